Source: an optimization exercise on an open RTL-to-GDS flow (aim: small area, a short achievable clock period and few clock cycles). Production flows keep margins and buffers that such runs may drop.
In this exercise RTL edits were held to simulation tests only and were not proved equivalent to the original.
Order is by start time. A run may have started before the one above it ended, and the first run may already hold edits.
Not every run is shown, and edits may drop behaviour that the tests do not exercise.
Power is estimated from default activity; no workload was simulated.

==> flow/design.v <==
module cache(
    clk,
    proc_reset,
    proc_read,
    proc_write,
    proc_addr,
    proc_rdata,
    proc_wdata,
    proc_stall,
    mem_read,
    mem_write,
    mem_addr,
    mem_rdata,
    mem_wdata,
    mem_ready
);
    input          clk;
    input          proc_reset;                   
    input          proc_read, proc_write;        
    input   [29:0] proc_addr;                    
    input   [31:0] proc_wdata;                   
    output         proc_stall;                   
    output  [31:0] proc_rdata;                   
    input  [127:0] mem_rdata;                    
    input          mem_ready;                    
    output         mem_read, mem_write;          
    output  [27:0] mem_addr;                     
    output [127:0] mem_wdata;                    
    parameter WORDLEN = 32;
    parameter BLOCKNUM = 8;
    parameter TAGLEN = 25;
    parameter IDLE = 2'd0;
    parameter COMPARE = 2'd1;
    parameter ALLOCATE = 2'd2;
    parameter WRITEBACK = 2'd3;
    reg     [WORDLEN*4-1:0] cch     [0:BLOCKNUM-1];
    reg     [WORDLEN*4-1:0] cch_nxt [0:BLOCKNUM-1];
    reg     [1:0]           state, state_nxt;
    reg     [TAGLEN-1:0]    tag     [0:BLOCKNUM-1];
    reg     [TAGLEN-1:0]    tag_nxt [0:BLOCKNUM-1];
    reg     valid       [0:BLOCKNUM-1];
    reg     valid_nxt   [0:BLOCKNUM-1];
    reg     dirty       [0:BLOCKNUM-1];
    reg     dirty_nxt   [0:BLOCKNUM-1];
    reg     proc_stall, proc_stall_nxt;
    reg     [31:0]  proc_rdata, proc_rdata_nxt;
    reg     mem_read, mem_read_nxt;
    reg     mem_write, mem_write_nxt;
    reg     [27:0]  mem_addr, mem_addr_nxt;
    reg     [127:0] mem_wdata, mem_wdata_nxt;
    wire    [2:0]   block_now;
    wire    [24:0]  tag_now;
    wire    [1:0]   word_idx;
    integer i;
assign block_now = proc_addr[4:2];
assign tag_now = proc_addr[29:5];
assign word_idx = proc_addr[1:0];
always @(*) begin  
    state_nxt = state;
    case (state)
        IDLE: begin
            if (proc_read || proc_write) begin
                state_nxt = COMPARE;
                proc_stall_nxt = 1;
            end
            else begin
                state_nxt = IDLE;
                proc_stall_nxt = 0;
            end
        end 
        COMPARE: begin
            if (valid[block_now]==1) begin
                if (tag[block_now] == tag_now) begin
                    proc_stall_nxt = 0;
                    state_nxt = IDLE;
                end
                else if (dirty[block_now] == 0) begin
                    proc_stall_nxt = 1;
                    state_nxt = ALLOCATE;
                end
                else begin
                    proc_stall_nxt = 1;
                    state_nxt = WRITEBACK;
                end
            end
            else begin
                proc_stall_nxt = 1;
                state_nxt = ALLOCATE;
            end
        end
        ALLOCATE: begin
            proc_stall_nxt = 1;
            if (mem_ready) begin
                state_nxt = COMPARE;
            end
            else begin
                state_nxt = ALLOCATE;
            end
        end
        WRITEBACK: begin
            proc_stall_nxt = 1;
            if (mem_ready) begin
                state_nxt = ALLOCATE;
            end
            else begin
                state_nxt = WRITEBACK;
            end
        end
        default: begin
            proc_stall_nxt = 0;
            state_nxt = IDLE;
        end
    endcase
end
always @(*) begin
    for(i=0;i<BLOCKNUM;i=i+1) begin
        cch_nxt[i] = cch[i];
        valid_nxt[i] = valid[i];
        tag_nxt[i] = tag[i];
        dirty_nxt[i] = dirty[i];
    end
    proc_rdata_nxt = 0;
    mem_read_nxt = 0;
    mem_write_nxt = 0;
    mem_addr_nxt = 0;
    mem_wdata_nxt = 0;
    case (state)
        IDLE: begin
            tag_nxt[block_now] = tag[block_now];
            dirty_nxt[block_now] = dirty[block_now];
            valid_nxt[block_now] = valid[block_now];
        end
        COMPARE: begin
            if (valid[block_now]==1 && tag[block_now] == tag_now) begin
                if (proc_read && ~proc_write) begin
                    case (word_idx)
                        0: proc_rdata_nxt = cch[block_now][31:0];
                        1: proc_rdata_nxt = cch[block_now][63:32];
                        2: proc_rdata_nxt = cch[block_now][95:64];
                        3: proc_rdata_nxt = cch[block_now][127:96];
                        default: proc_rdata_nxt = 0;
                    endcase
                end
                else if (proc_write && ~proc_read) begin
                    case (word_idx)
                        0: cch_nxt[block_now][31:0] = proc_wdata;
                        1: cch_nxt[block_now][63:32] = proc_wdata;
                        2: cch_nxt[block_now][95:64] = proc_wdata;
                        3: cch_nxt[block_now][127:96] = proc_wdata;
                        default: cch_nxt[block_now] = cch[block_now];
                    endcase
                    valid_nxt[block_now] = valid[block_now];
                    tag_nxt[block_now] = tag_now;
                    dirty_nxt[block_now] = 1;
                end
            end
        end
        ALLOCATE: begin
            if (~mem_ready) begin
                mem_read_nxt = 1;
                mem_write_nxt = 0;
                mem_wdata_nxt = 0;
                mem_addr_nxt = proc_addr[29:2];
            end
            else begin
                tag_nxt[block_now] = tag_now;
                valid_nxt[block_now] = 1;
                dirty_nxt[block_now] = 0;
                cch_nxt[block_now] = mem_rdata;
            end
        end
        WRITEBACK: begin
            if (~mem_ready) begin 
                mem_write_nxt = 1;
                mem_wdata_nxt = cch[block_now];
                mem_addr_nxt = {tag[block_now],block_now};
            end
        end
        default: begin
            tag_nxt[block_now] = tag[block_now];
            valid_nxt[block_now] = valid[block_now];
            dirty_nxt[block_now] = dirty[block_now];
        end
    endcase
end
always@( posedge clk ) begin
    if( proc_reset ) begin
        state   <= IDLE;
        for (i = 0; i<BLOCKNUM; i=i+1) begin
            cch[i]      <= 0;
            tag[i]      <= 0;
            valid[i]    <= 0;
            dirty[i]    <= 0;
        end
        proc_stall      <= 0;
        proc_rdata      <= 0;
        mem_read        <= 0;
        mem_write       <= 0;
        mem_addr        <= 0;
        mem_wdata       <= 0;
    end
    else begin
        state   <= state_nxt;
        for (i = 0; i<BLOCKNUM; i=i+1) begin
            cch[i]      <= cch_nxt[i];
            tag[i]      <= tag_nxt[i];
            valid[i]    <= valid_nxt[i];
            dirty[i]    <= dirty_nxt[i];
        end
        proc_rdata      <= proc_rdata_nxt;
        mem_read        <= mem_read_nxt;
        mem_write       <= mem_write_nxt;
        mem_addr        <= mem_addr_nxt;
        mem_wdata       <= mem_wdata_nxt;
        proc_stall      <= proc_stall_nxt;
    end
end
endmodule
==> flow/run.sh <==
#!/bin/bash
# synth_recipe.tcl (not shown) runs the flow's synth.tcl, then flattens the netlist and writes it again
# the make line also repeats each setting of config.mk as NAME=value (left out here)
make -C /OpenROAD-flow-scripts/flow DESIGN_CONFIG=/design/flow/config.mk WORK_HOME=/design/flow/orfs CLKGATE_MAP_FILE= SYNTH_SCRIPT=/design/flow/synth_recipe.tcl finish
==> flow/config.mk <==
export PLATFORM = sky130hd
export DESIGN_NAME = cache
export DESIGN_NICKNAME = cache
export VERILOG_FILES = /design/flow/design.v
export SDC_FILE = /design/flow/constraint.sdc
export NUM_CORES = 4
export LEC_CHECK = 0
export CAP_MARGIN = 20
export CORE_MARGIN = 2
export CORE_UTILIZATION = 40
export SLEW_MARGIN = 20
==> flow/constraint.sdc <==
create_clock -name core_clock -period 5.0 [get_ports {clk}]
set_input_delay 1.0000 -clock core_clock [delete_from_list [all_inputs] [get_ports {clk}]]
set_output_delay 1.0000 -clock core_clock [all_outputs]
set_load 0.01 [all_outputs]
==> results.txt, run 1 <==
status no timing/DRC/antenna violations; Die X-Extent 392 µm; aggregate global routing overflow 0; setup bufs post-CTS 0; R2R cell count 12; Pwr per Cell Area slightly above 400 mW/mm²; Clock power frac 39.0%; first-pass GRT wire length 373000 µm; Area after DPL 0.0697 mm²; Core Area between 0.1 and 0.15 mm²; IO Port Bufs ~390; Synth warnings 9; Critical Path Sink Type register; die area around 0.15 mm²; critical path fanouts, max 32; DR iter-0 viols 6241; critical path class in -> reg; hold path depth 1; switching power 0.00935 W; Peak Freq 217 MHz; cts-stage hold buffer count 0; worst hold path class reg -> reg; Area Overhead vs Synth 24.6%; CP startpoint kind primary input; ys flop type dfxtp_1; minimum clock period after layout around 4.6 ns; DRC 0; vias in the first global route 50900; Slew Limit Fails 0; WP data arrival around 5.4 ns; #FFs+latches synth between 1000 and 1500; Post-Place Cells ~8400; worst skew pair latency about 0.83 ns; CTS Buf Count 155; Starting Density about two fifths; post-synthesis cell type count 79; Leak 30.5 nW; Mean Syn Cell Area 9.98 µm²; largest net degree at the start of global routing ~220; fill cell count 13600; final core utilization 50.2%; FF+latch area 0.0287 mm²; DP Wirelength 176000 µm; initial antenna violation count 37; CTS Root Buffer Type clkbuf_16; final period utilization 92.2%; drt pass-1 iters 6; post-synthesis sequential area ratio ~48%; routability cong. 0.959; Final Cell Area 0.0751 mm²; Yosys top cell by area dfxtp_1; sequential power share 41.6%; unrepaired setup endpoints after global routing false; CTS Sinks 1433; Max VDD drop 0.350 mV; vias 53000; Boundary Pins 386; Int Power roughly 0.022 W; Layout Cells excl Fill 8684; GRT Overall Usage about 33%; final count of hold timing violations 0; ys async rst share 0%; Max Buffers Root-to-Sink 3; worst slew pin tran 1.19 ns; Synth area leaders dfxtp_1 (48%), mux2i_1 (11%), a22o_1 (11%), nand2b_1 (5.4%), clkbuf_1 (2.3%); nets@finish 6720; net count after synthesis around 6200; synthesized instance count slightly above 6000; combinational power share 19.4%; die height between 300 and 400 µm; multi-input logic area 0.0298 mm²; Setup-failing EPs final 0; Detail Route Antenna Nets 0; Synth top area share 47.6%; H-tree depth 4; slew margin rel. 20.5%; clk slew on worst S/H paths roughly 0.06 ns; num rows 142; CP required 5.74 ns; setup TNS 0 ns; Sw Share ~30%; Mapped Area 0.0603 mm²; max-cap viol count 0; routed wire length per instance 30.3 µm; CTS resizes 0; drt total wl between 200000 and 300000 µm; Post-synth EDFFs 0; clock skew 0.0666 ns; CTS tree yes; Vias per Instance between 6 and 7; layout cell share with drive strength beyond 1 14.1%
==> path summary, 6_finish.rpt <==
| check | slack (ns) | startpoint | to |
|---|---|---|---|
| max reg2reg | 0.86 | tag[7][5] | cch[1][115] |
| max | 0.39 | proc_addr[2] | cch[1][115] |
| min | 0.46 | tag[1][22] | tag[1][22] |
| min reg2reg | 0.46 | tag[1][22] | tag[1][22] |
==> critical path, stage by stage <==
cell	delay (ns)
clkbuf_8	0.13
buf_4	0.21
buf_12	0.24
nand2b_1	0.38
nor2_1	0.10
a311oi_1	0.69
nor3_1	0.13
a221o_1	0.33
or4_1	0.64
o41ai_4	0.45
buf_12	0.21
and3_2	0.27
buf_12	0.24
mux2i_1	0.22
==> final cells by class <==
class                           count  area share, %
Timing Repair Buffer              860           11.5
Clock buffer                      217           5.87
Inverter                           36          0.186
Sequential cell                  1433           38.2
Multi-Input combinational cell   4035           39.6
Tap cell                         2016           3.36
Clock inverter                     68           1.27
Antenna cell                       19         0.0633
==> cells in the mapped netlist, types with 27 or more instances <==
cell type,count
mux2_2,78
inv_1,33
o2bb2ai_1,34
a21oi_1,245
a22oi_1,69
a22o_1,737
buf_1,46
clkbuf_1,367
mux4_2,27
nor2b_1,73
nand2_1,317
a21o_1,96
mux2i_1,648
nor3_1,103
nand2b_1,522
o21ai_0,182
and2_1,27
a221oi_1,90
nor2_1,351
buf_2,89
dfxtp_1,1433
o221ai_1,34
a211oi_1,27
o22ai_1,131
==> cells in the final DEF, fill, tap and decap left out, types with 10 or more instances in the layout <==
cell and count:
diode_2 19, nand2b_1 520, mux4_2 27, nand3_1 14
dfxtp_1 1433, mux2_2 78, nor4_1 12, a221oi_1 90
clkbuf_8 29, nand2_1 317, a21oi_1 237, mux2_1 10
o221ai_1 34, a21o_1 96, a211oi_1 27, buf_12 95
nor3_1 103, a22o_1 737, clkbuf_16 156, inv_1 30
nor2b_1 71, clkdlybuf4s50_1 379, a22oi_1 68, clkbuf_1 33
o22a_1 22, buf_4 379, bufinv_16 15, a221o_1 11
o22ai_1 131, o2bb2ai_1 34, o21ai_0 181, and2_1 27
mux2i_1 648, clkinv_2 30, nor2_1 342
==> power by group through the flow <==
stage | logic, W | registers (W) | clock network (W)
after detailed placement | 0.00587 | 0.0132 | 0
after CTS | 0.00589 | 0.0129 | 0.0122
final | 0.00604 | 0.0130 | 0.0122
after floorplan | 0.00322 | 0.0130 | 0
after global routing | 0.00621 | 0.0131 | 0.0127
after global placement | 0.00581 | 0.0131 | 0
==> cells by family (layout without fill, tap and decap cells) <==
group,Yosys count,in the layout,synth area share (%)
adders and majority gates,4,4,0.0830
muxes,763,763,13.4
and+or+nand+nor,1475,1475,12.4
other,0,19,0
xor gates and xnor gates,4,4,0.0581
DFF,1433,1433,47.6
buffers and inverters,577,1181,4.16
AOI/OAI and AO/OA,1789,1789,22.3
==> per-layer routing <==
layer,track usage (%),routed length (µm),up-vias
li1,-,-,23100
met1,44.0,108000,26300
met2,48.2,110000,2895
met3,7.67,26400,639
met4,21.6,19100,26
met5,0,182,-
==> sequential cells by signal, summed over array words and instances (netlist names), 2 cells and up <==
register	cells
cch	1024
dirty	8
mem_addr	28
mem_wdata	128
proc_rdata	32
state	2
tag	200
valid	8
==> stage by stage <==
stage | total power [W] | hold WS (ns) | setup slack [ns]
floorplan | 0.0162 | 0.424 | 0.466
global placement | 0.0190 | 0.439 | -0.290
detailed placement | 0.0190 | 0.443 | -0.280
CTS | 0.0310 | 0.460 | 0.557
global route | 0.0320 | 0.474 | 0.347
finish | 0.0312 | 0.464 | 0.391
Testbench counts, summed over its fixed seeds: cycles 209,281.
==> run 2: changes to the inputs <==
==> flow/design.v (replaced) <==
module cache(
    clk,
    proc_reset,
    proc_read,
    proc_write,
    proc_addr,
    proc_rdata,
    proc_wdata,
    proc_stall,
    mem_read,
    mem_write,
    mem_addr,
    mem_rdata,
    mem_wdata,
    mem_ready
);
    input          clk;
    input          proc_reset;
    input          proc_read, proc_write;
    input   [29:0] proc_addr;
    input   [31:0] proc_wdata;
    output         proc_stall;
    output  [31:0] proc_rdata;
    input  [127:0] mem_rdata;
    input          mem_ready;
    output         mem_read, mem_write;
    output  [27:0] mem_addr;
    output [127:0] mem_wdata;
    reg [127:0] data  [0:7];
    reg  [24:0] tag   [0:7];
    reg   [7:0] valid;
    reg   [7:0] dirty;
    reg         st_acc;      
    reg         st_hit;      
    reg         st_wb;       
    reg         st_rd;       
    reg         mem_read_q, mem_write_q;
    reg  [27:0] mem_addr_q;
    reg   [7:0] blk_q;       
    reg   [3:0] word_q;      
    reg   [3:0] wsel_q;      
    reg         wr_q;
    wire  [2:0] idx  = proc_addr[4:2];
    wire [24:0] ptag = proc_addr[29:5];
    wire        req  = proc_read | proc_write;
    wire [24:0] tag_idx = tag[idx];
    wire        hit     = valid[idx] & (tag_idx == ptag);
    wire        vd      = valid[idx] & dirty[idx];
    wire        fill    = st_rd & mem_ready;
    integer b, w;
    reg [127:0] sel_blk;
    always @(*) begin
        sel_blk = 128'd0;
        for (b = 0; b < 8; b = b + 1)
            sel_blk = sel_blk | (data[b] & {128{blk_q[b]}});
    end
    reg [31:0] rword;
    always @(*) begin
        rword = 32'd0;
        for (w = 0; w < 4; w = w + 1)
            rword = rword | (sel_blk[32*w +: 32] & {32{st_hit & word_q[w]}})
                          | (mem_rdata[32*w +: 32] & {32{~st_hit & word_q[w]}});
    end
    reg [127:0] wdata;
    always @(*) begin
        for (w = 0; w < 4; w = w + 1)
            wdata[32*w +: 32] = wsel_q[w] ? proc_wdata : mem_rdata[32*w +: 32];
    end
    assign proc_stall = ~(st_hit | fill);
    assign proc_rdata = rword;
    assign mem_read   = mem_read_q;
    assign mem_write  = mem_write_q;
    assign mem_addr   = mem_addr_q;
    assign mem_wdata  = sel_blk;
    always @(posedge clk) begin
        blk_q  <= 8'd1 << idx;
        word_q <= 4'd1 << proc_addr[1:0];
        wsel_q <= {4{proc_write}} & (4'd1 << proc_addr[1:0]);
        wr_q   <= proc_write;
        mem_addr_q <= {(st_acc & vd) ? tag_idx : ptag, idx};
    end
    always @(posedge clk) begin
        if (proc_reset) begin
            st_acc      <= 1'b1;
            st_hit      <= 1'b0;
            st_wb       <= 1'b0;
            st_rd       <= 1'b0;
            mem_read_q  <= 1'b0;
            mem_write_q <= 1'b0;
        end else begin
            st_acc      <= (st_acc & ~req) | st_hit | fill;
            st_hit      <= st_acc & req & hit;
            st_wb       <= (st_acc & req & ~hit & vd) | (st_wb & ~mem_ready);
            st_rd       <= (st_acc & req & ~hit & ~vd) | (st_wb & mem_ready) | (st_rd & ~mem_ready);
            mem_read_q  <= (st_acc & req & ~hit & ~vd) | (st_wb & mem_ready);
            mem_write_q <= st_acc & req & ~hit & vd;
        end
    end
    always @(posedge clk) begin
        for (b = 0; b < 8; b = b + 1) begin
            for (w = 0; w < 4; w = w + 1)
                if (blk_q[b] & (fill | (st_hit & wsel_q[w])))
                    data[b][32*w +: 32] <= wdata[32*w +: 32];
            if (blk_q[b] & fill)
                tag[b] <= ptag;
            if (blk_q[b] & (fill | (st_hit & wr_q)))
                dirty[b] <= wr_q;
        end
    end
    always @(posedge clk) begin
        if (proc_reset)
            valid <= 8'd0;
        else
            for (b = 0; b < 8; b = b + 1)
                if (blk_q[b] & fill)
                    valid[b] <= 1'b1;
    end
endmodule
==> results.txt, run 2 <==
critical path class reg -> out (was in -> reg); slew margin rel. 26.5% (was 20.5%); Worst path depth 7 (was 14); biggest regs data: 1024 flops, tag: 200 flops, mem_addr_q: 28 flops (was cch: 1024 flops, tag: 200 flops, mem_wdata: 128 flops); die height 356 µm (was 392 µm); Peak Freq 205 MHz (was 217 MHz); WP data arrival 3.88 ns (was 5.35 ns); setup bufs post-CTS 0 (unchanged); Slew Limit Fails 0 (unchanged); Core Area 0.122 mm² (was 0.150 mm²); commonest non-fill, non-tap cell in the layout edfxtp_1 (was dfxtp_1); Min Hold Slack 0.494 ns (was 0.464 ns); Detail Route Antenna Nets 0 (unchanged); slowest CP cell a22oi_1 (was a311oi_1); worst hold path class reg -> reg (unchanged); Post-synth EDFFs 1232 (was 0); multi-input logic area 0.0106 mm² (was 0.0298 mm²); Max VDD drop 0.356 mV (was 0.350 mV); drt total wl 180000 µm (was 263000 µm); Area Overhead vs Synth 22.0% (was 24.6%); Int Power 0.0184 W (was 0.0218 W); ys async rst share 0% (unchanged); Clock power frac 41.4% (was 39.0%); layout cell share with drive strength beyond 1 15.7% (was 14.1%); largest net degree at the start of global routing 61 (was 221); Boundary Pins 386 (unchanged); CTS Root Buffer Type clkbuf_16 (unchanged); most frequent cell after synthesis edfxtp_1 (was dfxtp_1); CTS Sinks 1291 (was 1433); Yosys top cell by area edfxtp_1 (was dfxtp_1); DR iter-0 viols 5167 (was 6241); synth cell count leaders edfxtp_1 (1232), a22oi_1 (586), clkbuf_1 (181), mux2_2 (144), nand4_1 (131) (was dfxtp_1 (1433), a22o_1 (737), mux2i_1 (648), nand2b_1 (522), clkbuf_1 (367)); drt pass-1 iters 6 (unchanged); worst slew pin tran 1.10 ns (was 1.19 ns); initial antenna violation count 16 (was 37); Mean Syn Cell Area 17.1 µm² (was 9.98 µm²); setup TNS 0 ns (unchanged); post-synthesis sequential area ratio 77.2% (was 47.6%); Leak 19.1 nW (was 30.5 nW); cts-stage hold buffer count 0 (unchanged); CTS tree yes (unchanged); most frequent cells in the layout edfxtp_1 (1232), a22oi_1 (586), clkdlybuf4s50_1 (382), mux2_2 (144), clkbuf_16 (139) (was dfxtp_1 (1433), a22o_1 (737), mux2i_1 (648), nand2b_1 (520)); vias in the first global route 30200 (was 50900); num rows 128 (was 142); CTS resizes 0 (unchanged); CP cell instances buf_4, buf_4, a22oi_1, nand4_1, a22oi_1, nand3_1, clkdlybuf4s50_1 (was clkbuf_8, buf_4, buf_12, nand2b_1, nor2_1, a311oi_1, nor3_1, a221o_1, or4_1, o41ai_4, buf_12, and3_2, buf_12, mux2i_1); post-synthesis cell type count 63 (was 79); max FFs per register 1024 (unchanged); Setup-failing EPs final 0 (unchanged); ys flop type edfxtp_1 (was dfxtp_1); status no timing/DRC/antenna violations (unchanged); die area 0.126 mm² (was 0.154 mm²); DP Wirelength 121000 µm (was 176000 µm); first-pass GRT wire length 246000 µm (was 373000 µm); minimum clock period after layout 4.88 ns (was 4.61 ns); H-tree depth 4 (unchanged); sequential power share 50.3% (was 41.6%); delay-heaviest family, CP buffers and inverters (was simple AND/OR/NAND/NOR gates); worst skew pair latency 0.75 ns (was 0.83 ns); Synth top area share 74.9% (was 47.6%); clock skew 0.0368 ns (was 0.0666 ns); CP startpoint kind register (was primary input); Synth warnings 3 (was 9); FF+latch area 0.0382 mm² (was 0.0287 mm²); Max Buffers Root-to-Sink 3 (unchanged); Buf/Inv on CP 3 (was 5); DRC 0 (unchanged); max-cap viol count 0 (unchanged); Vias per Instance 6.33 (was 6.10); #FFs+latches synth 1291 (was 1433); unrepaired setup endpoints after global routing false (unchanged); switching power 0.00562 W (was 0.00935 W); clk slew on worst S/H paths 0.06 ns (about the same); Critical Path Sink Type output pin (was register); Pwr per Cell Area 399 mW/mm² (was 415 mW/mm²); final period utilization 97.6% (was 92.2%); CP required 4.00 ns (was 5.74 ns); Largest Register data (was cch); CTS Buf Count 136 (was 155); R2R cell count 4 (was 12); Synth area leaders edfxtp_1 (75%), a22oi_1 (8.9%), mux2_2 (3.3%), dfxtp_1 (2.4%), nand4_1 (1.7%) (was dfxtp_1 (48%), mux2i_1 (11%), a22o_1 (11%), nand2b_1 (5.4%), clkbuf_1 (2.3%)); Starting Density 40.4% (was 40.3%); GRT Overall Usage 27.9% (was 33.2%); fill cell count 10200 (was 13600); Die X-Extent 356 µm (was 392 µm); synthesized instance count 2893 (was 6045); hold path depth 1 (unchanged); vias 32200 (was 53000); critical path fanouts, max 48 (was 32); Mapped Area 0.0494 mm² (was 0.0603 mm²); Sw Share 23.3% (was 30.0%); net count after synthesis 3088 (was 6244); aggregate global routing overflow 0 (unchanged); final count of hold timing violations 0 (unchanged); routed wire length per instance 35.4 µm (was 30.3 µm); nets@finish 3543 (was 6720); IO Port Bufs 385 (unchanged); combinational power share 8.3% (was 19.4%); max incr delay on CP 0.61 ns (was 0.69 ns); routability cong. 1.05 (was 0.959)
## run 2: metrics by stage
stage | area [µm²] | setup WS, ns | power (W) | utilization [%] | cells
after global placement | 55900 | 0.738 | 0.0143 | 45.8 | 4835
after global routing | 60300 | 0.0985 | 0.0246 | 49.3 | 5079
final | 60300 | 0.121 | 0.0241 | 49.3 | 5083
after detailed placement | 55900 | 0.665 | 0.0143 | 45.8 | 4835
after floorplan | 49400 | 1.64 | 0.0131 | - | 2893
after CTS | 60300 | 0.192 | 0.0241 | 49.3 | 5079
## run 2: kinds of logic (layout without fill, tap and decap cells)
family	count (synthesis)	count (layout)	synth area share, %
DFF	1291	1291	77.2
AOI/OAI and AO/OA	790	790	12.1
other	0	4	0
xor gates and xnor gates	6	6	0.106
muxes	189	189	4.33
buffers and inverters	230	791	1.87
and+or+nand+nor	387	387	4.38
## run 2: power groups by stage
stage | logic [W] | registers [W] | clock network, W
2_1_floorplan | 0.000774 | 0.0123 | 0
3_3_place_gp | 0.00194 | 0.0123 | 0
3_5_place_dp | 0.00195 | 0.0123 | 0
4_1_cts | 0.00196 | 0.0121 | 0.0100
5_1_grt | 0.00204 | 0.0121 | 0.0104
6_report | 0.00200 | 0.0121 | 0.00995
## run 2: path summary, 6_finish.rpt
| check | startpoint | to | slack [ns] |
|---|---|---|---|
| setup / recovery | blk_q[4] | proc_rdata[8] | 0.12 |
| hold / removal | st_acc | st_acc | 0.49 |
| setup reg to reg | st_rd | data[3][49] | 2.20 |
| hold reg to reg | st_acc | st_acc | 0.49 |
## run 2: final cells by class
cell class | instances | share of cell area (%)
antenna | 4 | 0.0166
clock buffer | 165 | 5.93
clock inverter | 79 | 1.32
inverter | 23 | 0.143
multi-input combinational | 1372 | 17.6
sequential | 1291 | 63.4
tap | 1625 | 3.37
timing repair buffer | 524 | 8.25
## run 2: worst register-to-register path: cells and delay by family, from the launching register on
family	cells	cell delay, ns
AOI/OAI and AO/OA	1	0.29
buffers and inverters	1	0.46
DFF	1	0.51
and+or+nand+nor	2	1.21
## run 2: per-layer routing
metal / GRT usage [%] / share of wire, % / vias to the layer above
li1: - / - / 13000
met1: 38.7 / 39 / 16600
met2: 42.1 / 45 / 2268
met3: 7.09 / 11 / 304
met4: 11.1 / 4.4 / 10
met5: 0 / 0.033 / -
Testbench counts for the RTL of run 2, summed over its fixed seeds: cycles 154,099.
==> run 3: changes to the inputs <==
--- a/flow/design.v
+++ b/flow/design.v
@@ -38,8 +38,9 @@
     reg  [27:0] mem_addr_q;
-    reg   [7:0] blk_q;       
-    reg   [3:0] word_q;      
-    reg   [3:0] wsel_q;      
-    reg         wr_q;
+    reg [127:0] blk_q;       
+    reg   [3:0] hsel_q;      
+    reg   [3:0] fsel_q;      
     wire  [2:0] idx  = proc_addr[4:2];
     wire [24:0] ptag = proc_addr[29:5];
+    wire  [3:0] word = 4'd1 << proc_addr[1:0];
+    wire  [7:0] blk  = 8'd1 << idx;
     wire        req  = proc_read | proc_write;
@@ -48,2 +49,3 @@
     wire        vd      = valid[idx] & dirty[idx];
+    wire        look    = st_acc & req;
     wire        fill    = st_rd & mem_ready;
@@ -54,3 +56,3 @@
         for (b = 0; b < 8; b = b + 1)
-            sel_blk = sel_blk | (data[b] & {128{blk_q[b]}});
+            sel_blk = sel_blk | (data[b] & {128{blk[b]}});
     end
@@ -60,9 +62,11 @@
         for (w = 0; w < 4; w = w + 1)
-            rword = rword | (sel_blk[32*w +: 32] & {32{st_hit & word_q[w]}})
-                          | (mem_rdata[32*w +: 32] & {32{~st_hit & word_q[w]}});
+            rword = rword | (blk_q[32*w +: 32] & {32{hsel_q[w]}})
+                          | (mem_rdata[32*w +: 32] & {32{fsel_q[w]}});
     end
     reg [127:0] wdata;
+    reg   [3:0] wsel;
     always @(*) begin
+        wsel = {4{proc_write}} & word;
         for (w = 0; w < 4; w = w + 1)
-            wdata[32*w +: 32] = wsel_q[w] ? proc_wdata : mem_rdata[32*w +: 32];
+            wdata[32*w +: 32] = wsel[w] ? proc_wdata : mem_rdata[32*w +: 32];
     end
@@ -73,8 +77,7 @@
     assign mem_addr   = mem_addr_q;
-    assign mem_wdata  = sel_blk;
+    assign mem_wdata  = blk_q;
     always @(posedge clk) begin
-        blk_q  <= 8'd1 << idx;
-        word_q <= 4'd1 << proc_addr[1:0];
-        wsel_q <= {4{proc_write}} & (4'd1 << proc_addr[1:0]);
-        wr_q   <= proc_write;
+        blk_q      <= sel_blk;
+        hsel_q     <= {4{look & hit}} & word;
+        fsel_q     <= {4{~(look & hit)}} & word;
         mem_addr_q <= {(st_acc & vd) ? tag_idx : ptag, idx};
@@ -91,7 +94,7 @@
             st_acc      <= (st_acc & ~req) | st_hit | fill;
-            st_hit      <= st_acc & req & hit;
-            st_wb       <= (st_acc & req & ~hit & vd) | (st_wb & ~mem_ready);
-            st_rd       <= (st_acc & req & ~hit & ~vd) | (st_wb & mem_ready) | (st_rd & ~mem_ready);
-            mem_read_q  <= (st_acc & req & ~hit & ~vd) | (st_wb & mem_ready);
-            mem_write_q <= st_acc & req & ~hit & vd;
+            st_hit      <= look & hit;
+            st_wb       <= (look & ~hit & vd) | (st_wb & ~mem_ready);
+            st_rd       <= (look & ~hit & ~vd) | (st_wb & mem_ready) | (st_rd & ~mem_ready);
+            mem_read_q  <= (look & ~hit & ~vd) | (st_wb & mem_ready);
+            mem_write_q <= look & ~hit & vd;
         end
@@ -101,8 +104,8 @@
             for (w = 0; w < 4; w = w + 1)
-                if (blk_q[b] & (fill | (st_hit & wsel_q[w])))
+                if (blk[b] & (fill | (st_hit & wsel[w])))
                     data[b][32*w +: 32] <= wdata[32*w +: 32];
-            if (blk_q[b] & fill)
+            if (blk[b] & fill)
                 tag[b] <= ptag;
-            if (blk_q[b] & (fill | (st_hit & wr_q)))
-                dirty[b] <= wr_q;
+            if (blk[b] & (fill | (st_hit & proc_write)))
+                dirty[b] <= proc_write;
         end
@@ -114,3 +117,3 @@
             for (b = 0; b < 8; b = b + 1)
-                if (blk_q[b] & fill)
+                if (blk[b] & fill)
                     valid[b] <= 1'b1;
--- a/flow/config.mk
+++ b/flow/config.mk
@@ -9,3 +9,4 @@
 export CORE_MARGIN = 2
-export CORE_UTILIZATION = 40
+export CORE_UTILIZATION = 60
+export SETUP_SLACK_MARGIN = 2.5
 export SLEW_MARGIN = 20
==> results.txt, run 3 <==
status no timing/DRC/antenna violations (unchanged); vias 34100 (was 32200); vias in the first global route 32800 (was 30200); ys async rst share 0% (unchanged); Area after DPL 0.0592 mm² (was 0.0559 mm²); most frequent cells in the layout edfxtp_1 (1232), a22oi_1 (343), mux2_2 (213), dlygate4sd2_1 (192), clkbuf_16 (146) (was edfxtp_1 (1232), a22oi_1 (586), clkdlybuf4s50_1 (382), mux2_2 (144), clkbuf_16 (139)); Max VDD drop 0.386 mV (was 0.356 mV); synth cell count leaders edfxtp_1 (1232), a22oi_1 (401), mux2_2 (275), dfxtp_1 (178), clkbuf_1 (157) (was edfxtp_1 (1232), a22oi_1 (586), clkbuf_1 (181), mux2_2 (144), nand4_1 (131)); Final Cell Area 0.0660 mm² (was 0.0603 mm²); setup TNS 0 ns (unchanged); Synth warnings 3 (unchanged); critical path fanouts, max 5 (was 48); routability cong. 1.02 (was 1.05); worst hold path class reg -> reg (unchanged); CP required 4.00 ns (about the same); Area Overhead vs Synth 25.3% (was 22.0%); clock skew 0.0246 ns (was 0.0368 ns); r2r setup slk 2.16 ns (was 2.20 ns); CTS Sinks 1410 (was 1291); clk slew on worst S/H paths 0.06 ns (about the same); Setup-failing EPs final 0 (unchanged); Synth area leaders edfxtp_1 (70%), dfxtp_1 (6.8%), mux2_2 (5.9%), a22oi_1 (5.7%), a221oi_1 (2.6%) (was edfxtp_1 (75%), a22oi_1 (8.9%), mux2_2 (3.3%), dfxtp_1 (2.4%), nand4_1 (1.7%)); Mapped Area 0.0527 mm² (was 0.0494 mm²); final count of hold timing violations 0 (unchanged); hold path depth 2 (was 1); post-synthesis sequential area ratio 77.0% (was 77.2%); H-tree depth 4 (unchanged); net count after synthesis 3250 (was 3088); Largest Register data (unchanged); layout cell share with drive strength beyond 1 30.3% (was 15.7%); Yosys top cell by area edfxtp_1 (unchanged); max-cap viol count 0 (unchanged); #FFs+latches synth 1410 (was 1291); biggest regs data: 1024 flops, tag: 200 flops, blk_q: 128 flops (was data: 1024 flops, tag: 200 flops, mem_addr_q: 28 flops); Vias per Instance 6.95 (was 6.33); largest net degree at the start of global routing 96 (was 61); routed wire length per instance 37.2 µm (was 35.4 µm); worst slew pin tran 1.14 ns (was 1.10 ns); first-pass GRT wire length 249000 µm (was 246000 µm); Leak 22.4 nW (was 19.1 nW); commonest non-fill, non-tap cell in the layout edfxtp_1 (unchanged); num rows 108 (was 128); FF-to-FF Start tag[7][8] (was st_rd); Tot Pwr 0.0256 W (was 0.0241 W); Max Buffers Root-to-Sink 3 (unchanged); Peak Freq 310 MHz (was 205 MHz); critical path class reg -> out (unchanged); Slew Limit Fails 0 (unchanged); DR iter-0 viols 5197 (was 5167); Boundary Pins 386 (unchanged); ys flop type edfxtp_1 (unchanged); CTS tree yes (unchanged); Core Area 0.0869 mm² (was 0.122 mm²); WP data arrival 2.23 ns (was 3.88 ns); Detail Route Antenna Nets 0 (unchanged); slew margin rel. 23.8% (was 26.5%); Mean Syn Cell Area 17.2 µm² (was 17.1 µm²); CP startpoint kind register (unchanged); capture point of the worst reg-to-reg path hsel_q[1] (was data[3][49]); Synth top area share 70.2% (was 74.9%); CTS Buf Count 139 (was 136); initial antenna violation count 15 (was 16); post-synthesis cell type count 60 (was 63); DRC 0 (unchanged); drt pass-1 iters 9 (was 6); minimum clock period after layout 3.23 ns (was 4.88 ns); drt total wl 182000 µm (was 180000 µm); Worst Hold End blk_q[119] (was st_acc); synthesized instance count 3055 (was 2893); GRT Overall Usage 40.0% (was 27.9%); worst skew pair latency 0.77 ns (was 0.75 ns); DP Wirelength 113000 µm (was 121000 µm); nets@finish 3818 (was 3543); Worst Min Path Start data[1][119] (was st_acc); cts-stage hold buffer count 0 (unchanged); fill cell count 5009 (was 10200); die height 300 µm (was 356 µm); Pwr per Cell Area 388 mW/mm² (was 399 mW/mm²); Post-synth EDFFs 1232 (unchanged); Die X-Extent 300 µm (was 356 µm); most frequent cell after synthesis edfxtp_1 (unchanged); final period utilization 64.6% (was 97.6%); Starting Density 60.6% (was 40.4%); aggregate global routing overflow 0 (unchanged); CTS Root Buffer Type clkbuf_16 (unchanged); unrepaired setup endpoints after global routing true (was false); max FFs per register 1024 (unchanged); die area 0.0902 mm² (was 0.126 mm²); Critical Path Sink Type output pin (unchanged); R2R cell count 9 (was 4); IO Port Bufs 385 (unchanged)
-- run 3: cell count changes after synthesis, moves of 55 or more --
| cell | delta |
|---|---|
| mux2_2 | +131 |
| nand4_1 | -55 |
| dfxtp_1 | +119 |
| o21ai_0 | +72 |
| a221oi_1 | +120 |
| a22oi_1 | -185 |
-- run 3: kinds of logic (layout without fill, tap and decap cells) --
kind of cell	after synthesis	after routing	synth area share [%]
AO/OA/AOI/OAI	773	773	11.1
XOR/XNOR	13	13	0.216
buffers and inverters	223	902	1.68
flip-flops	1410	1410	77.0
multiplexers	319	319	6.91
other	0	12	0
AND/OR/NAND/NOR	317	318	3.08
-- run 3: critical path, cell delays in order, from the launching register on --
cell and delay (ns):
dfxtp_4 0.42, buf_6 0.14, a22oi_2 0.47, nand4_1 0.23, buf_2 0.20
-- run 3: final cells by class --
cell class                 count  area [µm²]  area share [%]
clock inverter                70         689            1.04
tap                         1155        1450            2.19
sequential                  1410       40800            61.9
inverter                      24         104           0.157
timing repair buffer         625        6180            9.37
clock buffer                 183        3810            5.77
antenna                       12        30.0          0.0455
multi-input combinational   1423       12900            19.6
-- run 3: timing repair --
| item | 4_1_cts | 5_1_grt |
|---|---|---|
| hold endpoints to repair | 0 | 0 |
| endpoints found under the setup margin | 2560 | 909 |
| pin swaps | 88 | 68 |
| gates cloned | 13 | 6 |
| resized for setup | 764 | 102 |
| buffers inserted | 82 | 39 |
-- run 3: worst max path at each step --
stage                 startpoint              to  slack [ns]  depth (start not counted)
global route           hsel_q[0]   proc_rdata[4]        1.76                          4
global placement    proc_addr[4]       blk_q[79]        0.91                          6
CTS                    hsel_q[0]  proc_rdata[29]        1.88                          5
finish                 hsel_q[0]   proc_rdata[4]        1.77                          4
floorplan           proc_addr[3]       hsel_q[0]        1.73                         11
detailed placement  proc_addr[2]       hsel_q[1]        0.85                         11
-- run 3: layer usage --
metal,vias up,global-route usage (%),wire length (µm)
met1,17300,55.5,66600
met5,-,0,21
met3,401,12.6,25700
met2,2575,57.8,79600
met4,4,19.7,10500
li1,13800,-,-
-- run 3: stage by stage --
step / std cells / setup slack [ns] / util [%] / hold slack, ns
global route: 4892 / 1.76 / 76.0 / 0.487
detailed placement: 4497 / 0.850 / 68.1 / 0.453
finish: 4902 / 1.77 / 76.0 / 0.457
CTS: 4845 / 1.88 / 75.1 / 0.465
global placement: 4496 / 0.909 / 68.1 / 0.445
floorplan: 3055 / 1.73 / - / 0.435
-- run 3: power by group --
part	switching, W	internal, W	total, W	leakage [nW]
registers	0.000275	0.0130	0.0133	12.6
clock network	0.00440	0.00591	0.0103	2.20
logic	0.00125	0.000749	0.00200	7.57
Testbench counts for the RTL of run 3, summed over its fixed seeds: cycles 154,099.
==> run 4: changes to the inputs <==
--- a/flow/design.v
+++ b/flow/design.v
@@ -41,2 +41,3 @@
     reg   [3:0] fsel_q;      
+    integer b, w;
     wire  [2:0] idx  = proc_addr[4:2];
@@ -47,7 +48,10 @@
     wire [24:0] tag_idx = tag[idx];
-    wire        hit     = valid[idx] & (tag_idx == ptag);
-    wire        vd      = valid[idx] & dirty[idx];
+    wire        vd      = |(blk & valid & dirty);
+    reg   [7:0] match;
+    always @(*)
+        for (b = 0; b < 8; b = b + 1)
+            match[b] = valid[b] & (tag[b] == ptag);
+    wire        hit     = |(blk & match);
     wire        look    = st_acc & req;
     wire        fill    = st_rd & mem_ready;
-    integer b, w;
     reg [127:0] sel_blk;
==> flow/flow/run.sh (new file) <==
#!/bin/bash
# The standard layout (standard.sh, unchanged synthesis and steps),
# with the input and output port buffers made of the smallest buffer cell
# (sky130_fd_sc_hd__buf_1) instead of clkdlybuf4s50_1; timing repair still
# resizes any of them that limit timing. make's full output goes to
# standard.log; each ORFS step keeps its own log under orfs/logs/.
set -uo pipefail
export BUFFER_PORTS_ARGS="-buffer_cell sky130_fd_sc_hd__buf_1"
bash standard.sh > standard.log 2>&1
==> flow/standard.sh (new file) <==
#!/bin/bash
# synth_recipe.tcl (not shown) runs the flow's synth.tcl, then flattens the netlist and writes it again
# the make line also repeats each setting of config.mk as NAME=value (left out here)
make -C /OpenROAD-flow-scripts/flow DESIGN_CONFIG=/design/flow/config.mk WORK_HOME=/design/flow/orfs CLKGATE_MAP_FILE= SYNTH_SCRIPT=/design/flow/synth_recipe.tcl "${@:-finish}"
--- a/flow/config.mk
+++ b/flow/config.mk
@@ -10,2 +10,4 @@
 export CORE_UTILIZATION = 60
+export CTS_CLUSTER_DIAMETER = 100
+export CTS_CLUSTER_SIZE = 20
 export SETUP_SLACK_MARGIN = 2.5
removed: flow/run.sh
==> results.txt, run 4 <==
status no timing/DRC/antenna violations (unchanged); FF-to-FF Start st_rd (was tag[7][8]); CTS Buf Count 80 (was 139); DR iter-0 viols 5486 (was 5197); WP data arrival 2.13 ns (was 2.23 ns); Peak Freq 319 MHz (was 310 MHz); Area Overhead vs Synth 15.3% (was 25.3%); #FFs+latches synth 1410 (unchanged); worst hold path class reg -> reg (unchanged); GRT Overall Usage 41.1% (was 40.0%); met3 routed wirelength 26700 µm (was 25700 µm); final core utilization 69.6% (was 76.0%); Setup-failing EPs final 0 (unchanged); DP Wirelength 114000 µm (was 113000 µm); die height 302 µm (was 300 µm); post-synthesis cell type count 47 (was 60); drt pass-1 iters 8 (was 9); cts-stage hold buffer count 0 (unchanged); DRC 0 (unchanged); drt total wl 191000 µm (was 182000 µm); unrepaired setup endpoints after global routing true (unchanged); vias in the first global route 32500 (was 32800); setup slack after layout 1.87 ns (was 1.77 ns); Worst Min Path Start data[0][63] (was data[1][119]); Starting Density 60.4% (was 60.6%); Core Area 0.0882 mm² (was 0.0869 mm²); CP startpoint kind register (unchanged); ys async rst share 0% (unchanged); worst skew pair latency 0.69 ns (was 0.77 ns); layout cell share with drive strength beyond 1 18.9% (was 30.3%); Worst Setup SP hsel_q[0] (unchanged); DR WL met2 84400 µm (was 79600 µm); Pwr per Cell Area 357 mW/mm² (was 388 mW/mm²); Yosys top cell by area edfxtp_1 (unchanged); Post-synth EDFFs 1232 (unchanged); Critical Path Sink Type output pin (unchanged); most frequent cell after synthesis edfxtp_1 (unchanged); Mapped Area 0.0533 mm² (was 0.0527 mm²); Max Buffers Root-to-Sink 3 (unchanged); minimum clock period after layout 3.13 ns (was 3.23 ns); Detail Route Antenna Nets 0 (unchanged); nets@finish 3895 (was 3818); CTS tree yes (unchanged); worst slack, placed 1.22 ns (was 0.850 ns); post-synthesis sequential area ratio 76.1% (was 77.0%); most frequent cells in the layout edfxtp_1 (1232), a22oi_1 (572), buf_1 (320), nand4_1 (195) (was edfxtp_1 (1232), a22oi_1 (343), mux2_2 (213), dlygate4sd2_1 (192), clkbuf_16 (146)); biggest regs data: 1024 flops, tag: 200 flops, blk_q: 128 flops (unchanged); synth cell count leaders edfxtp_1 (1232), a22oi_1 (650), nand4_1 (195), dfxtp_1 (178), clkbuf_1 (154) (was edfxtp_1 (1232), a22oi_1 (401), mux2_2 (275), dfxtp_1 (178), clkbuf_1 (157)); Slew Limit Fails 0 (unchanged); num rows 109 (was 108); commonest non-fill, non-tap cell in the layout edfxtp_1 (unchanged); max-cap viol count 0 (unchanged); Largest Register data (unchanged); clock skew 0.0248 ns (was 0.0246 ns); top sig layer met5 (unchanged); critical path class reg -> out (unchanged); max FFs per register 1024 (unchanged); Synth warnings 3 (unchanged); largest net degree at the start of global routing 98 (was 96); Max VDD drop 0.383 mV (was 0.386 mV); ys flop type edfxtp_1 (unchanged); IO Port Bufs 385 (unchanged); r2r setup slk 2.61 ns (was 2.16 ns); CTS Sinks 1410 (unchanged); DRT met1 WL 67300 µm (was 66600 µm); worst slew pin tran 1.06 ns (was 1.14 ns); H-tree depth 3 (was 4); routed wire length per instance 38.6 µm (was 37.2 µm); fill cell count 5897 (was 5009); Leak 19.4 nW (was 22.4 nW); setup TNS 0 ns (unchanged); Area after DPL 0.0565 mm² (was 0.0592 mm²); aggregate global routing overflow 0 (unchanged); first-pass GRT wire length 256000 µm (was 249000 µm); slew margin rel. 29.5% (was 23.8%); Boundary Pins 386 (unchanged); clk slew on worst S/H paths 0.08 ns (was 0.06 ns); vias 34800 (was 34100); net count after synthesis 3426 (was 3250); critical path fanouts, max 8 (was 5); final period utilization 62.7% (was 64.6%); Mean Syn Cell Area 16.5 µm² (was 17.2 µm²); Die X-Extent 302 µm (was 300 µm); routability cong. 1.01 (was 1.02); CTS Root Buffer Type clkbuf_16 (unchanged); Synth area leaders edfxtp_1 (69%), a22oi_1 (9.2%), dfxtp_1 (6.7%), mux2_2 (2.9%), nand4_1 (2.3%) (was edfxtp_1 (70%), dfxtp_1 (6.8%), mux2_2 (5.9%), a22oi_1 (5.7%), a221oi_1 (2.6%)); die area 0.0912 mm² (was 0.0902 mm²); Synth top area share 69.4% (was 70.2%); Final Cell Area 0.0614 mm² (was 0.0660 mm²); initial antenna violation count 22 (was 15); Vias per Instance 7.05 (was 6.95); synthesized instance count 3231 (was 3055); CP required 4.00 ns (about the same); final count of hold timing violations 0 (unchanged)
## run 4: worst paths after layout
check / end / cells after the start
min reg2reg: blk_q[63] / 2
max: proc_rdata[5] / 4
min: blk_q[63] / 2
max reg2reg: data[0][121] / 5
## run 4: repair_timing
item                                    in CTS  in global routing
gates resized for setup                    267                 65
pin swaps                                   69                 41
endpoints found under the setup margin    1034                911
cloned                                      13                  3
setup buffers                               77                 36
## run 4: cells by family (layout without fill, tap and decap cells)
group | Yosys count | in the layout | share of synthesized area (%)
compound gates | 796 | 796 | 10.9
xor+xnor | 200 | 200 | 3.29
buf+inv | 237 | 765 | 1.90
flops | 1410 | 1410 | 76.1
mux | 159 | 159 | 3.38
other cells | 0 | 10 | 0
simple gates | 429 | 433 | 4.39
## run 4: report_power, final
group,internal [W],switching [W]
Clock,0.00316,0.00373
Sequential,0.0130,0.000303
Combinational,0.000533,0.00120
Total,0.0167,0.00523
## run 4: layout make-up
type / count / area, µm² / area share, %
flip-flops and latches: 1410 / 40600 / 66.1
multi-input cells: 1588 / 12700 / 20.6
repair buffers: 597 / 4180 / 6.80
clock buffers: 140 / 2290 / 3.73
well taps: 1165 / 1460 / 2.37
inverters: 23 / 90.1 / 0.147
clock inverters: 5 / 80.1 / 0.130
diodes: 10 / 25.0 / 0.0407
## run 4: per-layer routing
| metal | track usage [%] | vias to the layer above |
|---|---|---|
| met5 | 0.621 | - |
| met4 | 20.7 | 24 |
| met3 | 13.5 | 535 |
| met2 | 61.0 | 2656 |
| met1 | 54.9 | 17600 |
| li1 | - | 14000 |
## run 4: stage by stage
stage	hold WS [ns]	instances	power, W
floorplan	0.427	3231	0.0142
global placement	0.436	4654	0.0150
detailed placement	0.455	4654	0.0150
CTS	0.473	4889	0.0218
global route	0.487	4934	0.0224
finish	0.475	4938	0.0219
## run 4: critical path: stages (launching register included)
cell and delay, ns:
dfxtp_4 0.38, buf_12 0.16, a22oi_2 0.55, nand4_1 0.17, buf_1 0.18
Testbench counts for the RTL of run 4, summed over its fixed seeds: cycles 154,099.
==> run 5: changes to the inputs <==
==> flow/run.sh (new file) <==
#!/bin/bash
# synth_recipe.tcl (not shown) runs the flow's synth.tcl, then flattens the netlist and writes it again
# the make line also repeats each setting of config.mk as NAME=value (left out here)
make -C /OpenROAD-flow-scripts/flow DESIGN_CONFIG=/design/flow/config.mk WORK_HOME=/design/flow/orfs CLKGATE_MAP_FILE= SYNTH_SCRIPT=/design/flow/synth_recipe.tcl finish
removed: flow/flow/run.sh
removed: flow/standard.sh
==> results.txt, run 5 <==
Peak Freq 324 MHz (was 319 MHz); Pwr per Cell Area 348 mW/mm² (was 357 mW/mm²); most frequent cells in the layout edfxtp_1 (1232), a22oi_1 (575), dlygate4sd2_1 (250), nand4_1 (195), mux2_2 (139) (was edfxtp_1 (1232), a22oi_1 (572), buf_1 (320), nand4_1 (195)); nets@finish 3851 (was 3895); Yosys top cell by area edfxtp_1 (unchanged); Area Overhead vs Synth 18.3% (was 15.3%); WP data arrival 2.08 ns (was 2.13 ns); setup TNS 0 ns (unchanged); Starting Density 60.4% (unchanged); biggest regs data: 1024 flops, tag: 200 flops, blk_q: 128 flops (unchanged); GRT Overall Usage 40.2% (was 41.1%); r2r setup slk 2.61 ns (about the same); unrepaired setup endpoints after global routing true (unchanged); worst slew pin tran 1.04 ns (was 1.06 ns); Core Area 0.0882 mm² (unchanged); first-pass GRT wire length 252000 µm (was 256000 µm); CTS Root Buffer Type clkbuf_16 (unchanged); Critical Path Sink Type output pin (unchanged); critical path fanouts, max 2 (was 8); minimum clock period after layout 3.08 ns (was 3.13 ns); num rows 109 (unchanged); ys flop type edfxtp_1 (unchanged); Synth warnings 3 (unchanged); Synth area leaders edfxtp_1 (69%), a22oi_1 (9.2%), dfxtp_1 (6.7%), mux2_2 (2.9%), nand4_1 (2.3%) (unchanged); clock skew 0.0536 ns (was 0.0248 ns); net count after synthesis 3426 (unchanged); status no timing/DRC/antenna violations (unchanged); synthesized instance count 3231 (unchanged); synth cell count leaders edfxtp_1 (1232), a22oi_1 (650), nand4_1 (195), dfxtp_1 (178), clkbuf_1 (154) (unchanged); drt total wl 187000 µm (was 191000 µm); die height 302 µm (unchanged); worst skew pair latency 0.69 ns (about the same); fill cell count 5678 (was 5897); max FFs per register 1024 (unchanged); largest net degree at the start of global routing 113 (was 98); worst hold path class reg -> reg (unchanged); IO Port Bufs 385 (unchanged); CP startpoint kind primary input (was register); Detail Route Antenna Nets 0 (unchanged); routed wire length per instance 38.2 µm (was 38.6 µm); Slew Limit Fails 0 (unchanged); commonest non-fill, non-tap cell in the layout edfxtp_1 (unchanged); Final Cell Area 0.0630 mm² (was 0.0614 mm²); Vias per Instance 7.01 (was 7.05); Die X-Extent 302 µm (unchanged); Synth top area share 69.4% (unchanged); post-synthesis cell type count 47 (unchanged); DR iter-0 viols 5501 (was 5486); CTS Buf Count 80 (unchanged); DP Wirelength 116000 µm (was 114000 µm); drt pass-1 iters 6 (was 8); CP required 4.00 ns (about the same); Post-synth EDFFs 1232 (unchanged); CTS Sinks 1410 (unchanged); most frequent cell after synthesis edfxtp_1 (unchanged); DRC 0 (unchanged); Largest Register data (unchanged); Mean Syn Cell Area 16.5 µm² (unchanged); Mapped Area 0.0533 mm² (unchanged); final count of hold timing violations 0 (unchanged); ys async rst share 0% (unchanged); H-tree depth 3 (unchanged); aggregate global routing overflow 0 (unchanged); vias 34300 (was 34800); final core utilization 71.4% (was 69.6%); Boundary Pins 386 (unchanged); #FFs+latches synth 1410 (unchanged); Max Buffers Root-to-Sink 3 (unchanged); clk slew on worst S/H paths 0.08 ns (about the same); Leak 20.5 nW (was 19.4 nW); Area after DPL 0.0588 mm² (was 0.0565 mm²); Setup-failing EPs final 0 (unchanged); initial antenna violation count 22 (unchanged); die area 0.0912 mm² (unchanged); slew margin rel. 30.5% (was 29.5%); layout cell share with drive strength beyond 1 20.5% (was 18.9%); post-synthesis sequential area ratio 76.1% (unchanged); max-cap viol count 0 (unchanged); vias in the first global route 32200 (was 32500); critical path class in -> out (was reg -> out); routability cong. 0.977 (was 1.01); final period utilization 61.7% (was 62.7%); CTS tree yes (unchanged); Max VDD drop 0.425 mV (was 0.383 mV)
## run 5: changes by cell type in the layout (fill, tap and decap cells not counted), sizes merged
cell,delta
clkdlybuf4s50,+41
clkinv,+4
clkbuf,+16
dlymetal6s2s,+5
buf,-373
clkinvlp,-1
dlygate4sd2,+250
clkdlybuf4s15,+19
bufbuf,-6
## run 5: what timing repair did
| action | 4_1_cts | 5_1_grt |
|---|---|---|
| gates cloned | 8 | 6 |
| setup endpoints to repair | 2370 | 372 |
| hold buffers | 0 | 0 |
| resized for setup | 927 | 84 |
| buffers inserted | 54 | 23 |
| pin swaps | 96 | 46 |
## run 5: stage by stage
step / hold WS, ns / total power (W) / instances / worst slack, ns
3_5_place_dp: 0.455 / 0.0153 / 4648 / 0.981
6_report: 0.460 / 0.0219 / 4893 / 1.92
4_1_cts: 0.460 / 0.0218 / 4854 / 2.02
5_1_grt: 0.480 / 0.0224 / 4887 / 1.96
3_3_place_gp: 0.435 / 0.0153 / 4648 / 1.03
2_1_floorplan: 0.427 / 0.0142 / 3231 / 2.09
## run 5: layout make-up
class | instances | area, µm² | area share [%]
well taps | 1165 | 1460 | 2.31
flip-flops and latches | 1410 | 40800 | 64.8
diodes | 10 | 25.0 | 0.0397
clock buffers | 136 | 2210 | 3.51
repair buffers | 553 | 5520 | 8.75
multi-input cells | 1588 | 12700 | 20.2
inverters | 23 | 86.3 | 0.137
clock inverters | 8 | 140 | 0.222
## run 5: worst max-delay path, cell delays in order
cell and delay, ns:
clkdlybuf4s15_1 0.19, a22oi_2 0.42, nand4_1 0.26, buf_2 0.21
## run 5: metal layers
metal  global-route usage, %  routed length [µm]
met5                       0                  88
met4                    19.7               11700
met3                    10.9               25300
met2                    60.3               83300
met1                    55.1               66300
## run 5: worst paths after layout
kind                                     from             end  cells past startpoint
worst max-delay path            mem_rdata[24]  proc_rdata[24]                      4
worst max register to register          st_rd    data[3][100]                      5
worst min register to register   data[6][111]      blk_q[111]                      2
worst min-delay path             data[6][111]      blk_q[111]                      2
## run 5: logic make-up (layout without fill, tap and decap cells)
group / count (synthesis) / count (layout) / share of synthesized area, %
AO/OA/AOI/OAI: 796 / 796 / 10.9
other: 0 / 10 / 0
XOR/XNOR: 200 / 200 / 3.29
flip-flops: 1410 / 1410 / 76.1
AND/OR/NAND/NOR: 429 / 433 / 4.39
buffers and inverters: 237 / 720 / 1.90
multiplexers: 159 / 159 / 3.38
## run 5: report_power, final
part	switching (W)	internal, W	total (W)
Clock	0.00375	0.00308	0.00683
Combinational	0.00119	0.000640	0.00183
Sequential	0.000281	0.0130	0.0133
==> run 6: changes to the inputs <==
==> flow/flow/run.sh (new file) <==
#!/bin/bash
# The standard layout (standard.sh: unchanged synthesis and steps)
# with two changes to how it is placed:
#  - the input and output port buffers are the smallest buffer cell
#    (sky130_fd_sc_hd__buf_1) instead of clkdlybuf4s50_1; timing repair
#    still resizes any of them that limit timing;
#  - before pin placement, flow/pins.tcl groups the ports of each data bit
#    side by side on the die edge (see gen/make_pins.py).
# make's full output goes to standard.log; each ORFS step keeps its own log
# under orfs/logs/.
set -uo pipefail
here=$(pwd)
export BUFFER_PORTS_ARGS="-buffer_cell sky130_fd_sc_hd__buf_1"
export PRE_IO_PLACEMENT_TCL="$here/flow/pins.tcl"
bash standard.sh > standard.log 2>&1
==> flow/flow/pins.tcl (new file) <==
set_io_pin_constraint -group -order -pin_names {proc_wdata[0] mem_rdata[0] mem_rdata[32] mem_rdata[64] mem_rdata[96] proc_rdata[0] mem_wdata[0] mem_wdata[32] mem_wdata[64] mem_wdata[96]}
set_io_pin_constraint -group -order -pin_names {proc_wdata[1] mem_rdata[1] mem_rdata[33] mem_rdata[65] mem_rdata[97] proc_rdata[1] mem_wdata[1] mem_wdata[33] mem_wdata[65] mem_wdata[97]}
set_io_pin_constraint -group -order -pin_names {proc_wdata[2] mem_rdata[2] mem_rdata[34] mem_rdata[66] mem_rdata[98] proc_rdata[2] mem_wdata[2] mem_wdata[34] mem_wdata[66] mem_wdata[98]}
set_io_pin_constraint -group -order -pin_names {proc_wdata[3] mem_rdata[3] mem_rdata[35] mem_rdata[67] mem_rdata[99] proc_rdata[3] mem_wdata[3] mem_wdata[35] mem_wdata[67] mem_wdata[99]}
set_io_pin_constraint -group -order -pin_names {proc_wdata[4] mem_rdata[4] mem_rdata[36] mem_rdata[68] mem_rdata[100] proc_rdata[4] mem_wdata[4] mem_wdata[36] mem_wdata[68] mem_wdata[100]}
set_io_pin_constraint -group -order -pin_names {proc_wdata[5] mem_rdata[5] mem_rdata[37] mem_rdata[69] mem_rdata[101] proc_rdata[5] mem_wdata[5] mem_wdata[37] mem_wdata[69] mem_wdata[101]}
set_io_pin_constraint -group -order -pin_names {proc_wdata[6] mem_rdata[6] mem_rdata[38] mem_rdata[70] mem_rdata[102] proc_rdata[6] mem_wdata[6] mem_wdata[38] mem_wdata[70] mem_wdata[102]}
set_io_pin_constraint -group -order -pin_names {proc_wdata[7] mem_rdata[7] mem_rdata[39] mem_rdata[71] mem_rdata[103] proc_rdata[7] mem_wdata[7] mem_wdata[39] mem_wdata[71] mem_wdata[103]}
set_io_pin_constraint -group -order -pin_names {proc_wdata[8] mem_rdata[8] mem_rdata[40] mem_rdata[72] mem_rdata[104] proc_rdata[8] mem_wdata[8] mem_wdata[40] mem_wdata[72] mem_wdata[104]}
set_io_pin_constraint -group -order -pin_names {proc_wdata[9] mem_rdata[9] mem_rdata[41] mem_rdata[73] mem_rdata[105] proc_rdata[9] mem_wdata[9] mem_wdata[41] mem_wdata[73] mem_wdata[105]}
set_io_pin_constraint -group -order -pin_names {proc_wdata[10] mem_rdata[10] mem_rdata[42] mem_rdata[74] mem_rdata[106] proc_rdata[10] mem_wdata[10] mem_wdata[42] mem_wdata[74] mem_wdata[106]}
set_io_pin_constraint -group -order -pin_names {proc_wdata[11] mem_rdata[11] mem_rdata[43] mem_rdata[75] mem_rdata[107] proc_rdata[11] mem_wdata[11] mem_wdata[43] mem_wdata[75] mem_wdata[107]}
set_io_pin_constraint -group -order -pin_names {proc_wdata[12] mem_rdata[12] mem_rdata[44] mem_rdata[76] mem_rdata[108] proc_rdata[12] mem_wdata[12] mem_wdata[44] mem_wdata[76] mem_wdata[108]}
set_io_pin_constraint -group -order -pin_names {proc_wdata[13] mem_rdata[13] mem_rdata[45] mem_rdata[77] mem_rdata[109] proc_rdata[13] mem_wdata[13] mem_wdata[45] mem_wdata[77] mem_wdata[109]}
set_io_pin_constraint -group -order -pin_names {proc_wdata[14] mem_rdata[14] mem_rdata[46] mem_rdata[78] mem_rdata[110] proc_rdata[14] mem_wdata[14] mem_wdata[46] mem_wdata[78] mem_wdata[110]}
set_io_pin_constraint -group -order -pin_names {proc_wdata[15] mem_rdata[15] mem_rdata[47] mem_rdata[79] mem_rdata[111] proc_rdata[15] mem_wdata[15] mem_wdata[47] mem_wdata[79] mem_wdata[111]}
set_io_pin_constraint -group -order -pin_names {proc_wdata[16] mem_rdata[16] mem_rdata[48] mem_rdata[80] mem_rdata[112] proc_rdata[16] mem_wdata[16] mem_wdata[48] mem_wdata[80] mem_wdata[112]}
set_io_pin_constraint -group -order -pin_names {proc_wdata[17] mem_rdata[17] mem_rdata[49] mem_rdata[81] mem_rdata[113] proc_rdata[17] mem_wdata[17] mem_wdata[49] mem_wdata[81] mem_wdata[113]}
set_io_pin_constraint -group -order -pin_names {proc_wdata[18] mem_rdata[18] mem_rdata[50] mem_rdata[82] mem_rdata[114] proc_rdata[18] mem_wdata[18] mem_wdata[50] mem_wdata[82] mem_wdata[114]}
set_io_pin_constraint -group -order -pin_names {proc_wdata[19] mem_rdata[19] mem_rdata[51] mem_rdata[83] mem_rdata[115] proc_rdata[19] mem_wdata[19] mem_wdata[51] mem_wdata[83] mem_wdata[115]}
set_io_pin_constraint -group -order -pin_names {proc_wdata[20] mem_rdata[20] mem_rdata[52] mem_rdata[84] mem_rdata[116] proc_rdata[20] mem_wdata[20] mem_wdata[52] mem_wdata[84] mem_wdata[116]}
set_io_pin_constraint -group -order -pin_names {proc_wdata[21] mem_rdata[21] mem_rdata[53] mem_rdata[85] mem_rdata[117] proc_rdata[21] mem_wdata[21] mem_wdata[53] mem_wdata[85] mem_wdata[117]}
set_io_pin_constraint -group -order -pin_names {proc_wdata[22] mem_rdata[22] mem_rdata[54] mem_rdata[86] mem_rdata[118] proc_rdata[22] mem_wdata[22] mem_wdata[54] mem_wdata[86] mem_wdata[118]}
set_io_pin_constraint -group -order -pin_names {proc_wdata[23] mem_rdata[23] mem_rdata[55] mem_rdata[87] mem_rdata[119] proc_rdata[23] mem_wdata[23] mem_wdata[55] mem_wdata[87] mem_wdata[119]}
set_io_pin_constraint -group -order -pin_names {proc_wdata[24] mem_rdata[24] mem_rdata[56] mem_rdata[88] mem_rdata[120] proc_rdata[24] mem_wdata[24] mem_wdata[56] mem_wdata[88] mem_wdata[120]}
set_io_pin_constraint -group -order -pin_names {proc_wdata[25] mem_rdata[25] mem_rdata[57] mem_rdata[89] mem_rdata[121] proc_rdata[25] mem_wdata[25] mem_wdata[57] mem_wdata[89] mem_wdata[121]}
set_io_pin_constraint -group -order -pin_names {proc_wdata[26] mem_rdata[26] mem_rdata[58] mem_rdata[90] mem_rdata[122] proc_rdata[26] mem_wdata[26] mem_wdata[58] mem_wdata[90] mem_wdata[122]}
set_io_pin_constraint -group -order -pin_names {proc_wdata[27] mem_rdata[27] mem_rdata[59] mem_rdata[91] mem_rdata[123] proc_rdata[27] mem_wdata[27] mem_wdata[59] mem_wdata[91] mem_wdata[123]}
set_io_pin_constraint -group -order -pin_names {proc_wdata[28] mem_rdata[28] mem_rdata[60] mem_rdata[92] mem_rdata[124] proc_rdata[28] mem_wdata[28] mem_wdata[60] mem_wdata[92] mem_wdata[124]}
set_io_pin_constraint -group -order -pin_names {proc_wdata[29] mem_rdata[29] mem_rdata[61] mem_rdata[93] mem_rdata[125] proc_rdata[29] mem_wdata[29] mem_wdata[61] mem_wdata[93] mem_wdata[125]}
set_io_pin_constraint -group -order -pin_names {proc_wdata[30] mem_rdata[30] mem_rdata[62] mem_rdata[94] mem_rdata[126] proc_rdata[30] mem_wdata[30] mem_wdata[62] mem_wdata[94] mem_wdata[126]}
set_io_pin_constraint -group -order -pin_names {proc_wdata[31] mem_rdata[31] mem_rdata[63] mem_rdata[95] mem_rdata[127] proc_rdata[31] mem_wdata[31] mem_wdata[63] mem_wdata[95] mem_wdata[127]}
==> flow/standard.sh (new file) <==
#!/bin/bash
# synth_recipe.tcl (not shown) runs the flow's synth.tcl, then flattens the netlist and writes it again
# the make line also repeats each setting of config.mk as NAME=value (left out here)
make -C /OpenROAD-flow-scripts/flow DESIGN_CONFIG=/design/flow/config.mk WORK_HOME=/design/flow/orfs CLKGATE_MAP_FILE= SYNTH_SCRIPT=/design/flow/synth_recipe.tcl "${@:-finish}"
removed: flow/run.sh
==> results.txt, run 6 <==
Max VDD drop 0.349 mV (was 0.425 mV); Synth area leaders edfxtp_1 (69%), a22oi_1 (9.2%), dfxtp_1 (6.7%), mux2_2 (2.9%), nand4_1 (2.3%) (unchanged); synthesized instance count 3231 (unchanged); Synth warnings 3 (unchanged); final period utilization 57.7% (was 61.7%); minimum clock period after layout 2.88 ns (was 3.08 ns); critical path class reg -> out (was in -> out); cts-stage hold buffer count 0 (unchanged); CP startpoint kind register (was primary input); CP required 4.00 ns (about the same); post-synthesis cell type count 47 (unchanged); synth cell count leaders edfxtp_1 (1232), a22oi_1 (650), nand4_1 (195), dfxtp_1 (178), clkbuf_1 (154) (unchanged); drt total wl 182000 µm (was 187000 µm); net count after synthesis 3426 (unchanged); ys async rst share 0% (unchanged); unrepaired setup endpoints after global routing true (unchanged); commonest non-fill, non-tap cell in the layout edfxtp_1 (unchanged); die height 302 µm (unchanged); first-pass GRT wire length 247000 µm (was 252000 µm); Leak 19.4 nW (was 20.5 nW); vias in the first global route 32200 (about the same); Starting Density 60.4% (unchanged); slew margin rel. 32.9% (was 30.5%); Mean Syn Cell Area 16.5 µm² (unchanged); #FFs+latches synth 1410 (unchanged); Critical Path Sink Type output pin (unchanged); H-tree depth 3 (unchanged); status no timing/DRC/antenna violations (unchanged); Largest Register data (unchanged); Area Overhead vs Synth 15.2% (was 18.3%); largest net degree at the start of global routing 129 (was 113); clock skew 0.0377 ns (was 0.0536 ns); critical path fanouts, max 8 (was 2); Slew Limit Fails 0 (unchanged); Max Buffers Root-to-Sink 3 (unchanged); vias 34400 (was 34300); FF-to-FF Start tag[7][4] (was st_rd); Setup-failing EPs final 0 (unchanged); Vias per Instance 6.99 (was 7.01); fill cell count 5896 (was 5678); num rows 109 (unchanged); max-cap viol count 0 (unchanged); Core Area 0.0882 mm² (unchanged); initial antenna violation count 15 (was 22); clk slew on worst S/H paths 0.08 ns (about the same); die area 0.0912 mm² (unchanged); worst skew pair latency 0.69 ns (about the same); Die X-Extent 302 µm (unchanged); post-synthesis sequential area ratio 76.1% (unchanged); IO Port Bufs 385 (unchanged); most frequent cells in the layout edfxtp_1 (1232), a22oi_1 (590), buf_1 (325), nand4_1 (195), dfxtp_1 (148) (was edfxtp_1 (1232), a22oi_1 (575), dlygate4sd2_1 (250), nand4_1 (195), mux2_2 (139)); layout cell share with drive strength beyond 1 18.0% (was 20.5%); DRC 0 (unchanged); Worst Setup SP hsel_q[2] (was mem_rdata[24]); Worst Min Path Start data[5][47] (was data[6][111]); Detail Route Antenna Nets 0 (unchanged); Boundary Pins 386 (unchanged); Synth top area share 69.4% (unchanged); routed wire length per instance 37.1 µm (was 38.2 µm); aggregate global routing overflow 0 (unchanged); routability cong. 0.918 (was 0.977); r2r setup slk 2.62 ns (was 2.61 ns); Pwr per Cell Area 355 mW/mm² (was 348 mW/mm²); CTS tree yes (unchanged); Mapped Area 0.0533 mm² (unchanged); CTS Buf Count 80 (unchanged); biggest regs data: 1024 flops, tag: 200 flops, blk_q: 128 flops (unchanged); DP Wirelength 105000 µm (was 116000 µm); max FFs per register 1024 (unchanged); CTS Root Buffer Type clkbuf_16 (unchanged); GRT Overall Usage 39.3% (was 40.2%); Min Hold Slack 0.447 ns (was 0.460 ns); final count of hold timing violations 0 (unchanged); DR iter-0 viols 5823 (was 5501); nets@finish 3878 (was 3851); ys flop type edfxtp_1 (unchanged); setup TNS 0 ns (unchanged); worst hold path class reg -> reg (unchanged); Peak Freq 347 MHz (was 324 MHz); CTS Sinks 1410 (unchanged); drt pass-1 iters 8 (was 6); worst slew pin tran 1.01 ns (was 1.04 ns); Post-synth EDFFs 1232 (unchanged); Yosys top cell by area edfxtp_1 (unchanged); most frequent cell after synthesis edfxtp_1 (unchanged); WP data arrival 1.88 ns (was 2.08 ns)
[run 6: power by group]
| part | total, W | internal, W | switching (W) |
|---|---|---|---|
| registers | 0.0133 | 0.0130 | 0.000296 |
| clock network | 0.00684 | 0.00312 | 0.00372 |
| logic | 0.00166 | 0.000538 | 0.00112 |
[run 6: layout make-up]
class | count | area [µm²] | area share (%)
multi-input cells | 1590 | 12700 | 20.7
inverters | 23 | 86.3 | 0.141
clock buffers | 137 | 2260 | 3.68
clock inverters | 6 | 91.3 | 0.149
repair buffers | 578 | 4160 | 6.78
diodes | 7 | 17.5 | 0.0285
well taps | 1165 | 1460 | 2.37
flip-flops and latches | 1410 | 40600 | 66.2
[run 6: logic make-up after synthesis]
kind of cell | count (synthesis) | share of synthesized area [%]
AO/OA/AOI/OAI | 796 | 10.9
buffers and inverters | 237 | 1.90
XOR/XNOR | 200 | 3.29
multiplexers | 159 | 3.38
flip-flops | 1410 | 76.1
AND/OR/NAND/NOR | 429 | 4.39
[run 6: per-stage QoR]
| step | cells | utilization (%) | setup WS, ns | total power (W) | area (µm²) |
|---|---|---|---|---|---|
| floorplan | 3231 | - | 2.09 | 0.0142 | 54000 |
| global placement | 4654 | 64.0 | 1.02 | 0.0149 | 56400 |
| detailed placement | 4654 | 64.0 | 1.03 | 0.0149 | 56400 |
| CTS | 4881 | 68.9 | 2.15 | 0.0217 | 60800 |
| global route | 4912 | 69.6 | 2.07 | 0.0223 | 61400 |
| finish | 4916 | 69.6 | 2.12 | 0.0218 | 61400 |
[run 6: worst paths after layout]
kind / depth (start not counted) / to
setup / recovery: 5 / proc_rdata[30]
hold / removal: 2 / blk_q[47]
setup reg to reg: 7 / st_rd
hold reg to reg: 2 / blk_q[47]
[run 6: critical path, cell delays in order (launching register included)]
cell	delay (ns)
dfxtp_4	0.43
buf_12	0.16
buf_16	0.16
a22oi_2	0.17
nand4_1	0.12
buf_2	0.16
[run 6: what timing repair did]
| item | 4_1_cts | 5_1_grt |
|---|---|---|
| setup buffers | 61 | 21 |
| endpoints found under the setup margin | 1446 | 522 |
| resized for setup | 263 | 90 |
| cloned | 23 | 7 |
| pin swaps | 60 | 32 |
[run 6: metal layers]
layer | vias up | GRT usage [%] | share of wire [%]
li1 | 14000 | - | -
met1 | 17400 | 56.4 | 38
met2 | 2586 | 57.7 | 44
met3 | 408 | 11.4 | 14
met4 | 4 | 14.3 | 4.6
met5 | - | 0 | 0.014
==> run 7: changes to the inputs <==
--- a/flow/config.mk
+++ b/flow/config.mk
@@ -12,3 +12,3 @@
 export CTS_CLUSTER_SIZE = 20
-export SETUP_SLACK_MARGIN = 2.5
+export SETUP_SLACK_MARGIN = 2.2
 export SLEW_MARGIN = 20
==> results.txt, run 7 <==
status no timing/DRC/antenna violations (unchanged); critical path class in -> reg (was reg -> out); Area Overhead vs Synth 11.5% (was 15.2%); Buf/Inv on CP 2 (was 3); worst skew pair latency 0.67 ns (was 0.69 ns); sequential power share 61.6% (was 61.0%); most frequent cells in the layout edfxtp_1 (1232), a22oi_1 (645), buf_1 (363), nand4_1 (195), dfxtp_1 (172) (was edfxtp_1 (1232), a22oi_1 (590), buf_1 (325), nand4_1 (195), dfxtp_1 (148)); CTS tree yes (unchanged); net count after synthesis 3426 (unchanged); post-synthesis simple-gate area fraction 4.39% (unchanged); adder-cell area share of the yosys netlist 0% (unchanged); #FFs+latches synth 1410 (unchanged); vias in the first global route 31700 (was 32200); capture point of the worst reg-to-reg path fsel_q[2] (was st_rd); Critical Path Sink Type register (was output pin); Int Power 0.0165 W (was 0.0167 W); Detail Route Antenna Nets 0 (unchanged); Synth warnings 3 (unchanged); cts-stage hold buffer count 0 (unchanged); Vias per Instance 6.93 (was 6.99); Synth area leaders edfxtp_1 (69%), a22oi_1 (9.2%), dfxtp_1 (6.7%), mux2_2 (2.9%), nand4_1 (2.3%) (unchanged); Pwr per Cell Area 362 mW/mm² (was 355 mW/mm²); delay-heaviest family, CP simple AND/OR/NAND/NOR gates (was buffers and inverters); combinational power share 7.2% (was 7.6%); vias 33500 (was 34400); Worst Setup SP proc_addr[2] (was hsel_q[2]); drt pass-1 iters 6 (was 8); Post-Place Cells 4666 (was 4654); routability cong. 0.934 (was 0.918); max-cap viol count 0 (unchanged); nets@finish 3804 (was 3878); mux share of post-synthesis cell area 3.38% (unchanged); DR iter-0 viols 5077 (was 5823); Synth top area share 69.4% (unchanged); die height 302 µm (unchanged); Compound-Gate Fraction of Synth Area 10.9% (unchanged); routed wire length per instance 35.6 µm (was 37.1 µm); largest family of logic cells by synthesized area compound AO/OA/AOI/OAI gates (unchanged); max incr delay on CP 0.58 ns (was 0.43 ns); final period utilization 56.0% (was 57.7%); setup TNS 0 ns (unchanged); CTS Buf Count 80 (unchanged); worst slew pin tran 1.20 ns (was 1.01 ns); die area 0.0912 mm² (unchanged); Mapped Area 0.0533 mm² (unchanged); Area after DPL 0.0565 mm² (was 0.0564 mm²); WP data arrival 3.08 ns (was 1.88 ns); Final Cell Area 0.0594 mm² (was 0.0614 mm²); Mean Syn Cell Area 16.5 µm² (unchanged); CTS Root Buffer Type clkbuf_16 (unchanged); most frequent cell after synthesis edfxtp_1 (unchanged); initial antenna violation count 12 (was 15); XOR/XNOR Fraction of Synth Area 3.29% (unchanged); Max Buffers Root-to-Sink 3 (unchanged); Die X-Extent 302 µm (unchanged); H-tree depth 3 (unchanged); worst hold path class reg -> reg (unchanged); Largest Register data (unchanged); slowest CP cell buf_4 (was dfxtp_4); Peak Freq 357 MHz (was 347 MHz); Yosys top cell by area edfxtp_1 (unchanged); fill cell count 6050 (was 5896); Worst path depth 6 (was 5); num rows 109 (unchanged); clk slew on worst S/H paths 0.08 ns (about the same); Post-synth EDFFs 1232 (unchanged); DP Wirelength 107000 µm (was 105000 µm); first-pass GRT wire length 237000 µm (was 247000 µm); CP cell instances buf_4, or2b_4, nor2_4, nand2_4, nor2_4, buf_4 (was buf_12, buf_16, a22oi_2, nand4_1, buf_2); synth cell count leaders edfxtp_1 (1232), a22oi_1 (650), nand4_1 (195), dfxtp_1 (178), clkbuf_1 (154) (unchanged); r2r setup slk 2.47 ns (was 2.62 ns); minimum clock period after layout 2.80 ns (was 2.88 ns); post-synthesis cell type count 47 (unchanged); switching power 0.00500 W (was 0.00514 W); post-synthesis sequential area ratio 76.1% (unchanged); CTS Sinks 1410 (unchanged); ys async rst share 0% (unchanged); Slew Limit Fails 0 (unchanged); R2R cell count 7 (unchanged); Sw Share 23.2% (was 23.6%); drt total wl 172000 µm (was 182000 µm); GRT Overall Usage 37.3% (was 39.3%); DRC 0 (unchanged); critical path fanouts, max 32 (was 8); Clock power frac 31.2% (was 31.4%); commonest non-fill, non-tap cell in the layout edfxtp_1 (unchanged); aggregate global routing overflow 0 (unchanged); slew margin rel. 20.1% (was 32.9%); IO Port Bufs 385 (unchanged); layout cell share with drive strength beyond 1 12.5% (was 18.0%); Leak 18.5 nW (was 19.4 nW); Max VDD drop 0.360 mV (was 0.349 mV); synthesized instance count 3231 (unchanged); FF-to-FF Start tag[5][16] (was tag[7][4]); clock skew 0.0295 ns (was 0.0377 ns); Starting Density 60.4% (unchanged); Core Area 0.0882 mm² (unchanged); ys flop type edfxtp_1 (unchanged); final count of hold timing violations 0 (unchanged); unrepaired setup endpoints after global routing true (unchanged); largest net degree at the start of global routing 132 (was 129); Boundary Pins 386 (unchanged); CP required 5.28 ns (was 4.00 ns); Worst setup endpoint data[1][58] (was proc_rdata[30]); Setup-failing EPs final 0 (unchanged); Layout Cells excl Fill 4835 (was 4916); CP startpoint kind primary input (was register); biggest regs data: 1024 flops, tag: 200 flops, blk_q: 128 flops (unchanged); max FFs per register 1024 (unchanged)
run 7: changes by cell type in the layout (fill, tap and decap cells not counted), moves of 9 or more:
cell / change
buf_12: -19
bufbuf_16: -9
buf_1: +38
buf_6: -22
buf_4: -17
a22oi_1: +55
buf_2: -33
dfxtp_2: -22
a22oi_2: -55
dfxtp_1: +24
nor4_1: +9
run 7: cells by family after synthesis:
logic type / Yosys count
buffers and inverters: 237
muxes: 159
DFF: 1410
AOI/OAI and AO/OA: 796
xor gates and xnor gates: 200
and+or+nand+nor: 429
run 7: metal layers:
layer  global-route usage, %  routed length, µm  vias to the layer above
met5                    1.04                147                        -
met4                    12.8               6880                        4
met3                    9.70              22500                      357
met2                    55.5              76600                     2350
met1                    54.1              66200                    17100
li1                        -                  -                    13800
run 7: area by class of cell:
type | instances | area [µm²] | share of cell area (%)
diodes | 3 | 7.51 | 0.0126
repair buffers | 508 | 2820 | 4.74
well taps | 1165 | 1460 | 2.45
flip-flops and latches | 1410 | 40600 | 68.3
clock buffers | 136 | 2230 | 3.76
inverters | 23 | 90.1 | 0.152
clock inverters | 4 | 52.6 | 0.0884
multi-input cells | 1586 | 12200 | 20.5
run 7: timing repair:
action	in CTS	in global routing
gates resized for setup	42	37
buffers inserted	20	1
endpoints found under the setup margin	466	355
cloned	3	2
pin swaps	4	1
run 7: worst min path at each step:
stage,cells after the start,startpoint,slack [ns],end
after floorplan,1,st_wb,0.43,st_wb
after global placement,1,st_wb,0.44,st_wb
after detailed placement,1,st_wb,0.45,st_wb
after CTS,1,st_wb,0.48,st_wb
after global routing,2,data[3][0],0.50,blk_q[0]
final,2,data[3][72],0.47,blk_q[72]
run 7: metrics by stage:
| stage | utilization, % | worst slack, ns | total power, W | hold slack (ns) |
|---|---|---|---|---|
| final | 67.3 | 2.20 | 0.0215 | 0.471 |
| after CTS | 67.1 | 2.13 | 0.0215 | 0.476 |
| after global placement | 64.0 | 1.30 | 0.0149 | 0.437 |
| after floorplan | - | 2.00 | 0.0141 | 0.427 |
| after global routing | 67.3 | 2.18 | 0.0220 | 0.498 |
| after detailed placement | 64.0 | 1.24 | 0.0150 | 0.450 |
run 7: worst reg2reg max path: stages (launching register included):
cell      delay (ns)
edfxtp_1        0.46
xor2_1          0.20
nor4_1          0.65
nand4_1         0.23
o32ai_1         0.18
or4_4           0.21
nand2b_1        0.23
and2_1          0.26
run 7: power groups by stage:
stage	registers [W]	logic, W	clock network (W)
floorplan	0.0134	0.000746	0
global placement	0.0135	0.00141	0
detailed placement	0.0135	0.00144	0
CTS	0.0132	0.00149	0.00675
global route	0.0133	0.00161	0.00715
finish	0.0133	0.00154	0.00672
==> run 8: changes to the inputs <==
--- a/flow/config.mk
+++ b/flow/config.mk
@@ -9,6 +9,7 @@
 export CORE_MARGIN = 2
-export CORE_UTILIZATION = 60
+export CORE_UTILIZATION = 66
 export CTS_CLUSTER_DIAMETER = 100
 export CTS_CLUSTER_SIZE = 20
-export SETUP_SLACK_MARGIN = 2.2
+export PLACE_DENSITY = 0.72
+export SETUP_SLACK_MARGIN = 2.5
 export SLEW_MARGIN = 20
==> results.txt, run 8 <==
post-synthesis sequential area ratio 76.1% (unchanged); R2R cell count 8 (was 7); Pwr per Cell Area 357 mW/mm² (was 362 mW/mm²); routed wire length per instance 36.3 µm (was 35.6 µm); Max Buffers Root-to-Sink 3 (unchanged); sequential power share 61.2% (was 61.6%); Peak Freq 353 MHz (was 357 MHz); CP required 4.00 ns (was 5.28 ns); post-synthesis cell type count 47 (unchanged); Detail Route Antenna Nets 0 (unchanged); Mean Syn Cell Area 16.5 µm² (unchanged); Synth warnings 3 (unchanged); Worst setup endpoint proc_rdata[31] (was data[1][58]); DP Wirelength 103000 µm (was 107000 µm); H-tree depth 3 (unchanged); drt total wl 173000 µm (was 172000 µm); Die X-Extent 288 µm (was 302 µm); Int Power 0.0166 W (was 0.0165 W); DR iter-0 viols 5769 (was 5077); DRC 0 (unchanged); critical path fanouts, max 8 (was 32); Tot Pwr 0.0217 W (was 0.0215 W); CTS Buf Count 80 (unchanged); net count after synthesis 3426 (unchanged); Min Hold Slack 0.470 ns (was 0.471 ns); IO Port Bufs 385 (unchanged); clk slew on worst S/H paths 0.09 ns (was 0.08 ns); CP startpoint kind register (was primary input); layout cell share with drive strength beyond 1 17.2% (was 12.5%); commonest non-fill, non-tap cell in the layout edfxtp_1 (unchanged); Clock power frac 31.3% (was 31.2%); Core Area 0.0803 mm² (was 0.0882 mm²); most frequent cells in the layout edfxtp_1 (1232), a22oi_1 (578), buf_1 (328), nand4_1 (195), dfxtp_1 (169) (was edfxtp_1 (1232), a22oi_1 (645), buf_1 (363), nand4_1 (195), dfxtp_1 (172)); worst skew pair latency 0.67 ns (about the same); setup slack after layout 2.17 ns (was 2.20 ns); FF-to-FF Start tag[5][11] (was tag[5][16]); r2r setup slk 2.62 ns (was 2.47 ns); final period utilization 56.6% (was 56.0%); worst hold path class reg -> reg (unchanged); aggregate global routing overflow 0 (unchanged); combinational power share 7.5% (was 7.2%); clock skew 0.0174 ns (was 0.0295 ns); Setup-failing EPs final 0 (unchanged); status no timing/DRC/antenna violations (unchanged); Synth area leaders edfxtp_1 (69%), a22oi_1 (9.2%), dfxtp_1 (6.7%), mux2_2 (2.9%), nand4_1 (2.3%) (unchanged); Worst Setup SP fsel_q[0] (was proc_addr[2]); ys async rst share 0% (unchanged); die height 288 µm (was 302 µm); cts-stage hold buffer count 0 (unchanged); fill cell count 4698 (was 6050); slew margin rel. 32.2% (was 20.1%); most frequent cell after synthesis edfxtp_1 (unchanged); Yosys top cell by area edfxtp_1 (unchanged); first-pass GRT wire length 240000 µm (was 237000 µm); max-cap viol count 0 (unchanged); unrepaired setup endpoints after global routing true (unchanged); Largest Register data (unchanged); ys flop type edfxtp_1 (unchanged); CTS Sinks 1410 (unchanged); nets@finish 3845 (was 3804); final count of hold timing violations 0 (unchanged); critical path class reg -> out (was in -> reg); CTS tree yes (unchanged); switching power 0.00508 W (was 0.00500 W); Post-synth EDFFs 1232 (unchanged); Worst Min Path Start data[3][32] (was data[3][72]); Starting Density 66.4% (was 60.4%); Sw Share 23.4% (was 23.2%); minimum clock period after layout 2.83 ns (was 2.80 ns); CTS Root Buffer Type clkbuf_16 (unchanged); GRT Overall Usage 41.4% (was 37.3%); biggest regs data: 1024 flops, tag: 200 flops, blk_q: 128 flops (unchanged); synth cell count leaders edfxtp_1 (1232), a22oi_1 (650), nand4_1 (195), dfxtp_1 (178), clkbuf_1 (154) (unchanged); Slew Limit Fails 0 (unchanged); initial antenna violation count 5 (was 12); Synth top area share 69.4% (unchanged); setup TNS 0 ns (unchanged); largest net degree at the start of global routing 129 (was 132); Vias per Instance 7.23 (was 6.93); WP data arrival 1.83 ns (was 3.08 ns); Area Overhead vs Synth 14.0% (was 11.5%); worst slack, placed 0.938 ns (was 1.24 ns); vias in the first global route 32500 (was 31700); num rows 104 (was 109); Max VDD drop 0.313 mV (was 0.360 mV); Leak 19.0 nW (was 18.5 nW); drt pass-1 iters 7 (was 6); multi-input logic area 0.0129 mm² (was 0.0122 mm²); die area 0.0830 mm² (was 0.0912 mm²); Boundary Pins 386 (unchanged); vias 34500 (was 33500); #FFs+latches synth 1410 (unchanged); routability cong. 0.935 (was 0.934); Critical Path Sink Type output pin (was register); capture point of the worst reg-to-reg path hsel_q[1] (was fsel_q[2]); worst slew pin tran 1.02 ns (was 1.20 ns); FF+latch area 0.0406 mm² (about the same); max FFs per register 1024 (unchanged); Mapped Area 0.0533 mm² (unchanged); synthesized instance count 3231 (unchanged)
run 8: power groups by stage:
stage | combinational [W] | clock, W | sequential, W
5_1_grt | 0.00169 | 0.00716 | 0.0133
2_1_floorplan | 0.000768 | 0 | 0.0134
3_3_place_gp | 0.00137 | 0 | 0.0135
3_5_place_dp | 0.00141 | 0 | 0.0135
4_1_cts | 0.00154 | 0.00679 | 0.0132
6_report | 0.00163 | 0.00677 | 0.0133
run 8: stage by stage:
step | cell area, µm² | cells | utilization (%)
after floorplan | 54000 | 3231 | -
after global placement | 56300 | 4549 | 70.1
after detailed placement | 56300 | 4549 | 70.1
after CTS | 60200 | 4760 | 75.0
after global routing | 60700 | 4771 | 75.6
final | 60700 | 4772 | 75.6
run 8: layer usage:
| metal | vias to the layer above | track usage [%] | routed length, µm |
|---|---|---|---|
| li1 | 13800 | - | - |
| met1 | 17400 | 57.7 | 61500 |
| met2 | 2810 | 62.3 | 78800 |
| met3 | 438 | 11.7 | 24600 |
| met4 | 2 | 17.2 | 8190 |
| met5 | - | 0 | 13 |
run 8: cell families (layout without fill, tap and decap cells):
group           count (synthesis)  after routing  share of synthesized area [%]
flops                        1410           1410                           76.1
xor+xnor                      200            200                           3.29
other cells                     0              1                              0
compound gates                796            796                           10.9
buf+inv                       237            711                           1.90
simple gates                  429            435                           4.39
mux                           159            159                           3.38
run 8: how the worst min path moves through the flow:
stage / endpoint / cells past startpoint / slack (ns)
after detailed placement: blk_q[36] / 2 / 0.46
after floorplan: st_wb / 1 / 0.43
after global placement: st_wb / 1 / 0.44
after global routing: blk_q[32] / 2 / 0.49
final: blk_q[32] / 2 / 0.47
after CTS: blk_q[32] / 2 / 0.46
run 8: worst max-delay path, cell delays in order (launching register included):
cell and delay, ns:
dfxtp_4 0.41, buf_12 0.15, buf_16 0.16, a22oi_2 0.16, nand4_1 0.11, buf_2 0.16
run 8: repair_timing:
item                                   in CTS  in global routing
pin swaps                                  71                 31
setup endpoints to repair                1935               1101
buffers inserted                           60                  8
gates cloned                                8                  3
resized for setup                         209                 87
endpoints found under the hold margin       0                  0
run 8: area by class of cell:
class	count	area share [%]
clock inverters	8	0.245
diodes	1	0.00412
inverters	23	0.148
well taps	1060	2.18
clock buffers	135	3.64
repair buffers	545	5.74
flip-flops and latches	1410	66.8
multi-input cells	1590	21.2
==> run 9: changes to the inputs <==
--- a/flow/config.mk
+++ b/flow/config.mk
@@ -9,7 +9,6 @@
 export CORE_MARGIN = 2
-export CORE_UTILIZATION = 66
+export CORE_UTILIZATION = 60
 export CTS_CLUSTER_DIAMETER = 100
 export CTS_CLUSTER_SIZE = 20
-export PLACE_DENSITY = 0.72
-export SETUP_SLACK_MARGIN = 2.5
+export SETUP_SLACK_MARGIN = 1.9
 export SLEW_MARGIN = 20
==> results.txt, run 9 <==
status no timing/DRC/antenna violations (unchanged); vias in the first global route 31200 (was 32500); slew margin rel. 22.4% (was 32.2%); Boundary Pins 386 (unchanged); final period utilization 60.6% (was 56.6%); Setup-failing EPs final 0 (unchanged); Peak Freq 330 MHz (was 353 MHz); Synth top area share 69.4% (unchanged); Area Overhead vs Synth 10.5% (was 14.0%); Post-Place Cells 4667 (was 4549); largest net degree at the start of global routing 130 (was 129); synth cell count leaders edfxtp_1 (1232), a22oi_1 (650), nand4_1 (195), dfxtp_1 (178), clkbuf_1 (154) (unchanged); DP Wirelength 107000 µm (was 103000 µm); biggest regs data: 1024 flops, tag: 200 flops, blk_q: 128 flops (unchanged); hold path depth 1 (was 2); unrepaired setup endpoints after global routing true (unchanged); DRC 0 (unchanged); die height 302 µm (was 288 µm); Die X-Extent 302 µm (was 288 µm); max-cap viol count 0 (unchanged); final core utilization 66.7% (was 75.6%); nets@finish 3783 (was 3845); first-pass GRT wire length 232000 µm (was 240000 µm); CP required 5.58 ns (was 4.00 ns); Largest Register data (unchanged); net count after synthesis 3426 (unchanged); die area 0.0912 mm² (was 0.0830 mm²); worst slew pin tran 1.16 ns (was 1.02 ns); num rows 109 (was 104); minimum clock period after layout 3.03 ns (was 2.83 ns); Area after DPL 0.0564 mm² (was 0.0563 mm²); most frequent cell after synthesis edfxtp_1 (unchanged); Synth warnings 3 (unchanged); Core Area 0.0882 mm² (was 0.0803 mm²); Slew Limit Fails 0 (unchanged); final count of hold timing violations 0 (unchanged); CTS tree yes (unchanged); CP startpoint kind primary input (was register); critical path class in -> reg (was reg -> out); post-synthesis sequential area ratio 76.1% (unchanged); worst hold path class reg -> reg (unchanged); clock skew 0.0265 ns (was 0.0174 ns); WP data arrival 3.61 ns (was 1.83 ns); drt total wl 167000 µm (was 173000 µm); Final Cell Area 0.0589 mm² (was 0.0607 mm²); setup TNS 0 ns (unchanged); Post-synth EDFFs 1232 (unchanged); H-tree depth 3 (unchanged); Detail Route Antenna Nets 0 (unchanged); DR iter-0 viols 5118 (was 5769); aggregate global routing overflow 0 (unchanged); critical path fanouts, max 50 (was 8); Leak 18.2 nW (was 19.0 nW); Starting Density 60.4% (was 66.4%); Mean Syn Cell Area 16.5 µm² (unchanged); post-synthesis cell type count 47 (unchanged); routability cong. 0.922 (was 0.935); CTS Sinks 1410 (unchanged); worst skew pair latency 0.66 ns (was 0.67 ns); commonest non-fill, non-tap cell in the layout edfxtp_1 (unchanged); Max Buffers Root-to-Sink 3 (unchanged); GRT Overall Usage 36.4% (was 41.4%); Mapped Area 0.0533 mm² (unchanged); Critical Path Sink Type register (was output pin); layout cell share with drive strength beyond 1 11.1% (was 17.2%); CTS Buf Count 80 (unchanged); Pwr per Cell Area 367 mW/mm² (was 357 mW/mm²); Synth area leaders edfxtp_1 (69%), a22oi_1 (9.2%), dfxtp_1 (6.7%), mux2_2 (2.9%), nand4_1 (2.3%) (unchanged); R2R cell count 5 (was 8); CTS Root Buffer Type clkbuf_16 (unchanged); Vias per Instance 6.89 (was 7.23); ys async rst share 0% (unchanged); Max VDD drop 0.331 mV (was 0.313 mV); routed wire length per instance 34.6 µm (was 36.3 µm); clk slew on worst S/H paths 0.08 ns (was 0.09 ns); Layout Cells excl Fill 4822 (was 4772); ys flop type edfxtp_1 (unchanged); initial antenna violation count 8 (was 5); IO Port Bufs 385 (unchanged); most frequent cells in the layout edfxtp_1 (1232), a22oi_1 (650), buf_1 (373), nand4_1 (195), dfxtp_1 (174) (was edfxtp_1 (1232), a22oi_1 (578), buf_1 (328), nand4_1 (195), dfxtp_1 (169)); drt pass-1 iters 6 (was 7); #FFs+latches synth 1410 (unchanged); Min Hold Slack 0.461 ns (was 0.470 ns); Yosys top cell by area edfxtp_1 (unchanged); max FFs per register 1024 (unchanged); vias 33200 (was 34500); synthesized instance count 3231 (unchanged)
==> run 9: cell count changes in the layout (fill, tap and decap cells not counted), moves of 8 or more <==
cell      delta
buf_1       +45
buf_2       -29
clkbuf_4    -10
a22oi_2     -72
buf_12      -30
nor2_4       -8
xor2_1      +11
buf_6       -23
a22oi_1     +72
xor2_2      -11
==> run 9: final cells by class <==
class,instances,area (µm²)
Clock buffer,145,2310
Tap cell,1165,1460
Antenna cell,2,5.00
Fill cell,6144,29400
Multi-Input combinational cell,1586,12100
Timing Repair Buffer,487,2310
Sequential cell,1410,40600
Inverter,23,86.3
Clock inverter,4,37.5
==> run 9: power by group <==
group | internal, W | leakage [nW] | switching [W]
registers | 0.0130 | 12.6 | 0.000291
clock network | 0.00316 | 1.12 | 0.00366
logic | 0.000439 | 4.54 | 0.00106
==> run 9: cell families after synthesis <==
kind of cell | Yosys count | synth area share (%)
buf+inv | 237 | 1.90
xor+xnor | 200 | 3.29
mux | 159 | 3.38
simple gates | 429 | 4.39
compound gates | 796 | 10.9
flops | 1410 | 76.1
==> run 9: worst paths after layout <==
check        slack (ns)          from           to
min reg2reg        0.46         st_wb        st_wb
min                0.46         st_wb        st_wb
max                1.97  proc_addr[3]        st_rd
max reg2reg        2.27         st_rd  data[6][61]
==> run 9: critical path, stage by stage <==
cell and delay, ns:
clkbuf_2 0.31, buf_4 0.68, nor2_4 0.17, nand4_1 0.15
o32ai_1 0.09, or4_4 0.59, or3_1 0.41, a31oi_1 0.18
==> run 9: timing repair <==
action / CTS / global route
resized for setup: 6 / 20
endpoints found under the setup margin: 78 / 150
buffers inserted: 0 / 2
hold buffers: 0 / 0
pin swaps: 1 / 2
gates cloned: 0 / 2
==> run 9: through the flow <==
stage                     power [W]  setup WS, ns
after floorplan              0.0141          1.25
after global placement       0.0149          1.10
after detailed placement     0.0150          1.04
after CTS                    0.0216          1.86
after global routing         0.0221          1.90
final                        0.0216          1.97
==> run 9: routing by layer <==
layer  part of all wire, %  vias to the layer above  GRT usage, %
met5                 0.078                        -             0
met4                   2.3                        2          8.50
met3                    14                      254          12.0
met2                    44                     2307          53.4
met1                    39                    16900          53.4
li1                      -                    13700             -
==> run 10: changes to the inputs <==
--- a/flow/config.mk
+++ b/flow/config.mk
@@ -12,3 +12,3 @@
 export CTS_CLUSTER_SIZE = 20
-export SETUP_SLACK_MARGIN = 1.9
+export SETUP_SLACK_MARGIN = 1.6
 export SLEW_MARGIN = 20
==> results.txt, run 10 <==
#FFs+latches synth 1410 (unchanged); routed wire length per instance 34.3 µm (was 34.6 µm); Pwr per Cell Area 365 mW/mm² (was 367 mW/mm²); R2R cell count 5 (unchanged); r2r setup slk 2.27 ns (about the same); Core Area 0.0882 mm² (unchanged); Max Buffers Root-to-Sink 3 (unchanged); Peak Freq 306 MHz (was 330 MHz); Setup-failing EPs final 0 (unchanged); most frequent cells in the layout edfxtp_1 (1232), a22oi_1 (650), buf_1 (382), nand4_1 (195), dfxtp_1 (171) (was edfxtp_1 (1232), a22oi_1 (650), buf_1 (373), nand4_1 (195), dfxtp_1 (174)); hold path depth 2 (was 1); Starting Density 60.4% (unchanged); CTS resizes 0 (was 6); Leak 18.2 nW (about the same); max FFs per register 1024 (unchanged); most frequent cell after synthesis edfxtp_1 (unchanged); setup bufs post-CTS 0 (unchanged); clk slew on worst S/H paths 0.09 ns (was 0.08 ns); GRT Overall Usage 36.0% (was 36.4%); Post-synth EDFFs 1232 (unchanged); Slew Limit Fails 0 (unchanged); vias 33200 (about the same); post-synthesis sequential area ratio 76.1% (unchanged); cts-stage hold buffer count 0 (unchanged); Boundary Pins 386 (unchanged); Clock power frac 31.5% (was 31.6%); die height 302 µm (unchanged); critical path class reg -> out (was in -> reg); layout cell share with drive strength beyond 1 10.7% (was 11.1%); minimum clock period after layout 3.27 ns (was 3.03 ns); Yosys top cell by area edfxtp_1 (unchanged); switching power 0.00498 W (was 0.00501 W); vias in the first global route 31600 (was 31200); ys flop type edfxtp_1 (unchanged); slew margin rel. 24.4% (was 22.4%); FF-to-FF Start st_rd (unchanged); CTS tree yes (unchanged); Worst Min Path Start data[0][3] (was st_wb); Synth area leaders edfxtp_1 (69%), a22oi_1 (9.2%), dfxtp_1 (6.7%), mux2_2 (2.9%), nand4_1 (2.3%) (unchanged); critical path fanouts, max 32 (was 50); Die X-Extent 302 µm (unchanged); Mapped Area 0.0533 mm² (unchanged); capture point of the worst reg-to-reg path data[0][114] (was data[6][61]); sequential power share 61.7% (was 61.5%); biggest regs data: 1024 flops, tag: 200 flops, blk_q: 128 flops (unchanged); Worst Hold End blk_q[3] (was st_wb); CP startpoint kind register (was primary input); num rows 109 (unchanged); setup slack after layout 1.73 ns (was 1.97 ns); die area 0.0912 mm² (unchanged); Synth top area share 69.4% (unchanged); synth cell count leaders edfxtp_1 (1232), a22oi_1 (650), nand4_1 (195), dfxtp_1 (178), clkbuf_1 (154) (unchanged); Critical Path Sink Type output pin (was register); aggregate global routing overflow 0 (unchanged); Int Power 0.0165 W (was 0.0166 W); routability cong. 0.931 (was 0.922); drt pass-1 iters 6 (unchanged); post-synthesis cell type count 47 (unchanged); unrepaired setup endpoints after global routing false (was true); WP data arrival 2.27 ns (was 3.61 ns); DR iter-0 viols 5146 (was 5118); first-pass GRT wire length 232000 µm (about the same); CTS Root Buffer Type clkbuf_16 (unchanged); H-tree depth 3 (unchanged); CTS Buf Count 80 (unchanged); clock skew 0.0200 ns (was 0.0265 ns); worst hold path class reg -> reg (unchanged); net count after synthesis 3426 (unchanged); final count of hold timing violations 0 (unchanged); IO Port Bufs 385 (unchanged); DRC 0 (unchanged); Area Overhead vs Synth 10.5% (about the same); combinational power share 6.8% (was 6.9%); worst slack, placed 1.24 ns (was 1.04 ns); Sw Share 23.2% (about the same); status no timing/DRC/antenna violations (unchanged); Vias per Instance 6.91 (was 6.89); CP required 4.00 ns (was 5.58 ns); max-cap viol count 0 (unchanged); largest net degree at the start of global routing 131 (was 130); Max VDD drop 0.351 mV (was 0.331 mV); setup TNS 0 ns (unchanged); final period utilization 65.4% (was 60.6%); synthesized instance count 3231 (unchanged); DP Wirelength 105000 µm (was 107000 µm); worst slew pin tran 1.13 ns (was 1.16 ns); Largest Register data (unchanged); drt total wl 165000 µm (was 167000 µm); initial antenna violation count 12 (was 8); nets@finish 3776 (was 3783); Mean Syn Cell Area 16.5 µm² (unchanged); ys async rst share 0% (unchanged); Synth warnings 3 (unchanged); worst skew pair latency 0.66 ns (about the same); commonest non-fill, non-tap cell in the layout edfxtp_1 (unchanged); Detail Route Antenna Nets 0 (unchanged); CTS Sinks 1410 (unchanged)
[run 10: cell counts after synthesis]
No cell type changed its count.
[run 10: worst max path at each step]
stage,cells after the start,startpoint,slack (ns),end
6_report,3,fsel_q[0],1.73,proc_rdata[14]
5_1_grt,3,hsel_q[2],1.72,proc_rdata[30]
4_1_cts,3,fsel_q[2],1.70,proc_rdata[8]
3_5_place_dp,8,proc_addr[17],1.24,fsel_q[2]
3_3_place_gp,8,proc_addr[17],1.20,fsel_q[2]
2_1_floorplan,7,proc_addr[4],0.96,data[2][0]
[run 10: cells by family (layout without fill, tap and decap cells)]
logic type / after synthesis / count (layout) / synth area share, %
other cells: 0 / 2 / 0
flops: 1410 / 1410 / 76.1
buf+inv: 237 / 647 / 1.90
xor+xnor: 200 / 200 / 3.29
simple gates: 429 / 429 / 4.39
compound gates: 796 / 796 / 10.9
mux: 159 / 159 / 3.38
[run 10: layout make-up]
| class | count | area, µm² |
|---|---|---|
| Timing Repair Buffer | 482 | 2380 |
| Clock buffer | 136 | 2230 |
| Antenna cell | 2 | 5.00 |
| Tap cell | 1165 | 1460 |
| Multi-Input combinational cell | 1584 | 12000 |
| Inverter | 23 | 86.3 |
| Clock inverter | 6 | 98.8 |
| Sequential cell | 1410 | 40600 |
| Fill cell | 6128 | 29400 |
[run 10: critical path: stages, from the launching register on]
cell     delay (ns)
dfxtp_2        0.97
a22oi_1        0.23
nand4_1        0.17
buf_1          0.17
[run 10: per-layer routing]
| metal | up-vias | GRT usage [%] | share of wire, % |
|---|---|---|---|
| met5 | - | 0 | 0.0073 |
| li1 | 13700 | - | - |
| met2 | 2281 | 52.7 | 44 |
| met4 | 2 | 11.2 | 3.1 |
| met1 | 16900 | 54.5 | 40 |
| met3 | 312 | 7.86 | 13 |
[run 10: metrics by stage]
step	utilization, %	cells	total power, W	hold slack [ns]	cell area (µm²)
after detailed placement	64.1	4664	0.0149	0.460	56500
after CTS	66.7	4806	0.0215	0.445	58900
final	66.7	4808	0.0215	0.460	58900
after global placement	64.1	4664	0.0149	0.435	56500
after floorplan	-	3231	0.0141	0.427	53400
after global routing	66.7	4807	0.0220	0.476	58900
[run 10: power groups by stage]
stage | clock [W] | combinational (W) | sequential (W)
2_1_floorplan | 0 | 0.000729 | 0.0134
3_3_place_gp | 0 | 0.00140 | 0.0135
3_5_place_dp | 0 | 0.00142 | 0.0135
4_1_cts | 0.00682 | 0.00143 | 0.0133
5_1_grt | 0.00718 | 0.00154 | 0.0133
6_report | 0.00677 | 0.00145 | 0.0133
==> run 11: changes to the inputs <==
--- a/flow/config.mk
+++ b/flow/config.mk
@@ -9,6 +9,7 @@
 export CORE_MARGIN = 2
-export CORE_UTILIZATION = 60
+export CORE_UTILIZATION = 66
 export CTS_CLUSTER_DIAMETER = 100
 export CTS_CLUSTER_SIZE = 20
-export SETUP_SLACK_MARGIN = 1.6
+export PLACE_DENSITY = 0.72
+export SETUP_SLACK_MARGIN = 2.2
 export SLEW_MARGIN = 20
==> results.txt, run 11 <==
status no timing/DRC/antenna violations (unchanged); post-synthesis cell type count 47 (unchanged); Area Overhead vs Synth 11.6% (was 10.5%); Tot Pwr 0.0215 W (about the same); drt total wl 166000 µm (was 165000 µm); GRT Overall Usage 39.9% (was 36.0%); aggregate global routing overflow 0 (unchanged); die height 288 µm (was 302 µm); first-pass GRT wire length 232000 µm (about the same); ys async rst share 0% (unchanged); Max VDD drop 0.318 mV (was 0.351 mV); max-cap viol count 0 (unchanged); CP startpoint kind primary input (was register); Detail Route Antenna Nets 0 (unchanged); Critical Path Sink Type register (was output pin); worst skew pair latency 0.68 ns (was 0.66 ns); CTS Buf Count 80 (unchanged); worst slew pin tran 1.11 ns (was 1.13 ns); commonest non-fill, non-tap cell in the layout edfxtp_1 (unchanged); Boundary Pins 386 (unchanged); IO Port Bufs 385 (unchanged); Synth warnings 3 (unchanged); cts-stage hold buffer count 0 (unchanged); H-tree depth 3 (unchanged); Final Cell Area 0.0594 mm² (was 0.0589 mm²); largest net degree at the start of global routing 129 (was 131); synth cell count leaders edfxtp_1 (1232), a22oi_1 (650), nand4_1 (195), dfxtp_1 (178), clkbuf_1 (154) (unchanged); clk slew on worst S/H paths 0.09 ns (about the same); critical path fanouts, max 17 (was 32); Max Buffers Root-to-Sink 3 (unchanged); slew margin rel. 26.1% (was 24.4%); routability cong. 0.950 (was 0.931); Mapped Area 0.0533 mm² (unchanged); biggest regs data: 1024 flops, tag: 200 flops, blk_q: 128 flops (unchanged); clock skew 0.0334 ns (was 0.0200 ns); Post-synth EDFFs 1232 (unchanged); Mean Syn Cell Area 16.5 µm² (unchanged); vias 33900 (was 33200); Starting Density 66.4% (was 60.4%); DP Wirelength 99600 µm (was 105000 µm); layout cell share with drive strength beyond 1 12.7% (was 10.7%); #FFs+latches synth 1410 (unchanged); post-synthesis sequential area ratio 76.1% (unchanged); CTS Root Buffer Type clkbuf_16 (unchanged); DR iter-0 viols 4997 (was 5146); most frequent cells in the layout edfxtp_1 (1232), a22oi_1 (649), buf_1 (362), nand4_1 (195), dfxtp_1 (170) (was edfxtp_1 (1232), a22oi_1 (650), buf_1 (382), nand4_1 (195), dfxtp_1 (171)); initial antenna violation count 5 (was 12); Largest Register data (unchanged); Leak 18.6 nW (was 18.2 nW); ys flop type edfxtp_1 (unchanged); Peak Freq 358 MHz (was 306 MHz); drt pass-1 iters 6 (unchanged); num rows 104 (was 109); die area 0.0830 mm² (was 0.0912 mm²); Synth area leaders edfxtp_1 (69%), a22oi_1 (9.2%), dfxtp_1 (6.7%), mux2_2 (2.9%), nand4_1 (2.3%) (unchanged); final count of hold timing violations 0 (unchanged); Slew Limit Fails 0 (unchanged); Pwr per Cell Area 362 mW/mm² (was 365 mW/mm²); Die X-Extent 288 µm (was 302 µm); worst hold path class reg -> reg (unchanged); critical path class in -> reg (was reg -> out); routed wire length per instance 35.1 µm (was 34.3 µm); unrepaired setup endpoints after global routing true (was false); synthesized instance count 3231 (unchanged); minimum clock period after layout 2.79 ns (was 3.27 ns); Yosys top cell by area edfxtp_1 (unchanged); nets@finish 3811 (was 3776); DRC 0 (unchanged); CTS Sinks 1410 (unchanged); Synth top area share 69.4% (unchanged); most frequent cell after synthesis edfxtp_1 (unchanged); setup TNS 0 ns (unchanged); CP required 5.54 ns (was 4.00 ns); Vias per Instance 7.15 (was 6.91); Setup-failing EPs final 0 (unchanged); WP data arrival 3.33 ns (was 2.27 ns); Area after DPL 0.0564 mm² (was 0.0565 mm²); Core Area 0.0803 mm² (was 0.0882 mm²); final period utilization 55.8% (was 65.4%); net count after synthesis 3426 (unchanged); vias in the first global route 32200 (was 31600); CTS tree yes (unchanged); max FFs per register 1024 (unchanged)
## run 11: cell counts after synthesis
Identical to the previous run, type by type.
## run 11: layout make-up
class | count | area, µm²
Inverter | 23 | 86.3
Clock buffer | 138 | 2240
Timing Repair Buffer | 515 | 2930
Sequential cell | 1410 | 40600
Antenna cell | 1 | 2.50
Tap cell | 1060 | 1330
Clock inverter | 6 | 98.8
Fill cell | 4822 | 20800
Multi-Input combinational cell | 1586 | 12200
## run 11: cells by family after synthesis
family | Yosys count | synth area share (%)
mux | 159 | 3.38
xor+xnor | 200 | 3.29
buf+inv | 237 | 1.90
simple gates | 429 | 4.39
compound gates | 796 | 10.9
flops | 1410 | 76.1
## run 11: worst paths after layout
path / from / endpoint / slack, ns / depth (start not counted)
worst max-delay path: proc_addr[4] / fsel_q[0] / 2.21 / 8
worst min-delay path: data[0][68] / blk_q[68] / 0.47 / 2
worst max register to register: st_rd / data[2][106] / 2.45 / 5
worst min register to register: data[0][68] / blk_q[68] / 0.47 / 2
## run 11: layer usage
layer	part of all wire, %	global-route usage, %
met5	0.11	0
met4	5.6	19.5
met3	15	11.1
met2	44	59.2
met1	35	55.5
## run 11: where the power goes
| part | internal, W | switching, W | total (W) | leakage [nW] |
|---|---|---|---|---|
| Clock | 0.00310 | 0.00367 | 0.00676 | 1.11 |
| Sequential | 0.0130 | 0.000251 | 0.0132 | 12.6 |
| Combinational | 0.000459 | 0.00105 | 0.00151 | 4.87 |
| Total | 0.0165 | 0.00497 | 0.0215 | 18.6 |
## run 11: critical path: stages
cell      delay, ns
clkbuf_2       0.32
nor3_2         0.53
nand4_1        0.19
nor3_1         0.44
a22o_1         0.22
or4_4          0.16
nand2b_1       0.22
and2_1         0.23
## run 11: stage by stage
step | util, % | hold slack (ns) | setup slack (ns) | instances
floorplan | - | 0.427 | 2.00 | 3231
global placement | 70.2 | 0.437 | 1.19 | 4550
detailed placement | 70.2 | 0.458 | 1.18 | 4550
CTS | 73.8 | 0.454 | 2.12 | 4726
global route | 74.0 | 0.496 | 2.11 | 4738
finish | 74.0 | 0.469 | 2.21 | 4739
## run 11: what timing repair did
action | CTS | global route
pin swaps | 3 | 3
hold endpoints to repair | 0 | 0
gates cloned | 3 | 0
buffers inserted | 29 | 12
gates resized for setup | 31 | 36
endpoints found under the setup margin | 282 | 392
==> run 12: changes to the inputs <==
--- a/flow/config.mk
+++ b/flow/config.mk
@@ -9,7 +9,6 @@
 export CORE_MARGIN = 2
-export CORE_UTILIZATION = 66
+export CORE_UTILIZATION = 60
 export CTS_CLUSTER_DIAMETER = 100
 export CTS_CLUSTER_SIZE = 20
-export PLACE_DENSITY = 0.72
-export SETUP_SLACK_MARGIN = 2.2
+export SETUP_SLACK_MARGIN = 2.35
 export SLEW_MARGIN = 20
==> results.txt, run 12 <==
largest family of logic cells by synthesized area compound AO/OA/AOI/OAI gates (unchanged); status no timing/DRC/antenna violations (unchanged); max incr delay on CP 0.55 ns (was 0.53 ns); Slew Limit Fails 0 (unchanged); worst skew pair latency 0.68 ns (about the same); routed wire length per instance 35.9 µm (was 35.1 µm); Tot Pwr 0.0217 W (was 0.0215 W); Synth area leaders edfxtp_1 (69%), a22oi_1 (9.2%), dfxtp_1 (6.7%), mux2_2 (2.9%), nand4_1 (2.3%) (unchanged); R2R cell count 5 (unchanged); Setup-failing EPs final 0 (unchanged); vias 33800 (was 33900); worst slack, placed 0.880 ns (was 1.18 ns); setup slack after layout 2.16 ns (was 2.21 ns); Max VDD drop 0.293 mV (was 0.318 mV); delay-heaviest family, CP flip-flops (was simple AND/OR/NAND/NOR gates); Post-synth EDFFs 1232 (unchanged); Synth warnings 3 (unchanged); Leak 18.8 nW (was 18.6 nW); DRC 0 (unchanged); critical path class reg -> out (was in -> reg); Area Overhead vs Synth 13.0% (was 11.6%); final count of hold timing violations 0 (unchanged); most frequent cell after synthesis edfxtp_1 (unchanged); max FFs per register 1024 (unchanged); DR iter-0 viols 5122 (was 4997); post-synthesis simple-gate area fraction 4.39% (unchanged); critical path fanouts, max 8 (was 17); Synth top area share 69.4% (unchanged); Largest Register data (unchanged); CP cell instances buf_12, a22oi_1, nand4_1, buf_2 (was clkbuf_2, nor3_2, nand4_1, nor3_1, a22o_1, or4_4, nand2b_1, and2_1); layout cell share with drive strength beyond 1 15.8% (was 12.7%); Mean Syn Cell Area 16.5 µm² (unchanged); max-cap viol count 0 (unchanged); Compound-Gate Fraction of Synth Area 10.9% (unchanged); minimum clock period after layout 2.84 ns (was 2.79 ns); Detail Route Antenna Nets 0 (unchanged); Yosys top cell by area edfxtp_1 (unchanged); WP data arrival 1.84 ns (was 3.33 ns); DP Wirelength 106000 µm (was 99600 µm); XOR/XNOR Fraction of Synth Area 3.29% (unchanged); Core Area 0.0882 mm² (was 0.0803 mm²); worst slew pin tran 1.13 ns (was 1.11 ns); net count after synthesis 3426 (unchanged); Worst Hold End st_wb (was blk_q[68]); Starting Density 60.4% (was 66.4%); Peak Freq 352 MHz (was 358 MHz); final period utilization 56.8% (was 55.8%); first-pass GRT wire length 239000 µm (was 232000 µm); CTS Root Buffer Type clkbuf_16 (unchanged); initial antenna violation count 6 (was 5); hold path depth 1 (was 2); IO Port Bufs 385 (unchanged); Critical Path Sink Type output pin (was register); clock skew 0.0337 ns (was 0.0334 ns); capture point of the worst reg-to-reg path data[5][60] (was data[2][106]); Vias per Instance 6.96 (was 7.15); r2r setup slk 2.54 ns (was 2.45 ns); Post-Place Cells 4652 (was 4550); synthesized instance count 3231 (unchanged); nets@finish 3825 (was 3811); Die X-Extent 302 µm (was 288 µm); #FFs+latches synth 1410 (unchanged); aggregate global routing overflow 0 (unchanged); largest net degree at the start of global routing 129 (unchanged); Worst Min Path Start st_wb (was data[0][68]); worst hold path class reg -> reg (unchanged); drt total wl 174000 µm (was 166000 µm); Pwr per Cell Area 360 mW/mm² (was 362 mW/mm²); GRT Overall Usage 37.7% (was 39.9%); final core utilization 68.2% (was 74.0%); synth cell count leaders edfxtp_1 (1232), a22oi_1 (650), nand4_1 (195), dfxtp_1 (178), clkbuf_1 (154) (unchanged); Max Buffers Root-to-Sink 3 (unchanged); Boundary Pins 386 (unchanged); drt pass-1 iters 5 (was 6); vias in the first global route 31800 (was 32200); cts-stage hold buffer count 0 (unchanged); slew margin rel. 24.3% (was 26.1%); Buf/Inv on CP 2 (was 1); ys async rst share 0% (unchanged); Layout Cells excl Fill 4858 (was 4739); clk slew on worst S/H paths 0.09 ns (about the same); H-tree depth 3 (unchanged); post-synthesis cell type count 47 (unchanged); most frequent cells in the layout edfxtp_1 (1232), a22oi_1 (590), buf_1 (327), nand4_1 (195), dfxtp_1 (172) (was edfxtp_1 (1232), a22oi_1 (649), buf_1 (362), nand4_1 (195), dfxtp_1 (170)); FF-to-FF Start st_rd (unchanged); num rows 109 (was 104); commonest non-fill, non-tap cell in the layout edfxtp_1 (unchanged); mux share of post-synthesis cell area 3.38% (unchanged); slowest CP cell dfxtp_4 (was nor3_2); die area 0.0912 mm² (was 0.0830 mm²); ys flop type edfxtp_1 (unchanged); CP required 4.00 ns (was 5.54 ns); adder-cell area share of the yosys netlist 0% (unchanged); CTS tree yes (unchanged); unrepaired setup endpoints after global routing true (unchanged); CP startpoint kind register (was primary input); setup TNS 0 ns (unchanged); post-synthesis sequential area ratio 76.1% (unchanged); die height 302 µm (was 288 µm); CTS Sinks 1410 (unchanged); CTS Buf Count 80 (unchanged); Mapped Area 0.0533 mm² (unchanged); routability cong. 0.974 (was 0.950); biggest regs data: 1024 flops, tag: 200 flops, blk_q: 128 flops (unchanged)
## run 12: cell counts after synthesis
No cell type changed its count.
## run 12: cell type report
| cell class | count | area [µm²] |
|---|---|---|
| diodes | 3 | 7.51 |
| clock buffers | 136 | 2250 |
| clock inverters | 6 | 85.1 |
| fillers | 5960 | 28000 |
| inverters | 23 | 90.1 |
| multi-input cells | 1590 | 12600 |
| flip-flops and latches | 1410 | 40600 |
| well taps | 1165 | 1460 |
| repair buffers | 525 | 3100 |
## run 12: power by group
| part | switching [W] | internal, W |
|---|---|---|
| clock network | 0.00368 | 0.00312 |
| logic | 0.00110 | 0.000489 |
| registers | 0.000286 | 0.0130 |
## run 12: how the worst max path moves through the flow
stage,startpoint,endpoint,slack [ns],depth (start not counted)
2_1_floorplan,proc_addr[4],data[1][100],2.09,7
3_3_place_gp,proc_addr[25],fsel_q[2],1.0,8
3_5_place_dp,proc_addr[15],hsel_q[2],0.88,8
4_1_cts,hsel_q[3],proc_rdata[17],2.17,4
5_1_grt,hsel_q[2],proc_rdata[27],2.13,4
6_report,fsel_q[3],proc_rdata[23],2.16,4
## run 12: timing repair
item,4_1_cts,5_1_grt
setup endpoints to repair,667,810
gates cloned,6,5
buffers inserted,34,16
gates resized for setup,122,106
pin swaps,31,44
## run 12: cells by family after synthesis
logic type      count (synthesis)
xor+xnor                      200
buf+inv                       237
compound gates                796
simple gates                  429
mux                           159
flops                        1410
## run 12: routing by layer
metal  routed length, µm  up-vias  global-route usage, %
li1                    -    13800                      -
met1               66900    17200                   54.0
met2               80100     2408                   58.9
met3               20700      335                   8.19
met4                6180        6                   11.1
met5                 278        -                   2.07
## run 12: metrics by stage
| stage | hold WS, ns | area, µm² |
|---|---|---|
| 2_1_floorplan | 0.427 | 53900 |
| 3_3_place_gp | 0.437 | 56400 |
| 3_5_place_dp | 0.440 | 56400 |
| 4_1_cts | 0.459 | 59700 |
| 5_1_grt | 0.498 | 60200 |
| 6_report | 0.456 | 60200 |
==> run 13: changes to the inputs <==
--- a/flow/design.v
+++ b/flow/design.v
@@ -41,2 +41,5 @@
     reg   [3:0] fsel_q;      
+    reg   [7:0] blk_r;       
+    reg   [3:0] wsel_r;      
+    reg         wr_r;        
     integer b, w;
@@ -53,3 +56,3 @@
             match[b] = valid[b] & (tag[b] == ptag);
-    wire        hit     = |(blk & match);
+    wire        hit     = match[idx];
     wire        look    = st_acc & req;
@@ -74,3 +77,3 @@
         for (w = 0; w < 4; w = w + 1)
-            wdata[32*w +: 32] = wsel[w] ? proc_wdata : mem_rdata[32*w +: 32];
+            wdata[32*w +: 32] = wsel_r[w] ? proc_wdata : mem_rdata[32*w +: 32];
     end
@@ -84,4 +87,7 @@
         blk_q      <= sel_blk;
-        hsel_q     <= {4{look & hit}} & word;
-        fsel_q     <= {4{~(look & hit)}} & word;
+        hsel_q     <= {4{st_acc}} & word;
+        fsel_q     <= {4{~st_acc}} & word;
+        blk_r      <= blk;
+        wsel_r     <= wsel;
+        wr_r       <= proc_write;
         mem_addr_q <= {(st_acc & vd) ? tag_idx : ptag, idx};
@@ -108,8 +114,8 @@
             for (w = 0; w < 4; w = w + 1)
-                if (blk[b] & (fill | (st_hit & wsel[w])))
+                if (blk_r[b] & (fill | (st_hit & wsel_r[w])))
                     data[b][32*w +: 32] <= wdata[32*w +: 32];
-            if (blk[b] & fill)
+            if (blk_r[b] & fill)
                 tag[b] <= ptag;
-            if (blk[b] & (fill | (st_hit & proc_write)))
-                dirty[b] <= proc_write;
+            if (blk_r[b] & (fill | (st_hit & wr_r)))
+                dirty[b] <= wr_r;
         end
@@ -121,3 +127,3 @@
             for (b = 0; b < 8; b = b + 1)
-                if (blk[b] & fill)
+                if (blk_r[b] & fill)
                     valid[b] <= 1'b1;
--- a/flow/config.mk
+++ b/flow/config.mk
@@ -12,3 +12,3 @@
 export CTS_CLUSTER_SIZE = 20
-export SETUP_SLACK_MARGIN = 2.35
+export SETUP_SLACK_MARGIN = 2.2
 export SLEW_MARGIN = 20
==> results.txt, run 13 <==
WP data arrival 3.42 ns (was 1.84 ns); critical path class in -> reg (was reg -> out); Synth warnings 3 (unchanged); critical path fanouts, max 37 (was 8); Tot Pwr 0.0221 W (was 0.0217 W); unrepaired setup endpoints after global routing false (was true); die area 0.0918 mm² (was 0.0912 mm²); Yosys top cell by area edfxtp_1 (unchanged); DP Wirelength 109000 µm (was 106000 µm); drt total wl 174000 µm (about the same); Starting Density 60.6% (was 60.4%); vias in the first global route 31700 (was 31800); vias 33600 (was 33800); Setup-failing EPs final 0 (unchanged); clock skew 0.0401 ns (was 0.0337 ns); Area Overhead vs Synth 11.7% (was 13.0%); Post-synth EDFFs 1232 (unchanged); CTS Buf Count 81 (was 80); CP startpoint kind primary input (was register); post-synthesis sequential area ratio 76.1% (about the same); Max Buffers Root-to-Sink 3 (unchanged); Synth area leaders edfxtp_1 (69%), a22oi_1 (9.3%), dfxtp_1 (7.1%), mux2_2 (2.9%), nand4_1 (2.4%) (was edfxtp_1 (69%), a22oi_1 (9.2%), dfxtp_1 (6.7%), mux2_2 (2.9%), nand4_1 (2.3%)); drt pass-1 iters 6 (was 5); routability cong. 0.937 (was 0.974); synth cell count leaders edfxtp_1 (1232), a22oi_1 (667), nand4_1 (202), dfxtp_1 (191), xnor2_1 (144) (was edfxtp_1 (1232), a22oi_1 (650), nand4_1 (195), dfxtp_1 (178), clkbuf_1 (154)); Max VDD drop 0.345 mV (was 0.293 mV); net count after synthesis 3406 (was 3426); minimum clock period after layout 2.82 ns (was 2.84 ns); met2 usage 56.3% (was 58.9%); #FFs+latches synth 1423 (was 1410); Slew Limit Fails 0 (unchanged); DR iter-0 viols 5289 (was 5122); worst skew pair latency 0.67 ns (was 0.68 ns); post-synthesis cell type count 56 (was 47); final period utilization 56.4% (was 56.8%); slew margin rel. 31.3% (was 24.3%); max-cap viol count 0 (unchanged); DRC 0 (unchanged); gr busiest metal met2 (unchanged); synthesized instance count 3211 (was 3231); Mapped Area 0.0537 mm² (was 0.0533 mm²); H-tree depth 3 (unchanged); routed wire length per instance 36.0 µm (was 35.9 µm); worst hold path class reg -> reg (unchanged); largest net degree at the start of global routing 89 (was 129); most frequent cell after synthesis edfxtp_1 (unchanged); clk slew on worst S/H paths 0.09 ns (about the same); num rows 109 (unchanged); Vias per Instance 6.96 (about the same); Synth top area share 68.9% (was 69.4%); CTS tree yes (unchanged); Mean Syn Cell Area 16.7 µm² (was 16.5 µm²); most frequent cells in the layout edfxtp_1 (1232), a22oi_1 (666), buf_1 (380), nand4_1 (202), dfxtp_1 (178) (was edfxtp_1 (1232), a22oi_1 (590), buf_1 (327), nand4_1 (195), dfxtp_1 (172)); final core utilization 67.7% (was 68.2%); aggregate global routing overflow 0 (unchanged); cts-stage hold buffer count 0 (unchanged); commonest non-fill, non-tap cell in the layout edfxtp_1 (unchanged); GRT Overall Usage 37.5% (was 37.7%); met1 layer usage reported by global route 54.8% (was 54.0%); IO Port Bufs 385 (unchanged); max FFs per register 1024 (unchanged); Boundary Pins 386 (unchanged); ys flop type edfxtp_1 (unchanged); die height 303 µm (was 302 µm); worst slew pin tran 1.03 ns (was 1.13 ns); biggest regs data: 1024 flops, tag: 200 flops, blk_q: 128 flops (unchanged); CTS Root Buffer Type clkbuf_16 (unchanged); setup TNS 0 ns (unchanged); status no timing/DRC/antenna violations (unchanged); CP required 5.61 ns (was 4.00 ns); Pwr per Cell Area 369 mW/mm² (was 360 mW/mm²); CTS Sinks 1423 (was 1410); GR Util met3 8.20% (was 8.19%); final count of hold timing violations 0 (unchanged); Detail Route Antenna Nets 0 (unchanged); Critical Path Sink Type register (was output pin); fill cell count 6030 (was 5960); Peak Freq 355 MHz (was 352 MHz); Die X-Extent 303 µm (was 302 µm); initial antenna violation count 9 (was 6); nets@finish 3785 (was 3825); Leak 18.4 nW (was 18.8 nW); first-pass GRT wire length 239000 µm (about the same); ys async rst share 0% (unchanged); Core Area 0.0885 mm² (was 0.0882 mm²); layout cell share with drive strength beyond 1 11.9% (was 15.8%); Largest Register data (unchanged)
==> run 13: changes by cell type after synthesis, moves of 14 or more <==
cell / change
inv_1: -14
buf_4: -22
xnor2_1: +20
a22oi_1: +17
o22ai_1: +17
nor2b_1: +28
nor2_1: -61
clkbuf_1: -34
xor2_1: -23
a21oi_1: -17
buf_2: +58
==> run 13: layout make-up <==
type | instances | area, µm² | share of cell area (%)
Sequential cell | 1423 | 40900 | 68.2
Antenna cell | 3 | 7.51 | 0.0125
Multi-Input combinational cell | 1564 | 12100 | 20.2
Timing Repair Buffer | 509 | 3050 | 5.09
Clock inverter | 6 | 90.1 | 0.150
Clock buffer | 145 | 2310 | 3.85
Inverter | 11 | 46.3 | 0.0772
Tap cell | 1165 | 1460 | 2.43
==> run 13: per-layer routing <==
| layer | share of wire (%) | vias up |
|---|---|---|
| met5 | 0.014 | - |
| met4 | 3.8 | 4 |
| met3 | 12 | 333 |
| met2 | 45 | 2448 |
| met1 | 38 | 17100 |
| li1 | - | 13700 |
==> run 13: worst max-delay path: stages <==
cell	delay, ns
clkbuf_2	0.32
nor2_2	0.59
nand2_1	0.21
inv_4	0.51
buf_4	0.46
a22oi_1	0.17
nand4_1	0.12
==> run 13: worst paths after layout <==
path	startpoint	endpoint	slack, ns	cells after the start
max reg2reg	wsel_r[1]	data[1][60]	2.38	5
min	data[1][121]	blk_q[121]	0.46	2
max	proc_addr[2]	blk_q[52]	2.18	7
min reg2reg	data[1][121]	blk_q[121]	0.46	2
==> run 13: repair_timing <==
item                       4_1_cts  5_1_grt
buffers inserted                16        3
pin swaps                        0        2
setup endpoints to repair       95       17
gates cloned                     0        0
resized for setup               15        7
==> run 13: kinds of logic after synthesis <==
family,after synthesis,synth area share [%]
AOI/OAI and AO/OA,805,10.9
xor gates and xnor gates,200,3.31
buffers and inverters,224,1.90
DFF,1423,76.1
muxes,160,3.44
and+or+nand+nor,399,4.34
==> run 13: stage by stage <==
stage / setup slack [ns] / area, µm² / instances / hold WS (ns)
after floorplan: 1.67 / 53700 / 3211 / 0.444
after global placement: 1.46 / 57100 / 4653 / 0.448
after detailed placement: 1.40 / 57100 / 4653 / 0.460
after CTS: 2.20 / 59900 / 4820 / 0.465
after global routing: 2.20 / 59900 / 4823 / 0.485
final: 2.18 / 59900 / 4826 / 0.461
==> run 13: power breakdown <==
part | leakage (nW) | internal [W] | switching (W) | total [W]
registers | 12.7 | 0.0132 | 0.000301 | 0.0135
clock network | 1.14 | 0.00318 | 0.00372 | 0.00690
logic | 4.56 | 0.000530 | 0.00120 | 0.00173
Testbench counts for the RTL of run 13, summed over its fixed seeds: cycles 154,099.
==> run 14: changes to the inputs <==
--- a/flow/config.mk
+++ b/flow/config.mk
@@ -9,5 +9,6 @@
 export CORE_MARGIN = 2
-export CORE_UTILIZATION = 60
+export CORE_UTILIZATION = 66
 export CTS_CLUSTER_DIAMETER = 100
 export CTS_CLUSTER_SIZE = 20
+export PLACE_DENSITY = 0.72
 export SETUP_SLACK_MARGIN = 2.2
==> results.txt, run 14 <==
status no timing/DRC/antenna violations (unchanged); WP data arrival 1.81 ns (was 3.42 ns); clock skew 0.0536 ns (was 0.0401 ns); CTS Root Buffer Type clkbuf_16 (unchanged); final period utilization 56.3% (was 56.4%); capture point of the worst reg-to-reg path data[7][66] (was data[1][60]); worst slew pin tran 1.00 ns (was 1.03 ns); Core Area 0.0805 mm² (was 0.0885 mm²); critical path fanouts, max 2 (was 37); Layout Cells excl Fill 4711 (was 4826); ys flop type edfxtp_1 (unchanged); initial antenna violation count 12 (was 9); setup TNS 0 ns (unchanged); commonest non-fill, non-tap cell in the layout edfxtp_1 (unchanged); die area 0.0836 mm² (was 0.0918 mm²); FF-to-FF Start wsel_r[2] (was wsel_r[1]); final count of hold timing violations 0 (unchanged); Peak Freq 355 MHz (about the same); first-pass GRT wire length 231000 µm (was 239000 µm); routed wire length per instance 35.0 µm (was 36.0 µm); critical path class reg -> out (was in -> reg); sequential power share 61.0% (about the same); Vias per Instance 7.10 (was 6.96); synthesized instance count 3211 (unchanged); Max Buffers Root-to-Sink 3 (unchanged); CTS tree yes (unchanged); num rows 104 (was 109); R2R cell count 4 (was 5); Boundary Pins 386 (unchanged); Slew Limit Fails 0 (unchanged); Clock power frac 31.4% (was 31.2%); Synth warnings 3 (unchanged); Largest Register data (unchanged); worst skew pair latency 0.68 ns (was 0.67 ns); CTS Buf Count 81 (unchanged); Min Hold Slack 0.452 ns (was 0.461 ns); largest net degree at the start of global routing 130 (was 89); Pwr per Cell Area 373 mW/mm² (was 369 mW/mm²); DRC 0 (unchanged); Int Power 0.0169 W (about the same); most frequent cells in the layout edfxtp_1 (1232), a22oi_1 (664), buf_1 (376), nand4_1 (202), dfxtp_1 (175) (was edfxtp_1 (1232), a22oi_1 (666), buf_1 (380), nand4_1 (202), dfxtp_1 (178)); cts-stage hold buffer count 0 (unchanged); Setup-failing EPs final 0 (unchanged); r2r setup slk 2.37 ns (was 2.38 ns); DP Wirelength 108000 µm (was 109000 µm); CP required 4.00 ns (was 5.61 ns); CTS Sinks 1423 (unchanged); vias in the first global route 31800 (was 31700); DR iter-0 viols 4935 (was 5289); Worst setup endpoint proc_rdata[23] (was blk_q[52]); combinational power share 7.6% (was 7.8%); Area Overhead vs Synth 10.8% (was 11.7%); vias 33500 (was 33600); GRT Overall Usage 39.4% (was 37.5%); routability cong. 0.976 (was 0.937); IO Port Bufs 385 (unchanged); CP startpoint kind register (was primary input); Die X-Extent 289 µm (was 303 µm); post-synthesis cell type count 56 (unchanged); synth cell count leaders edfxtp_1 (1232), a22oi_1 (667), nand4_1 (202), dfxtp_1 (191), xnor2_1 (144) (unchanged); drt pass-1 iters 6 (unchanged); biggest regs data: 1024 flops, tag: 200 flops, blk_q: 128 flops (unchanged); Sw Share 23.7% (was 23.6%); aggregate global routing overflow 0 (unchanged); Starting Density 66.6% (was 60.6%); minimum clock period after layout 2.81 ns (was 2.82 ns); #FFs+latches synth 1423 (unchanged); most frequent cell after synthesis edfxtp_1 (unchanged); die height 289 µm (was 303 µm); max FFs per register 1024 (unchanged); post-synthesis sequential area ratio 76.1% (unchanged); nets@finish 3773 (was 3785); Detail Route Antenna Nets 0 (unchanged); net count after synthesis 3406 (unchanged); layout cell share with drive strength beyond 1 11.9% (about the same); max-cap viol count 0 (unchanged); switching power 0.00526 W (was 0.00522 W); Leak 18.3 nW (was 18.4 nW); Yosys top cell by area edfxtp_1 (unchanged); ys async rst share 0% (unchanged); Max VDD drop 0.381 mV (was 0.345 mV); Synth area leaders edfxtp_1 (69%), a22oi_1 (9.3%), dfxtp_1 (7.1%), mux2_2 (2.9%), nand4_1 (2.4%) (unchanged); Post-synth EDFFs 1232 (unchanged); Mean Syn Cell Area 16.7 µm² (unchanged); clk slew on worst S/H paths 0.08 ns (was 0.09 ns); Mapped Area 0.0537 mm² (unchanged); slew margin rel. 33.1% (was 31.3%); drt total wl 165000 µm (was 174000 µm); Worst Setup SP blk_q[55] (was proc_addr[2]); worst hold path class reg -> reg (unchanged); Critical Path Sink Type output pin (was register); Synth top area share 68.9% (unchanged); H-tree depth 3 (unchanged); unrepaired setup endpoints after global routing true (was false); Post-Place Cells 4546 (was 4653); Tot Pwr 0.0222 W (was 0.0221 W)
run 14: what timing repair did:
item	CTS	global route
endpoints found under the hold margin	0	0
setup endpoints to repair	199	48
gates resized for setup	23	32
setup buffers	7	0
pin swaps	1	0
run 14: area by class of cell:
type	instances	area (µm²)
Fill cell	4946	21100
Clock inverter	6	125
Multi-Input combinational cell	1564	12100
Tap cell	1060	1330
Inverter	11	46.3
Sequential cell	1423	40800
Antenna cell	4	10.0
Timing Repair Buffer	497	2630
Clock buffer	146	2310
run 14: layer usage:
metal  share of wire (%)  vias up  global-route usage [%]
li1                    -    13700                       -
met1                  36    16900                    54.5
met2                  46     2487                    60.0
met3                  13      356                    10.5
met4                 5.1        6                    17.2
met5               0.022        -                       0
run 14: power groups by stage:
stage	Sequential [W]	Combinational, W	Clock [W]
final	0.0135	0.00169	0.00695
after global routing	0.0135	0.00177	0.00734
after CTS	0.0135	0.00165	0.00696
after detailed placement	0.0138	0.00161	0
after global placement	0.0138	0.00157	0
after floorplan	0.0136	0.000812	0
run 14: worst max-delay path, stage by stage, from the launching register on:
cell     delay, ns
dfxtp_1       0.69
a22oi_1       0.17
nand4_1       0.11
buf_1         0.16
run 14: metrics by stage:
stage / utilization [%] / setup WS [ns] / area [µm²]
2_1_floorplan: - / 1.67 / 53700
3_3_place_gp: 70.3 / 1.46 / 56700
3_5_place_dp: 70.4 / 1.42 / 56700
4_1_cts: 73.6 / 2.20 / 59300
5_1_grt: 73.8 / 2.18 / 59400
6_report: 73.8 / 2.19 / 59400
run 14: logic make-up (layout without fill, tap and decap cells):
kind of cell / after synthesis / in the layout / synth area share, %
other: 0 / 4 / 0
xor gates and xnor gates: 200 / 200 / 3.31
DFF: 1423 / 1423 / 76.1
buffers and inverters: 224 / 660 / 1.90
muxes: 160 / 160 / 3.44
and+or+nand+nor: 399 / 399 / 4.34
AOI/OAI and AO/OA: 805 / 805 / 10.9
run 14: worst min-delay path by stage:
stage	cells past startpoint	from	to	slack, ns
finish	2	data[0][66]	blk_q[66]	0.45
global route	2	data[2][42]	blk_q[42]	0.49
CTS	2	data[0][66]	blk_q[66]	0.45
detailed placement	2	data[2][76]	blk_q[76]	0.46
global placement	2	data[7][125]	blk_q[125]	0.45
floorplan	2	data[2][0]	blk_q[0]	0.44
==> run 15: changes to the inputs <==
--- a/flow/design.v
+++ b/flow/design.v
@@ -41,5 +41,2 @@
     reg   [3:0] fsel_q;      
-    reg   [7:0] blk_r;       
-    reg   [3:0] wsel_r;      
-    reg         wr_r;        
     integer b, w;
@@ -56,3 +53,3 @@
             match[b] = valid[b] & (tag[b] == ptag);
-    wire        hit     = match[idx];
+    wire        hit     = |(blk & match);
     wire        look    = st_acc & req;
@@ -77,3 +74,3 @@
         for (w = 0; w < 4; w = w + 1)
-            wdata[32*w +: 32] = wsel_r[w] ? proc_wdata : mem_rdata[32*w +: 32];
+            wdata[32*w +: 32] = wsel[w] ? proc_wdata : mem_rdata[32*w +: 32];
     end
@@ -87,7 +84,4 @@
         blk_q      <= sel_blk;
-        hsel_q     <= {4{st_acc}} & word;
-        fsel_q     <= {4{~st_acc}} & word;
-        blk_r      <= blk;
-        wsel_r     <= wsel;
-        wr_r       <= proc_write;
+        hsel_q     <= {4{look & hit}} & word;
+        fsel_q     <= {4{~(look & hit)}} & word;
         mem_addr_q <= {(st_acc & vd) ? tag_idx : ptag, idx};
@@ -114,8 +108,8 @@
             for (w = 0; w < 4; w = w + 1)
-                if (blk_r[b] & (fill | (st_hit & wsel_r[w])))
+                if (blk[b] & (fill | (st_hit & wsel[w])))
                     data[b][32*w +: 32] <= wdata[32*w +: 32];
-            if (blk_r[b] & fill)
+            if (blk[b] & fill)
                 tag[b] <= ptag;
-            if (blk_r[b] & (fill | (st_hit & wr_r)))
-                dirty[b] <= wr_r;
+            if (blk[b] & (fill | (st_hit & proc_write)))
+                dirty[b] <= proc_write;
         end
@@ -127,3 +121,3 @@
             for (b = 0; b < 8; b = b + 1)
-                if (blk_r[b] & fill)
+                if (blk[b] & fill)
                     valid[b] <= 1'b1;
--- a/flow/config.mk
+++ b/flow/config.mk
@@ -9,6 +9,5 @@
 export CORE_MARGIN = 2
-export CORE_UTILIZATION = 66
-export CTS_CLUSTER_DIAMETER = 100
-export CTS_CLUSTER_SIZE = 20
-export PLACE_DENSITY = 0.72
+export CORE_UTILIZATION = 60
+export CTS_CLUSTER_DIAMETER = 80
+export CTS_CLUSTER_SIZE = 25
 export SETUP_SLACK_MARGIN = 2.2
==> results.txt, run 15 <==
status no timing/DRC/antenna violations (unchanged); critical path class in -> reg (was reg -> out); worst slew pin tran 1.19 ns (was 1.00 ns); Mapped Area 0.0533 mm² (was 0.0537 mm²); DRC 0 (unchanged); Yosys top cell by area edfxtp_1 (unchanged); clock skew 0.0258 ns (was 0.0536 ns); Min Hold Slack 0.454 ns (was 0.452 ns); Max VDD drop 0.312 mV (was 0.381 mV); vias 33500 (about the same); synthesized instance count 3231 (was 3211); most frequent cell after synthesis edfxtp_1 (unchanged); DP Wirelength 107000 µm (was 108000 µm); worst hold path class reg -> reg (unchanged); ys flop type edfxtp_1 (unchanged); switching power 0.00493 W (was 0.00526 W); Vias per Instance 6.93 (was 7.10); Largest Register data (unchanged); CP startpoint kind primary input (was register); Area Overhead vs Synth 11.3% (was 10.8%); max-cap viol count 0 (unchanged); synth cell count leaders edfxtp_1 (1232), a22oi_1 (650), nand4_1 (195), dfxtp_1 (178), clkbuf_1 (154) (was edfxtp_1 (1232), a22oi_1 (667), nand4_1 (202), dfxtp_1 (191), xnor2_1 (144)); Int Power 0.0162 W (was 0.0169 W); most frequent cells in the layout edfxtp_1 (1232), a22oi_1 (649), buf_1 (365), nand4_1 (195), dfxtp_1 (173) (was edfxtp_1 (1232), a22oi_1 (664), buf_1 (376), nand4_1 (202), dfxtp_1 (175)); drt pass-1 iters 8 (was 6); worst skew pair latency 0.65 ns (was 0.68 ns); Synth warnings 3 (unchanged); Slew Limit Fails 0 (unchanged); CP required 5.57 ns (was 4.00 ns); minimum clock period after layout 2.85 ns (was 2.81 ns); max FFs per register 1024 (unchanged); Peak Freq 351 MHz (was 355 MHz); Synth top area share 69.4% (was 68.9%); multi-input logic area 0.0122 mm² (was 0.0121 mm²); Setup-failing EPs final 0 (unchanged); CTS Buf Count 67 (was 81); Post-synth EDFFs 1232 (unchanged); Core Area 0.0882 mm² (was 0.0805 mm²); final period utilization 57.1% (was 56.3%); largest net degree at the start of global routing 132 (was 130); Synth area leaders edfxtp_1 (69%), a22oi_1 (9.2%), dfxtp_1 (6.7%), mux2_2 (2.9%), nand4_1 (2.3%) (was edfxtp_1 (69%), a22oi_1 (9.3%), dfxtp_1 (7.1%), mux2_2 (2.9%), nand4_1 (2.4%)); IO Port Bufs 385 (unchanged); net count after synthesis 3426 (was 3406); commonest non-fill, non-tap cell in the layout edfxtp_1 (unchanged); Critical Path Sink Type register (was output pin); nets@finish 3804 (was 3773); final core utilization 67.2% (was 73.8%); initial antenna violation count 10 (was 12); Sw Share 23.3% (was 23.7%); die height 302 µm (was 289 µm); Pwr per Cell Area 356 mW/mm² (was 373 mW/mm²); Die X-Extent 302 µm (was 289 µm); FF+latch area 0.0406 mm² (was 0.0408 mm²); setup TNS 0 ns (unchanged); CTS tree yes (unchanged); clk slew on worst S/H paths 0.10 ns (was 0.08 ns); die area 0.0912 mm² (was 0.0836 mm²); Boundary Pins 386 (unchanged); critical path fanouts, max 40 (was 2); sequential power share 62.9% (was 61.0%); #FFs+latches synth 1410 (was 1423); cts-stage hold buffer count 0 (unchanged); fill cell count 6081 (was 4946); CTS Root Buffer Type clkbuf_16 (unchanged); CTS Sinks 1410 (was 1423); layout cell share with drive strength beyond 1 12.5% (was 11.9%); num rows 109 (was 104); combinational power share 7.3% (was 7.6%); final count of hold timing violations 0 (unchanged); first-pass GRT wire length 237000 µm (was 231000 µm); ys async rst share 0% (unchanged); post-synthesis sequential area ratio 76.1% (about the same); unrepaired setup endpoints after global routing true (unchanged); Detail Route Antenna Nets 0 (unchanged); routed wire length per instance 35.6 µm (was 35.0 µm); Starting Density 60.4% (was 66.6%); WP data arrival 3.42 ns (was 1.81 ns); Mean Syn Cell Area 16.5 µm² (was 16.7 µm²); Area after DPL 0.0565 mm² (was 0.0567 mm²); aggregate global routing overflow 0 (unchanged); DR iter-0 viols 4829 (was 4935); vias in the first global route 31600 (was 31800); Leak 18.4 nW (was 18.3 nW); drt total wl 172000 µm (was 165000 µm); slew margin rel. 20.7% (was 33.1%); routability cong. 0.934 (was 0.976); post-synthesis cell type count 47 (was 56); Final Cell Area 0.0593 mm² (was 0.0594 mm²); biggest regs data: 1024 flops, tag: 200 flops, blk_q: 128 flops (unchanged); H-tree depth 3 (unchanged); Max Buffers Root-to-Sink 3 (unchanged); Clock power frac 29.8% (was 31.4%); GRT Overall Usage 37.3% (was 39.4%)
==> run 15: cell types whose count changed after synthesis, sizes merged, moves of 18 or more <==
cell	previous run	this run
nor2	27	86
clkbuf	120	155
buf	93	59
nor2b	43	15
xnor2	144	124
xor2	56	76
a22oi	668	650
==> run 15: layout make-up <==
cell class	instances	area share (%)
multi-input combinational	1587	20.6
tap	1165	2.46
antenna	3	0.0127
sequential	1410	68.5
clock buffer	109	3.13
inverter	23	0.152
clock inverter	13	0.285
timing repair buffer	520	4.95
==> run 15: worst max-delay path, stage by stage <==
cell and delay (ns):
buf_2 0.42, buf_4 0.52, nor2_1 0.16, nand2_1 0.35
buf_4 0.42, o21ai_0 0.28, o21ai_0 0.20
==> run 15: cells by family (layout without fill, tap and decap cells) <==
group	count (synthesis)	after routing	share of synthesized area [%]
xor gates and xnor gates	200	200	3.29
other	0	3	0
AOI/OAI and AO/OA	796	796	10.9
buffers and inverters	237	665	1.90
and+or+nand+nor	429	432	4.39
muxes	159	159	3.38
DFF	1410	1410	76.1
==> run 15: power by group through the flow <==
stage / Sequential [W] / Clock (W) / Combinational (W)
floorplan: 0.0134 / 0 / 0.000746
global placement: 0.0135 / 0 / 0.00141
detailed placement: 0.0135 / 0 / 0.00144
CTS: 0.0132 / 0.00631 / 0.00150
global route: 0.0133 / 0.00670 / 0.00162
finish: 0.0133 / 0.00630 / 0.00155
==> run 15: layer usage <==
layer	track usage (%)	part of all wire [%]	up-vias
li1	-	-	13800
met1	54.3	39	17100
met2	55.8	45	2275
met3	9.16	13	353
met4	12.3	3.7	6
met5	1.04	0.094	-
==> run 15: per-stage QoR <==
stage / instances / power (W) / worst slack [ns]
6_report: 4830 / 0.0211 / 2.15
5_1_grt: 4828 / 0.0216 / 2.18
4_1_cts: 4815 / 0.0211 / 2.12
3_5_place_dp: 4666 / 0.0150 / 1.24
3_3_place_gp: 4665 / 0.0149 / 1.30
2_1_floorplan: 3231 / 0.0141 / 2.00
==> run 15: final timing paths <==
kind / from / end / slack, ns / cells after the start
setup / recovery: proc_addr[4] / mem_addr_q[6] / 2.15 / 7
hold / removal: data[3][72] / blk_q[72] / 0.45 / 2
setup reg to reg: st_rd / data[5][14] / 2.44 / 5
hold reg to reg: data[3][72] / blk_q[72] / 0.45 / 2
==> run 15: repair_timing <==
action | 4_1_cts | 5_1_grt
setup endpoints to repair | 488 | 382
pin swaps | 7 | 4
setup buffers | 23 | 11
resized for setup | 43 | 32
gates cloned | 4 | 1
Testbench counts for the RTL of run 15, summed over its fixed seeds: cycles 154,099.
==> run 16: changes to the inputs <==
--- a/flow/config.mk
+++ b/flow/config.mk
@@ -9,5 +9,5 @@
 export CORE_MARGIN = 2
-export CORE_UTILIZATION = 60
-export CTS_CLUSTER_DIAMETER = 80
-export CTS_CLUSTER_SIZE = 25
+export CORE_UTILIZATION = 55
+export CTS_CLUSTER_DIAMETER = 100
+export CTS_CLUSTER_SIZE = 20
 export SETUP_SLACK_MARGIN = 2.2
==> results.txt, run 16 <==
largest net degree at the start of global routing 129 (was 132); Leak 18.5 nW (was 18.4 nW); CTS Buf Count 80 (was 67); setup slack after layout 2.16 ns (was 2.15 ns); largest family of logic cells by synthesized area compound AO/OA/AOI/OAI gates (unchanged); mux share of post-synthesis cell area 3.38% (unchanged); critical path class reg -> out (was in -> reg); DP Wirelength 106000 µm (was 107000 µm); slew margin rel. 18.3% (was 20.7%); Critical Path Sink Type output pin (was register); Post-synth EDFFs 1232 (unchanged); Mean Syn Cell Area 16.5 µm² (unchanged); Compound-Gate Fraction of Synth Area 10.9% (unchanged); routed wire length per instance 35.2 µm (was 35.6 µm); setup TNS 0 ns (unchanged); cts-stage hold buffer count 0 (unchanged); commonest non-fill, non-tap cell in the layout edfxtp_1 (unchanged); biggest regs data: 1024 flops, tag: 200 flops, blk_q: 128 flops (unchanged); Max VDD drop 0.306 mV (was 0.312 mV); worst skew pair latency 0.69 ns (was 0.65 ns); Slew Limit Fails 0 (unchanged); status no timing/DRC/antenna violations (unchanged); GRT Overall Usage 34.2% (was 37.3%); aggregate global routing overflow 0 (unchanged); Synth warnings 3 (unchanged); FF-to-FF Start tag[6][3] (was st_rd); CTS Sinks 1410 (unchanged); layout cell share with drive strength beyond 1 12.8% (was 12.5%); unrepaired setup endpoints after global routing true (unchanged); CTS Root Buffer Type clkbuf_16 (unchanged); ys flop type edfxtp_1 (unchanged); Synth area leaders edfxtp_1 (69%), a22oi_1 (9.2%), dfxtp_1 (6.7%), mux2_2 (2.9%), nand4_1 (2.3%) (unchanged); most frequent cell after synthesis edfxtp_1 (unchanged); Synth top area share 69.4% (unchanged); routability cong. 0.961 (was 0.934); DR iter-0 viols 5304 (was 4829); XOR/XNOR Fraction of Synth Area 3.29% (unchanged); CP startpoint kind register (was primary input); clock skew 0.0304 ns (was 0.0258 ns); CP required 4.00 ns (was 5.57 ns); worst slack, placed 1.33 ns (was 1.24 ns); max-cap viol count 0 (unchanged); worst slew pin tran 1.23 ns (was 1.19 ns); minimum clock period after layout 2.84 ns (was 2.85 ns); vias 33300 (was 33500); adder-cell area share of the yosys netlist 0% (unchanged); drt pass-1 iters 8 (unchanged); post-synthesis cell type count 47 (unchanged); max FFs per register 1024 (unchanged); Area Overhead vs Synth 11.9% (was 11.3%); H-tree depth 3 (unchanged); WP data arrival 1.84 ns (was 3.42 ns); #FFs+latches synth 1410 (unchanged); nets@finish 3797 (was 3804); Detail Route Antenna Nets 0 (unchanged); Tot Pwr 0.0216 W (was 0.0211 W); Worst Min Path Start st_wb (was data[3][72]); vias in the first global route 31200 (was 31600); Vias per Instance 6.74 (was 6.93); critical path fanouts, max 16 (was 40); Largest Register data (unchanged); final count of hold timing violations 0 (unchanged); clk slew on worst S/H paths 0.09 ns (was 0.10 ns); synthesized instance count 3231 (unchanged); DRC 0 (unchanged); Starting Density 55.3% (was 60.4%); Boundary Pins 386 (unchanged); initial antenna violation count 7 (was 10); synth cell count leaders edfxtp_1 (1232), a22oi_1 (650), nand4_1 (195), dfxtp_1 (178), clkbuf_1 (154) (unchanged); die area 0.0994 mm² (was 0.0912 mm²); Max Buffers Root-to-Sink 3 (unchanged); Mapped Area 0.0533 mm² (unchanged); num rows 114 (was 109); post-synthesis sequential area ratio 76.1% (unchanged); Yosys top cell by area edfxtp_1 (unchanged); Worst Setup SP fsel_q[1] (was proc_addr[4]); final period utilization 56.7% (was 57.1%); net count after synthesis 3426 (unchanged); Peak Freq 352 MHz (was 351 MHz); most frequent cells in the layout edfxtp_1 (1232), a22oi_1 (637), buf_1 (352), nand4_1 (195), dfxtp_1 (174) (was edfxtp_1 (1232), a22oi_1 (649), buf_1 (365), nand4_1 (195), dfxtp_1 (173)); first-pass GRT wire length 238000 µm (was 237000 µm); IO Port Bufs 385 (unchanged); Pwr per Cell Area 363 mW/mm² (was 356 mW/mm²); Core Area 0.0963 mm² (was 0.0882 mm²); worst hold path class reg -> reg (unchanged); die height 315 µm (was 302 µm); Setup-failing EPs final 0 (unchanged); post-synthesis simple-gate area fraction 4.39% (unchanged); CTS tree yes (unchanged); ys async rst share 0% (unchanged); drt total wl 174000 µm (was 172000 µm); Die X-Extent 315 µm (was 302 µm)
-- run 16: through the flow --
| step | util (%) | hold slack (ns) | cells | area [µm²] |
|---|---|---|---|---|
| final | 61.9 | 0.458 | 4946 | 59600 |
| after global routing | 61.9 | 0.486 | 4940 | 59600 |
| after CTS | 61.5 | 0.462 | 4921 | 59300 |
| after detailed placement | 58.9 | 0.442 | 4766 | 56700 |
| after global placement | 58.9 | 0.437 | 4766 | 56700 |
| after floorplan | - | 0.427 | 3231 | 53700 |
-- run 16: repair_timing --
item                                    CTS  global route
gates cloned                              0             5
setup buffers                            11            14
gates resized for setup                  35            57
pin swaps                                 3             4
endpoints found under the setup margin   81           303
-- run 16: kinds of logic after synthesis --
group,count (synthesis)
AOI/OAI and AO/OA,796
xor gates and xnor gates,200
buffers and inverters,237
DFF,1410
muxes,159
and+or+nand+nor,429
-- run 16: critical path, cell delays in order (launching register included) --
cell and delay [ns]:
dfxtp_4 0.42, buf_12 0.18, a22oi_1 0.21, nand4_1 0.15, clkbuf_2 0.16
-- run 16: cell type report --
cell class,count,area (µm²)
Sequential cell,1410,40600
Fill cell,7136,36600
Multi-Input combinational cell,1584,12200
Timing Repair Buffer,503,2840
Clock buffer,138,2240
Tap cell,1276,1600
Clock inverter,6,92.6
Inverter,23,90.1
Antenna cell,6,15.0
-- run 16: worst paths after layout --
path              slack [ns]  cells past startpoint        endpoint
setup reg to reg        2.56                      7       fsel_q[2]
setup / recovery        2.16                      4  proc_rdata[15]
hold / removal          0.46                      1           st_wb
hold reg to reg         0.46                      1           st_wb
-- run 16: layer usage --
metal,up-vias,share of wire (%),GRT usage [%]
met1,17100,40,51.4
met3,261,12,6.43
li1,13800,-,-
met2,2228,46,51.9
met5,-,0.0080,0
met4,2,2.7,8.44
-- run 16: power by group --
part / switching, W / leakage (nW) / internal (W) / total (W)
Combinational: 0.00108 / 4.81 / 0.000460 / 0.00154
Sequential: 0.000261 / 12.6 / 0.0130 / 0.0133
Clock: 0.00375 / 1.11 / 0.00310 / 0.00685
==> run 17: changes to the inputs <==
--- a/flow/config.mk
+++ b/flow/config.mk
@@ -9,6 +9,6 @@
 export CORE_MARGIN = 2
-export CORE_UTILIZATION = 55
+export CORE_UTILIZATION = 60
 export CTS_CLUSTER_DIAMETER = 100
 export CTS_CLUSTER_SIZE = 20
-export SETUP_SLACK_MARGIN = 2.2
+export SETUP_SLACK_MARGIN = 2.1
 export SLEW_MARGIN = 20
==> results.txt, run 17 <==
first-pass GRT wire length 236000 µm (was 238000 µm); commonest non-fill, non-tap cell in the layout edfxtp_1 (unchanged); Layout Cells excl Fill 4840 (was 4946); DR iter-0 viols 5455 (was 5304); CTS tree yes (unchanged); setup TNS 0 ns (unchanged); IO Port Bufs 385 (unchanged); post-synthesis sequential area ratio 76.1% (unchanged); capture point of the worst reg-to-reg path data[5][90] (was fsel_q[2]); hold path depth 2 (was 1); Slew Limit Fails 0 (unchanged); worst slack, placed 1.03 ns (was 1.33 ns); Setup-failing EPs final 0 (unchanged); met1 layer usage reported by global route 54.8% (was 51.4%); Starting Density 60.4% (was 55.3%); most frequent cells in the layout edfxtp_1 (1232), a22oi_1 (650), buf_1 (365), nand4_1 (195), dfxtp_1 (172) (was edfxtp_1 (1232), a22oi_1 (637), buf_1 (352), nand4_1 (195), dfxtp_1 (174)); worst hold path class reg -> reg (unchanged); num rows 109 (was 114); clk slew on worst S/H paths 0.09 ns (about the same); post-synthesis cell type count 47 (unchanged); die area 0.0912 mm² (was 0.0994 mm²); Yosys top cell by area edfxtp_1 (unchanged); synthesized instance count 3231 (unchanged); CTS Root Buffer Type clkbuf_16 (unchanged); Worst path depth 3 (was 4); final count of hold timing violations 0 (unchanged); GR Util met3 9.43% (was 6.43%); Boundary Pins 386 (unchanged); Post-synth EDFFs 1232 (unchanged); routability cong. 0.957 (was 0.961); Max Buffers Root-to-Sink 3 (unchanged); most frequent cell after synthesis edfxtp_1 (unchanged); met2 usage 55.4% (was 51.9%); drt pass-1 iters 6 (was 8); unrepaired setup endpoints after global routing true (unchanged); drt total wl 169000 µm (was 174000 µm); Mapped Area 0.0533 mm² (unchanged); largest net degree at the start of global routing 100 (was 129); max FFs per register 1024 (unchanged); Sw Share 23.3% (was 23.5%); aggregate global routing overflow 0 (unchanged); Area Overhead vs Synth 11.0% (was 11.9%); Synth top area share 69.4% (unchanged); synth cell count leaders edfxtp_1 (1232), a22oi_1 (650), nand4_1 (195), dfxtp_1 (178), clkbuf_1 (154) (unchanged); vias 33600 (was 33300); slowest CP cell dfxtp_4 (unchanged); Worst Hold End blk_q[109] (was st_wb); DP Wirelength 107000 µm (was 106000 µm); vias in the first global route 31600 (was 31200); combinational power share 7.0% (was 7.1%); net count after synthesis 3426 (unchanged); R2R cell count 5 (was 7); max-cap viol count 0 (unchanged); Int Power 0.0165 W (was 0.0166 W); WP data arrival 1.94 ns (was 1.84 ns); Mean Syn Cell Area 16.5 µm² (unchanged); CP required 4.00 ns (about the same); setup slack after layout 2.06 ns (was 2.16 ns); GRT Overall Usage 36.9% (was 34.2%); gr busiest metal met2 (unchanged); Synth area leaders edfxtp_1 (69%), a22oi_1 (9.2%), dfxtp_1 (6.7%), mux2_2 (2.9%), nand4_1 (2.3%) (unchanged); H-tree depth 3 (unchanged); status no timing/DRC/antenna violations (unchanged); max incr delay on CP 0.70 ns (was 0.42 ns); CP cell instances a22oi_1, nand4_1, buf_1 (was buf_12, a22oi_1, nand4_1, clkbuf_2); FF-to-FF Start st_rd (was tag[6][3]); Max VDD drop 0.372 mV (was 0.306 mV); Core Area 0.0882 mm² (was 0.0963 mm²); Peak Freq 340 MHz (was 352 MHz); critical path class reg -> out (unchanged); Clock power frac 31.4% (was 31.6%); r2r setup slk 2.38 ns (was 2.56 ns); die height 302 µm (was 315 µm); cts-stage hold buffer count 0 (unchanged); sequential power share 61.6% (was 61.2%); worst skew pair latency 0.67 ns (was 0.69 ns); Post-Place Cells 4667 (was 4766); nets@finish 3804 (was 3797); Die X-Extent 302 µm (was 315 µm); final period utilization 58.8% (was 56.7%); CP startpoint kind register (unchanged); layout cell share with drive strength beyond 1 12.0% (was 12.8%); biggest regs data: 1024 flops, tag: 200 flops, blk_q: 128 flops (unchanged); #FFs+latches synth 1410 (unchanged); worst slew pin tran 1.16 ns (was 1.23 ns); switching power 0.00501 W (was 0.00509 W); CTS Buf Count 80 (unchanged); fill cell count 6052 (was 7136); DRC 0 (unchanged); FF+latch area 0.0406 mm² (about the same); Detail Route Antenna Nets 0 (unchanged); ys async rst share 0% (unchanged); CTS Sinks 1410 (unchanged); minimum clock period after layout 2.94 ns (was 2.84 ns); Largest Register data (unchanged); clock skew 0.0300 ns (was 0.0304 ns); Vias per Instance 6.94 (was 6.74); final core utilization 67.0% (was 61.9%); Buf/Inv on CP 1 (was 2); delay-heaviest family, CP flip-flops (unchanged); routed wire length per instance 34.9 µm (was 35.2 µm); critical path fanouts, max 32 (was 16); Synth warnings 3 (unchanged); Critical Path Sink Type output pin (unchanged); ys flop type edfxtp_1 (unchanged); Pwr per Cell Area 364 mW/mm² (was 363 mW/mm²); Worst Min Path Start data[4][109] (was st_wb); slew margin rel. 22.6% (was 18.3%); initial antenna violation count 5 (was 7); Leak 18.4 nW (was 18.5 nW); multi-input logic area 0.0121 mm² (was 0.0122 mm²)
==> run 17: repair_timing <==
item                       4_1_cts  5_1_grt
pin swaps                        2        5
buffers inserted                 6       18
cloned                           1        0
resized for setup               13       33
setup endpoints to repair       94      198
==> run 17: kinds of logic after synthesis <==
group,after synthesis,share of synthesized area (%)
compound gates,796,10.9
xor+xnor,200,3.29
buf+inv,237,1.90
flops,1410,76.1
mux,159,3.38
simple gates,429,4.39
==> run 17: routing by layer <==
metal / vias to the layer above / part of all wire, %
met2: 2473 / 45
met4: 4 / 2.6
met5: - / 0.098
li1: 13800 / -
met3: 319 / 14
met1: 17000 / 39
==> run 17: worst max-delay path by stage <==
stage	end	start
after global routing	proc_rdata[11]	fsel_q[0]
after global placement	mem_addr_q[10]	proc_addr[3]
final	proc_rdata[5]	hsel_q[2]
after floorplan	data[6][100]	proc_addr[2]
after CTS	proc_rdata[11]	hsel_q[3]
after detailed placement	mem_addr_q[10]	proc_addr[3]
==> run 17: metrics by stage <==
| step | total power, W | hold WS (ns) | cell area (µm²) |
|---|---|---|---|
| final | 0.0215 | 0.476 | 59200 |
| after global routing | 0.0221 | 0.487 | 59200 |
| after CTS | 0.0215 | 0.474 | 58900 |
| after detailed placement | 0.0149 | 0.457 | 56500 |
| after global placement | 0.0149 | 0.435 | 56500 |
| after floorplan | 0.0141 | 0.427 | 53600 |
==> run 17: layout make-up <==
class                      instances  area share, %
tap                             1165           2.46
clock inverter                     4         0.0888
multi-input combinational       1584           20.4
clock buffer                     142           3.81
sequential                      1410           68.6
antenna                            2        0.00846
timing repair buffer             510           4.47
inverter                          23          0.146
==> run 17: tightest hold or removal path, cell delays in order, from the launching register on <==
cell	delay, ns
edfxtp_1	0.33
a22oi_1	0.06
nand4_1	0.06
==> run 17: power by group through the flow <==
| stage | Combinational [W] | Clock [W] | Sequential [W] |
|---|---|---|---|
| floorplan | 0.000741 | 0 | 0.0134 |
| global placement | 0.00141 | 0 | 0.0135 |
| detailed placement | 0.00143 | 0 | 0.0135 |
| CTS | 0.00146 | 0.00680 | 0.0132 |
| global route | 0.00158 | 0.00722 | 0.0133 |
| finish | 0.00150 | 0.00677 | 0.0133 |

## afterwards: timing with drivers on the ports
How much do the figures lean on ideal ports? The routed layouts below were timed once more, with nothing changed but the port constraints. Step 1 sets driving cells, clkbuf_16 on the clock port and buf_2 on the other inputs (assumed; they add their load-dependent delay and slew). Step 2, shift: input delay + t, output delay - t, t = (earliest + latest rising clock arrival at the registers) / 2. This alone moves slack from input paths to output paths. Three values: ideal ports, drivers, drivers and shift; two values: the first two.
run | shift t [ns] | setup slack, ns | worst setup path at the end | worst slew at a driven data input, ns | pins driven straight from the clock port
run 1 | 0.885 | 0.391 / 0.437 / -0.448 | input to register | 0.24 | 1
run 2 | 0.814 | 0.121 / 0.039 / 0.650 | input to register | 0.24 | 1
run 3 | 0.833 | 1.770 / 1.692 / 0.951 | input to register | 0.38 | 1
run 4 | 0.752 | 1.867 / 1.788 / 1.704 | input to register | 0.17 | 1
run 5 | 0.736 | 1.916 / 1.833 / 1.791 | input to register | 0.16 | 1
run 6 | 0.739 | 2.117 / 2.050 / 1.682 | input to register | 0.17 | 1
run 7 | 0.728 | 2.198 / 2.130 / 1.448 | input to register | 0.16 | 1
run 8 | 0.748 | 2.169 / 2.090 / 1.608 | input to register | 0.25 | 1
run 9 | 0.722 | 1.972 / 1.918 / 1.289 | input to register | 0.26 | 1
run 10 | 0.730 | 1.728 / 1.653 / 1.192 | input to register | 0.23 | 1
run 11 | 0.734 | 2.211 / 2.079 / 1.345 | input to register | 0.24 | 1
run 12 | 0.740 | 2.158 / 2.082 / 1.444 | input to register | 0.28 | 1
run 13 | 0.728 | 2.181 / 2.134 / 1.506 | input to register | 0.13 | 1
run 14 | 0.724 | 2.186 / 2.118 / 1.544 | input to register | 0.12 | 1
run 15 | 0.712 | 2.147 / 2.132 / 1.420 | input to register | 0.15 | 1
run 16 | 0.751 | 2.163 / 2.089 / 1.351 | input to register | 0.26 | 1
run 17 | 0.730 | 2.058 / 1.983 / 1.422 | input to register | 0.25 | 1
With both steps, setup timing fails in run 1, where it was met with ideal ports. For run 11, which loses most, drivers alone change the setup slack by -0.132 ns; drivers and shift together by -0.866 ns.
